Source: an optimization exercise on an open RTL-to-GDS flow (aim: small area). Production flows keep margins and buffers that such runs may drop. RTL that was checked went through simulation tests only; none was proved equivalent to the original. The runs stand in the order in which they began. Some may have run side by side, so a run need not build on the results above it, and the first need not be the original design. Not every run is shown, and edits may drop behaviour that the tests do not exercise. The RTL of runs 1 to 3 was laid out without a check of its function. The clock port is modelled as an ideal driver; clocking choices that lean on that would not hold on a real chip. No activity file was given, so power comes from the tool's default toggle rates.

==> design/flow/config.mk <==
export PLATFORM = sky130hd
export DESIGN_NAME = state_machine_project_top
export DESIGN_NICKNAME = state_machine_project_top
export VERILOG_FILES = /design/flow/design.v
export SDC_FILE = /design/flow/constraint.sdc
export NUM_CORES = 4
export LEC_CHECK = 0
export CAP_MARGIN = 20
export CORE_MARGIN = 2
export CORE_UTILIZATION = 40
export SLEW_MARGIN = 20
==> design/flow/constraint.sdc <==
create_clock -name core_clock -period 10.0 [get_ports {i_clk}]
set_input_delay 2.0000 -clock core_clock [delete_from_list [all_inputs] [get_ports {i_clk}]]
set_output_delay 2.0000 -clock core_clock [all_outputs]
set_load 0.01 [all_outputs]
==> design/flow/design.v <==
module binary_to_7segment(
    input i_clk,
    input i_rst,
    input[3:0] i_binary_num,
    output o_segment_a,
    output o_segment_b,
    output o_segment_c,
    output o_segment_d,
    output o_segment_e,
    output o_segment_f,
    output o_segment_g
    );
    reg[6:0] r_hex_encoding;
    always @(posedge i_clk)
    begin
        if(i_rst)
            r_hex_encoding <= 7'b0000000;
        else
        case(i_binary_num)
            4'b0000 : r_hex_encoding <= 7'b1111110;  
            4'b0001 : r_hex_encoding <= 7'b0110000;  
            4'b0010 : r_hex_encoding <= 7'b1101101;  
            4'b0011 : r_hex_encoding <= 7'b1111001;  
            4'b0100 : r_hex_encoding <= 7'b0110011;  
            4'b0101 : r_hex_encoding <= 7'b1011011;  
            4'b0110 : r_hex_encoding <= 7'b1011111;  
            4'b0111 : r_hex_encoding <= 7'b1110000;  
            4'b1000 : r_hex_encoding <= 7'b1111111;  
            4'b1001 : r_hex_encoding <= 7'b1111011;  
            4'b1010 : r_hex_encoding <= 7'b1110111;  
            4'b1011 : r_hex_encoding <= 7'b0011111;  
            4'b1100 : r_hex_encoding <= 7'b1001110;  
            4'b1101 : r_hex_encoding <= 7'b0111101;  
            4'b1110 : r_hex_encoding <= 7'b1001111;  
            4'b1111 : r_hex_encoding <= 7'b1000111;  
            default : r_hex_encoding <= 7'b0000000;  
        endcase
    end
    assign o_segment_a = r_hex_encoding[6];
    assign o_segment_b = r_hex_encoding[5];
    assign o_segment_c = r_hex_encoding[4];
    assign o_segment_d = r_hex_encoding[3];
    assign o_segment_e = r_hex_encoding[2];
    assign o_segment_f = r_hex_encoding[1];
    assign o_segment_g = r_hex_encoding[0];
endmodule
module count_and_toggle #(parameter COUNT_LIMIT = 10) (
    input i_clk,
    input i_rst,
    input i_enable,
    output reg o_toggle
);
reg [$clog2(COUNT_LIMIT-1):0] r_counter;
always @(posedge i_clk) begin
    if(i_rst) begin
        o_toggle <= 1'b0;
        r_counter <= 0;
    end
    else if(i_enable == 1'b1) begin
        if(r_counter == COUNT_LIMIT - 1) begin
            o_toggle <= !o_toggle;
            r_counter <= 0;
        end
        else begin
            r_counter <= r_counter + 1;
        end
    end
    else begin
        o_toggle <= 1'b0;
    end
end
endmodule
module debounce_filter #(parameter
    DEBOUNCE_LIMIT = 20
    ) (
    input i_clk,
    input i_rst,
    input i_bouncy,
    output o_debounced
);
reg[$clog2(DEBOUNCE_LIMIT)-1:0] r_count;
reg r_state;
always @(posedge i_clk)
begin
    if(i_rst)
    begin
        r_state <= 1'b0;
        r_count <= 0;
    end
    else if(i_bouncy !== r_state && r_count < DEBOUNCE_LIMIT-1)
    begin
        r_count <= r_count +1;
    end
    else if(r_count == DEBOUNCE_LIMIT-1)
    begin
        r_state <= i_bouncy;
        r_count <= 0;
    end
    else
    begin
        r_count <= 0;
    end
end
assign o_debounced = r_state;
endmodule
module lfsr_22(
    input i_clk,
    input i_rst,
    output[21:0] o_lfsr_data,
    output o_lfsr_done
);
reg[21:0] r_lfsr;
wire w_xnor;
always @(posedge i_clk) begin
    if(i_rst)
        r_lfsr <= 22'd0;
    else
        r_lfsr <= {r_lfsr[20:0], w_xnor};
end
assign w_xnor = r_lfsr[21] ^~ r_lfsr[20];
assign o_lfsr_done = (r_lfsr == 22'd0);
assign o_lfsr_data = r_lfsr;
endmodule
module state_machine_game #(parameter CLKS_PER_SEC = 25000000, parameter GAME_LIMIT = 6)(
    input i_clk,
    input i_rst,
    input i_switch_1,
    input i_switch_2,
    input i_switch_3,
    input i_switch_4,
    output reg [3:0] o_score,
    output o_led_1,
    output o_led_2,
    output o_led_3,
    output o_led_4
    );
    localparam START = 3'd0;
    localparam PATTERN_OFF = 3'd1;
    localparam PATTERN_SHOW = 3'd2;
    localparam WAIT_PLAYER = 3'd3;
    localparam INCR_SCORE = 3'd4;
    localparam LOSER = 3'd5;
    localparam WINNER = 3'd6;
    reg[2:0] r_sm_main;
    reg r_toggle, r_switch_1, r_switch_2, r_switch_3, r_switch_4, r_button_dv;
    reg[1:0] r_pattern[0:10];  
    wire [21:0] w_lfsr_data;
    reg[$clog2(GAME_LIMIT)-1:0] r_index;  
    reg[1:0] r_button_id;
    wire w_count_en, w_toggle;
    always @(posedge i_clk)
    begin
        if(i_rst)
        begin
            o_score <= 0;
            r_index <= 0;
            r_sm_main <= START;
        end
        else if(i_switch_1 & i_switch_2)
            r_sm_main <= START;
        else
        begin
            case(r_sm_main)
                START:
                begin
                    if(!i_switch_1 & !i_switch_2 & r_button_dv)
                    begin
                        o_score <= 0;
                        r_index <= 0;
                        r_sm_main <= PATTERN_OFF;
                    end
                end
                PATTERN_OFF:
                begin
                    if(!w_toggle & r_toggle)  
                        r_sm_main <= PATTERN_SHOW;
                end
                PATTERN_SHOW:
                begin
                    if(!w_toggle & r_toggle)  
                        if(o_score == r_index)
                        begin
                            r_index <= 0;
                            r_sm_main <= WAIT_PLAYER;
                        end
                        else
                        begin
                            r_index <= r_index + 1;
                            r_sm_main <= PATTERN_OFF;
                        end
                end
                WAIT_PLAYER:
                begin
                    if(r_button_dv)
                        if(r_pattern[r_index] == r_button_id && r_index == o_score)
                        begin
                            r_index <= 0;
                            r_sm_main <= INCR_SCORE;
                        end
                        else if(r_pattern[r_index] != r_button_id)
                            r_sm_main <= LOSER;
                        else
                            r_index <= r_index + 1;
                end
                INCR_SCORE:
                begin
                    o_score <= o_score + 1;
                    if(o_score == GAME_LIMIT - 1)
                        r_sm_main <= WINNER;
                    else
                        r_sm_main <= PATTERN_OFF;
                end
                WINNER:
                begin
                    o_score <= 4'hA;  
                end
                LOSER:
                begin
                    o_score <= 4'hF;  
                end
                default:
                    r_sm_main <= START;
            endcase
        end
    end
    always @(posedge i_clk)
    begin
        if(i_rst)
        begin
            r_pattern[0] <= 2'b00;
            r_pattern[1] <= 2'b00;
            r_pattern[2] <= 2'b00;
            r_pattern[3] <= 2'b00;
            r_pattern[4] <= 2'b00;
            r_pattern[5] <= 2'b00;
            r_pattern[6] <= 2'b00;
            r_pattern[7] <= 2'b00;
            r_pattern[8] <= 2'b00;
            r_pattern[9] <= 2'b00;
            r_pattern[10] <= 2'b00;
        end
        else if(r_sm_main == START)
        begin
            r_pattern[0] <= w_lfsr_data[1:0];
            r_pattern[1] <= w_lfsr_data[3:2];
            r_pattern[2] <= w_lfsr_data[5:4];
            r_pattern[3] <= w_lfsr_data[7:6];
            r_pattern[4] <= w_lfsr_data[9:8];
            r_pattern[5] <= w_lfsr_data[11:10];
            r_pattern[6] <= w_lfsr_data[13:12];
            r_pattern[7] <= w_lfsr_data[15:14];
            r_pattern[8] <= w_lfsr_data[17:16];
            r_pattern[9] <= w_lfsr_data[19:18];
            r_pattern[10] <= w_lfsr_data[21:20];
        end
    end
    assign o_led_1 = (r_sm_main == PATTERN_SHOW && r_pattern[r_index] == 2'b00) ? 1'b1 : i_switch_1;
    assign o_led_2 = (r_sm_main == PATTERN_SHOW && r_pattern[r_index] == 2'b01) ? 1'b1 : i_switch_2;
    assign o_led_3 = (r_sm_main == PATTERN_SHOW && r_pattern[r_index] == 2'b10) ? 1'b1 : i_switch_3;
    assign o_led_4 = (r_sm_main == PATTERN_SHOW && r_pattern[r_index] == 2'b11) ? 1'b1 : i_switch_4;
    always @(posedge i_clk)
    begin
        if(i_rst)
        begin
            r_toggle <= 1'b0;
            r_switch_1 <= 1'b0;
            r_switch_2 <= 1'b0;
            r_switch_3 <= 1'b0;
            r_switch_4 <= 1'b0;
            r_button_dv <= 1'b0;
            r_button_id <= 0;
        end
        else
        begin
        r_toggle <= w_toggle;
        r_switch_1 <= i_switch_1;
        r_switch_2 <= i_switch_2;
        r_switch_3 <= i_switch_3;
        r_switch_4 <= i_switch_4;
        if(r_switch_1 & !i_switch_1)
        begin
            r_button_dv <= 1'b1;
            r_button_id <= 0;
        end
        else if(r_switch_2 & !i_switch_2)
        begin
            r_button_dv <= 1'b1;
            r_button_id <= 1;
        end
        else if(r_switch_3 & !i_switch_3)
        begin
            r_button_dv <= 1'b1;
            r_button_id <= 2;
        end
        else if(r_switch_4 & !i_switch_4)
        begin
            r_button_dv <= 1'b1;
            r_button_id <= 3;
        end
        else
        begin
            r_button_dv <= 1'b0;
            r_button_id <= 0;
        end
        end
    end
    assign w_count_en = (r_sm_main == PATTERN_SHOW || r_sm_main == PATTERN_OFF);
    count_and_toggle #(.COUNT_LIMIT(CLKS_PER_SEC/4)) count_inst(
        .i_clk(i_clk),
        .i_rst(i_rst),
        .i_enable(w_count_en),
        .o_toggle(w_toggle)
    );
    lfsr_22 lfsr_inst(
        .i_clk(i_clk),
        .i_rst(i_rst),
        .o_lfsr_data(w_lfsr_data),
        .o_lfsr_done()  
    );
endmodule
module state_machine_project_top(
    input i_clk,
    input i_rst,
    input i_switch_1,
    input i_switch_2,
    input i_switch_3,
    input i_switch_4,
    output o_led_1,
    output o_led_2,
    output o_led_3,
    output o_led_4,
    output o_segment2_a,
    output o_segment2_b,
    output o_segment2_c,
    output o_segment2_d,
    output o_segment2_e,
    output o_segment2_f,
    output o_segment2_g,
	output o_segment2_digit
    );
    localparam GAME_LIMIT = 7;  
    localparam CLKS_PER_SEC = 20000;  
    localparam DEBOUNCE_LIMIT = 250;  
    wire w_switch_1, w_switch_2, w_switch_3, w_switch_4;
    wire w_segment2_a, w_segment2_b, w_segment2_c, w_segment2_d, w_segment2_e, w_segment2_f, w_segment2_g;
    wire[3:0] w_score;
    debounce_filter #(.DEBOUNCE_LIMIT(DEBOUNCE_LIMIT)) debounce_sw1(
        .i_clk(i_clk),
        .i_rst(i_rst),
        .i_bouncy(!i_switch_1),  
        .o_debounced(w_switch_1)
    );
    debounce_filter #(.DEBOUNCE_LIMIT(DEBOUNCE_LIMIT)) debounce_sw2(
        .i_clk(i_clk),
        .i_rst(i_rst),
        .i_bouncy(i_switch_2),
        .o_debounced(w_switch_2)
    );
    debounce_filter #(.DEBOUNCE_LIMIT(DEBOUNCE_LIMIT)) debounce_sw3(
        .i_clk(i_clk),
        .i_rst(i_rst),
        .i_bouncy(i_switch_3),
        .o_debounced(w_switch_3)
    );
    debounce_filter #(.DEBOUNCE_LIMIT(DEBOUNCE_LIMIT)) debounce_sw4(
        .i_clk(i_clk),
        .i_rst(i_rst),
        .i_bouncy(i_switch_4),
        .o_debounced(w_switch_4)
    );
    state_machine_game #(.CLKS_PER_SEC(CLKS_PER_SEC), .GAME_LIMIT(GAME_LIMIT)) game_inst(
        .i_clk(i_clk),
        .i_rst(i_rst),
        .i_switch_1(w_switch_1),
        .i_switch_2(w_switch_2),
        .i_switch_3(w_switch_3),
        .i_switch_4(w_switch_4),
        .o_score(w_score),
        .o_led_1(o_led_1),
        .o_led_2(o_led_2),
        .o_led_3(o_led_3),
        .o_led_4(o_led_4)
    );
    binary_to_7segment scoreboard(
        .i_clk(i_clk),
        .i_rst(i_rst),
        .i_binary_num(w_score),
        .o_segment_a(w_segment2_a),
        .o_segment_b(w_segment2_b),
        .o_segment_c(w_segment2_c),
        .o_segment_d(w_segment2_d),
        .o_segment_e(w_segment2_e),
        .o_segment_f(w_segment2_f),
        .o_segment_g(w_segment2_g)
    );
    assign o_segment2_a = w_segment2_a;
    assign o_segment2_b = w_segment2_b;
    assign o_segment2_c = w_segment2_c;
    assign o_segment2_d = w_segment2_d;
    assign o_segment2_e = w_segment2_e;
    assign o_segment2_f = w_segment2_f;
    assign o_segment2_g = w_segment2_g;
	assign o_segment2_digit = 1'b0;  
endmodule
==> design/flow/run.sh <==
#!/bin/bash
# synth_recipe.tcl (not shown) runs the flow's synth.tcl, then flattens the netlist and writes it again
# the make line also repeats each setting of config.mk as NAME=value (left out here)
make -C /OpenROAD-flow-scripts/flow DESIGN_CONFIG=/design/flow/config.mk WORK_HOME=/design/flow/orfs CLKGATE_MAP_FILE= SYNTH_SCRIPT=/design/flow/synth_recipe.tcl finish
==> results of run 1 <==
-- critical path, stage by stage, from the launching register on --
cell	delay, ns
dfxtp_1	0.42
inv_1	0.11
ha_1	0.25
or3_1	0.38
nand3_1	0.13
o22ai_2	0.13
o41ai_1	0.36
clkdlybuf4s50_1	0.60
-- power groups by stage --
| stage | clock (mW) | combinational (mW) | sequential, mW |
|---|---|---|---|
| 2_1_floorplan | 0 | 0.0236 | 0.473 |
| 3_3_place_gp | 0 | 0.0328 | 0.473 |
| 3_5_place_dp | 0 | 0.0336 | 0.473 |
| 4_1_cts | 0.549 | 0.0337 | 0.464 |
| 5_1_grt | 0.569 | 0.0379 | 0.464 |
| 6_report | 0.536 | 0.0330 | 0.464 |
-- layout make-up --
class,count,area (µm²),share of cell area [%]
clock buffers,25,505,8.75
inverters,26,97.6,1.69
well taps,168,210,3.64
multi-input cells,402,2490,43.0
repair buffers,18,170,2.94
clock inverters,5,27.5,0.476
flip-flops and latches,114,2280,39.5
-- cell families (layout without fill, tap and decap cells) --
kind of cell               after synthesis  in the layout  synth area share (%)
xor gates and xnor gates                44             44                  7.90
and+or+nand+nor                        242            242                  23.2
AOI/OAI and AO/OA                       80             80                  10.3
buffers and inverters                   51             74                  4.10
adders and majority gates               27             27                  6.79
other                                    1              1                0.0754
muxes                                    8              8                  1.71
DFF                                    114            114                  45.9
-- flip-flops by register name, indices dropped and copies added, names as in the netlist, 2 cells and up --
register                        cells
debounce_sw1.r_count                8
debounce_sw2.r_count                8
debounce_sw3.r_count                8
debounce_sw4.r_count                8
game_inst.count_inst.r_counter     14
game_inst.lfsr_inst.r_lfsr         22
game_inst.o_score                   4
game_inst.r_button_id               2
game_inst.r_index                   3
game_inst.r_pattern                16
game_inst.r_sm_main                 3
scoreboard.r_hex_encoding           7
-- worst max-delay path by stage --
stage / to
after floorplan: o_led_2
after global placement: o_led_2
after detailed placement: o_led_2
after CTS: o_led_2
after global routing: o_led_2
final: o_led_2
-- layer usage --
layer	routed length [µm]	vias up	share of wire, %
met2	4680	40	50
li1	-	1918	-
met1	4270	1737	46
met4	104	0	1.1
met3	220	9	2.4
met5	0	-	0
-- placed cells by master (no fill, tap or decap), types with 2 or more instances in the layout --
master           synthesis  final
a211o_1                  3      3
a211oi_1                 4      4
a21oi_1                 30     30
a221oi_1                 3      3
a22oi_1                  2      2
a311oi_1                 4      4
a31oi_1                  8      8
and3_1                  13     13
buf_4                    1      2
clkbuf_1                20      3
clkbuf_16                0     17
clkbuf_8                 0      5
clkdlybuf4s50_1          0     15
clkinv_2                 0      4
dfxtp_1                114    114
ha_1                    27     27
inv_1                   26     26
mux2i_1                  7      7
nand2_1                 59     59
nand2b_1                 7      7
nand3_1                 24     24
nand3b_1                 5      5
nand4_1                  4      4
nor2_1                  76     76
nor2b_1                 30     30
nor3_1                   8      8
nor4_1                   2      2
o21ai_0                 10     10
o21bai_1                 2      2
o22ai_1                  4      4
o41ai_1                  2      2
or2_2                    2      2
or3_1                    6      6
xnor2_1                 17     17
xor2_1                  26     26
==> impl_metrics.toml, run 1 <==
[global_routing]
first_global_vias = 3619
grt_util_met1_pct = 17.7
met2_usage_pct = 26.4
grt_pass1_wl_um = 16200
grt.overflow.total = 0
grtUsageTotal_pct = 15.4
grt_antenna_before_repair = 0
grt_use_met3_pct = 4.29
global_route.peak_usage_layer = "met2"
grt_start_max_net_pins = 73

[synth]
syn_area_um2 = 4970
postSynthAreaPerCell_um2 = 8.77
synth-async-reset-ratio_pct = 0
post_synth_most_frequent_cells = "114 x dfxtp_1, 76 x nor2_1, 59 x nand2_1, 30 x a21oi_1, 30 x nor2b_1"
synth_cells = 567
yosys.cell_count.top_type = "dfxtp_1"
synth.net_count = 600
register_bit_count_reported_by_yosys = 114
seq_area_frac_synth_pct = 45.9
synth.yosys.warnings = 6
synth_top_flop_cell = "dfxtp_1"
synth_top_cells_by_area = "dfxtp_1 46%, ha_1 6.8%, nor2_1 5.7%, xor2_1 4.6%, nand2_1 4.5%"
netlist.top_cell.by_area = "dfxtp_1"
yosysTopAreaCellShare_pct = 45.9
yosysUniqueCellTypes = 51
synth_edf_count = 0

[die]
design.die.area_um2 = 13300
std_cell_rows = 40
start_util_pct = 41.2
core-area_um2 = 12100
design.portCount = 18
die_x_um = 115
fp.dieH_um = 115

[clock_network]
cts_repair_resize_count = 0
cts_post_setup_buffers_inserted = 0
clock_sink_count = 114
clock_tree.htree_level_count = 4
cts_tree = "done"
ctsHoldBuffers = 0
cts-buffers-inserted = 17
clock_insertion_delay_at_the_later_pin_of_the_skew_report_ns = 0.41
clock_slew_at_the_register_clock_pins_of_the_worst_setup_and_hold_paths_ns = 0.05
buffer_cell_driving_the_clock_tree_root = "clkbuf_16"
clockBufferDepth = 2

[critical_path]
reg2reg_slack_ns = 7.47
worstSetupPathType = "flop to primary output"
startpoint = "game_inst.r_index[1]"
r2r.worst_path.cells = 6
worst-endpoint-arrival_ns = 2.79
crit_required_ns = 8.00
crit-reg2reg-capture = "game_inst.r_sm_main[1]"
critical_path.max_fanout = 6
start_kind = "flop"
r2r-start = "game_inst.r_sm_main[0]"
setup_crit_end_kind = "primary output"

[finish]
fin_util_pct = 47.9
fillers = 1166
stdcell_count = 758
ant_diodes = 0
nNetsFinal = 612
syn_to_final_growth_pct = 16.2
layout_cell_share_with_drive_strength_beyond_1_pct = 6.61
postLayoutCellArea_um2 = 5780

[timing]
clock.fmax_ghz = 0.209
slew-limit-headroom_pct = 44.1
finalSetupViolCount = 0
finalHoldViolCount = 0
min_period_ns = 4.79
maxSlewViolCount = 0
grt_setup_unrepaired = "no"
worst_tran_pin_value_ns = 0.837
setup_total_negative_slack_ns = 0
final.setup_skew_ns = 0.0105
timing.final.ws_setup_ns = 5.21
hold_slack_final_ns = 0.448
tcrit_tclk_final_pct = 47.9

[place]
dpl_cell_area_um2 = 5250
dp_worst_setup_slack_ns = 5.62
placed_cells = 728
detailedPlacementHpwl_um = 6360
finalWeightedCongestion = 0.862
portBuffers = 16

[power_and_ir_drop]
power.share.sequential_pct = 44.9
combPwrFrac_pct = 3.2
power.net_switching_uw = 216
internal-power_uw = 817
swShare_pct = 20.9
total_power_density_per_cell_area_nw_per_um2 = 179
post-layout-total-power_mw = 1.03
total_leakage_power_nw = 2.22
clockPowerShare_pct = 51.9
ir_drop_mv = 0.106

[route]
first_iter_violations = 179
wirelength_um = 9270
drtAntennaViolNets = 0
drc = 0
route.vias.total = 3704
vias_per_cell = 4.89
route.detailed.wl_per_inst_um = 12.2
detail_route.first_pass.iterations = 4

[min_path]
hold_path_class = "flop to flop"
hold_path.startpoint = "game_inst.lfsr_inst.r_lfsr[0]"
min_to = "game_inst.r_pattern[0][0]"
timing.hold.worst_path_depth = 2

[status]
status = "finished clean"

[job]
cap_violations = 0
==> inputs of run 2 (changes only) <==
--- a/design/flow/config.mk
+++ b/design/flow/config.mk
@@ -7,5 +7,8 @@
 export LEC_CHECK = 0
 export CAP_MARGIN = 20
 export CORE_MARGIN = 2
-export CORE_UTILIZATION = 40
+export CORE_UTILIZATION = 70
+export CTS_BUF_LIST = sky130_fd_sc_hd__clkbuf_4
+export CTS_CLUSTER_DIAMETER = 100
+export CTS_CLUSTER_SIZE = 30
 export SLEW_MARGIN = 20
==> run 2 against run 1 <==
Still clean on timing, DRC and antenna. Via count is 0.86% higher. Synthesized area stayed put. Worst setup slack worse by 0.18 ns. Combinational power is 1% higher. Sequential power hardly changed. Clock skew is 0.0017 ns higher. Synthesized cell count stayed put. Final cell count is 9.6% lower. Largest cell class unchanged.
==> impl_metrics.toml, run 2 <==
[power_and_ir_drop]
post-layout-total-power_uw = 779
total_power_density_per_cell_area_nw_per_um2 = 145
ir_drop_mv = 0.147
total_leakage_power_nw = 2.09

[clock_network]
cts-buffers-inserted = 17
buffer_cell_driving_the_clock_tree_root = "clkbuf_4"
clock_sink_count = 114
cts_post_setup_buffers_inserted = 0
clock_insertion_delay_at_the_later_pin_of_the_skew_report_ns = 0.50
cts_tree = "done"
clock_tree.htree_level_count = 4
ctsHoldBuffers = 0
cts_repair_resize_count = 0
clockBufferDepth = 2
clock_slew_at_the_register_clock_pins_of_the_worst_setup_and_hold_paths_ns = 0.09

[critical_path]
critical_path.max_stage_delay_ns = 0.63
reg2reg_slack_ns = 7.40
start_kind = "flop"
setup_crit_end_kind = "primary output"
worst_path_max_delay_cell = "clkdlybuf4s50_1"
critical_path.max_fanout = 6
worst-endpoint-arrival_ns = 2.97
r2r-start = "game_inst.r_sm_main[0]"
worstSetupPathType = "flop to primary output"
startpoint = "game_inst.r_index[1]"
crit_chain = "inv_1 -> ha_1 -> or3_1 -> nand3_1 -> o22ai_2 -> o41ai_1 -> clkdlybuf4s50_1"
crit_required_ns = 8.00

[finish]
final-seq-area_um2 = 2280
largest_reg_flops = 22
syn_to_final_growth_pct = 8.20
fillers = 512
nNetsFinal = 612
ant_diodes = 0
final_common_cell = "dfxtp_1"
multiInputGateArea_um2 = 2490
final_cell_mix = "114 x dfxtp_1, 76 x nor2_1, 59 x nand2_1"
layout_cell_share_with_drive_strength_beyond_1_pct = 6.79
regs_by_ff_count = "game_inst.lfsr_inst.r_lfsr (22), game_inst.r_pattern (16), game_inst.count_inst.r_counter (14)"
most_flops_register = "game_inst.lfsr_inst.r_lfsr"

[global_routing]
grt_antenna_before_repair = 0
grt_start_max_net_pins = 73
grt_pass1_wl_um = 15400
grtUsageTotal_pct = 25.4
first_global_vias = 3629
grt.overflow.total = 0

[synth]
synth.yosys.warnings = 6
synth_top_cells_by_area = "dfxtp_1 46%, ha_1 6.8%, nor2_1 5.7%, xor2_1 4.6%, nand2_1 4.5%"
yosysTopAreaCellShare_pct = 45.9
synth.net_count = 600
yosys.cell_count.top_type = "dfxtp_1"
register_bit_count_reported_by_yosys = 114
post_synth_most_frequent_cells = "114 x dfxtp_1, 76 x nor2_1, 59 x nand2_1, 30 x a21oi_1, 30 x nor2b_1"
synth_cells = 567
syn_area_um2 = 4970
synth-async-reset-ratio_pct = 0
synth_edf_count = 0
netlist.top_cell.by_area = "dfxtp_1"
seq_area_frac_synth_pct = 45.9
yosysUniqueCellTypes = 51
synth_top_flop_cell = "dfxtp_1"
postSynthAreaPerCell_um2 = 8.77

[min_path]
hold_path.startpoint = "game_inst.lfsr_inst.r_lfsr[16]"
hold_path_class = "flop to flop"

[die]
std_cell_rows = 30
design.die.area_um2 = 7790
die_x_um = 88.3
core-area_um2 = 6830
start_util_pct = 72.8
design.portCount = 18
fp.dieH_um = 88.3

[route]
vias_per_cell = 5.45
wirelength_um = 9000
detail_route.first_pass.iterations = 4
first_iter_violations = 141
drtAntennaViolNets = 0
drc = 0
route.detailed.wl_per_inst_um = 13.1
route.vias.total = 3736

[timing]
worst_tran_pin_value_ns = 0.814
finalSetupViolCount = 0
grt_setup_unrepaired = "no"
clock.fmax_ghz = 0.201
finalHoldViolCount = 0
hold_slack_final_ns = 0.441
final.setup_skew_ns = 0.0122
slew-limit-headroom_pct = 45.6
maxSlewViolCount = 0
min_period_ns = 4.97
tcrit_tclk_final_pct = 49.7
setup_total_negative_slack_ns = 0

[place]
detailedPlacementHpwl_um = 6280
finalWeightedCongestion = 0.850
portBuffers = 16

[status]
status = "finished clean"

[job]
cap_violations = 0
run 2: cell counts after synthesis:
No cell type changed its count.
run 2: critical path: cells and delay by family (launching register included):
family | cells | cell delay, ns
flip-flops | 1 | 0.44
adder cells (fa/ha/maj) | 1 | 0.25
buffers and inverters | 2 | 0.75
AO/OA/AOI/OAI | 2 | 0.53
AND/OR/NAND/NOR | 2 | 0.50
run 2: path summary, 6_finish.rpt:
kind	cells past startpoint	endpoint
worst max-delay path	7	o_led_2
worst min-delay path	1	game_inst.lfsr_inst.r_lfsr[17]
worst max register to register	6	game_inst.r_sm_main[1]
worst min register to register	1	game_inst.lfsr_inst.r_lfsr[17]
run 2: cell families (layout without fill, tap and decap cells):
family	count (synthesis)	after routing	synth area share, %
xor+xnor	44	44	7.90
buf+inv	51	73	4.10
simple gates	242	242	23.2
fa+ha+maj	27	27	6.79
mux	8	8	1.71
compound gates	80	80	10.3
flops	114	114	45.9
other cells	1	1	0.0754
run 2: layer usage:
metal,share of wire [%],track usage (%),vias to the layer above
met4,1.6,10.6,0
met1,46,30.0,1732
met2,49,43.2,60
met5,0,0,-
met3,3.3,7.37,15
li1,-,-,1929
run 2: final cells by class:
type                            count  area share [%]
Inverter                           26            1.81
Sequential cell                   114            42.4
Clock buffer                       21            2.93
Timing Repair Buffer               18            3.16
Tap cell                           96            2.23
Clock inverter                      8            1.23
Multi-Input combinational cell    402            46.2
run 2: metrics by stage:
step | util [%] | instances | setup slack (ns) | cell area (µm²)
after floorplan | - | 567 | 6.19 | 4970
final | 78.8 | 685 | 5.03 | 5380
after global routing | 78.8 | 685 | 4.88 | 5380
after detailed placement | 75.5 | 656 | 5.55 | 5160
after global placement | 75.5 | 656 | 5.55 | 5160
after CTS | 78.8 | 685 | 4.99 | 5380
run 2: power breakdown:
part	internal [mW]	switching [mW]
clock	0.127	0.156
combinational	0.0130	0.0204
sequential	0.459	0.00405
==> inputs of run 3 (changes only) <==
--- a/design/flow/config.mk
+++ b/design/flow/config.mk
@@ -8,7 +8,7 @@
 export CAP_MARGIN = 20
 export CORE_MARGIN = 2
 export CORE_UTILIZATION = 70
-export CTS_BUF_LIST = sky130_fd_sc_hd__clkbuf_4
-export CTS_CLUSTER_DIAMETER = 100
-export CTS_CLUSTER_SIZE = 30
+export CTS_BUF_LIST = sky130_fd_sc_hd__clkbuf_8
+export CTS_CLUSTER_DIAMETER = 200
+export CTS_CLUSTER_SIZE = 60
 export SLEW_MARGIN = 20
==> run 3 against run 2 <==
Critical path type unchanged. Critical endpoint unchanged. Fmax is 1.7% higher. Global-route usage is 0.39 points higher. Still clean on timing, DRC and antenna. Worst hold slack worse by 0.0064 ns.
==> impl_metrics.toml, run 3 <==
[status]
status = "finished clean"

[critical_path]
start_kind = "flop"
critical_path.max_fanout = 5
crit_required_ns = 8.00
setup_crit_end_kind = "primary output"
worst-endpoint-arrival_ns = 2.89
worstSetupPathType = "flop to primary output"

[place]
finalWeightedCongestion = 0.850
detailedPlacementHpwl_um = 6280
dpl_cell_area_um2 = 5160
portBuffers = 16

[synth]
netlist.top_cell.by_area = "dfxtp_1"
synth-async-reset-ratio_pct = 0
yosys.cell_count.top_type = "dfxtp_1"
synth.yosys.warnings = 6
synth_top_flop_cell = "dfxtp_1"
yosysUniqueCellTypes = 51
register_bit_count_reported_by_yosys = 114
post_synth_most_frequent_cells = "114 x dfxtp_1, 76 x nor2_1, 59 x nand2_1, 30 x a21oi_1, 30 x nor2b_1"
yosysTopAreaCellShare_pct = 45.9
synth_edf_count = 0
seq_area_frac_synth_pct = 45.9
postSynthAreaPerCell_um2 = 8.77
synth.net_count = 600
syn_area_um2 = 4970
synth_cells = 567
synth_top_cells_by_area = "dfxtp_1 46%, ha_1 6.8%, nor2_1 5.7%, xor2_1 4.6%, nand2_1 4.5%"

[power_and_ir_drop]
ir_drop_mv = 0.131
total_power_density_per_cell_area_nw_per_um2 = 156
total_leakage_power_nw = 2.14

[route]
detail_route.first_pass.iterations = 4
route.vias.total = 3743
vias_per_cell = 5.46
route.detailed.wl_per_inst_um = 13.3
drtAntennaViolNets = 0
wirelength_um = 9140
drc = 0
first_iter_violations = 171

[global_routing]
grtUsageTotal_pct = 25.8
grt_use_met3_pct = 7.65
grt.overflow.total = 0
grt_util_met1_pct = 30.6
grt_antenna_before_repair = 0
global_route.peak_usage_layer = "met2"
grt_start_max_net_pins = 73
grt_pass1_wl_um = 15700
first_global_vias = 3637
met2_usage_pct = 44.2

[finish]
nNetsFinal = 612
postLayoutCellArea_um2 = 5480
regs_by_ff_count = "game_inst.lfsr_inst.r_lfsr (22), game_inst.r_pattern (16), game_inst.count_inst.r_counter (14)"
final_common_cell = "dfxtp_1"
multiInputGateArea_um2 = 2490
layout_cell_share_with_drive_strength_beyond_1_pct = 6.28
final_cell_mix = "114 x dfxtp_1, 76 x nor2_1, 59 x nand2_1"
largest_reg_flops = 22
final-seq-area_um2 = 2280
ant_diodes = 0
fillers = 488
most_flops_register = "game_inst.lfsr_inst.r_lfsr"
syn_to_final_growth_pct = 10.2

[timing]
clock.fmax_ghz = 0.205
tcrit_tclk_final_pct = 48.9
finalHoldViolCount = 0
finalSetupViolCount = 0
setup_total_negative_slack_ns = 0
final.setup_skew_ns = 0.0114
maxSlewViolCount = 0
slew-limit-headroom_pct = 46.1
grt_setup_unrepaired = "no"
hold_slack_final_ns = 0.434
worst_tran_pin_value_ns = 0.808
min_period_ns = 4.89

[die]
start_util_pct = 72.8
design.portCount = 18
die_x_um = 88.3
fp.dieH_um = 88.3
design.die.area_um2 = 7790
std_cell_rows = 30
core-area_um2 = 6830

[clock_network]
clock_tree.htree_level_count = 4
clock_slew_at_the_register_clock_pins_of_the_worst_setup_and_hold_paths_ns = 0.06
cts_post_setup_buffers_inserted = 0
clock_sink_count = 114
clock_insertion_delay_at_the_later_pin_of_the_skew_report_ns = 0.42
ctsHoldBuffers = 0
clockBufferDepth = 2
cts_tree = "done"
cts_repair_resize_count = 0
cts-buffers-inserted = 17
buffer_cell_driving_the_clock_tree_root = "clkbuf_8"

[min_path]
hold_path_class = "flop to flop"

[job]
cap_violations = 0
-- run 3: cell type report --
cell class	instances	area share (%)
Clock buffer	18	4.52
Clock inverter	11	1.42
Inverter	26	1.78
Multi-Input combinational cell	402	45.4
Sequential cell	114	41.6
Tap cell	96	2.19
Timing Repair Buffer	18	3.10
-- run 3: where the power goes --
group / internal (mW) / total, mW / switching [mW]
sequential: 0.459 / 0.463 / 0.00405
clock: 0.192 / 0.359 / 0.167
combinational: 0.0130 / 0.0336 / 0.0206
-- run 3: per-stage QoR --
step | worst slack [ns] | util (%) | total power, mW | cells
finish | 5.11 | 80.2 | 0.856 | 685
global route | 4.98 | 80.2 | 0.888 | 685
CTS | 5.09 | 80.2 | 0.865 | 685
detailed placement | 5.55 | 75.5 | 0.507 | 656
global placement | 5.55 | 75.5 | 0.505 | 656
floorplan | 6.19 | - | 0.496 | 567
-- run 3: worst max-delay path, stage by stage (launching register included) --
cell	delay, ns
dfxtp_1	0.37
ha_1	0.25
ha_1	0.23
a222oi_1	0.43
a21oi_2	0.18
o41ai_1	0.39
clkdlybuf4s50_1	0.62
-- run 3: cell families after synthesis --
| logic type | share of synthesized area [%] |
|---|---|
| buf+inv | 4.10 |
| simple gates | 23.2 |
| mux | 1.71 |
| other cells | 0.0754 |
| fa+ha+maj | 6.79 |
| compound gates | 10.3 |
| flops | 45.9 |
| xor+xnor | 7.90 |
-- run 3: worst paths after layout --
kind | start | to | slack, ns | cells after the start
hold reg to reg | game_inst.lfsr_inst.r_lfsr[16] | game_inst.lfsr_inst.r_lfsr[17] | 0.43 | 1
hold / removal | game_inst.lfsr_inst.r_lfsr[16] | game_inst.lfsr_inst.r_lfsr[17] | 0.43 | 1
setup / recovery | game_inst.r_index[0] | o_led_2 | 5.11 | 6
setup reg to reg | game_inst.r_sm_main[0] | game_inst.r_sm_main[1] | 7.43 | 6
-- run 3: metal layers --
layer,vias to the layer above,wire (µm)
li1,1918,-
met1,1758,4330
met2,54,4450
met3,13,231
met4,0,127
met5,-,0
==> inputs of run 4 (changes only) <==
==> design/flow/design.v (replaced) <==
module binary_to_7segment(
    input i_clk,
    input i_rst,
    input[3:0] i_binary_num,
    output o_segment_a,
    output o_segment_b,
    output o_segment_c,
    output o_segment_d,
    output o_segment_e,
    output o_segment_f,
    output o_segment_g
    );
    reg[3:0] d;
    always @(posedge i_clk)
    begin
        if(i_rst)
            d <= 4'h9;
        else
            d <= i_binary_num;
    end
    assign o_segment_a = !((!d[3] & d[2] & !d[1] & !d[0]) | (!d[2] & !d[1] & d[0]));
    assign o_segment_b =   (d[1] & d[0]) | (!d[3] & !d[2]) | (!d[1] & !d[0]);
    assign o_segment_c = !((d[3] & !d[2]) | (!d[2] & d[1] & !d[0]));
    assign o_segment_d = !(d[3] | (!d[2] & !d[1] & d[0]) | (d[2] & d[1] & d[0]) | (d[2] & !d[1] & !d[0]));
    assign o_segment_e = !(d[0] | (!d[3] & d[2] & !d[1]));
    assign o_segment_f = !((!d[3] & !d[2] & d[1]) | (!d[2] & d[0]) | (d[1] & d[0]));
    assign o_segment_g = !((!d[2] & !d[1]) | (d[2] & d[1] & d[0]));
endmodule
module count_and_toggle #(parameter COUNT_LIMIT = 5000) (
    input i_clk,
    input i_rst,
    input i_enable,
    output reg o_toggle
);
localparam [12:0] Q_START = 13'd11;   
reg [12:0] r_counter;
wire w_last = !r_counter[0] & !r_counter[1] & !r_counter[3] & !r_counter[5] &
              !r_counter[6] & !r_counter[9] & !r_counter[10] & !r_counter[12];
wire w_fb = r_counter[12] ~^ ~(r_counter[0] & r_counter[1]);
always @(posedge i_clk) begin
    if (i_rst | (i_enable & w_last))
        r_counter <= Q_START;
    else if (i_enable)
        r_counter <= {r_counter[11:0], w_fb};
    o_toggle <= !i_rst & i_enable & (o_toggle ^ w_last);
end
endmodule
module debounce_filter #(parameter
    DEBOUNCE_LIMIT = 250
    ) (
    input i_clk,
    input i_rst,
    input i_bouncy,
    output o_debounced
);
localparam [7:0] Q_START = 8'd15;    
reg [7:0] r_count;
reg r_state;
wire w_last = (r_count[6:0] == 7'd0);           
wire w_diff = i_bouncy ^ r_state;
wire w_clr  = i_rst | w_last | !w_diff;
wire w_fb   = r_count[7] ~^ ~(r_count[0] & r_count[4]);
always @(posedge i_clk)
begin
    if (w_clr)
        r_count <= Q_START;
    else
        r_count <= {~r_count[6:0], w_fb};
    if (i_rst)
        r_state <= 1'b0;
    else if (w_last)
        r_state <= i_bouncy;
end
assign o_debounced = r_state;
endmodule
module lfsr_22(
    input i_clk,
    input i_rst,
    output[21:0] o_lfsr_data
);
localparam [21:0] INV = 22'h2AAAAA;   
reg[21:0] r_lfsr;
always @(posedge i_clk) begin
    if(i_rst)
        r_lfsr <= INV;
    else
        r_lfsr <= {~r_lfsr[20:0], r_lfsr[21] ^ r_lfsr[20]};
end
assign o_lfsr_data = r_lfsr;
endmodule
module state_machine_game #(parameter CLKS_PER_SEC = 25000000, parameter GAME_LIMIT = 6)(
    input i_clk,
    input i_rst,
    input i_switch_1,
    input i_switch_2,
    input i_switch_3,
    input i_switch_4,
    output reg [3:0] o_score,
    output o_led_1,
    output o_led_2,
    output o_led_3,
    output o_led_4
    );
    localparam START = 3'd0;
    localparam PATTERN_OFF = 3'd2;
    localparam PATTERN_SHOW = 3'd3;
    localparam WAIT_PLAYER = 3'd1;
    localparam INCR_SCORE = 3'd4;
    localparam LOSER = 3'd5;
    localparam WINNER = 3'd6;
    localparam [3:0] SCORE_WIN = 4'hC;
    localparam [3:0] SCORE_LOSE = 4'hA;
    reg[2:0] r_sm_main;
    reg r_toggle, r_button_dv;
    reg[3:0] r_switch_n;    
    reg[13:0] r_pattern;
    wire [21:0] w_lfsr_data;
    reg[2:0] r_index;
    reg[1:0] r_button_raw;  
    wire w_count_en, w_toggle;
    wire [1:0] w_pat_raw =
        r_index[2] ? (r_index[1] ? r_pattern[13:12] : (r_index[0] ? r_pattern[11:10] : r_pattern[9:8]))
                   : (r_index[1] ? (r_index[0] ? r_pattern[7:6] : r_pattern[5:4])
                                 : (r_index[0] ? r_pattern[3:2] : r_pattern[1:0]));
    wire w_fall = !w_toggle & r_toggle;
    wire w_last = (o_score[2:0] == r_index);
    always @(posedge i_clk)
    begin
        if(i_rst)
        begin
            o_score <= 0;
            r_sm_main <= START;
        end
        else if(i_switch_1 & i_switch_2)
            r_sm_main <= START;
        else
        begin
            case(r_sm_main)
                START:
                begin
                    if(!i_switch_1 & !i_switch_2 & r_button_dv)
                    begin
                        o_score <= 0;
                        r_index <= 0;
                        r_sm_main <= PATTERN_OFF;
                    end
                end
                PATTERN_OFF:
                begin
                    if(w_fall)
                        r_sm_main <= PATTERN_SHOW;
                end
                PATTERN_SHOW:
                begin
                    if(w_fall)
                        if(w_last)
                        begin
                            r_index <= 0;
                            r_sm_main <= WAIT_PLAYER;
                        end
                        else
                        begin
                            r_index <= r_index + 1;
                            r_sm_main <= PATTERN_OFF;
                        end
                end
                WAIT_PLAYER:
                begin
                    if(r_button_dv)
                        if(w_pat_raw != r_button_raw)
                            r_sm_main <= LOSER;
                        else if(w_last)
                        begin
                            r_index <= 0;
                            r_sm_main <= INCR_SCORE;
                        end
                        else
                            r_index <= r_index + 1;
                end
                INCR_SCORE:
                begin
                    o_score <= {1'b0, o_score[2:0] + 3'd1};
                    if(o_score[2:1] == 2'b11)  
                        r_sm_main <= WINNER;
                    else
                        r_sm_main <= PATTERN_OFF;
                end
                WINNER:
                    o_score <= SCORE_WIN;
                LOSER:
                    o_score <= SCORE_LOSE;
                default:
                    r_sm_main <= START;
            endcase
        end
    end
    always @(posedge i_clk)
    begin
        if(r_sm_main == START)
            r_pattern <= w_lfsr_data[13:0];
    end
    wire w_show = (r_sm_main == PATTERN_SHOW);
    assign o_led_1 = (w_show & (w_pat_raw == 2'b10)) | i_switch_1;
    assign o_led_2 = (w_show & (w_pat_raw == 2'b11)) | i_switch_2;
    assign o_led_3 = (w_show & (w_pat_raw == 2'b00)) | i_switch_3;
    assign o_led_4 = (w_show & (w_pat_raw == 2'b01)) | i_switch_4;
    wire w_rel_1 = !r_switch_n[0] & !i_switch_1;
    wire w_rel_2 = !r_switch_n[1] & !i_switch_2;
    wire w_rel_3 = !r_switch_n[2] & !i_switch_3;
    wire w_rel_4 = !r_switch_n[3] & !i_switch_4;
    always @(posedge i_clk)
    begin
        r_toggle <= w_toggle;
        r_switch_n <= i_rst ? 4'b1111 : ~{i_switch_4, i_switch_3, i_switch_2, i_switch_1};
        r_button_dv <= !i_rst & (w_rel_1 | w_rel_2 | w_rel_3 | w_rel_4);
        r_button_raw[1] <= w_rel_1 | w_rel_2;
        r_button_raw[0] <= !w_rel_1 & (w_rel_2 | !w_rel_3);
    end
    assign w_count_en = r_sm_main[2:1] == 2'b01;  
    count_and_toggle #(.COUNT_LIMIT(CLKS_PER_SEC/4)) count_inst(
        .i_clk(i_clk),
        .i_rst(i_rst),
        .i_enable(w_count_en),
        .o_toggle(w_toggle)
    );
    lfsr_22 lfsr_inst(
        .i_clk(i_clk),
        .i_rst(i_rst),
        .o_lfsr_data(w_lfsr_data)
    );
endmodule
module state_machine_project_top(
    input i_clk,
    input i_rst,
    input i_switch_1,
    input i_switch_2,
    input i_switch_3,
    input i_switch_4,
    output o_led_1,
    output o_led_2,
    output o_led_3,
    output o_led_4,
    output o_segment2_a,
    output o_segment2_b,
    output o_segment2_c,
    output o_segment2_d,
    output o_segment2_e,
    output o_segment2_f,
    output o_segment2_g,
	output o_segment2_digit
    );
    localparam GAME_LIMIT = 7;  
    localparam CLKS_PER_SEC = 20000;  
    localparam DEBOUNCE_LIMIT = 250;  
    wire w_switch_1, w_switch_2, w_switch_3, w_switch_4;
    wire w_segment2_a, w_segment2_b, w_segment2_c, w_segment2_d, w_segment2_e, w_segment2_f, w_segment2_g;
    wire[3:0] w_score;
    debounce_filter #(.DEBOUNCE_LIMIT(DEBOUNCE_LIMIT)) debounce_sw1(
        .i_clk(i_clk),
        .i_rst(i_rst),
        .i_bouncy(!i_switch_1),  
        .o_debounced(w_switch_1)
    );
    debounce_filter #(.DEBOUNCE_LIMIT(DEBOUNCE_LIMIT)) debounce_sw2(
        .i_clk(i_clk),
        .i_rst(i_rst),
        .i_bouncy(i_switch_2),
        .o_debounced(w_switch_2)
    );
    debounce_filter #(.DEBOUNCE_LIMIT(DEBOUNCE_LIMIT)) debounce_sw3(
        .i_clk(i_clk),
        .i_rst(i_rst),
        .i_bouncy(i_switch_3),
        .o_debounced(w_switch_3)
    );
    debounce_filter #(.DEBOUNCE_LIMIT(DEBOUNCE_LIMIT)) debounce_sw4(
        .i_clk(i_clk),
        .i_rst(i_rst),
        .i_bouncy(i_switch_4),
        .o_debounced(w_switch_4)
    );
    state_machine_game #(.CLKS_PER_SEC(CLKS_PER_SEC), .GAME_LIMIT(GAME_LIMIT)) game_inst(
        .i_clk(i_clk),
        .i_rst(i_rst),
        .i_switch_1(w_switch_1),
        .i_switch_2(w_switch_2),
        .i_switch_3(w_switch_3),
        .i_switch_4(w_switch_4),
        .o_score(w_score),
        .o_led_1(o_led_1),
        .o_led_2(o_led_2),
        .o_led_3(o_led_3),
        .o_led_4(o_led_4)
    );
    binary_to_7segment scoreboard(
        .i_clk(i_clk),
        .i_rst(i_rst),
        .i_binary_num(w_score),
        .o_segment_a(w_segment2_a),
        .o_segment_b(w_segment2_b),
        .o_segment_c(w_segment2_c),
        .o_segment_d(w_segment2_d),
        .o_segment_e(w_segment2_e),
        .o_segment_f(w_segment2_f),
        .o_segment_g(w_segment2_g)
    );
    assign o_segment2_a = w_segment2_a;
    assign o_segment2_b = w_segment2_b;
    assign o_segment2_c = w_segment2_c;
    assign o_segment2_d = w_segment2_d;
    assign o_segment2_e = w_segment2_e;
    assign o_segment2_f = w_segment2_f;
    assign o_segment2_g = w_segment2_g;
	assign o_segment2_digit = 1'b0;  
endmodule
--- a/design/flow/config.mk
+++ b/design/flow/config.mk
@@ -7,8 +7,5 @@
 export LEC_CHECK = 0
 export CAP_MARGIN = 20
 export CORE_MARGIN = 2
-export CORE_UTILIZATION = 70
-export CTS_BUF_LIST = sky130_fd_sc_hd__clkbuf_8
-export CTS_CLUSTER_DIAMETER = 200
-export CTS_CLUSTER_SIZE = 60
+export CORE_UTILIZATION = 40
 export SLEW_MARGIN = 20
==> run 4 against run 3 <==
Sequential share of layout area increased by 12 points. Synthesized cell count decreased by 29%. Fmax increased by 4.2%. Critical path depth decreased by 1. Non-clock buffer count unchanged. Total power decreased by 12%. Register-to-register slack improved by 0.19 ns. Wire length decreased by 27%. Via count decreased by 28%. Die area increased by 36%. Clock skew decreased by 0.00095 ns. Largest power group unchanged.
==> impl_metrics.toml, run 4 <==
[status]
status = "finished clean"

[synth]
synth.net_count = 412
yosys.cell_count.top_type = "dfxtp_1"
postSynthAreaPerCell_um2 = 9.73
synth_compound_area_share_pct = 10.2
synth-async-reset-ratio_pct = 0
register_bit_count_reported_by_yosys = 108
synth_cells = 404
yosysTopAreaCellShare_pct = 46.3
synth_top_family_by_area = "simple AND/OR/NAND/NOR gates"
synth_top_cells_by_area = "dfxtp_1 46%, edfxtp_1 13%, nand2_1 5.8%, nor2_1 5.2%, nand2b_1 3.3%"
synth_xor_xnor_area_share_pct = 3.34
area_share_of_and_or_nand_nor_cells_after_synthesis_pct = 21.9
synth_mux_area_share_pct = 1.94
netlist.top_cell.by_area = "dfxtp_1"
syn_area_um2 = 3930
synth_top_flop_cell = "dfxtp_1"
synth.yosys.warnings = 5
yosysUniqueCellTypes = 49
synth_edf_count = 17
post_synth_most_frequent_cells = "91 x dfxtp_1, 61 x nand2_1, 54 x nor2_1, 21 x nand2b_1, 20 x a21oi_1"
seq_area_frac_synth_pct = 59.3
synth_adder_area_share_pct = 0.637

[clock_network]
cts_post_setup_buffers_inserted = 0
cts_tree = "done"
clock_tree.htree_level_count = 3
cts_repair_resize_count = 0
cts-buffers-inserted = 9
clock_slew_at_the_register_clock_pins_of_the_worst_setup_and_hold_paths_ns = 0.10
clockBufferDepth = 2
ctsHoldBuffers = 0
clock_sink_count = 108
buffer_cell_driving_the_clock_tree_root = "clkbuf_8"
clock_insertion_delay_at_the_later_pin_of_the_skew_report_ns = 0.37

[finish]
final_cell_mix = "91 x dfxtp_1, 61 x nand2_1, 54 x nor2_1"
stdcell_count = 551
regs_by_ff_count = "game_inst.lfsr_inst.r_lfsr (22), game_inst.r_pattern (14), game_inst.count_inst.r_counter (13)"
layout_cell_share_with_drive_strength_beyond_1_pct = 6.46
largest_reg_flops = 22
nNetsFinal = 421
most_flops_register = "game_inst.lfsr_inst.r_lfsr"
final_common_cell = "dfxtp_1"
ant_diodes = 0
syn_to_final_growth_pct = 11.4

[route]
wirelength_um = 6670
route.vias.total = 2681
drtAntennaViolNets = 0
route.detailed.wl_per_inst_um = 12.1
detail_route.first_pass.iterations = 4
drc = 0
first_iter_violations = 60
vias_per_cell = 4.87

[die]
fp.dieH_um = 103
start_util_pct = 40.8
design.portCount = 18
std_cell_rows = 36
design.die.area_um2 = 10600
die_x_um = 103
core-area_um2 = 9640

[critical_path]
r2r.worst_path.cells = 5
r2r-start = "game_inst.r_index[0]"
worstSetupPathType = "flop to primary output"
reg2reg_slack_ns = 7.62
worst-endpoint-arrival_ns = 2.69
startpoint = "game_inst.r_index[0]"
crit-reg2reg-capture = "game_inst.r_index[2]"
critical_path.max_fanout = 7
setup_crit_end_kind = "primary output"
start_kind = "flop"
termination_of_the_worst_setup_path = "o_led_3"
crit_required_ns = 8.00

[global_routing]
grt_pass1_wl_um = 11400
grt_antenna_before_repair = 0
first_global_vias = 2541
grt.overflow.total = 0
grtUsageTotal_pct = 13.8
grt_start_max_net_pins = 50

[place]
portBuffers = 16
finalWeightedCongestion = 0.755
detailedPlacementHpwl_um = 4630
placed_cells = 535

[timing]
clock.fmax_ghz = 0.213
final.setup_skew_ns = 0.0104
grt_setup_unrepaired = "no"
maxSlewViolCount = 0
tcrit_tclk_final_pct = 46.9
finalHoldViolCount = 0
min_period_ns = 4.69
setup_total_negative_slack_ns = 0
slew-limit-headroom_pct = 38.0
worst_tran_pin_value_ns = 0.927
finalSetupViolCount = 0

[min_path]
hold_path_class = "flop to flop"

[job]
cap_violations = 0

[power_and_ir_drop]
total_power_density_per_cell_area_nw_per_um2 = 172
total_leakage_power_nw = 1.57
ir_drop_mv = 0.0965
## run 4: cell type report
class                   instances  area, µm²
multi-input cells             271       1500
well taps                     133        166
inverters                       5       18.8
repair buffers                 18        175
fillers                       956       5260
clock inverters                 6       58.8
flip-flops and latches        108       2330
clock buffers                  10        128
## run 4: through the flow
step	cell area, µm²	setup slack [ns]	utilization [%]	total power [mW]	hold WS [ns]
finish	4380	5.31	45.4	0.752	0.386
global route	4380	5.20	45.4	0.785	0.390
floorplan	3930	6.19	-	0.501	0.353
detailed placement	4190	5.71	43.5	0.514	0.365
global placement	4190	5.75	43.5	0.513	0.360
CTS	4380	5.29	45.4	0.761	0.386
## run 4: routing by layer
metal  share of wire, %  track usage, %
met5                  0               0
met4                1.3            6.28
met3                3.7            3.66
met2                 47            22.7
met1                 48            16.9
## run 4: worst min path at each step
stage,startpoint,endpoint,slack [ns],cells after the start
3_3_place_gp,game_inst.lfsr_inst.r_lfsr[18],game_inst.lfsr_inst.r_lfsr[19],0.36,1
6_report,game_inst.lfsr_inst.r_lfsr[16],game_inst.lfsr_inst.r_lfsr[17],0.39,1
2_1_floorplan,debounce_sw1.r_count[2],debounce_sw1.r_count[3],0.35,1
4_1_cts,game_inst.count_inst.o_toggle,game_inst.r_toggle,0.39,0
3_5_place_dp,game_inst.lfsr_inst.r_lfsr[16],game_inst.lfsr_inst.r_lfsr[17],0.37,1
5_1_grt,game_inst.count_inst.o_toggle,game_inst.r_toggle,0.39,0
## run 4: critical path, stage by stage (launching register included)
cell and delay [ns]:
edfxtp_1 0.52, mux2_4 0.33, o211a_1 0.22, or2_2 0.31, o41ai_1 0.34, clkdlybuf4s50_1 0.60
## run 4: where the power goes
part           internal [mW]  leakage, nW  switching, mW
sequential             0.456        0.913        0.00917
combinational         0.0161        0.570         0.0222
clock                 0.0960       0.0906          0.153
## run 4: cells by family after synthesis
group	after synthesis
buffers and inverters	25
adder cells (fa/ha/maj)	2
AO/OA/AOI/OAI	61
other	1
flip-flops	108
XOR/XNOR	15
AND/OR/NAND/NOR	185
multiplexers	7
==> inputs of run 5 (changes only) <==
==> design/flow/flow/run.sh (new file) <==
#!/bin/bash
# Own layout flow: the standard flow (standard.sh) with two changes:
#  - ports are buffered with the smallest buffer (buf_1) instead of the
#    resizer's default choice;
#  - clock tree synthesis takes its arguments from flow/cts_args.txt
#    (e.g. a smaller buffer list, no dummy loads).
# Every tool's output goes to a log file in this folder (and ORFS's own logs
# stay under orfs/logs).
set -euo pipefail
HERE=$(cd "$(dirname "$0")" && pwd)
export BUFFER_PORTS_ARGS="-buffer_cell sky130_fd_sc_hd__buf_1"
export CTS_ARGS="$(cat "$HERE/cts_args.txt")"
bash standard.sh > standard_flow.log 2>&1
==> design/flow/flow/cts_args.txt (new file) <==
-sink_clustering_enable -repair_clock_nets -dont_use_dummy_load -buf_list sky130_fd_sc_hd__clkbuf_8 -sink_clustering_size 25 -sink_clustering_max_diameter 60
==> design/flow/standard.sh (new file) <==
#!/bin/bash
# synth_recipe.tcl (not shown) runs the flow's synth.tcl, then flattens the netlist and writes it again
# the make line also repeats each setting of config.mk as NAME=value (left out here)
make -C /OpenROAD-flow-scripts/flow DESIGN_CONFIG=/design/flow/config.mk WORK_HOME=/design/flow/orfs CLKGATE_MAP_FILE= SYNTH_SCRIPT=/design/flow/synth_recipe.tcl "${@:-finish}"
--- a/design/flow/config.mk
+++ b/design/flow/config.mk
@@ -7,5 +7,5 @@
 export LEC_CHECK = 0
 export CAP_MARGIN = 20
 export CORE_MARGIN = 2
-export CORE_UTILIZATION = 40
+export CORE_UTILIZATION = 60
 export SLEW_MARGIN = 20
removed: design/flow/run.sh
==> run 5 against run 4 <==
Final cell count shrank 12%. Clock-buffer cell count is 1 lower. Utilization grew 20 points. Worst setup slack gained 0.43 ns. Cell area shrank 5.5%. Highest routed layer unchanged.
==> impl_metrics.toml, run 5 <==
[status]
status = "finished clean"

[synth]
yosysUniqueCellTypes = 49
yosys.cell_count.top_type = "dfxtp_1"
synth_top_flop_cell = "dfxtp_1"
register_bit_count_reported_by_yosys = 108
yosysTopAreaCellShare_pct = 46.3
synth_top_cells_by_area = "dfxtp_1 46%, edfxtp_1 13%, nand2_1 5.8%, nor2_1 5.2%, nand2b_1 3.3%"
synth.net_count = 412
syn_area_um2 = 3930
synth.yosys.warnings = 5
netlist.top_cell.by_area = "dfxtp_1"
synth-async-reset-ratio_pct = 0
seq_area_frac_synth_pct = 59.3
synth_edf_count = 17
synth_cells = 404
postSynthAreaPerCell_um2 = 9.73
post_synth_most_frequent_cells = "91 x dfxtp_1, 61 x nand2_1, 54 x nor2_1, 21 x nand2b_1, 20 x a21oi_1"

[timing]
timing.final.ws_setup_ns = 5.74
finalSetupViolCount = 0
min_period_ns = 4.26
setup_total_negative_slack_ns = 0
maxSlewViolCount = 0
final.setup_skew_ns = 0.0219
slew-limit-headroom_pct = 37.9
clock.fmax_ghz = 0.235
finalHoldViolCount = 0
worst_tran_pin_value_ns = 0.928
grt_setup_unrepaired = "no"
tcrit_tclk_final_pct = 42.6

[clock_network]
ctsHoldBuffers = 0
cts-buffers-inserted = 9
buffer_cell_driving_the_clock_tree_root = "clkbuf_8"
clock_slew_at_the_register_clock_pins_of_the_worst_setup_and_hold_paths_ns = 0.09
cts_post_setup_buffers_inserted = 0
clock_sink_count = 108
clock_insertion_delay_at_the_later_pin_of_the_skew_report_ns = 0.35
clock_tree.htree_level_count = 3
cts_tree = "done"
cts_repair_resize_count = 0
clockBufferDepth = 2

[critical_path]
cp.buffers_inverters = 1
r2r.worst_path.cells = 5
crit-reg2reg-capture = "game_inst.r_index[0]"
critical_path.max_stage_delay_ns = 0.51
reg2reg_slack_ns = 7.68
worst-endpoint-arrival_ns = 2.26
setup_crit_end_kind = "primary output"
worstSetupPathDepth = 5
critical_path.max_fanout = 7
worstSetupPathType = "flop to primary output"
crit_required_ns = 8.00
r2r-start = "game_inst.r_index[0]"
worst_path_max_delay_cell = "edfxtp_1"
cp_top_family = "compound AO/OA/AOI/OAI gates"
crit_chain = "mux2_4 -> o211a_1 -> or2_2 -> o41ai_1 -> buf_1"
start_kind = "flop"

[place]
finalWeightedCongestion = 0.795
portBuffers = 16
detailedPlacementHpwl_um = 4480
dp_worst_setup_slack_ns = 6.09

[power_and_ir_drop]
total_power_density_per_cell_area_nw_per_um2 = 169
ir_drop_mv = 0.133
total_leakage_power_nw = 1.50

[finish]
nNetsFinal = 420
largest_reg_flops = 22
most_flops_register = "game_inst.lfsr_inst.r_lfsr"
regs_by_ff_count = "game_inst.lfsr_inst.r_lfsr (22), game_inst.r_pattern (14), game_inst.count_inst.r_counter (13)"
syn_to_final_growth_pct = 5.28
fin_util_pct = 65.2
layout_cell_share_with_drive_strength_beyond_1_pct = 5.12
final_common_cell = "dfxtp_1"
final_cell_mix = "91 x dfxtp_1, 61 x nand2_1, 54 x nor2_1"
ant_diodes = 0

[global_routing]
global_route.peak_usage_layer = "met2"
grtUsageTotal_pct = 19.5
first_global_vias = 2576
grt_util_met1_pct = 23.4
grt.overflow.total = 0
grt_antenna_before_repair = 0
grt_use_met3_pct = 6.03
grt_start_max_net_pins = 50
grt_pass1_wl_um = 11300
met2_usage_pct = 33.0

[route]
drc = 0
route.vias.total = 2666
detail_route.first_pass.iterations = 4
wirelength_um = 6390
vias_per_cell = 5.47
drtAntennaViolNets = 0
route.detailed.wl_per_inst_um = 13.1
first_iter_violations = 84

[die]
core-area_um2 = 6350
design.die.area_um2 = 7220
fp.dieH_um = 84.9
design.portCount = 18
start_util_pct = 61.9
die_x_um = 84.9
std_cell_rows = 29

[min_path]
timing.hold.worst_path_depth = 1
min_to = "game_inst.lfsr_inst.r_lfsr[19]"
hold_path.startpoint = "game_inst.lfsr_inst.r_lfsr[18]"
hold_path_class = "flop to flop"

[job]
cap_violations = 0
==> run 5: cell types whose count changed in the layout (fill, tap and decap cells not counted), sizes merged <==
cell           delta
clkinvlp          -1
clkdlybuf4s50    -16
inv               -3
buf              +14
clkinv            -2
==> run 5: per-stage QoR <==
stage | hold WS [ns] | cell area (µm²) | cells | total power, mW
2_1_floorplan | 0.353 | 3930 | 404 | 0.501
3_3_place_gp | 0.357 | 4020 | 478 | 0.509
3_5_place_dp | 0.361 | 4020 | 478 | 0.510
4_1_cts | 0.383 | 4140 | 487 | 0.710
5_1_grt | 0.396 | 4140 | 487 | 0.731
6_report | 0.380 | 4140 | 487 | 0.700
==> run 5: report_power, final <==
group / switching (mW) / internal (mW) / total [mW]
combinational: 0.0222 / 0.0130 / 0.0351
sequential: 0.00917 / 0.456 / 0.465
clock: 0.119 / 0.0810 / 0.200
total: 0.150 / 0.550 / 0.700
==> run 5: kinds of logic after synthesis <==
group                    synth area share [%]
XOR/XNOR                                 3.34
buffers and inverters                    2.55
flip-flops                               59.3
adder cells (fa/ha/maj)                 0.636
AND/OR/NAND/NOR                          21.9
AO/OA/AOI/OAI                            10.2
other                                  0.0954
multiplexers                             1.94
==> run 5: metal layers <==
metal | up-vias | share of wire, % | wire [µm]
met5 | - | 0 | 0
met4 | 0 | 1.3 | 80
met3 | 7 | 3.7 | 239
met2 | 31 | 49 | 3130
met1 | 1246 | 46 | 2940
li1 | 1382 | - | -
==> run 5: cell type report <==
cell class              instances  area (µm²)
repair buffers                 17        68.8
inverters                       5        18.8
fillers                       539        2210
flip-flops and latches        108        2330
clock buffers                   9         124
well taps                      77        96.3
multi-input cells             271        1500
==> run 5: worst max path at each step <==
stage	startpoint	end	slack (ns)
detailed placement	game_inst.r_index[0]	o_led_3	6.09
finish	game_inst.r_index[0]	o_led_3	5.74
floorplan	game_inst.r_index[0]	o_led_3	6.19
global route	game_inst.r_index[2]	o_led_3	5.63
CTS	game_inst.r_index[0]	o_led_3	5.71
global placement	game_inst.r_index[0]	o_led_3	6.08
==> run 5: worst reg2reg max path: cells and delay by family, from the launching register on <==
| family | cells | cell delay [ns] |
|---|---|---|
| AOI/OAI and AO/OA | 3 | 0.76 |
| muxes | 1 | 0.36 |
| DFF | 1 | 0.51 |
| and+or+nand+nor | 1 | 0.35 |
==> inputs of run 6 (changes only) <==
==> design/flow/flow/cts_args.txt (replaced) <==
-sink_clustering_enable -repair_clock_nets -dont_use_dummy_load
--- a/design/flow/config.mk
+++ b/design/flow/config.mk
@@ -7,5 +7,5 @@
 export LEC_CHECK = 0
 export CAP_MARGIN = 20
 export CORE_MARGIN = 2
-export CORE_UTILIZATION = 60
+export CORE_UTILIZATION = 40
 export SLEW_MARGIN = 20
==> run 6 against run 5 <==
Still clean on timing, DRC and antenna. Worst hold slack worse by 0.0012 ns. Final cell count up 12%. Utilization down 21 points. Wire length up 1.7%. Via count down 0.41%. Critical path type unchanged. Critical endpoint unchanged.
==> impl_metrics.toml, run 6 <==
[status]
status = "finished clean"

[timing]
min_period_ns = 4.32
hold_slack_final_ns = 0.378
tcrit_tclk_final_pct = 43.2
clock.fmax_ghz = 0.232
maxSlewViolCount = 0
final.setup_skew_ns = 0.0322
slew-limit-headroom_pct = 36.5
finalHoldViolCount = 0
finalSetupViolCount = 0
timing.final.ws_setup_ns = 5.68
worst_tran_pin_value_ns = 0.948
setup_total_negative_slack_ns = 0
grt_setup_unrepaired = "no"

[route]
drtAntennaViolNets = 0
vias_per_cell = 4.88
drc = 0
route.vias.total = 2655
wirelength_um = 6500
detail_route.first_pass.iterations = 4
route.detailed.wl_per_inst_um = 12.0
first_iter_violations = 75

[synth]
netlist.top_cell.by_area = "dfxtp_1"
synth_mux_area_share_pct = 1.94
synth-async-reset-ratio_pct = 0
synth_xor_xnor_area_share_pct = 3.34
yosys.cell_count.top_type = "dfxtp_1"
synth_edf_count = 17
synth.net_count = 412
area_share_of_and_or_nand_nor_cells_after_synthesis_pct = 21.9
synth_compound_area_share_pct = 10.2
register_bit_count_reported_by_yosys = 108
seq_area_frac_synth_pct = 59.3
synth_top_flop_cell = "dfxtp_1"
synth_top_family_by_area = "simple AND/OR/NAND/NOR gates"
yosysUniqueCellTypes = 49
post_synth_most_frequent_cells = "91 x dfxtp_1, 61 x nand2_1, 54 x nor2_1, 21 x nand2b_1, 20 x a21oi_1"
yosysTopAreaCellShare_pct = 46.3
synth_adder_area_share_pct = 0.637
synth_top_cells_by_area = "dfxtp_1 46%, edfxtp_1 13%, nand2_1 5.8%, nor2_1 5.2%, nand2b_1 3.3%"
synth_cells = 404
postSynthAreaPerCell_um2 = 9.73
syn_area_um2 = 3930
synth.yosys.warnings = 5

[power_and_ir_drop]
total_power_density_per_cell_area_nw_per_um2 = 167
total_leakage_power_nw = 1.51
ir_drop_mv = 0.117

[die]
core-area_um2 = 9640
design.die.area_um2 = 10600
start_util_pct = 40.8
fp.dieH_um = 103
std_cell_rows = 36
design.portCount = 18
die_x_um = 103

[job]
cap_violations = 0

[min_path]
hold_path_class = "flop to flop"

[global_routing]
grt_pass1_wl_um = 11000
grtUsageTotal_pct = 13.3
first_global_vias = 2456
grt_antenna_before_repair = 0
grt.overflow.total = 0
grt_start_max_net_pins = 50

[finish]
stdcell_count = 544
largest_reg_flops = 22
most_flops_register = "game_inst.lfsr_inst.r_lfsr"
ant_diodes = 0
regs_by_ff_count = "game_inst.lfsr_inst.r_lfsr (22), game_inst.r_pattern (14), game_inst.count_inst.r_counter (13)"
final_cell_mix = "91 x dfxtp_1, 61 x nand2_1, 54 x nor2_1"
fillers = 975
syn_to_final_growth_pct = 7.26
final_common_cell = "dfxtp_1"
layout_cell_share_with_drive_strength_beyond_1_pct = 5.35
nNetsFinal = 421

[place]
portBuffers = 16
placed_cells = 535
finalWeightedCongestion = 0.782
dp_worst_setup_slack_ns = 6.09
detailedPlacementHpwl_um = 4510

[clock_network]
cts-buffers-inserted = 9
clock_insertion_delay_at_the_later_pin_of_the_skew_report_ns = 0.36
cts_repair_resize_count = 0
clock_sink_count = 108
buffer_cell_driving_the_clock_tree_root = "clkbuf_8"
cts_post_setup_buffers_inserted = 0
clock_tree.htree_level_count = 3
ctsHoldBuffers = 0
cts_tree = "done"
clockBufferDepth = 2
clock_slew_at_the_register_clock_pins_of_the_worst_setup_and_hold_paths_ns = 0.10

[critical_path]
start_kind = "flop"
crit_chain = "mux2_4 -> o211a_1 -> or2_2 -> o41ai_1 -> buf_1"
worst_path_max_delay_cell = "edfxtp_1"
worstSetupPathType = "flop to primary output"
setup_crit_end_kind = "primary output"
worst-endpoint-arrival_ns = 2.32
critical_path.max_stage_delay_ns = 0.53
crit_required_ns = 8.00
critical_path.max_fanout = 7
## run 6: cell counts after synthesis
Identical to the previous run, type by type.
## run 6: kinds of logic after synthesis
logic type / count (synthesis)
AO/OA/AOI/OAI: 61
XOR/XNOR: 15
adder cells (fa/ha/maj): 2
buffers and inverters: 25
flip-flops: 108
multiplexers: 7
other: 1
AND/OR/NAND/NOR: 185
## run 6: cell type report
type	count	area, µm²	area share [%]
Sequential cell	108	2330	55.3
Timing Repair Buffer	18	76.3	1.81
Tap cell	133	166	3.95
Clock buffer	9	124	2.94
Multi-Input combinational cell	271	1500	35.5
Inverter	5	18.8	0.445
## run 6: critical path: cells and delay by family (launching register included)
kind / cells / cell delay [ns]
simple gates: 1 / 0.32
compound gates: 2 / 0.55
flops: 1 / 0.53
mux: 1 / 0.34
buf+inv: 1 / 0.21
## run 6: worst paths after layout
path | slack (ns) | cells past startpoint | start | endpoint
min reg2reg | 0.38 | 1 | debounce_sw1.r_count[1] | debounce_sw1.r_count[2]
max | 5.68 | 5 | game_inst.r_index[0] | o_led_3
max reg2reg | 7.61 | 5 | game_inst.r_index[0] | game_inst.r_index[2]
min | 0.38 | 1 | debounce_sw1.r_count[1] | debounce_sw1.r_count[2]
## run 6: metrics by stage
stage                     utilization [%]  power (mW)  cell area [µm²]
after global placement               42.5       0.510             4090
after detailed placement             42.5       0.511             4090
final                                43.7       0.703             4220
after floorplan                         -       0.501             3930
after CTS                            43.7       0.715             4220
after global routing                 43.7       0.737             4220
## run 6: layer usage
layer	track usage [%]	part of all wire [%]	vias to the layer above
met5	0	0	-
met3	4.20	3.8	10
met2	21.7	46	44
met1	16.3	48	1224
li1	-	-	1377
met4	5.67	2.1	0
## run 6: report_power, final
group	switching [mW]	internal, mW
clock	0.121	0.0811
sequential	0.00921	0.456
combinational	0.0223	0.0132
total	0.153	0.550
==> inputs of run 7 (changes only) <==
==> design/flow/flow/cts_args.txt (replaced) <==
-sink_clustering_enable -repair_clock_nets -dont_use_dummy_load -buf_list sky130_fd_sc_hd__clkbuf_8 -sink_clustering_size 40 -sink_clustering_max_diameter 100
--- a/design/flow/config.mk
+++ b/design/flow/config.mk
@@ -7,5 +7,5 @@
 export LEC_CHECK = 0
 export CAP_MARGIN = 20
 export CORE_MARGIN = 2
-export CORE_UTILIZATION = 40
+export CORE_UTILIZATION = 60
 export SLEW_MARGIN = 20
==> run 7 against run 6 <==
Still clean. Clock-buffer cell count unchanged. First-iteration DRC count increased by 12%. Wire length down 1.7%. Fmax increased by 1.2%. Die area down 32%. Synthesized cell count did not move. Utilization is 21 points higher. Final cell count fell by 10%. Total power down 0.40%. Critical endpoint unchanged. Largest cell class unchanged. Highest routed layer unchanged.
==> impl_metrics.toml, run 7 <==
[status]
status = "finished clean"

[die]
die_x_um = 84.9
start_util_pct = 61.9
design.portCount = 18
std_cell_rows = 29
design.die.area_um2 = 7220
fp.dieH_um = 84.9
core-area_um2 = 6350

[route]
wirelength_um = 6390
vias_per_cell = 5.47
first_iter_violations = 84
drtAntennaViolNets = 0
drc = 0
route.vias.total = 2666
route.detailed.wl_per_inst_um = 13.1
detail_route.first_pass.iterations = 4

[critical_path]
start_kind = "flop"
critical_path.max_stage_delay_ns = 0.51
critical_path.max_fanout = 7
worst-endpoint-arrival_ns = 2.26
setup_crit_end_kind = "primary output"
reg2reg_slack_ns = 7.68
cp_top_family = "compound AO/OA/AOI/OAI gates"
worstSetupPathType = "flop to primary output"
worst_path_max_delay_cell = "edfxtp_1"
cp.buffers_inverters = 1
crit_chain = "mux2_4 -> o211a_1 -> or2_2 -> o41ai_1 -> buf_1"
crit_required_ns = 8.00

[power_and_ir_drop]
power.share.sequential_pct = 66.4
total_power_density_per_cell_area_nw_per_um2 = 169
power.net_switching_uw = 150
total_leakage_power_nw = 1.50
combPwrFrac_pct = 5.0
ir_drop_mv = 0.133
internal-power_uw = 550
swShare_pct = 21.5
clockPowerShare_pct = 28.6

[finish]
final_cell_mix = "91 x dfxtp_1, 61 x nand2_1, 54 x nor2_1"
final_common_cell = "dfxtp_1"
layout_cell_share_with_drive_strength_beyond_1_pct = 5.12
largest_reg_flops = 22
syn_to_final_growth_pct = 5.28
multiInputGateArea_um2 = 1500
stdcell_count = 487
final-seq-area_um2 = 2330
regs_by_ff_count = "game_inst.lfsr_inst.r_lfsr (22), game_inst.r_pattern (14), game_inst.count_inst.r_counter (13)"
ant_diodes = 0
most_flops_register = "game_inst.lfsr_inst.r_lfsr"
postLayoutCellArea_um2 = 4140
fillers = 539
nNetsFinal = 420

[timing]
maxSlewViolCount = 0
min_period_ns = 4.26
grt_setup_unrepaired = "no"
final.setup_skew_ns = 0.0219
worst_tran_pin_value_ns = 0.928
hold_slack_final_ns = 0.380
finalSetupViolCount = 0
setup_total_negative_slack_ns = 0
finalHoldViolCount = 0
clock.fmax_ghz = 0.235
tcrit_tclk_final_pct = 42.6
slew-limit-headroom_pct = 37.9

[synth]
yosysUniqueCellTypes = 49
synth.yosys.warnings = 5
synth_cells = 404
synth_top_cells_by_area = "dfxtp_1 46%, edfxtp_1 13%, nand2_1 5.8%, nor2_1 5.2%, nand2b_1 3.3%"
netlist.top_cell.by_area = "dfxtp_1"
postSynthAreaPerCell_um2 = 9.73
yosys.cell_count.top_type = "dfxtp_1"
syn_area_um2 = 3930
yosysTopAreaCellShare_pct = 46.3
synth.net_count = 412
post_synth_most_frequent_cells = "91 x dfxtp_1, 61 x nand2_1, 54 x nor2_1, 21 x nand2b_1, 20 x a21oi_1"
register_bit_count_reported_by_yosys = 108
synth-async-reset-ratio_pct = 0
seq_area_frac_synth_pct = 59.3
synth_edf_count = 17
synth_top_flop_cell = "dfxtp_1"

[job]
cap_violations = 0

[place]
dpl_cell_area_um2 = 4020
placed_cells = 478
detailedPlacementHpwl_um = 4480
portBuffers = 16
finalWeightedCongestion = 0.795

[clock_network]
clock_tree.htree_level_count = 3
clock_sink_count = 108
buffer_cell_driving_the_clock_tree_root = "clkbuf_8"
cts-buffers-inserted = 9
cts_post_setup_buffers_inserted = 0
clock_insertion_delay_at_the_later_pin_of_the_skew_report_ns = 0.35
cts_tree = "done"
ctsHoldBuffers = 0
cts_repair_resize_count = 0
clockBufferDepth = 2
clock_slew_at_the_register_clock_pins_of_the_worst_setup_and_hold_paths_ns = 0.09

[min_path]
hold_path_class = "flop to flop"

[global_routing]
grt.overflow.total = 0
first_global_vias = 2576
grt_antenna_before_repair = 0
grtUsageTotal_pct = 19.5
grt_pass1_wl_um = 11300
grt_start_max_net_pins = 50
==> run 7: through the flow <==
| stage | utilization, % | power (mW) | worst slack [ns] |
|---|---|---|---|
| floorplan | - | 0.501 | 6.19 |
| finish | 65.2 | 0.700 | 5.74 |
| CTS | 65.2 | 0.710 | 5.71 |
| global placement | 63.2 | 0.509 | 6.08 |
| detailed placement | 63.2 | 0.510 | 6.09 |
| global route | 65.2 | 0.731 | 5.63 |
==> run 7: logic make-up (layout without fill, tap and decap cells) <==
family / Yosys count / count (layout) / share of synthesized area, %
fa+ha+maj: 2 / 2 / 0.636
buf+inv: 25 / 31 / 2.55
compound gates: 61 / 61 / 10.2
simple gates: 185 / 185 / 21.9
other cells: 1 / 1 / 0.0954
flops: 108 / 108 / 59.3
xor+xnor: 15 / 15 / 3.34
mux: 7 / 7 / 1.94
==> run 7: worst reg2reg max path, cell delays in order, from the launching register on <==
cell and delay, ns:
edfxtp_1 0.51, mux2_1 0.36, o211a_1 0.22, or3_1 0.35, a221o_1 0.35, o32ai_2 0.19
==> run 7: final cells by class <==
cell class / instances / area share, %
Sequential cell: 108 / 56.3
Multi-Input combinational cell: 271 / 36.2
Clock buffer: 9 / 2.99
Tap cell: 77 / 2.33
Timing Repair Buffer: 17 / 1.66
Inverter: 5 / 0.453
==> run 7: layer usage <==
metal | vias up | routed length [µm] | track usage (%)
li1 | 1382 | - | -
met1 | 1246 | 2940 | 23.4
met2 | 31 | 3130 | 33.0
met3 | 7 | 239 | 6.03
met4 | 0 | 80 | 7.50
met5 | - | 0 | 0
==> run 7: power groups by stage <==
stage / sequential, mW / combinational, mW / clock [mW]
floorplan: 0.471 / 0.0298 / 0
global placement: 0.475 / 0.0346 / 0
detailed placement: 0.475 / 0.0357 / 0
CTS: 0.465 / 0.0356 / 0.210
global route: 0.467 / 0.0404 / 0.223
finish: 0.465 / 0.0351 / 0.200
==> run 7: path summary, 6_finish.rpt <==
check                                               startpoint                              to  cells after the start
worst max-delay path                      game_inst.r_index[0]                         o_led_3                      5
worst min-delay path            game_inst.lfsr_inst.r_lfsr[18]  game_inst.lfsr_inst.r_lfsr[19]                      1
worst max register to register            game_inst.r_index[0]            game_inst.r_index[0]                      5
worst min register to register  game_inst.lfsr_inst.r_lfsr[18]  game_inst.lfsr_inst.r_lfsr[19]                      1
==> inputs of run 8 (changes only) <==
==> design/flow/flow/cts_args.txt (replaced) <==
-sink_clustering_enable -repair_clock_nets -dont_use_dummy_load -buf_list sky130_fd_sc_hd__clkbuf_16 -sink_clustering_size 60 -sink_clustering_max_diameter 150
==> run 8 against run 7 <==
Fmax increased by 0.74%. Via count decreased by 0.26%. Clock power increased by 44%. Flip-flop and latch count unchanged. Largest cell class unchanged. Clock-buffer cell count unchanged. Combinational power about the same. Synthesized cell count unchanged. Synthesized area unchanged. Critical path type unchanged.
==> impl_metrics.toml, run 8 <==
[finish]
layout_cell_share_with_drive_strength_beyond_1_pct = 5.12
stdcell_count = 487
ant_diodes = 0
nNetsFinal = 420
most_flops_register = "game_inst.lfsr_inst.r_lfsr"
syn_to_final_growth_pct = 7.86
fin_util_pct = 66.8
largest_reg_flops = 22
regs_by_ff_count = "game_inst.lfsr_inst.r_lfsr (22), game_inst.r_pattern (14), game_inst.count_inst.r_counter (13)"
final_cell_mix = "91 x dfxtp_1, 61 x nand2_1, 54 x nor2_1"
final_common_cell = "dfxtp_1"
postLayoutCellArea_um2 = 4240

[power_and_ir_drop]
clockPowerShare_pct = 36.6
total_leakage_power_nw = 1.55
power.net_switching_uw = 162
post-layout-total-power_uw = 789
ir_drop_mv = 0.149
combPwrFrac_pct = 4.4
swShare_pct = 20.5
total_power_density_per_cell_area_nw_per_um2 = 186
power.share.sequential_pct = 59.0
internal-power_uw = 628

[global_routing]
grtUsageTotal_pct = 19.8
grt_start_max_net_pins = 50
grt_pass1_wl_um = 11400
grt_antenna_before_repair = 0
first_global_vias = 2611
grt.overflow.total = 0

[min_path]
hold_path_class = "flop to flop"

[route]
route.detailed.wl_per_inst_um = 13.1
wl_met3_um = 236
first_iter_violations = 91
wl_met1_um = 2970
wirelength_um = 6400
vias_per_cell = 5.46
drc = 0
met2WireLength_um = 3100
drtAntennaViolNets = 0
detail_route.first_pass.iterations = 4
route.vias.total = 2659
top_layer = "met4"

[synth]
syn_area_um2 = 3930
synth_top_flop_cell = "dfxtp_1"
yosysUniqueCellTypes = 49
synth.net_count = 412
synth_edf_count = 17
synth_top_cells_by_area = "dfxtp_1 46%, edfxtp_1 13%, nand2_1 5.8%, nor2_1 5.2%, nand2b_1 3.3%"
post_synth_most_frequent_cells = "91 x dfxtp_1, 61 x nand2_1, 54 x nor2_1, 21 x nand2b_1, 20 x a21oi_1"
synth.yosys.warnings = 5
synth_cells = 404
seq_area_frac_synth_pct = 59.3
netlist.top_cell.by_area = "dfxtp_1"
synth-async-reset-ratio_pct = 0
postSynthAreaPerCell_um2 = 9.73
yosysTopAreaCellShare_pct = 46.3
register_bit_count_reported_by_yosys = 108
yosys.cell_count.top_type = "dfxtp_1"

[critical_path]
worst_path_max_delay_cell = "edfxtp_1"
worst-endpoint-arrival_ns = 2.23
setup_crit_end_kind = "primary output"
start_kind = "flop"
critical_path.max_fanout = 7
crit_chain = "mux2_4 -> o211a_1 -> or2_2 -> o41ai_1 -> buf_1"
crit_required_ns = 8.00
critical_path.max_stage_delay_ns = 0.51
worstSetupPathType = "flop to primary output"

[timing]
maxSlewViolCount = 0
finalHoldViolCount = 0
tcrit_tclk_final_pct = 42.3
hold_slack_final_ns = 0.373
timing.final.ws_setup_ns = 5.77
clock.fmax_ghz = 0.236
final.setup_skew_ns = 0.0189
min_period_ns = 4.23
slew-limit-headroom_pct = 38.4
setup_total_negative_slack_ns = 0
finalSetupViolCount = 0
grt_setup_unrepaired = "no"
worst_tran_pin_value_ns = 0.920

[clock_network]
cts_repair_resize_count = 0
clockBufferDepth = 2
clock_slew_at_the_register_clock_pins_of_the_worst_setup_and_hold_paths_ns = 0.06
cts_tree = "done"
clock_insertion_delay_at_the_later_pin_of_the_skew_report_ns = 0.34
ctsHoldBuffers = 0
clock_tree.htree_level_count = 3
buffer_cell_driving_the_clock_tree_root = "clkbuf_16"
cts_post_setup_buffers_inserted = 0
cts-buffers-inserted = 9
clock_sink_count = 108

[place]
dp_worst_setup_slack_ns = 6.09
detailedPlacementHpwl_um = 4480
placed_cells = 478
dpl_cell_area_um2 = 4020
portBuffers = 16
finalWeightedCongestion = 0.795

[job]
cap_violations = 0

[die]
design.portCount = 18
core-area_um2 = 6350
die_x_um = 84.9
fp.dieH_um = 84.9
std_cell_rows = 29
start_util_pct = 61.9
design.die.area_um2 = 7220

[status]
status = "finished clean"
run 8: final timing paths:
path                                  start                             end  slack, ns  cells past startpoint
max                    game_inst.r_index[0]                         o_led_3       5.77                      5
min          game_inst.lfsr_inst.r_lfsr[18]  game_inst.lfsr_inst.r_lfsr[19]       0.37                      1
max reg2reg            game_inst.r_index[0]            game_inst.r_index[0]       7.69                      5
min reg2reg  game_inst.lfsr_inst.r_lfsr[18]  game_inst.lfsr_inst.r_lfsr[19]       0.37                      1
run 8: cell type report:
class	count	area [µm²]
flip-flops and latches	108	2330
fillers	523	2110
multi-input cells	271	1500
clock buffers	9	225
well taps	77	96.3
repair buffers	17	68.8
inverters	5	18.8
run 8: layer usage:
layer  vias up  GRT usage [%]
met1      1234           23.6
li1       1380              -
met3         8           5.74
met2        37           33.0
met4         0           9.09
met5         -              0
run 8: cells by family (layout without fill, tap and decap cells):
family | after synthesis | in the layout | share of synthesized area [%]
AOI/OAI and AO/OA | 61 | 61 | 10.2
xor gates and xnor gates | 15 | 15 | 3.34
adders and majority gates | 2 | 2 | 0.636
buffers and inverters | 25 | 31 | 2.55
DFF | 108 | 108 | 59.3
muxes | 7 | 7 | 1.94
other | 1 | 1 | 0.0954
and+or+nand+nor | 185 | 185 | 21.9
run 8: power groups by stage:
stage / logic (mW) / registers (mW) / clock network (mW)
after floorplan: 0.0298 / 0.471 / 0
after global placement: 0.0346 / 0.475 / 0
after detailed placement: 0.0357 / 0.475 / 0
after CTS: 0.0357 / 0.465 / 0.300
after global routing: 0.0404 / 0.467 / 0.312
final: 0.0351 / 0.465 / 0.289
run 8: critical path, delay by kind of cell (launching register included):
kind	cells	cell delay, ns
mux	1	0.34
flops	1	0.51
simple gates	1	0.31
buf+inv	1	0.19
compound gates	2	0.56
==> inputs of run 9 (changes only) <==
==> design/flow/flow/cts_args.txt (replaced) <==
-sink_clustering_enable -repair_clock_nets -dont_use_dummy_load -buf_list sky130_fd_sc_hd__clkbuf_4 sky130_fd_sc_hd__clkbuf_8 -sink_clustering_size 30 -sink_clustering_max_diameter 80
--- a/design/flow/config.mk
+++ b/design/flow/config.mk
@@ -7,5 +7,5 @@
 export LEC_CHECK = 0
 export CAP_MARGIN = 20
 export CORE_MARGIN = 2
-export CORE_UTILIZATION = 60
+export CORE_UTILIZATION = 75
 export SLEW_MARGIN = 20
==> run 9 against run 8 <==
The flow now stops in clock tree synthesis. Synthesized area stayed put. Synthesized cell count did not move.
==> impl_metrics.toml, run 9 <==
[synth]
seq_area_frac_synth_pct = 59.3
synth_cells = 404
synth.net_count = 412
netlist.top_cell.by_area = "dfxtp_1"
synth-async-reset-ratio_pct = 0
register_bit_count_reported_by_yosys = 108
postSynthAreaPerCell_um2 = 9.73
synth_top_flop_cell = "dfxtp_1"
synth_top_cells_by_area = "dfxtp_1 46%, edfxtp_1 13%, nand2_1 5.8%, nor2_1 5.2%, nand2b_1 3.3%"
syn_area_um2 = 3930
post_synth_most_frequent_cells = "91 x dfxtp_1, 61 x nand2_1, 54 x nor2_1, 21 x nand2b_1, 20 x a21oi_1"
synth_edf_count = 17
yosysTopAreaCellShare_pct = 46.3
synth.yosys.warnings = 5
yosysUniqueCellTypes = 49
yosys.cell_count.top_type = "dfxtp_1"

[place]
portBuffers = 16
detailedPlacementHpwl_um = 4530
finalWeightedCongestion = 0.942

[status]
tool.error = "[ERROR STA-0564] clock_tree_synthesis positional arguments not supported."
flow.stopped_at = "clock tree synthesis"
status = "aborted with a tool error"

[die]
die_x_um = 76.4
fp.dieH_um = 76.4
design.portCount = 18
start_util_pct = 77.5
std_cell_rows = 26
run 9: through the flow:
stage / cells / setup WS, ns / instance area, µm²
floorplan: 404 / 6.19 / 3930
global placement: 471 / 6.17 / 4010
detailed placement: 471 / 6.06 / 4010
run 9: worst max path at each step:
stage,to,slack [ns],cells past startpoint,start
after global placement,o_led_3,6.17,5,game_inst.r_index[0]
after detailed placement,o_led_3,6.06,5,game_inst.r_index[0]
after floorplan,o_led_3,6.19,4,game_inst.r_index[0]
run 9: logic make-up after synthesis:
kind of cell,Yosys count,share of synthesized area (%)
AO/OA/AOI/OAI,61,10.2
XOR/XNOR,15,3.34
adder cells (fa/ha/maj),2,0.636
buffers and inverters,25,2.55
flip-flops,108,59.3
multiplexers,7,1.94
other,1,0.0954
AND/OR/NAND/NOR,185,21.9
run 9: power groups by stage:
stage | clock network [mW] | registers [mW] | logic [mW]
detailed placement | 0 | 0.475 | 0.0352
global placement | 0 | 0.474 | 0.0341
floorplan | 0 | 0.471 | 0.0298
==> inputs of run 10 (changes only) <==
==> design/flow/flow/cts_args.txt (replaced) <==
-sink_clustering_enable -repair_clock_nets -dont_use_dummy_load -root_buf sky130_fd_sc_hd__clkbuf_8 -buf_list sky130_fd_sc_hd__clkbuf_4 -sink_clustering_size 10 -sink_clustering_max_diameter 40
==> run 10 against run 9 <==
Now clean on timing, DRC and antenna. Synthesized area unchanged. Synthesized cell count did not move.
==> impl_metrics.toml, run 10 <==
[timing]
slew-limit-headroom_pct = 35.5
min_period_ns = 4.32
maxSlewViolCount = 0
finalHoldViolCount = 0
final.setup_skew_ns = 0.0263
hold_slack_final_ns = 0.370
tcrit_tclk_final_pct = 43.2
worst_tran_pin_value_ns = 0.964
finalSetupViolCount = 0
setup_total_negative_slack_ns = 0
grt_setup_unrepaired = "no"
clock.fmax_ghz = 0.231

[status]
status = "finished clean"

[critical_path]
setup_crit_end_kind = "primary output"
worst_path_max_delay_cell = "edfxtp_1"
start_kind = "flop"
startpoint = "game_inst.r_index[0]"
critical_path.max_fanout = 7
critical_path.max_stage_delay_ns = 0.51
r2r-start = "game_inst.r_index[0]"
worst-endpoint-arrival_ns = 2.32
crit_chain = "mux2_4 -> o211a_1 -> or2_2 -> o41ai_1 -> buf_1"
worstSetupPathType = "flop to primary output"
r2r.worst_path.cells = 5
crit_required_ns = 8.00

[synth]
synth_top_flop_cell = "dfxtp_1"
synth_cells = 404
synth-async-reset-ratio_pct = 0
syn_area_um2 = 3930
seq_area_frac_synth_pct = 59.3
synth.yosys.warnings = 5
netlist.top_cell.by_area = "dfxtp_1"
yosys.cell_count.top_type = "dfxtp_1"
post_synth_most_frequent_cells = "91 x dfxtp_1, 61 x nand2_1, 54 x nor2_1, 21 x nand2b_1, 20 x a21oi_1"
synth_edf_count = 17
yosysTopAreaCellShare_pct = 46.3
synth_top_cells_by_area = "dfxtp_1 46%, edfxtp_1 13%, nand2_1 5.8%, nor2_1 5.2%, nand2b_1 3.3%"
postSynthAreaPerCell_um2 = 9.73
register_bit_count_reported_by_yosys = 108
yosysUniqueCellTypes = 49
synth.net_count = 412

[min_path]
hold_path.startpoint = "debounce_sw2.r_count[1]"
hold_path_class = "flop to flop"
timing.hold.worst_path_depth = 1

[die]
design.portCount = 18
die_x_um = 76.4
std_cell_rows = 26
start_util_pct = 77.5
fp.dieH_um = 76.4
core-area_um2 = 5070
design.die.area_um2 = 5840

[finish]
final_common_cell = "dfxtp_1"
final-seq-area_um2 = 2330
multiInputGateArea_um2 = 1500
nNetsFinal = 420
largest_reg_flops = 22
ant_diodes = 0
layout_cell_share_with_drive_strength_beyond_1_pct = 5.12
regs_by_ff_count = "game_inst.lfsr_inst.r_lfsr (22), game_inst.r_pattern (14), game_inst.count_inst.r_counter (13)"
syn_to_final_growth_pct = 5.06
fin_util_pct = 81.4
postLayoutCellArea_um2 = 4130
most_flops_register = "game_inst.lfsr_inst.r_lfsr"
fillers = 331
final_cell_mix = "91 x dfxtp_1, 61 x nand2_1, 54 x nor2_1"

[clock_network]
clock_sink_count = 108
clock_slew_at_the_register_clock_pins_of_the_worst_setup_and_hold_paths_ns = 0.10
clockBufferDepth = 2
buffer_cell_driving_the_clock_tree_root = "clkbuf_8"
cts_tree = "done"
ctsHoldBuffers = 0
clock_insertion_delay_at_the_later_pin_of_the_skew_report_ns = 0.35
cts-buffers-inserted = 9
clock_tree.htree_level_count = 3
cts_post_setup_buffers_inserted = 0
cts_repair_resize_count = 0

[global_routing]
grt_pass1_wl_um = 11000
grt_start_max_net_pins = 50
grtUsageTotal_pct = 23.7
first_global_vias = 2524
grt_antenna_before_repair = 0
grt.overflow.total = 0

[route]
first_iter_violations = 245
route.vias.total = 2721
route.detailed.wl_per_inst_um = 13.4
wl_met1_um = 2910
drc = 0
wl_met3_um = 361
vias_per_cell = 5.67
detail_route.first_pass.iterations = 5
drtAntennaViolNets = 0
top_layer = "met4"
wirelength_um = 6430
met2WireLength_um = 3110

[power_and_ir_drop]
total_power_density_per_cell_area_nw_per_um2 = 169
ir_drop_mv = 0.157
post-layout-total-power_uw = 699
total_leakage_power_nw = 1.50

[job]
cap_violations = 0

[place]
dpl_cell_area_um2 = 4010
portBuffers = 16
finalWeightedCongestion = 0.942
detailedPlacementHpwl_um = 4530
[run 10: cell counts after synthesis]
Identical to the previous run, type by type.
[run 10: per-layer routing]
layer,vias up,track usage (%)
met3,6,6.75
met4,0,7.09
li1,1378,-
met1,1249,30.6
met2,88,38.9
met5,-,0
[run 10: final timing paths]
path | to | slack, ns
setup / recovery | o_led_3 | 5.68
setup reg to reg | game_inst.r_index[1] | 7.64
hold / removal | debounce_sw2.r_count[2] | 0.37
hold reg to reg | debounce_sw2.r_count[2] | 0.37
[run 10: area by class of cell]
cell class / instances / share of cell area, %
clock buffer: 9 / 3.00
inverter: 5 / 0.454
tap: 70 / 2.12
sequential: 108 / 56.5
multi-input combinational: 271 / 36.3
timing repair buffer: 17 / 1.67
[run 10: worst max-delay path: cells and delay by family, from the launching register on]
kind,cells,cell delay [ns]
AO/OA/AOI/OAI,2,0.62
flip-flops,1,0.51
multiplexers,1,0.35
AND/OR/NAND/NOR,1,0.32
buffers and inverters,1,0.20
[run 10: report_power, final]
group | leakage (nW) | switching, mW | internal [mW] | total (mW)
clock network | 0.0647 | 0.117 | 0.0810 | 0.199
logic | 0.527 | 0.0223 | 0.0130 | 0.0353
registers | 0.913 | 0.00967 | 0.456 | 0.465
total | 1.50 | 0.149 | 0.550 | 0.699
[run 10: kinds of logic (layout without fill, tap and decap cells)]
logic type,after synthesis,after routing,synth area share [%]
DFF,108,108,59.3
other,1,1,0.0954
xor gates and xnor gates,15,15,3.34
muxes,7,7,1.94
and+or+nand+nor,185,185,21.9
adders and majority gates,2,2,0.636
AOI/OAI and AO/OA,61,61,10.2
buffers and inverters,25,31,2.55
[run 10: stage by stage]
stage	std cells	setup slack, ns
final	480	5.68
after global routing	480	5.56
after CTS	480	5.68
after detailed placement	471	6.06
after global placement	471	6.17
after floorplan	404	6.19
==> inputs of run 11 (changes only) <==
==> design/flow/flow/cts_args.txt (replaced) <==
-sink_clustering_enable -repair_clock_nets -dont_use_dummy_load -buf_list {sky130_fd_sc_hd__clkbuf_4 sky130_fd_sc_hd__clkbuf_8} -sink_clustering_size 30 -sink_clustering_max_diameter 80
==> run 11 against run 10 <==
Worst hold slack unchanged. Die area unchanged. Critical path depth unchanged. Utilization unchanged. Combinational power about the same. Final cell count unchanged. First-iteration DRC count unchanged. Synthesized area unchanged. Synthesized cell count unchanged. Fmax unchanged. Flip-flop and latch count unchanged.
==> impl_metrics.toml, run 11 <==
[synth]
synth_cells = 404
synth_edf_count = 17
syn_area_um2 = 3930
register_bit_count_reported_by_yosys = 108
synth_top_flop_cell = "dfxtp_1"
postSynthAreaPerCell_um2 = 9.73
synth.net_count = 412
seq_area_frac_synth_pct = 59.3
netlist.top_cell.by_area = "dfxtp_1"
yosysTopAreaCellShare_pct = 46.3
yosys.cell_count.top_type = "dfxtp_1"
synth-async-reset-ratio_pct = 0
yosysUniqueCellTypes = 49
post_synth_most_frequent_cells = "91 x dfxtp_1, 61 x nand2_1, 54 x nor2_1, 21 x nand2b_1, 20 x a21oi_1"
synth_top_cells_by_area = "dfxtp_1 46%, edfxtp_1 13%, nand2_1 5.8%, nor2_1 5.2%, nand2b_1 3.3%"
synth.yosys.warnings = 5

[global_routing]
grtUsageTotal_pct = 23.7
grt_antenna_before_repair = 0
grt.overflow.total = 0
grt_pass1_wl_um = 11000
first_global_vias = 2524
grt_start_max_net_pins = 50

[critical_path]
start_kind = "flop"
reg2reg_slack_ns = 7.64
crit-reg2reg-capture = "game_inst.r_index[1]"
setup_crit_end_kind = "primary output"
r2r-start = "game_inst.r_index[0]"
crit_required_ns = 8.00
critical_path.max_fanout = 7
worstSetupPathType = "flop to primary output"
worst-endpoint-arrival_ns = 2.32
termination_of_the_worst_setup_path = "o_led_3"
r2r.worst_path.cells = 5
startpoint = "game_inst.r_index[0]"

[power_and_ir_drop]
combPwrFrac_pct = 5.0
power.net_switching_uw = 149
total_power_density_per_cell_area_nw_per_um2 = 169
swShare_pct = 21.4
total_leakage_power_nw = 1.50
clockPowerShare_pct = 28.4
power.share.sequential_pct = 66.6
internal-power_uw = 550
ir_drop_mv = 0.157

[job]
cap_violations = 0

[timing]
clock.fmax_ghz = 0.231
setup_total_negative_slack_ns = 0
final.setup_skew_ns = 0.0263
timing.final.ws_setup_ns = 5.68
finalSetupViolCount = 0
grt_setup_unrepaired = "no"
worst_tran_pin_value_ns = 0.964
min_period_ns = 4.32
slew-limit-headroom_pct = 35.5
maxSlewViolCount = 0
tcrit_tclk_final_pct = 43.2
finalHoldViolCount = 0

[route]
route.vias.total = 2721
drc = 0
drtAntennaViolNets = 0
detail_route.first_pass.iterations = 5
wirelength_um = 6430
vias_per_cell = 5.67
route.detailed.wl_per_inst_um = 13.4
first_iter_violations = 245

[finish]
most_flops_register = "game_inst.lfsr_inst.r_lfsr"
fin_util_pct = 81.4
multiInputGateArea_um2 = 1500
final_cell_mix = "91 x dfxtp_1, 61 x nand2_1, 54 x nor2_1"
layout_cell_share_with_drive_strength_beyond_1_pct = 5.12
nNetsFinal = 420
postLayoutCellArea_um2 = 4130
final-seq-area_um2 = 2330
final_common_cell = "dfxtp_1"
syn_to_final_growth_pct = 5.06
fillers = 331
regs_by_ff_count = "game_inst.lfsr_inst.r_lfsr (22), game_inst.r_pattern (14), game_inst.count_inst.r_counter (13)"
ant_diodes = 0
largest_reg_flops = 22

[place]
dpl_cell_area_um2 = 4010
portBuffers = 16
finalWeightedCongestion = 0.942
dp_worst_setup_slack_ns = 6.06
detailedPlacementHpwl_um = 4530

[clock_network]
cts_tree = "done"
cts_post_setup_buffers_inserted = 0
cts_repair_resize_count = 0
buffer_cell_driving_the_clock_tree_root = "clkbuf_8"
clock_sink_count = 108
clock_slew_at_the_register_clock_pins_of_the_worst_setup_and_hold_paths_ns = 0.10
clock_insertion_delay_at_the_later_pin_of_the_skew_report_ns = 0.35
ctsHoldBuffers = 0
clock_tree.htree_level_count = 3
clockBufferDepth = 2
cts-buffers-inserted = 9

[die]
design.portCount = 18
design.die.area_um2 = 5840
fp.dieH_um = 76.4
start_util_pct = 77.5
die_x_um = 76.4
core-area_um2 = 5070
std_cell_rows = 26

[status]
status = "finished clean"

[min_path]
hold_path_class = "flop to flop"
[run 11: cell counts after synthesis]
Identical to the previous run, type by type.
[run 11: power by group through the flow]
stage	clock [mW]	sequential, mW	combinational (mW)
final	0.199	0.465	0.0353
after floorplan	0	0.471	0.0298
after CTS	0.205	0.465	0.0355
after global placement	0	0.474	0.0341
after detailed placement	0	0.475	0.0352
after global routing	0.220	0.467	0.0401
[run 11: kinds of logic (layout without fill, tap and decap cells)]
group	after synthesis	after routing	share of synthesized area (%)
and+or+nand+nor	185	185	21.9
DFF	108	108	59.3
AOI/OAI and AO/OA	61	61	10.2
buffers and inverters	25	31	2.55
xor gates and xnor gates	15	15	3.34
muxes	7	7	1.94
adders and majority gates	2	2	0.636
other	1	1	0.0954
[run 11: worst max-delay path: stages, from the launching register on]
cell and delay [ns]:
edfxtp_1 0.51, mux2_4 0.35, o211a_1 0.23, or2_2 0.32
o41ai_1 0.39, buf_1 0.20
[run 11: layout make-up]
class / instances / share of cell area [%]
sequential: 108 / 56.5
multi-input combinational: 271 / 36.3
clock buffer: 9 / 3.00
tap: 70 / 2.12
timing repair buffer: 17 / 1.67
inverter: 5 / 0.454
[run 11: stage by stage]
stage / hold slack (ns) / total power [mW] / instances
final: 0.370 / 0.699 / 480
after global routing: 0.395 / 0.727 / 480
after CTS: 0.379 / 0.706 / 480
after detailed placement: 0.364 / 0.510 / 471
after global placement: 0.359 / 0.509 / 471
after floorplan: 0.353 / 0.501 / 404
[run 11: worst min path at each step]
stage                                   startpoint                        endpoint  slack, ns  cells past startpoint
finish                     debounce_sw2.r_count[1]         debounce_sw2.r_count[2]       0.37                      1
global route         game_inst.count_inst.o_toggle              game_inst.r_toggle       0.40                      0
CTS                        debounce_sw2.r_count[1]         debounce_sw2.r_count[2]       0.38                      1
detailed placement  game_inst.lfsr_inst.r_lfsr[18]  game_inst.lfsr_inst.r_lfsr[19]       0.36                      1
global placement    game_inst.lfsr_inst.r_lfsr[18]  game_inst.lfsr_inst.r_lfsr[19]       0.36                      1
floorplan                  debounce_sw1.r_count[2]         debounce_sw1.r_count[3]       0.35                      1
[run 11: per-layer routing]
metal	share of wire (%)	track usage (%)	up-vias
met5	0	0	-
met4	0.72	7.09	0
met3	5.6	6.75	6
met2	48	38.9	88
met1	45	30.6	1249
li1	-	-	1378
==> inputs of run 12 (changes only) <==
--- a/design/flow/flow/run.sh
+++ b/design/flow/flow/run.sh
@@ -10,4 +10,5 @@
 HERE=$(cd "$(dirname "$0")" && pwd)
 export BUFFER_PORTS_ARGS="-buffer_cell sky130_fd_sc_hd__buf_1"
 export CTS_ARGS="$(cat "$HERE/cts_args.txt")"
+export POST_CTS_TCL="$HERE/post_cts.tcl"
 bash standard.sh > standard_flow.log 2>&1
==> design/flow/flow/cts_args.txt (replaced) <==
-sink_clustering_enable -repair_clock_nets -dont_use_dummy_load -buf_list sky130_fd_sc_hd__clkbuf_8 -sink_clustering_size 25 -sink_clustering_max_diameter 60
==> design/flow/flow/post_cts.tcl (new file) <==
set clk_slew_limit 0.110
proc my_max_clk_slew {} {
  estimate_parasitics -placement
  set mx 0
  foreach pin [get_pins -hierarchical */CLK] {
    set s [get_property $pin slew_max]
    if {$s > $mx} { set mx $s }
  }
  return $mx
}
set bufs {}
foreach inst [get_cells *] {
  set m [get_property $inst ref_name]
  set n [get_full_name $inst]
  if {[string match sky130_fd_sc_hd__clkbuf_* $m] && [string match clkbuf_* $n]} {
    lappend bufs [list $n $m]
  }
}
# leaves first, root last
set bufs [lsort -decreasing -index 0 $bufs]
puts "post_cts: clock slew before [my_max_clk_slew]"
foreach b $bufs {
  lassign $b n m
  foreach cand {sky130_fd_sc_hd__clkbuf_1 sky130_fd_sc_hd__clkbuf_2 sky130_fd_sc_hd__clkbuf_4} {
    if {$cand eq $m} { break }
    replace_cell $n $cand
    set s [my_max_clk_slew]
    if {$s <= $clk_slew_limit} {
      puts "post_cts: $n $m -> $cand (max clock slew $s)"
      set m $cand
      break
    }
    replace_cell $n $m
  }
}
puts "post_cts: clock slew after [my_max_clk_slew]"
detailed_placement
check_placement -verbose
--- a/design/flow/config.mk
+++ b/design/flow/config.mk
@@ -7,5 +7,5 @@
 export LEC_CHECK = 0
 export CAP_MARGIN = 20
 export CORE_MARGIN = 2
-export CORE_UTILIZATION = 75
+export CORE_UTILIZATION = 60
 export SLEW_MARGIN = 20
==> run 12 against run 11 <==
Wire length decreased by 0.87%. Die area increased by 24%. Final cell count increased by 1.5%. Clock skew increased by 0.0050 ns. Non-clock buffer count unchanged. Clock power decreased by 6%. Largest cell class unchanged. Register-to-register slack about the same. Cell area decreased by 0.15%. Largest power group unchanged. Still clean.
==> impl_metrics.toml, run 12 <==
[finish]
fillers = 541
syn_to_final_growth_pct = 4.90
nNetsFinal = 420
final_common_cell = "dfxtp_1"
most_flops_register = "game_inst.lfsr_inst.r_lfsr"
largest_reg_flops = 22
ant_diodes = 0
layout_cell_share_with_drive_strength_beyond_1_pct = 5.12
final_cell_mix = "91 x dfxtp_1, 61 x nand2_1, 54 x nor2_1"
regs_by_ff_count = "game_inst.lfsr_inst.r_lfsr (22), game_inst.r_pattern (14), game_inst.count_inst.r_counter (13)"
postLayoutCellArea_um2 = 4120

[timing]
tcrit_tclk_final_pct = 44.7
finalSetupViolCount = 0
setup_total_negative_slack_ns = 0
grt_setup_unrepaired = "no"
finalHoldViolCount = 0
final.setup_skew_ns = 0.0313
maxSlewViolCount = 0
clock.fmax_ghz = 0.224
min_period_ns = 4.47
worst_tran_pin_value_ns = 0.918
slew-limit-headroom_pct = 38.6

[critical_path]
critical_path.max_stage_delay_ns = 0.53
worst_path_max_delay_cell = "edfxtp_1"
startpoint = "game_inst.r_index[0]"
critical_path.max_fanout = 7
worst-endpoint-arrival_ns = 2.47
crit_required_ns = 8.00
r2r-start = "game_inst.r_index[0]"
start_kind = "flop"
cp.buffers_inverters = 1
crit_chain = "mux2_4 -> o211a_1 -> or2_2 -> o41ai_1 -> buf_1"
cp_top_family = "compound AO/OA/AOI/OAI gates"
setup_crit_end_kind = "primary output"
worstSetupPathType = "flop to primary output"

[synth]
yosys.cell_count.top_type = "dfxtp_1"
syn_area_um2 = 3930
register_bit_count_reported_by_yosys = 108
synth_top_flop_cell = "dfxtp_1"
netlist.top_cell.by_area = "dfxtp_1"
synth-async-reset-ratio_pct = 0
yosysTopAreaCellShare_pct = 46.3
synth.yosys.warnings = 5
yosysUniqueCellTypes = 49
postSynthAreaPerCell_um2 = 9.73
synth_top_cells_by_area = "dfxtp_1 46%, edfxtp_1 13%, nand2_1 5.8%, nor2_1 5.2%, nand2b_1 3.3%"
post_synth_most_frequent_cells = "91 x dfxtp_1, 61 x nand2_1, 54 x nor2_1, 21 x nand2b_1, 20 x a21oi_1"
synth_cells = 404
synth_edf_count = 17
seq_area_frac_synth_pct = 59.3
synth.net_count = 412

[global_routing]
grt_pass1_wl_um = 11300
first_global_vias = 2577
grt_start_max_net_pins = 50
grt_antenna_before_repair = 0
grt.overflow.total = 0
grtUsageTotal_pct = 19.5

[place]
portBuffers = 16
dpl_cell_area_um2 = 4020
finalWeightedCongestion = 0.795
detailedPlacementHpwl_um = 4480

[die]
die_x_um = 84.9
design.portCount = 18
design.die.area_um2 = 7220
std_cell_rows = 29
fp.dieH_um = 84.9
core-area_um2 = 6350
start_util_pct = 61.9

[power_and_ir_drop]
total_power_density_per_cell_area_nw_per_um2 = 167
ir_drop_mv = 0.130
post-layout-total-power_uw = 687
total_leakage_power_nw = 1.50

[route]
wirelength_um = 6370
detail_route.first_pass.iterations = 4
route.detailed.wl_per_inst_um = 13.1
vias_per_cell = 5.48
first_iter_violations = 85
route.vias.total = 2667
drc = 0
drtAntennaViolNets = 0

[min_path]
hold_path.startpoint = "game_inst.lfsr_inst.r_lfsr[18]"
hold_path_class = "flop to flop"

[clock_network]
cts_tree = "done"
clock_sink_count = 108
clock_slew_at_the_register_clock_pins_of_the_worst_setup_and_hold_paths_ns = 0.10
clock_insertion_delay_at_the_later_pin_of_the_skew_report_ns = 0.53

[job]
cap_violations = 0

[status]
status = "finished clean"
run 12: final timing paths:
kind | end | depth (start not counted) | slack (ns)
worst min register to register | game_inst.lfsr_inst.r_lfsr[19] | 1 | 0.38
worst max-delay path | o_led_3 | 5 | 5.53
worst min-delay path | game_inst.lfsr_inst.r_lfsr[19] | 1 | 0.38
worst max register to register | game_inst.r_index[1] | 5 | 7.64
run 12: power breakdown:
| part | switching, mW | total (mW) | internal, mW |
|---|---|---|---|
| clock | 0.118 | 0.187 | 0.0687 |
| combinational | 0.0222 | 0.0351 | 0.0130 |
| sequential | 0.00923 | 0.465 | 0.456 |
| total | 0.150 | 0.687 | 0.537 |
run 12: layer usage:
metal	part of all wire (%)	track usage, %	routed length, µm
met2	48	33.0	3080
met5	0	0	0
met1	46	23.4	2930
met4	1.3	7.50	81
met3	4.4	6.03	279
run 12: kinds of logic after synthesis:
group / count (synthesis) / share of synthesized area [%]
buffers and inverters: 25 / 2.55
flip-flops: 108 / 59.3
XOR/XNOR: 15 / 3.34
multiplexers: 7 / 1.94
AND/OR/NAND/NOR: 185 / 21.9
adder cells (fa/ha/maj): 2 / 0.636
other: 1 / 0.0954
AO/OA/AOI/OAI: 61 / 10.2
run 12: worst reg2reg max path, stage by stage, from the launching register on:
cell and delay (ns):
edfxtp_1 0.53, mux2_1 0.36, o211a_1 0.22, or3_1 0.35, a221o_1 0.35, o32ai_2 0.19
run 12: per-stage QoR:
| stage | instances | hold slack [ns] | setup slack, ns | util (%) |
|---|---|---|---|---|
| floorplan | 404 | 0.353 | 6.19 | - |
| global placement | 478 | 0.357 | 6.08 | 63.2 |
| detailed placement | 478 | 0.361 | 6.09 | 63.2 |
| global route | 487 | 0.396 | 5.39 | 64.9 |
| finish | 487 | 0.380 | 5.53 | 64.9 |
run 12: cell type report:
cell class                 count  area, µm²  area share, %
inverter                       5       18.8          0.455
tap                           77       96.3           2.34
clock buffer                   9        109           2.64
multi-input combinational    271       1500           36.3
sequential                   108       2330           56.6
timing repair buffer          17       68.8           1.67
==> inputs of run 13 (changes only) <==
--- a/design/flow/design.v
+++ b/design/flow/design.v
@@ -14,17 +14,17 @@
     always @(posedge i_clk)
     begin
         if(i_rst)
-            d <= 4'h9;
+            d <= 4'hD;
         else
             d <= i_binary_num;
     end
-    assign o_segment_a = !((!d[3] & d[2] & !d[1] & !d[0]) | (!d[2] & !d[1] & d[0]));
-    assign o_segment_b =   (d[1] & d[0]) | (!d[3] & !d[2]) | (!d[1] & !d[0]);
-    assign o_segment_c = !((d[3] & !d[2]) | (!d[2] & d[1] & !d[0]));
-    assign o_segment_d = !(d[3] | (!d[2] & !d[1] & d[0]) | (d[2] & d[1] & d[0]) | (d[2] & !d[1] & !d[0]));
-    assign o_segment_e = !(d[0] | (!d[3] & d[2] & !d[1]));
-    assign o_segment_f = !((!d[3] & !d[2] & d[1]) | (!d[2] & d[0]) | (d[1] & d[0]));
-    assign o_segment_g = !((!d[2] & !d[1]) | (d[2] & d[1] & d[0]));
+    assign o_segment_a = !((!d[3] & !d[2] & d[1] & !d[0]) | (d[2] & !d[1] & d[0]));
+    assign o_segment_b = (!d[3] & d[2]) | (!d[2] & !d[1] & d[0]) | (d[1] & !d[0]);
+    assign o_segment_c = !((d[3] & !d[1]) | (d[2] & !d[1] & !d[0]));
+    assign o_segment_d = !((d[3]) | (d[2] & d[0]) | (!d[2] & d[1] & !d[0]));
+    assign o_segment_e = !((d[2] & d[0]) | (!d[3] & d[1]));
+    assign o_segment_f = (!d[2]);
+    assign o_segment_g = (!d[2] & d[1]) | (!d[0]);
 endmodule
 module count_and_toggle #(parameter COUNT_LIMIT = 5000) (
     input i_clk,
@@ -51,7 +51,8 @@
     input i_clk,
     input i_rst,
     input i_bouncy,
-    output o_debounced
+    output o_debounced,
+    output o_release      
 );
 localparam [7:0] Q_START = 8'd15;    
 reg [7:0] r_count;
@@ -72,6 +73,7 @@
         r_state <= i_bouncy;
 end
 assign o_debounced = r_state;
+assign o_release = w_last & r_state & !i_bouncy;
 endmodule
 module lfsr_22(
     input i_clk,
@@ -95,6 +97,10 @@
     input i_switch_2,
     input i_switch_3,
     input i_switch_4,
+    input i_release_1,   
+    input i_release_2,
+    input i_release_3,
+    input i_release_4,
     output reg [3:0] o_score,
     output o_led_1,
     output o_led_2,
@@ -108,27 +114,38 @@
     localparam INCR_SCORE = 3'd4;
     localparam LOSER = 3'd5;
     localparam WINNER = 3'd6;
-    localparam [3:0] SCORE_WIN = 4'hC;
-    localparam [3:0] SCORE_LOSE = 4'hA;
+    localparam [2:0] CODE_0 = 3'd1;
+    localparam [3:0] SCORE_WIN = 4'hA;
+    localparam [3:0] SCORE_LOSE = 4'h8;
     reg[2:0] r_sm_main;
-    reg r_toggle, r_button_dv;
-    reg[3:0] r_switch_n;    
+    reg r_toggle, r_button_dv, r_release;
     reg[13:0] r_pattern;
     wire [21:0] w_lfsr_data;
     reg[2:0] r_index;
-    reg[1:0] r_button_raw;  
+    reg[1:0] r_release_raw;  
+    reg[1:0] r_button_raw;   
     wire w_count_en, w_toggle;
-    wire [1:0] w_pat_raw =
-        r_index[2] ? (r_index[1] ? r_pattern[13:12] : (r_index[0] ? r_pattern[11:10] : r_pattern[9:8]))
-                   : (r_index[1] ? (r_index[0] ? r_pattern[7:6] : r_pattern[5:4])
-                                 : (r_index[0] ? r_pattern[3:2] : r_pattern[1:0]));
+    reg [1:0] w_pat_raw;
+    always @(*)
+        case (r_index)
+            3'd1: w_pat_raw = r_pattern[1:0];
+            3'd5: w_pat_raw = r_pattern[3:2];
+            3'd4: w_pat_raw = r_pattern[5:4];
+            3'd6: w_pat_raw = r_pattern[7:6];
+            3'd2: w_pat_raw = r_pattern[9:8];
+            3'd3: w_pat_raw = r_pattern[11:10];
+            3'd0: w_pat_raw = r_pattern[13:12];
+            default: w_pat_raw = r_pattern[7:6];
+        endcase
+    wire [2:0] w_index_next = {~r_index[1], ~r_index[0], ~((r_index[0] & r_index[1]) | r_index[2])};
+    wire [2:0] w_score_next = {~o_score[1], ~o_score[0], ~((o_score[0] & o_score[1]) | o_score[2])};
     wire w_fall = !w_toggle & r_toggle;
     wire w_last = (o_score[2:0] == r_index);
     always @(posedge i_clk)
     begin
         if(i_rst)
         begin
-            o_score <= 0;
+            o_score <= {1'b0, CODE_0};
             r_sm_main <= START;
         end
         else if(i_switch_1 & i_switch_2)
@@ -140,8 +157,8 @@
                 begin
                     if(!i_switch_1 & !i_switch_2 & r_button_dv)
                     begin
-                        o_score <= 0;
-                        r_index <= 0;
+                        o_score <= {1'b0, CODE_0};
+                        r_index <= CODE_0;
                         r_sm_main <= PATTERN_OFF;
                     end
                 end
@@ -155,12 +172,12 @@
                     if(w_fall)
                         if(w_last)
                         begin
-                            r_index <= 0;
+                            r_index <= CODE_0;
                             r_sm_main <= WAIT_PLAYER;
                         end
                         else
                         begin
-                            r_index <= r_index + 1;
+                            r_index <= w_index_next;
                             r_sm_main <= PATTERN_OFF;
                         end
                 end
@@ -171,16 +188,16 @@
                             r_sm_main <= LOSER;
                         else if(w_last)
                         begin
-                            r_index <= 0;
+                            r_index <= CODE_0;
                             r_sm_main <= INCR_SCORE;
                         end
                         else
-                            r_index <= r_index + 1;
+                            r_index <= w_index_next;
                 end
                 INCR_SCORE:
                 begin
-                    o_score <= {1'b0, o_score[2:0] + 3'd1};
-                    if(o_score[2:1] == 2'b11)  
+                    o_score <= {1'b0, w_score_next};
+                    if(o_score[2:0] == 3'd0)  
                         r_sm_main <= WINNER;
                     else
                         r_sm_main <= PATTERN_OFF;
@@ -204,17 +221,14 @@
     assign o_led_2 = (w_show & (w_pat_raw == 2'b11)) | i_switch_2;
     assign o_led_3 = (w_show & (w_pat_raw == 2'b00)) | i_switch_3;
     assign o_led_4 = (w_show & (w_pat_raw == 2'b01)) | i_switch_4;
-    wire w_rel_1 = !r_switch_n[0] & !i_switch_1;
-    wire w_rel_2 = !r_switch_n[1] & !i_switch_2;
-    wire w_rel_3 = !r_switch_n[2] & !i_switch_3;
-    wire w_rel_4 = !r_switch_n[3] & !i_switch_4;
     always @(posedge i_clk)
     begin
         r_toggle <= w_toggle;
-        r_switch_n <= i_rst ? 4'b1111 : ~{i_switch_4, i_switch_3, i_switch_2, i_switch_1};
-        r_button_dv <= !i_rst & (w_rel_1 | w_rel_2 | w_rel_3 | w_rel_4);
-        r_button_raw[1] <= w_rel_1 | w_rel_2;
-        r_button_raw[0] <= !w_rel_1 & (w_rel_2 | !w_rel_3);
+        r_release <= !i_rst & (i_release_1 | i_release_2 | i_release_3 | i_release_4);
+        r_release_raw[1] <= i_release_1 | i_release_2;
+        r_release_raw[0] <= !i_release_1 & (i_release_2 | !i_release_3);
+        r_button_dv <= !i_rst & r_release;
+        r_button_raw <= r_release_raw;
     end
     assign w_count_en = r_sm_main[2:1] == 2'b01;  
     count_and_toggle #(.COUNT_LIMIT(CLKS_PER_SEC/4)) count_inst(
@@ -253,31 +267,36 @@
     localparam CLKS_PER_SEC = 20000;  
     localparam DEBOUNCE_LIMIT = 250;  
     wire w_switch_1, w_switch_2, w_switch_3, w_switch_4;
+    wire w_release_1, w_release_2, w_release_3, w_release_4;
     wire w_segment2_a, w_segment2_b, w_segment2_c, w_segment2_d, w_segment2_e, w_segment2_f, w_segment2_g;
     wire[3:0] w_score;
     debounce_filter #(.DEBOUNCE_LIMIT(DEBOUNCE_LIMIT)) debounce_sw1(
         .i_clk(i_clk),
         .i_rst(i_rst),
         .i_bouncy(!i_switch_1),  
-        .o_debounced(w_switch_1)
+        .o_debounced(w_switch_1),
+        .o_release(w_release_1)
     );
     debounce_filter #(.DEBOUNCE_LIMIT(DEBOUNCE_LIMIT)) debounce_sw2(
         .i_clk(i_clk),
         .i_rst(i_rst),
         .i_bouncy(i_switch_2),
-        .o_debounced(w_switch_2)
+        .o_debounced(w_switch_2),
+        .o_release(w_release_2)
     );
     debounce_filter #(.DEBOUNCE_LIMIT(DEBOUNCE_LIMIT)) debounce_sw3(
         .i_clk(i_clk),
         .i_rst(i_rst),
         .i_bouncy(i_switch_3),
-        .o_debounced(w_switch_3)
+        .o_debounced(w_switch_3),
+        .o_release(w_release_3)
     );
     debounce_filter #(.DEBOUNCE_LIMIT(DEBOUNCE_LIMIT)) debounce_sw4(
         .i_clk(i_clk),
         .i_rst(i_rst),
         .i_bouncy(i_switch_4),
-        .o_debounced(w_switch_4)
+        .o_debounced(w_switch_4),
+        .o_release(w_release_4)
     );
     state_machine_game #(.CLKS_PER_SEC(CLKS_PER_SEC), .GAME_LIMIT(GAME_LIMIT)) game_inst(
         .i_clk(i_clk),
@@ -286,6 +305,10 @@
         .i_switch_2(w_switch_2),
         .i_switch_3(w_switch_3),
         .i_switch_4(w_switch_4),
+        .i_release_1(w_release_1),
+        .i_release_2(w_release_2),
+        .i_release_3(w_release_3),
+        .i_release_4(w_release_4),
         .o_score(w_score),
         .o_led_1(o_led_1),
         .o_led_2(o_led_2),
==> design/flow/flow/run.sh (replaced) <==
#!/bin/bash
# Own layout flow: the standard flow (standard.sh, ORFS) with these changes:
#  - synthesis is the standard synthesis script (synth_recipe.tcl, sourced
#    unchanged) except that Yosys's abc call uses flow/area.abc, an
#    area-oriented mapping script, instead of ORFS's abc_speed.script; the
#    flip-flops are mapped before abc, so registers, names and cell types are
#    those of the standard synthesis;
#  - ports are buffered with the smallest buffer (buf_1);
set -euo pipefail
HERE=$(cd "$(dirname "$0")" && pwd)
WORK=$(pwd)
cat > "$WORK/own_synth.tcl" <<EOT
proc abc {args} {
  set i [lsearch \$args -script]
  if {\$i >= 0} { set args [lreplace \$args \$i [expr {\$i + 1}] -script $HERE/area.abc] }
  yosys abc {*}\$args
}
source $WORK/synth_recipe.tcl
EOT
sed "s#SYNTH_SCRIPT=[^ ]*#SYNTH_SCRIPT=$WORK/own_synth.tcl#" standard.sh > own_standard.sh
grep -q "SYNTH_SCRIPT=$WORK/own_synth.tcl" own_standard.sh
export BUFFER_PORTS_ARGS="-buffer_cell sky130_fd_sc_hd__buf_1"
export CTS_ARGS="$(cat "$HERE/cts_args.txt")"
export POST_CTS_TCL="$HERE/post_cts.tcl"
bash own_standard.sh > standard_flow.log 2>&1
==> design/flow/flow/area.abc (new file) <==
&get -n
&st
&syn2
&dch -f
&nf -R 1000 -p
&st
&syn2
&dch -f
&nf -R 1000 -p
&put
topo
dnsize -c
==> run 13 against run 12 <==
Die area is 6.6% lower. Wire length is 13% lower. Clock-buffer cell count stayed put. Worst setup slack better by 0.076 ns. Non-clock buffer count is 1 higher. Worst hold slack worse by 0.049 ns. Sequential power is 5.2% higher. Via count is 8.1% lower. Combinational power is 140% higher. Fmax is 1.7% higher. Largest cell class unchanged.
==> impl_metrics.toml, run 13 <==
[die]
fp.dieH_um = 82.1
die_x_um = 82.1
design.portCount = 18
std_cell_rows = 28
core-area_um2 = 5920
design.die.area_um2 = 6740
start_util_pct = 61.8

[power_and_ir_drop]
clockPowerShare_pct = 23.7
power.net_switching_uw = 188
total_power_density_per_cell_area_nw_per_um2 = 191
ir_drop_mv = 0.141
swShare_pct = 25.0
power.share.sequential_pct = 65.0
internal-power_uw = 564
combPwrFrac_pct = 11.3
total_leakage_power_nw = 1.44

[synth]
register_bit_count_reported_by_yosys = 107
netlist.top_cell.by_area = "dfxtp_1"
synth-async-reset-ratio_pct = 0
syn_area_um2 = 3660
synth_cells = 358
synth.yosys.warnings = 5
yosys.cell_count.top_type = "dfxtp_1"
yosysTopAreaCellShare_pct = 49.2
synth_edf_count = 17
synth_top_flop_cell = "dfxtp_1"
yosysUniqueCellTypes = 37
post_synth_most_frequent_cells = "90 x dfxtp_1, 58 x nand2_1, 53 x nor2_1, 19 x a21oi_1"
synth_top_cells_by_area = "dfxtp_1 49%, edfxtp_1 14%, nand2_1 5.9%, nor2_1 5.4%, nand2b_1 2.9%"
seq_area_frac_synth_pct = 63.2
synth.net_count = 364
postSynthAreaPerCell_um2 = 10.2

[global_routing]
grtUsageTotal_pct = 17.9
grt_antenna_before_repair = 0
grt_start_max_net_pins = 48
first_global_vias = 2139
grt.overflow.total = 0
grt_pass1_wl_um = 9150

[finish]
fin_util_pct = 66.4
fillers = 498
regs_by_ff_count = "game_inst.lfsr_inst.r_lfsr (22), game_inst.r_pattern (14), game_inst.count_inst.r_counter (13)"
largest_reg_flops = 22
layout_cell_share_with_drive_strength_beyond_1_pct = 3.65
syn_to_final_growth_pct = 7.38
nNetsFinal = 392
postLayoutCellArea_um2 = 3930
most_flops_register = "game_inst.lfsr_inst.r_lfsr"
multiInputGateArea_um2 = 1320
final_cell_mix = "90 x dfxtp_1, 58 x nand2_1, 53 x nor2_1"
stdcell_count = 459
final-seq-area_um2 = 2310
final_common_cell = "dfxtp_1"
ant_diodes = 0

[timing]
tcrit_tclk_final_pct = 44.0
min_period_ns = 4.40
maxSlewViolCount = 0
setup_total_negative_slack_ns = 0
grt_setup_unrepaired = "no"
clock.fmax_ghz = 0.227
worst_tran_pin_value_ns = 0.980
finalHoldViolCount = 0
slew-limit-headroom_pct = 34.3
finalSetupViolCount = 0
final.setup_skew_ns = 0.0274

[critical_path]
critical_path.max_fanout = 10
termination_of_the_worst_setup_path = "o_led_3"
worstSetupPathType = "flop to primary output"
startpoint = "game_inst.r_index[2]"
crit_required_ns = 8.00
reg2reg_slack_ns = 7.02
worst-endpoint-arrival_ns = 2.40
start_kind = "flop"
setup_crit_end_kind = "primary output"
r2r.worst_path.cells = 10
r2r-start = "game_inst.r_index[2]"
crit-reg2reg-capture = "game_inst.r_sm_main[1]"

[min_path]
hold_path_class = "flop to flop"

[route]
route.vias.total = 2451
drc = 0
wirelength_um = 5540
first_iter_violations = 141
drtAntennaViolNets = 0
detail_route.first_pass.iterations = 4
route.detailed.wl_per_inst_um = 12.1
vias_per_cell = 5.34

[status]
status = "finished clean"

[place]
portBuffers = 16
dpl_cell_area_um2 = 3830
finalWeightedCongestion = 0.807
detailedPlacementHpwl_um = 3900
placed_cells = 450

[clock_network]
clock_insertion_delay_at_the_later_pin_of_the_skew_report_ns = 0.50
clock_sink_count = 107
cts_tree = "done"
clock_slew_at_the_register_clock_pins_of_the_worst_setup_and_hold_paths_ns = 0.09

[job]
cap_violations = 0
[run 13: per-layer routing]
layer	up-vias	part of all wire (%)	global-route usage [%]
met5	-	0	0
met4	0	1.3	8.67
met3	8	4.0	5.11
met2	55	46	28.4
met1	1108	48	22.5
li1	1280	-	-
[run 13: final cells by class]
class / instances / area share, %
Sequential cell: 107 / 58.8
Multi-Input combinational cell: 244 / 33.7
Clock buffer: 9 / 2.61
Tap cell: 75 / 2.39
Timing Repair Buffer: 18 / 1.94
Inverter: 6 / 0.573
[run 13: power by group through the flow]
stage | logic [mW] | clock network (mW) | registers (mW)
after floorplan | 0.0641 | 0 | 0.493
final | 0.0846 | 0.178 | 0.489
after global placement | 0.0842 | 0 | 0.498
after global routing | 0.0981 | 0.200 | 0.493
after detailed placement | 0.0857 | 0 | 0.499
[run 13: logic make-up after synthesis]
kind of cell | synth area share (%)
AO/OA/AOI/OAI | 9.20
XOR/XNOR | 3.59
buffers and inverters | 0.821
flip-flops | 63.2
multiplexers | 1.71
other | 0.102
AND/OR/NAND/NOR | 21.4
[run 13: worst min-delay path by stage]
stage,start,cells past startpoint,end,slack [ns]
3_3_place_gp,game_inst.r_release_raw[0],0,game_inst.r_button_raw[0],0.31
5_1_grt,game_inst.r_release_raw[1],0,game_inst.r_button_raw[1],0.34
3_5_place_dp,game_inst.r_release_raw[1],0,game_inst.r_button_raw[1],0.32
2_1_floorplan,game_inst.r_release_raw[0],0,game_inst.r_button_raw[0],0.31
6_report,game_inst.r_release_raw[1],0,game_inst.r_button_raw[1],0.33
[run 13: stage by stage]
step                      power, mW  setup WS, ns  hold slack, ns
after floorplan               0.557          6.35           0.310
after global placement        0.582          6.10           0.314
after detailed placement      0.584          6.07           0.316
after global routing          0.791          5.37           0.341
final                         0.751          5.60           0.332
[run 13: worst max-delay path: stages, from the launching register on]
cell,delay (ns)
edfxtp_1,0.54
mux4_2,0.54
mux2i_1,0.35
clkinv_1,0.16
o21bai_1,0.15
buf_1,0.16
==> inputs of run 14 (changes only) <==
==> design/flow/flow/post_cts.tcl (replaced) <==
set clk_slew_limit 0.112
set sizes {sky130_fd_sc_hd__clkbuf_1 sky130_fd_sc_hd__clkbuf_2 sky130_fd_sc_hd__clkbuf_4 sky130_fd_sc_hd__clkbuf_8 sky130_fd_sc_hd__clkbuf_16}
proc my_max_clk_slew {} {
  estimate_parasitics -placement
  set mx 0
  foreach pin [get_pins -hierarchical */CLK] {
    set s [get_property $pin slew_max]
    if {$s > $mx} { set mx $s }
  }
  return $mx
}
proc my_area {m} { return [get_property [get_lib_cells $m] area] }
set root {}
set leaves {}
foreach inst [get_cells *] {
  set m [get_property $inst ref_name]
  set n [get_full_name $inst]
  if {[string match sky130_fd_sc_hd__clkbuf_* $m] && [string match clkbuf_* $n]} {
    if {[string match clkbuf_0_* $n]} { set root [list $n $m] } else { lappend leaves [list $n $m] }
  }
}
puts "post_cts: root $root, [llength $leaves] leaves, clock slew before [my_max_clk_slew]"
set best {}
set best_area 1e9
if {$root ne {}} {
  foreach rsize {sky130_fd_sc_hd__clkbuf_16 sky130_fd_sc_hd__clkbuf_8 sky130_fd_sc_hd__clkbuf_4 sky130_fd_sc_hd__clkbuf_2} {
    replace_cell [lindex $root 0] $rsize
    set config [list [list [lindex $root 0] $rsize]]
    set area [my_area $rsize]
    set ok 1
    foreach l $leaves {
      lassign $l n m
      replace_cell $n sky130_fd_sc_hd__clkbuf_8
    }
    if {[my_max_clk_slew] > $clk_slew_limit} { set ok 0 }
    if {$ok} {
      foreach l $leaves {
        lassign $l n m
        set chosen sky130_fd_sc_hd__clkbuf_8
        foreach cand {sky130_fd_sc_hd__clkbuf_1 sky130_fd_sc_hd__clkbuf_2 sky130_fd_sc_hd__clkbuf_4} {
          replace_cell $n $cand
          if {[my_max_clk_slew] <= $clk_slew_limit} { set chosen $cand; break }
        }
        replace_cell $n $chosen
        lappend config [list $n $chosen]
        set area [expr {$area + [my_area $chosen]}]
      }
      puts "post_cts: root $rsize -> clock buffer area $area"
      if {$area < $best_area} { set best_area $area; set best $config }
    }
  }
  if {$best eq {}} {
    set best [concat [list $root] $leaves]
  }
  foreach c $best { replace_cell [lindex $c 0] [lindex $c 1] }
}
puts "post_cts: chosen $best (area $best_area), clock slew after [my_max_clk_slew]"
detailed_placement
check_placement -verbose
==> run 14 against run 13 <==
Worst hold slack unchanged. Highest routed layer unchanged. Largest power group unchanged. Total power unchanged. First-iteration DRC count unchanged. Critical endpoint unchanged. Combinational power about the same. Still clean on timing, DRC and antenna. Via count unchanged. Non-clock buffer count unchanged. Fmax unchanged. Synthesized area unchanged. Final cell count unchanged. Cell area unchanged. Die area unchanged.
==> impl_metrics.toml, run 14 <==
[global_routing]
first_global_vias = 2139
grt_pass1_wl_um = 9150
grtUsageTotal_pct = 17.9
grt_start_max_net_pins = 48
grt.overflow.total = 0
grt_antenna_before_repair = 0

[clock_network]
clock_slew_at_the_register_clock_pins_of_the_worst_setup_and_hold_paths_ns = 0.09
clock_sink_count = 107
clock_insertion_delay_at_the_later_pin_of_the_skew_report_ns = 0.50
cts_tree = "done"

[synth]
syn_area_um2 = 3660
yosysTopAreaCellShare_pct = 49.2
synth_edf_count = 17
seq_area_frac_synth_pct = 63.2
post_synth_most_frequent_cells = "90 x dfxtp_1, 58 x nand2_1, 53 x nor2_1, 19 x a21oi_1"
synth_top_flop_cell = "dfxtp_1"
netlist.top_cell.by_area = "dfxtp_1"
synth-async-reset-ratio_pct = 0
yosys.cell_count.top_type = "dfxtp_1"
register_bit_count_reported_by_yosys = 107
synth_top_cells_by_area = "dfxtp_1 49%, edfxtp_1 14%, nand2_1 5.9%, nor2_1 5.4%, nand2b_1 2.9%"
synth.yosys.warnings = 5
yosysUniqueCellTypes = 37
postSynthAreaPerCell_um2 = 10.2
synth.net_count = 364
synth_cells = 358

[die]
design.portCount = 18
core-area_um2 = 5920
fp.dieH_um = 82.1
start_util_pct = 61.8
std_cell_rows = 28
die_x_um = 82.1
design.die.area_um2 = 6740

[timing]
setup_total_negative_slack_ns = 0
worst_tran_pin_value_ns = 0.980
final.setup_skew_ns = 0.0274
maxSlewViolCount = 0
tcrit_tclk_final_pct = 44.0
clock.fmax_ghz = 0.227
min_period_ns = 4.40
timing.final.ws_setup_ns = 5.60
slew-limit-headroom_pct = 34.3
grt_setup_unrepaired = "no"
finalSetupViolCount = 0
finalHoldViolCount = 0

[power_and_ir_drop]
total_leakage_power_nw = 1.44
total_power_density_per_cell_area_nw_per_um2 = 191
post-layout-total-power_uw = 751
ir_drop_mv = 0.141

[route]
vias_per_cell = 5.34
drtAntennaViolNets = 0
detail_route.first_pass.iterations = 4
route.detailed.wl_per_inst_um = 12.1
wirelength_um = 5540
route.vias.total = 2451
first_iter_violations = 141
drc = 0

[critical_path]
worstSetupPathType = "flop to primary output"
worst-endpoint-arrival_ns = 2.40
worst_path_max_delay_cell = "edfxtp_1"
crit-reg2reg-capture = "game_inst.r_sm_main[1]"
critical_path.max_stage_delay_ns = 0.54
crit_required_ns = 8.00
crit_chain = "mux4_2 -> mux2i_1 -> clkinv_1 -> o21bai_1 -> buf_1"
r2r-start = "game_inst.r_index[2]"
reg2reg_slack_ns = 7.02
r2r.worst_path.cells = 10
critical_path.max_fanout = 10
start_kind = "flop"
setup_crit_end_kind = "primary output"

[finish]
regs_by_ff_count = "game_inst.lfsr_inst.r_lfsr (22), game_inst.r_pattern (14), game_inst.count_inst.r_counter (13)"
nNetsFinal = 392
layout_cell_share_with_drive_strength_beyond_1_pct = 3.65
stdcell_count = 459
syn_to_final_growth_pct = 7.38
final_common_cell = "dfxtp_1"
fin_util_pct = 66.4
final_cell_mix = "90 x dfxtp_1, 58 x nand2_1, 53 x nor2_1"
ant_diodes = 0
largest_reg_flops = 22
most_flops_register = "game_inst.lfsr_inst.r_lfsr"

[min_path]
timing.hold.worst_path_depth = 0
hold_path_class = "flop to flop"
hold_path.startpoint = "game_inst.r_release_raw[1]"
min_to = "game_inst.r_button_raw[1]"

[place]
portBuffers = 16
finalWeightedCongestion = 0.807
placed_cells = 450
detailedPlacementHpwl_um = 3900
dp_worst_setup_slack_ns = 6.07

[job]
cap_violations = 0

[status]
status = "finished clean"
[run 14: cell counts in the layout (fill, tap and decap cells not counted)]
No cell type changed its count.
[run 14: cell families after synthesis]
kind of cell	Yosys count	share of synthesized area, %
AO/OA/AOI/OAI	53	9.20
XOR/XNOR	15	3.59
buffers and inverters	7	0.821
flip-flops	107	63.2
multiplexers	5	1.71
other	1	0.102
AND/OR/NAND/NOR	170	21.4
[run 14: metal layers]
metal | vias to the layer above | track usage, % | wire length [µm]
li1 | 1280 | - | -
met1 | 1108 | 22.5 | 2680
met2 | 55 | 28.4 | 2570
met3 | 8 | 5.11 | 224
met4 | 0 | 8.67 | 74
met5 | - | 0 | 0
[run 14: how the worst max path moves through the flow]
stage	endpoint	from	slack, ns
final	o_led_3	game_inst.r_index[2]	5.60
after global routing	o_led_3	game_inst.r_index[2]	5.37
after detailed placement	o_led_3	game_inst.r_index[2]	6.07
after global placement	o_led_3	game_inst.r_index[2]	6.10
after floorplan	o_led_3	game_inst.r_index[2]	6.35
[run 14: layout make-up]
class | count | area, µm²
timing repair buffer | 18 | 76.3
clock buffer | 9 | 103
inverter | 6 | 22.5
fill | 498 | 1990
multi-input combinational | 244 | 1320
tap | 75 | 93.8
sequential | 107 | 2310
[run 14: worst max-delay path: cells and delay by family (launching register included)]
family / cells / cell delay, ns
mux: 2 / 0.89
compound gates: 1 / 0.15
flops: 1 / 0.54
buf+inv: 2 / 0.32
[run 14: power breakdown]
group / leakage, nW / total [mW] / switching (mW) / internal, mW
logic: 0.498 / 0.0846 / 0.0546 / 0.0300
registers: 0.888 / 0.489 / 0.0196 / 0.469
clock network: 0.0565 / 0.178 / 0.113 / 0.0646
total: 1.44 / 0.751 / 0.188 / 0.564
[run 14: per-stage QoR]
step,hold WS (ns),cell area (µm²)
global placement,0.314,3830
finish,0.332,3930
global route,0.341,3930
detailed placement,0.316,3830
floorplan,0.310,3660
==> inputs of run 15 (changes only) <==
--- a/design/flow/design.v
+++ b/design/flow/design.v
@@ -107,7 +107,7 @@
     output o_led_3,
     output o_led_4
     );
-    localparam START = 3'd0;
+    localparam START = 3'd7;
     localparam PATTERN_OFF = 3'd2;
     localparam PATTERN_SHOW = 3'd3;
     localparam WAIT_PLAYER = 3'd1;
@@ -230,7 +230,7 @@
         r_button_dv <= !i_rst & r_release;
         r_button_raw <= r_release_raw;
     end
-    assign w_count_en = r_sm_main[2:1] == 2'b01;  
+    assign w_count_en = (r_sm_main == PATTERN_OFF) | (r_sm_main == PATTERN_SHOW);
     count_and_toggle #(.COUNT_LIMIT(CLKS_PER_SEC/4)) count_inst(
         .i_clk(i_clk),
         .i_rst(i_rst),
==> run 15 against run 14 <==
Synthesized area shrank 0.44%. Worst setup slack better by 0.032 ns. Still clean on timing, DRC and antenna. Flip-flop and latch count did not move. Final cell count rose by 0.22%. Highest routed layer unchanged. Fmax rose by 0.73%.
==> impl_metrics.toml, run 15 <==
[status]
status = "finished clean"

[clock_network]
cts_tree = "done"
clock_sink_count = 107
clock_slew_at_the_register_clock_pins_of_the_worst_setup_and_hold_paths_ns = 0.10
clock_insertion_delay_at_the_later_pin_of_the_skew_report_ns = 0.43

[critical_path]
worstSetupPathType = "flop to primary output"
start_kind = "flop"
crit_required_ns = 8.00
worst-endpoint-arrival_ns = 2.37
critical_path.max_fanout = 10
setup_crit_end_kind = "primary output"

[synth]
synth_top_flop_cell = "dfxtp_1"
register_bit_count_reported_by_yosys = 107
synth-async-reset-ratio_pct = 0
synth_top_cells_by_area = "dfxtp_1 49%, edfxtp_1 14%, nand2_1 7.1%, nor2_1 4.7%, a21oi_1 2.6%"
post_synth_most_frequent_cells = "90 x dfxtp_1, 69 x nand2_1, 46 x nor2_1, 19 x a21oi_1, 17 x edfxtp_1"
syn_area_um2 = 3640
netlist.top_cell.by_area = "dfxtp_1"
synth_cells = 358
yosysTopAreaCellShare_pct = 49.5
synth.net_count = 364
synth.yosys.warnings = 5
seq_area_frac_synth_pct = 63.5
yosysUniqueCellTypes = 41
postSynthAreaPerCell_um2 = 10.2
yosys.cell_count.top_type = "dfxtp_1"
synth_edf_count = 17

[die]
std_cell_rows = 28
design.die.area_um2 = 6710
fp.dieH_um = 81.9
die_x_um = 81.9
core-area_um2 = 5890
design.portCount = 18
start_util_pct = 61.9

[place]
finalWeightedCongestion = 0.792
detailedPlacementHpwl_um = 4180
dp_worst_setup_slack_ns = 6.04
portBuffers = 16

[global_routing]
grtUsageTotal_pct = 19.4
first_global_vias = 2177
grt_pass1_wl_um = 9660
grt_start_max_net_pins = 34
grt.overflow.total = 0
grt_antenna_before_repair = 0

[route]
vias_per_cell = 5.42
detail_route.first_pass.iterations = 4
route.detailed.wl_per_inst_um = 13.0
route.vias.total = 2494
drtAntennaViolNets = 0
drc = 0
first_iter_violations = 54
wirelength_um = 5990

[finish]
most_flops_register = "game_inst.lfsr_inst.r_lfsr"
final-seq-area_um2 = 2310
nNetsFinal = 393
layout_cell_share_with_drive_strength_beyond_1_pct = 3.38
fillers = 487
largest_reg_flops = 22
fin_util_pct = 66.5
ant_diodes = 0
multiInputGateArea_um2 = 1300
syn_to_final_growth_pct = 7.35
final_common_cell = "dfxtp_1"
final_cell_mix = "90 x dfxtp_1, 69 x nand2_1, 46 x nor2_1"
regs_by_ff_count = "game_inst.lfsr_inst.r_lfsr (22), game_inst.r_pattern (14), game_inst.count_inst.r_counter (13)"

[power_and_ir_drop]
clockPowerShare_pct = 20.5
combPwrFrac_pct = 19.4
power.share.sequential_pct = 60.1
total_leakage_power_nw = 1.45
swShare_pct = 29.5
total_power_density_per_cell_area_nw_per_um2 = 224
power.net_switching_uw = 258
ir_drop_mv = 0.114
internal-power_uw = 618

[timing]
worst_tran_pin_value_ns = 0.903
finalHoldViolCount = 0
timing.final.ws_setup_ns = 5.63
hold_slack_final_ns = 0.332
finalSetupViolCount = 0
tcrit_tclk_final_pct = 43.7
grt_setup_unrepaired = "no"
min_period_ns = 4.37
setup_total_negative_slack_ns = 0
final.setup_skew_ns = 0.0253
clock.fmax_ghz = 0.229
maxSlewViolCount = 0
slew-limit-headroom_pct = 38.2

[job]
cap_violations = 0

[min_path]
hold_path_class = "flop to flop"
run 15: power groups by stage:
stage / sequential, mW / combinational (mW) / clock, mW
after floorplan: 0.525 / 0.134 / 0
after global placement: 0.536 / 0.168 / 0
after detailed placement: 0.536 / 0.171 / 0
after global routing: 0.533 / 0.192 / 0.201
final: 0.526 / 0.170 / 0.180
run 15: metal layers:
layer,global-route usage [%],vias up,part of all wire [%]
li1,-,1283,-
met1,23.7,1167,48
met2,31.9,34,47
met3,6.59,10,3.4
met4,7.17,0,1.7
met5,0,-,0
run 15: critical path: stages (launching register included):
cell	delay, ns
edfxtp_1	0.55
mux4_2	0.54
mux2i_1	0.40
nand3_1	0.13
o21bai_1	0.15
buf_1	0.16
run 15: cell families (layout without fill, tap and decap cells):
kind of cell	Yosys count	in the layout	share of synthesized area, %
xor+xnor	16	16	3.85
compound gates	51	51	8.86
mux	4	4	1.44
flops	107	107	63.5
simple gates	172	172	21.5
other cells	1	1	0.103
buf+inv	7	34	0.824
run 15: per-stage QoR:
| step | std cells | total power, mW | instance area [µm²] |
|---|---|---|---|
| 2_1_floorplan | 358 | 0.659 | 3640 |
| 3_3_place_gp | 451 | 0.704 | 3810 |
| 3_5_place_dp | 451 | 0.707 | 3810 |
| 5_1_grt | 460 | 0.925 | 3910 |
| 6_report | 460 | 0.876 | 3910 |
run 15: final cells by class:
| cell class | instances | area share (%) |
|---|---|---|
| flip-flops and latches | 107 | 59.1 |
| well taps | 75 | 2.40 |
| clock buffers | 9 | 2.53 |
| inverters | 6 | 0.576 |
| multi-input cells | 244 | 33.3 |
| repair buffers | 19 | 2.11 |
run 15: worst paths after layout:
check / slack (ns) / cells after the start / startpoint / end
hold reg to reg: 0.33 / 0 / game_inst.r_release_raw[0] / game_inst.r_button_raw[0]
setup reg to reg: 7.10 / 6 / game_inst.r_index[2] / game_inst.r_index[0]
hold / removal: 0.33 / 0 / game_inst.r_release_raw[0] / game_inst.r_button_raw[0]
setup / recovery: 5.63 / 5 / game_inst.r_index[2] / o_led_3
==> inputs of run 16 (changes only) <==
--- a/design/flow/config.mk
+++ b/design/flow/config.mk
@@ -7,5 +7,5 @@
 export LEC_CHECK = 0
 export CAP_MARGIN = 20
 export CORE_MARGIN = 2
-export CORE_UTILIZATION = 60
+export CORE_UTILIZATION = 50
 export SLEW_MARGIN = 20
==> run 16 against run 15 <==
Die area is 19% higher. Synthesized area stayed put. Global-route usage is 2.3 points lower. Via count is 2.2% lower. Flip-flop and latch count stayed put. Critical path depth stayed put. Clock skew is 0.018 ns higher. Still clean. Sequential share of layout area is 0.51 points lower. Utilization is 11 points lower. Cell area is 0.86% higher. Largest cell class unchanged. Register-to-register slack worse by 0.04 ns. Fmax is 1.6% lower.
==> impl_metrics.toml, run 16 <==
[timing]
clock.fmax_ghz = 0.225
grt_setup_unrepaired = "no"
timing.final.ws_setup_ns = 5.56
maxSlewViolCount = 0
finalHoldViolCount = 0
finalSetupViolCount = 0
slew-limit-headroom_pct = 34.9
tcrit_tclk_final_pct = 44.4
worst_tran_pin_value_ns = 0.952
setup_total_negative_slack_ns = 0
final.setup_skew_ns = 0.0432
min_period_ns = 4.44

[synth]
synth_edf_count = 17
synth-async-reset-ratio_pct = 0
syn_area_um2 = 3640
yosysUniqueCellTypes = 41
synth_top_cells_by_area = "dfxtp_1 49%, edfxtp_1 14%, nand2_1 7.1%, nor2_1 4.7%, a21oi_1 2.6%"
register_bit_count_reported_by_yosys = 107
synth_top_flop_cell = "dfxtp_1"
netlist.top_cell.by_area = "dfxtp_1"
synth_cells = 358
yosys.cell_count.top_type = "dfxtp_1"
synth.yosys.warnings = 5
postSynthAreaPerCell_um2 = 10.2
seq_area_frac_synth_pct = 63.5
synth.net_count = 364
post_synth_most_frequent_cells = "90 x dfxtp_1, 69 x nand2_1, 46 x nor2_1, 19 x a21oi_1, 17 x edfxtp_1"
yosysTopAreaCellShare_pct = 49.5

[place]
detailedPlacementHpwl_um = 4140
dpl_cell_area_um2 = 3840
finalWeightedCongestion = 0.886
portBuffers = 16
dp_worst_setup_slack_ns = 6.03

[power_and_ir_drop]
swShare_pct = 29.5
total_power_density_per_cell_area_nw_per_um2 = 223
clockPowerShare_pct = 20.6
ir_drop_mv = 0.102
power.share.sequential_pct = 59.7
internal-power_uw = 621
combPwrFrac_pct = 19.7
total_leakage_power_nw = 1.45
power.net_switching_uw = 260

[die]
die_x_um = 89.4
std_cell_rows = 31
start_util_pct = 51.1
design.die.area_um2 = 7990
fp.dieH_um = 89.4
core-area_um2 = 7140
design.portCount = 18

[finish]
nNetsFinal = 393
final_cell_mix = "90 x dfxtp_1, 69 x nand2_1, 46 x nor2_1"
ant_diodes = 0
syn_to_final_growth_pct = 8.28
regs_by_ff_count = "game_inst.lfsr_inst.r_lfsr (22), game_inst.r_pattern (14), game_inst.count_inst.r_counter (13)"
most_flops_register = "game_inst.lfsr_inst.r_lfsr"
layout_cell_share_with_drive_strength_beyond_1_pct = 3.38
fillers = 652
postLayoutCellArea_um2 = 3950
largest_reg_flops = 22
final_common_cell = "dfxtp_1"
fin_util_pct = 55.3

[critical_path]
start_kind = "flop"
crit_required_ns = 8.00
critical_path.max_fanout = 10
reg2reg_slack_ns = 7.06
worstSetupPathType = "flop to primary output"
worst-endpoint-arrival_ns = 2.44
setup_crit_end_kind = "primary output"

[route]
detail_route.first_pass.iterations = 4
vias_per_cell = 5.04
wirelength_um = 5990
route.detailed.wl_per_inst_um = 12.4
route.vias.total = 2440
first_iter_violations = 162
drtAntennaViolNets = 0
drc = 0

[clock_network]
clock_slew_at_the_register_clock_pins_of_the_worst_setup_and_hold_paths_ns = 0.09
cts_tree = "done"
clock_sink_count = 107
clock_insertion_delay_at_the_later_pin_of_the_skew_report_ns = 0.52

[global_routing]
grt_start_max_net_pins = 34
grtUsageTotal_pct = 17.1
grt.overflow.total = 0
grt_antenna_before_repair = 0
grt_pass1_wl_um = 10300
first_global_vias = 2285

[job]
cap_violations = 0

[status]
status = "finished clean"

[min_path]
hold_path_class = "flop to flop"
run 16: cell counts after synthesis:
No cell type changed its count.
run 16: worst max-delay path: stages (launching register included):
cell,delay [ns]
edfxtp_1,0.55
mux4_2,0.55
mux2i_1,0.39
nand3_1,0.13
o21bai_1,0.15
buf_1,0.16
run 16: area by class of cell:
| class | instances | area, µm² | area share, % |
|---|---|---|---|
| Inverter | 6 | 22.5 | 0.571 |
| Sequential cell | 107 | 2310 | 58.6 |
| Timing Repair Buffer | 19 | 82.6 | 2.09 |
| Multi-Input combinational cell | 244 | 1300 | 33.0 |
| Tap cell | 99 | 124 | 3.14 |
| Clock buffer | 9 | 103 | 2.60 |
run 16: path summary, 6_finish.rpt:
path / cells past startpoint / endpoint / startpoint
worst min register to register: 0 / game_inst.r_button_raw[1] / game_inst.r_release_raw[1]
worst min-delay path: 0 / game_inst.r_button_raw[1] / game_inst.r_release_raw[1]
worst max-delay path: 5 / o_led_3 / game_inst.r_index[2]
worst max register to register: 6 / game_inst.r_index[0] / game_inst.r_index[2]
run 16: per-stage QoR:
step | hold slack [ns] | power, mW | instances
final | 0.335 | 0.881 | 484
after global routing | 0.346 | 0.939 | 484
after detailed placement | 0.314 | 0.711 | 475
after global placement | 0.311 | 0.709 | 475
after floorplan | 0.310 | 0.659 | 358
run 16: logic make-up (layout without fill, tap and decap cells):
kind of cell,after synthesis,after routing,share of synthesized area (%)
buffers and inverters,7,34,0.824
flip-flops,107,107,63.5
XOR/XNOR,16,16,3.85
AO/OA/AOI/OAI,51,51,8.86
AND/OR/NAND/NOR,172,172,21.5
multiplexers,4,4,1.44
other,1,1,0.103
run 16: power groups by stage:
stage	clock, mW	sequential [mW]	combinational, mW
floorplan	0	0.525	0.134
global placement	0	0.536	0.173
detailed placement	0	0.536	0.175
global route	0.206	0.534	0.199
finish	0.182	0.526	0.174
run 16: layer usage:
layer	vias to the layer above	track usage (%)	routed length (µm)
met5	-	0	0
met4	0	7.46	69
met3	6	5.08	213
met2	39	27.7	2830
met1	1101	21.1	2870
li1	1294	-	-
==> inputs of run 17 (changes only) <==
--- a/design/flow/config.mk
+++ b/design/flow/config.mk
@@ -7,5 +7,5 @@
 export LEC_CHECK = 0
 export CAP_MARGIN = 20
 export CORE_MARGIN = 2
-export CORE_UTILIZATION = 50
+export CORE_UTILIZATION = 80
 export SLEW_MARGIN = 20
==> run 17 against run 16 <==
Still clean. Non-clock buffer count down 2. Synthesized area unchanged. Flip-flop and latch count unchanged. Wire length up 27%. Clock power about the same. Synthesized cell count unchanged. Total power up 1.2%. Worst hold slack better by 0.0044 ns. Critical endpoint unchanged.
==> impl_metrics.toml, run 17 <==
[route]
route.detailed.wl_per_inst_um = 17.5
first_iter_violations = 229
drtAntennaViolNets = 0
wirelength_um = 7620
drc = 0
vias_per_cell = 6.27
route.vias.total = 2729
detail_route.first_pass.iterations = 5

[timing]
final.setup_skew_ns = 0.0299
min_period_ns = 4.59
grt_setup_unrepaired = "no"
finalSetupViolCount = 0
finalHoldViolCount = 0
setup_total_negative_slack_ns = 0
slew-limit-headroom_pct = 31.5
clock.fmax_ghz = 0.218
maxSlewViolCount = 0
worst_tran_pin_value_ns = 1.02
tcrit_tclk_final_pct = 45.9

[synth]
post_synth_most_frequent_cells = "90 x dfxtp_1, 69 x nand2_1, 46 x nor2_1, 19 x a21oi_1, 17 x edfxtp_1"
synth_cells = 358
synth_top_cells_by_area = "dfxtp_1 49%, edfxtp_1 14%, nand2_1 7.1%, nor2_1 4.7%, a21oi_1 2.6%"
postSynthAreaPerCell_um2 = 10.2
synth-async-reset-ratio_pct = 0
seq_area_frac_synth_pct = 63.5
synth.yosys.warnings = 5
syn_area_um2 = 3640
yosysUniqueCellTypes = 41
yosysTopAreaCellShare_pct = 49.5
synth.net_count = 364
netlist.top_cell.by_area = "dfxtp_1"
synth_edf_count = 17
yosys.cell_count.top_type = "dfxtp_1"
synth_top_flop_cell = "dfxtp_1"
register_bit_count_reported_by_yosys = 107

[clock_network]
clock_sink_count = 107
cts_tree = "done"
clock_slew_at_the_register_clock_pins_of_the_worst_setup_and_hold_paths_ns = 0.11
clock_insertion_delay_at_the_later_pin_of_the_skew_report_ns = 0.55

[finish]
layout_cell_share_with_drive_strength_beyond_1_pct = 2.87
nNetsFinal = 391
multiInputGateArea_um2 = 1300
ant_diodes = 0
final_cell_mix = "90 x dfxtp_1, 69 x nand2_1, 46 x nor2_1"
syn_to_final_growth_pct = 6.08
regs_by_ff_count = "game_inst.lfsr_inst.r_lfsr (22), game_inst.r_pattern (14), game_inst.count_inst.r_counter (13)"
fillers = 224
final_common_cell = "dfxtp_1"
most_flops_register = "game_inst.lfsr_inst.r_lfsr"
final-seq-area_um2 = 2310
largest_reg_flops = 22

[die]
std_cell_rows = 24
core-area_um2 = 4380
start_util_pct = 83.1
design.die.area_um2 = 5110
design.portCount = 18
fp.dieH_um = 71.5
die_x_um = 71.5

[global_routing]
grtUsageTotal_pct = 32.2
grt_pass1_wl_um = 12200
grt_start_max_net_pins = 34
grt_antenna_before_repair = 0
grt.overflow.total = 0
first_global_vias = 2628

[power_and_ir_drop]
total_power_density_per_cell_area_nw_per_um2 = 231
ir_drop_mv = 0.203
post-layout-total-power_uw = 892
total_leakage_power_nw = 1.44

[place]
finalWeightedCongestion = 0.893
portBuffers = 16
detailedPlacementHpwl_um = 4730

[critical_path]
worstSetupPathType = "flop to primary output"
crit_required_ns = 8.00
worst-endpoint-arrival_ns = 2.59
start_kind = "flop"
critical_path.max_fanout = 10
setup_crit_end_kind = "primary output"

[min_path]
hold_path_class = "flop to flop"

[status]
status = "finished clean"

[job]
cap_violations = 0
[run 17: cell counts after synthesis]
No cell type changed its count.
[run 17: cells by family (layout without fill, tap and decap cells)]
family | Yosys count | in the layout | synth area share [%]
xor gates and xnor gates | 16 | 16 | 3.85
other | 1 | 1 | 0.103
muxes | 4 | 4 | 1.44
and+or+nand+nor | 172 | 172 | 21.5
DFF | 107 | 107 | 63.5
AOI/OAI and AO/OA | 51 | 51 | 8.86
buffers and inverters | 7 | 32 | 0.824
[run 17: critical path, cell delays in order (launching register included)]
cell and delay (ns):
edfxtp_1 0.61, mux4_2 0.57, mux2i_1 0.39, nand3_1 0.14, o21bai_1 0.15, buf_1 0.17
[run 17: per-stage QoR]
stage               area (µm²)  util (%)  hold WS [ns]  cells  setup WS (ns)
detailed placement        3770      86.0         0.314    426           6.03
global placement          3770      86.0         0.311    426           6.12
global route              3860      88.2         0.341    435           5.27
finish                    3860      88.2         0.339    435           5.41
floorplan                 3640         -         0.310    358           6.35
[run 17: worst paths after layout]
check	start	to	slack, ns	cells after the start
max	game_inst.r_index[2]	o_led_3	5.41	5
min	game_inst.r_release_raw[1]	game_inst.r_button_raw[1]	0.34	0
max reg2reg	game_inst.r_index[2]	game_inst.r_index[2]	6.95	6
min reg2reg	game_inst.r_release_raw[1]	game_inst.r_button_raw[1]	0.34	0
[run 17: final cells by class]
class	count	area share, %
Clock buffer	9	2.49
Inverter	6	0.583
Multi-Input combinational cell	244	33.7
Sequential cell	107	59.8
Tap cell	52	1.68
Timing Repair Buffer	17	1.75
[run 17: per-layer routing]
metal,vias up,global-route usage (%),part of all wire [%]
met5,-,0,0
met4,0,14.5,3.0
met3,27,10.3,6.7
met2,128,57.2,52
met1,1294,34.9,39
li1,1280,-,-
[run 17: power by group]
| group | total (mW) | internal, mW | switching [mW] | leakage (nW) |
|---|---|---|---|---|
| sequential | 0.530 | 0.490 | 0.0401 | 0.891 |
| combinational | 0.182 | 0.0646 | 0.118 | 0.494 |
| clock | 0.179 | 0.0603 | 0.119 | 0.0539 |
| total | 0.892 | 0.615 | 0.277 | 1.44 |
==> inputs of run 18 (changes only) <==
--- a/design/flow/config.mk
+++ b/design/flow/config.mk
@@ -7,5 +7,5 @@
 export LEC_CHECK = 0
 export CAP_MARGIN = 20
 export CORE_MARGIN = 2
-export CORE_UTILIZATION = 80
+export CORE_UTILIZATION = 70
 export SLEW_MARGIN = 20
==> run 18 against run 17 <==
Final cell count increased by 4.1%. Utilization shrank 12 points. Largest power group unchanged. First-iteration DRC count decreased by 35%. Fmax rose by 3.4%. Worst setup slack improved by 0.15 ns.
==> impl_metrics.toml, run 18 <==
[timing]
clock.fmax_ghz = 0.225
slew-limit-headroom_pct = 34.1
final.setup_skew_ns = 0.0165
worst_tran_pin_value_ns = 0.963
timing.final.ws_setup_ns = 5.56
grt_setup_unrepaired = "no"
min_period_ns = 4.44
maxSlewViolCount = 0
tcrit_tclk_final_pct = 44.4
finalHoldViolCount = 0
hold_slack_final_ns = 0.337
finalSetupViolCount = 0
setup_total_negative_slack_ns = 0

[synth]
synth_adder_area_share_pct = 0
synth_top_flop_cell = "dfxtp_1"
synth-async-reset-ratio_pct = 0
syn_area_um2 = 3640
synth_xor_xnor_area_share_pct = 3.85
yosys.cell_count.top_type = "dfxtp_1"
postSynthAreaPerCell_um2 = 10.2
synth_top_cells_by_area = "dfxtp_1 49%, edfxtp_1 14%, nand2_1 7.1%, nor2_1 4.7%, a21oi_1 2.6%"
area_share_of_and_or_nand_nor_cells_after_synthesis_pct = 21.5
synth_edf_count = 17
synth_mux_area_share_pct = 1.44
seq_area_frac_synth_pct = 63.5
synth.net_count = 364
synth_top_family_by_area = "simple AND/OR/NAND/NOR gates"
synth_compound_area_share_pct = 8.86
post_synth_most_frequent_cells = "90 x dfxtp_1, 69 x nand2_1, 46 x nor2_1, 19 x a21oi_1, 17 x edfxtp_1"
synth_cells = 358
register_bit_count_reported_by_yosys = 107
synth.yosys.warnings = 5
netlist.top_cell.by_area = "dfxtp_1"
yosysTopAreaCellShare_pct = 49.5
yosysUniqueCellTypes = 41

[clock_network]
clock_insertion_delay_at_the_later_pin_of_the_skew_report_ns = 0.55
cts_tree = "done"
clock_sink_count = 107
clock_slew_at_the_register_clock_pins_of_the_worst_setup_and_hold_paths_ns = 0.09

[power_and_ir_drop]
internal-power_uw = 615
power.net_switching_uw = 264
power.share.sequential_pct = 60.1
total_leakage_power_nw = 1.44
ir_drop_mv = 0.147
clockPowerShare_pct = 20.4
total_power_density_per_cell_area_nw_per_um2 = 226
swShare_pct = 30.0
combPwrFrac_pct = 19.6

[die]
die_x_um = 76.1
start_util_pct = 71.8
design.portCount = 18
fp.dieH_um = 76.1
std_cell_rows = 26
design.die.area_um2 = 5800
core-area_um2 = 5070

[finish]
nNetsFinal = 391
ant_diodes = 0
most_flops_register = "game_inst.lfsr_inst.r_lfsr"
fillers = 373
largest_reg_flops = 22
final_common_cell = "dfxtp_1"
regs_by_ff_count = "game_inst.lfsr_inst.r_lfsr (22), game_inst.r_pattern (14), game_inst.count_inst.r_counter (13)"
layout_cell_share_with_drive_strength_beyond_1_pct = 2.87
final_cell_mix = "90 x dfxtp_1, 69 x nand2_1, 46 x nor2_1"
syn_to_final_growth_pct = 6.70
stdcell_count = 453

[critical_path]
start_kind = "flop"
cp.buffers_inverters = 1
worst_path_max_delay_cell = "edfxtp_1"
critical_path.max_stage_delay_ns = 0.55
crit_required_ns = 8.00
cp_top_family = "multiplexers"
crit_chain = "mux4_2 -> mux2i_1 -> nand3_1 -> o21bai_1 -> buf_1"
worstSetupPathType = "flop to primary output"
worst-endpoint-arrival_ns = 2.44
critical_path.max_fanout = 10
setup_crit_end_kind = "primary output"

[route]
drtAntennaViolNets = 0
met2WireLength_um = 3160
first_iter_violations = 148
wl_met3_um = 195
top_layer = "met4"
route.detailed.wl_per_inst_um = 13.8
route.vias.total = 2536
wl_met1_um = 2800
drc = 0
detail_route.first_pass.iterations = 5
wirelength_um = 6250
vias_per_cell = 5.60

[job]
cap_violations = 0

[global_routing]
first_global_vias = 2401
grtUsageTotal_pct = 23.4
grt.overflow.total = 0
grt_antenna_before_repair = 0
grt_start_max_net_pins = 34
grt_pass1_wl_um = 10600

[place]
placed_cells = 444
dp_worst_setup_slack_ns = 6.00
finalWeightedCongestion = 0.860
detailedPlacementHpwl_um = 4320
portBuffers = 16

[min_path]
hold_path_class = "flop to flop"

[status]
status = "finished clean"
==> run 18: path summary, 6_finish.rpt <==
kind / from / end / slack [ns] / cells past startpoint
worst min-delay path: game_inst.r_release_raw[0] / game_inst.r_button_raw[0] / 0.34 / 0
worst min register to register: game_inst.r_release_raw[0] / game_inst.r_button_raw[0] / 0.34 / 0
worst max register to register: game_inst.r_index[2] / game_inst.r_index[2] / 7.06 / 6
worst max-delay path: game_inst.r_index[2] / o_led_3 / 5.56 / 5
==> run 18: cell families after synthesis <==
logic type             count (synthesis)
AND/OR/NAND/NOR                      172
flip-flops                           107
AO/OA/AOI/OAI                         51
XOR/XNOR                              16
buffers and inverters                  7
multiplexers                           4
other                                  1
==> run 18: worst register-to-register path, delay by kind of cell, from the launching register on <==
kind,cells,cell delay [ns]
mux,2,0.91
simple gates,2,0.24
flops,1,0.55
compound gates,1,0.76
xor+xnor,1,0.11
==> run 18: area by class of cell <==
cell class	count	area (µm²)	share of cell area, %
Clock buffer	9	96.3	2.48
Inverter	6	22.5	0.579
Multi-Input combinational cell	244	1300	33.5
Sequential cell	107	2310	59.5
Tap cell	70	87.6	2.25
Timing Repair Buffer	17	67.6	1.74
==> run 18: layer usage <==
metal | vias up | global-route usage, %
met3 | 10 | 6.04
li1 | 1284 | -
met1 | 1205 | 28.2
met2 | 37 | 40.3
met5 | - | 0
met4 | 0 | 9.82
==> run 18: power by group through the flow <==
stage | logic [mW] | registers (mW) | clock network, mW
2_1_floorplan | 0.134 | 0.525 | 0
6_report | 0.172 | 0.527 | 0.179
3_5_place_dp | 0.171 | 0.537 | 0
3_3_place_gp | 0.166 | 0.535 | 0
5_1_grt | 0.193 | 0.533 | 0.196
==> run 18: through the flow <==
| stage | total power [mW] | area, µm² | utilization (%) |
|---|---|---|---|
| final | 0.878 | 3890 | 76.6 |
| after global routing | 0.922 | 3890 | 76.6 |
| after detailed placement | 0.708 | 3790 | 74.7 |
| after global placement | 0.701 | 3790 | 74.7 |
| after floorplan | 0.659 | 3640 | - |
==> inputs of run 19 (changes only) <==
--- a/design/flow/flow/post_cts.tcl
+++ b/design/flow/flow/post_cts.tcl
@@ -1,4 +1,4 @@
-set clk_slew_limit 0.112
+set clk_slew_limit 0.120
 set sizes {sky130_fd_sc_hd__clkbuf_1 sky130_fd_sc_hd__clkbuf_2 sky130_fd_sc_hd__clkbuf_4 sky130_fd_sc_hd__clkbuf_8 sky130_fd_sc_hd__clkbuf_16}
 proc my_max_clk_slew {} {
   estimate_parasitics -placement
==> run 19 against run 18 <==
Clock power about the same. Critical path depth unchanged. Highest routed layer unchanged. Final cell count unchanged. Worst hold slack unchanged. Global-route usage unchanged. First-iteration DRC count unchanged. Die area unchanged. Largest power group unchanged. Sequential share of layout area unchanged.
==> impl_metrics.toml, run 19 <==
[status]
status = "finished clean"

[min_path]
hold_path.startpoint = "game_inst.r_release_raw[0]"
hold_path_class = "flop to flop"

[critical_path]
crit_required_ns = 8.00
start_kind = "flop"
termination_of_the_worst_setup_path = "o_led_3"
r2r-start = "game_inst.r_index[2]"
crit-reg2reg-capture = "game_inst.r_index[2]"
critical_path.max_fanout = 10
setup_crit_end_kind = "primary output"
worstSetupPathType = "flop to primary output"
reg2reg_slack_ns = 7.06
r2r.worst_path.cells = 6
worst-endpoint-arrival_ns = 2.44
startpoint = "game_inst.r_index[2]"

[route]
detail_route.first_pass.iterations = 5
drtAntennaViolNets = 0
route.detailed.wl_per_inst_um = 13.8
vias_per_cell = 5.60
first_iter_violations = 148
drc = 0
wirelength_um = 6250
route.vias.total = 2536

[timing]
tcrit_tclk_final_pct = 44.4
timing.final.ws_setup_ns = 5.56
finalHoldViolCount = 0
final.setup_skew_ns = 0.0165
slew-limit-headroom_pct = 34.1
worst_tran_pin_value_ns = 0.963
clock.fmax_ghz = 0.225
finalSetupViolCount = 0
grt_setup_unrepaired = "no"
setup_total_negative_slack_ns = 0
maxSlewViolCount = 0
min_period_ns = 4.44

[synth]
synth_cells = 358
netlist.top_cell.by_area = "dfxtp_1"
syn_area_um2 = 3640
yosysUniqueCellTypes = 41
synth_top_cells_by_area = "dfxtp_1 49%, edfxtp_1 14%, nand2_1 7.1%, nor2_1 4.7%, a21oi_1 2.6%"
synth.yosys.warnings = 5
register_bit_count_reported_by_yosys = 107
postSynthAreaPerCell_um2 = 10.2
yosys.cell_count.top_type = "dfxtp_1"
seq_area_frac_synth_pct = 63.5
yosysTopAreaCellShare_pct = 49.5
post_synth_most_frequent_cells = "90 x dfxtp_1, 69 x nand2_1, 46 x nor2_1, 19 x a21oi_1, 17 x edfxtp_1"
synth_edf_count = 17
synth_top_flop_cell = "dfxtp_1"
synth.net_count = 364
synth-async-reset-ratio_pct = 0

[job]
cap_violations = 0

[clock_network]
clock_insertion_delay_at_the_later_pin_of_the_skew_report_ns = 0.55
clock_slew_at_the_register_clock_pins_of_the_worst_setup_and_hold_paths_ns = 0.09
clock_sink_count = 107
cts_tree = "done"

[finish]
nNetsFinal = 391
final_cell_mix = "90 x dfxtp_1, 69 x nand2_1, 46 x nor2_1"
most_flops_register = "game_inst.lfsr_inst.r_lfsr"
ant_diodes = 0
largest_reg_flops = 22
final_common_cell = "dfxtp_1"
layout_cell_share_with_drive_strength_beyond_1_pct = 2.87
regs_by_ff_count = "game_inst.lfsr_inst.r_lfsr (22), game_inst.r_pattern (14), game_inst.count_inst.r_counter (13)"
syn_to_final_growth_pct = 6.70

[place]
detailedPlacementHpwl_um = 4320
finalWeightedCongestion = 0.860
dp_worst_setup_slack_ns = 6.00
portBuffers = 16

[global_routing]
grt.overflow.total = 0
grt_antenna_before_repair = 0
grt_pass1_wl_um = 10600
grtUsageTotal_pct = 23.4
first_global_vias = 2401
grt_start_max_net_pins = 34

[die]
design.portCount = 18
fp.dieH_um = 76.1
std_cell_rows = 26
die_x_um = 76.1
design.die.area_um2 = 5800
start_util_pct = 71.8
core-area_um2 = 5070

[power_and_ir_drop]
total_leakage_power_nw = 1.44
ir_drop_mv = 0.147
total_power_density_per_cell_area_nw_per_um2 = 226
post-layout-total-power_uw = 878
run 19: cell counts in the layout (fill, tap and decap cells not counted):
Identical to the previous run, type by type.
run 19: worst min-delay path by stage:
| stage | end | depth (start not counted) |
|---|---|---|
| final | game_inst.r_button_raw[0] | 0 |
| after detailed placement | game_inst.r_button_raw[0] | 0 |
| after global placement | game_inst.r_button_raw[0] | 0 |
| after floorplan | game_inst.r_button_raw[0] | 0 |
| after global routing | game_inst.r_button_raw[0] | 0 |
run 19: layout make-up:
type,instances,area (µm²)
Inverter,6,22.5
Clock buffer,9,96.3
Timing Repair Buffer,17,67.6
Multi-Input combinational cell,244,1300
Sequential cell,107,2310
Tap cell,70,87.6
Fill cell,373,1190
run 19: report_power, final:
group	internal (mW)	total [mW]	switching (mW)
sequential	0.490	0.527	0.0378
combinational	0.0646	0.172	0.107
clock	0.0604	0.179	0.119
total	0.615	0.878	0.264
run 19: cells by family (layout without fill, tap and decap cells):
| kind of cell | after synthesis | count (layout) | share of synthesized area, % |
|---|---|---|---|
| xor+xnor | 16 | 16 | 3.85 |
| simple gates | 172 | 172 | 21.5 |
| flops | 107 | 107 | 63.5 |
| other cells | 1 | 1 | 0.103 |
| compound gates | 51 | 51 | 8.86 |
| mux | 4 | 4 | 1.44 |
| buf+inv | 7 | 32 | 0.824 |
run 19: metrics by stage:
step                      cells  hold slack [ns]  area, µm²  util, %
after floorplan             358            0.310       3640        -
after global placement      444            0.310       3790     74.7
after detailed placement    444            0.319       3790     74.7
after global routing        453            0.352       3890     76.6
final                       453            0.337       3890     76.6
run 19: critical path: stages (launching register included):
cell      delay [ns]
edfxtp_1        0.55
mux4_2          0.54
mux2i_1         0.37
nand3_1         0.14
o21bai_1        0.15
buf_1           0.16
run 19: routing by layer:
metal	GRT usage, %	vias to the layer above	wire length (µm)
met5	0	-	0
met1	28.2	1205	2800
met3	6.04	10	195
met4	9.82	0	95
li1	-	1284	-
met2	40.3	37	3160

## afterwards: timing with drivers on the ports
In the flow no input, the clock included, has a driving cell. The finished layouts below were timed again as built, in two steps.
Step 1: set_driving_cell puts a clkbuf_16 on i_clk and a buf_2 on each other input, an assumption about the parent block.
Step 2 also shifts input and output timing later by t, the mid clock arrival at the registers, as if the neighbouring blocks saw the same clock.
Slacks: ideal ports / drivers / drivers and shift; pairs: ideal ports / drivers.
run | t, ns | setup slack, ns | worst setup path at the end | worst data-port slew with drivers (ns)
run 1 | 0.443 | 5.214 / 5.173 / 5.616 | register to output | 0.03
run 2 | 0.526 | 5.033 / 5.003 / 5.529 | register to output | 0.03
run 3 | 0.445 | 5.115 / 5.084 / 5.529 | register to output | 0.03
run 4 | 0.400 | 5.310 / 5.276 / 5.675 | register to output | 0.04
run 5 | 0.374 | 5.738 / 5.707 / 6.081 | register to output | 0.03
run 6 | 0.376 | 5.685 / 5.654 / 6.030 | register to output | 0.03
run 7 | 0.374 | 5.738 / 5.707 / 6.081 | register to output | 0.03
run 8 | 0.363 | 5.769 / 5.733 / 6.096 | register to output | 0.03
run 10 | 0.367 | 5.678 / 5.649 / 6.017 | register to output | 0.03
run 11 | 0.367 | 5.678 / 5.649 / 6.017 | register to output | 0.03
run 12 | 0.544 | 5.526 / 5.497 / 6.042 | register to output | 0.03
run 13 | 0.513 | 5.602 / 5.576 / 6.089 | register to output | 0.03
run 14 | 0.513 | 5.602 / 5.576 / 6.089 | register to output | 0.03
run 15 | 0.444 | 5.634 / 5.605 / 6.049 | register to output | 0.03
run 16 | 0.524 | 5.562 / 5.534 / 6.048 | input to register | 0.03
run 17 | 0.567 | 5.410 / 5.380 / 5.947 | register to output | 0.03
run 18 | 0.564 | 5.561 / 5.534 / 6.003 | input to register | 0.03
run 19 | 0.564 | 5.561 / 5.534 / 6.003 | input to register | 0.03
After both steps every run listed still meets setup and hold.
